Background: an optimization exercise with open tools, aiming at small area. Do not read the settings as production practice.
In this exercise RTL edits were held to simulation tests only and were not proved equivalent to the original.
The runs stand in the order in which they began. Some may have run side by side, so a run need not build on the results above it, and the first need not be the original design.
The series may have gaps, and a smaller design here may also do less where the tests do not look.
The clock port is modelled as an ideal driver; clocking choices that lean on that would not hold on a real chip.
Power figures rest on the tool's default switching activity, not on a simulated workload.

`run.sh`:
```
#!/bin/bash
# synth_recipe.tcl (not shown) runs the flow's synth.tcl, then flattens the netlist and writes it again
# the make line also repeats each setting of config.mk as NAME=value (left out here)
make -C /OpenROAD-flow-scripts/flow DESIGN_CONFIG=/design/flow/config.mk WORK_HOME=/design/flow/orfs CLKGATE_MAP_FILE= SYNTH_SCRIPT=/design/flow/synth_recipe.tcl finish
```
`config.mk`:
```
export PLATFORM = sky130hd
export DESIGN_NAME = axi4_straddle_convertor
export DESIGN_NICKNAME = axi4_straddle_convertor
export VERILOG_FILES = /design/flow/design.v
export SDC_FILE = /design/flow/constraint.sdc
export NUM_CORES = 4
export LEC_CHECK = 0
export CAP_MARGIN = 20
export CORE_MARGIN = 2
export CORE_UTILIZATION = 40
export PLACE_DENSITY = 0.6
export SLEW_MARGIN = 20
```
`constraint.sdc`:
```
create_clock -name core_clock -period 5.5 [get_ports {ACLK}]
set_input_delay 1.1000 -clock core_clock [delete_from_list [all_inputs] [get_ports {ACLK}]]
set_output_delay 1.1000 -clock core_clock [all_outputs]
set_load 0.01 [all_outputs]
```
`design.v`:
```
`timescale 1ns / 1ps
module axi4_straddle_convertor #
(
    parameter integer AXI_TUSER_L        = 161,  
    parameter integer BUFFER_SIZE        = 4
)
(
    input wire                                  ACLK,
    input wire                                  ARESETN,
    input wire [AXI_TUSER_L-1:0]               S_AXIS_TUSER,
    input wire [511:0]                         S_AXIS_TDATA,
    input wire [15:0]                          S_AXIS_TKEEP,
    input wire                                 S_AXIS_TLAST,
    input wire                                 S_AXIS_TVALID,
    output wire                                S_AXIS_TREADY,
    output wire [AXI_TUSER_L-1:0]              M_AXIS_TUSER,
    output wire [511:0]                        M_AXIS_TDATA,
    output wire [15:0]                         M_AXIS_TKEEP,
    output wire                                M_AXIS_TLAST,
    output wire                                M_AXIS_TVALID,
    input wire                                 M_AXIS_TREADY,
    output reg [1:0]                                error_invalid_state
);
reg [511:0] data0_reg [0:BUFFER_SIZE-1];
reg [15:0]  keep0_reg [0:BUFFER_SIZE-1];
reg [511:0] data1_reg [0:BUFFER_SIZE-1];
reg [15:0]  keep1_reg [0:BUFFER_SIZE-1];
reg [$clog2(BUFFER_SIZE)-1:0] write_ptr0, read_ptr0;
reg [$clog2(BUFFER_SIZE)-1:0] write_ptr1, read_ptr1;
reg [1:0] buffer0_lanes_valid;
reg [1:0] buffer1_lanes_valid;
reg illegal_sop_encountered;
reg illegal_eop_encountered;
reg buffer1_full, buffer1_empty;
reg buffer0_full, buffer0_empty;
reg [1:0] tlp_active;
reg [1:0] tlp_active_next;
reg [1:0] tlp_active_current;
reg old_tlp;
reg old_tlp_current;
reg [BUFFER_SIZE-1:0] buffer0_eop;
reg [BUFFER_SIZE-1:0] buffer1_eop;
reg reading_from_buffer0;   
reg output_is_sop;   
reg [3:0] byte_lane_tracker;
reg [3:0] byte_lane_tracker_next;
reg [3:0] byte_lane_tracker_current;
reg [3:0] is_eop_delayed;
reg [15:0] keep0_masked;
reg [15:0] keep1_masked;
reg [15:0] mask0, mask1;
wire [3:0]  is_sop;
wire [3:0]  is_eop;
wire [1:0]  is_sop0_ptr, is_sop1_ptr;
wire [3:0]  is_eop0_ptr, is_eop1_ptr;
wire discontinue;
wire [73:0] first_be0, first_be1, last_be0, last_be1;
assign first_be0 = S_AXIS_TUSER[3:0];
assign first_be1 = S_AXIS_TUSER[7:4];
assign last_be0  = S_AXIS_TUSER[11:8];
assign last_be1  = S_AXIS_TUSER[15:12];
assign is_sop = (AXI_TUSER_L == 161) ? S_AXIS_TUSER[67:64] : S_AXIS_TUSER[81:80];
assign is_eop = (AXI_TUSER_L == 161) ? S_AXIS_TUSER[79:76] : S_AXIS_TUSER[87:86];
assign is_sop0_ptr = (AXI_TUSER_L == 161) ? S_AXIS_TUSER[69:68] : S_AXIS_TUSER[83:82];
assign is_sop1_ptr = (AXI_TUSER_L == 161) ? S_AXIS_TUSER[71:70] : S_AXIS_TUSER[85:84];
assign is_eop0_ptr = (AXI_TUSER_L == 161) ? S_AXIS_TUSER[83:80] : S_AXIS_TUSER[91:88];
assign is_eop1_ptr = (AXI_TUSER_L == 161) ? S_AXIS_TUSER[87:84] : S_AXIS_TUSER[95:92];
assign discontinue = (AXI_TUSER_L == 161) ? S_AXIS_TUSER[96]    : S_AXIS_TUSER[96];
assign S_AXIS_TREADY = !buffer0_full && !buffer1_full;
wire [$clog2(BUFFER_SIZE)-1:0] next_write_ptr0 = (write_ptr0 == BUFFER_SIZE - 1) ? 0 : write_ptr0 + 1;
wire [$clog2(BUFFER_SIZE)-1:0] next_write_ptr1 = (write_ptr1 == BUFFER_SIZE - 1) ? 0 : write_ptr1 + 1;
wire [$clog2(BUFFER_SIZE)-1:0] next_next_write_ptr0 = (next_write_ptr0 == BUFFER_SIZE - 1) ? 0 : next_write_ptr0 + 1;
wire [$clog2(BUFFER_SIZE)-1:0] next_next_write_ptr1 = (next_write_ptr1 == BUFFER_SIZE - 1) ? 0 : next_write_ptr1 + 1;
wire buffer0_would_be_full = (next_write_ptr0 == read_ptr0);
wire buffer1_would_be_full = (next_write_ptr1 == read_ptr1);
wire buffer0_next_would_be_full = (next_next_write_ptr0 == read_ptr0);
wire buffer1_next_would_be_full = (next_next_write_ptr1 == read_ptr1);
reg buffer0_lane0_filled;
reg buffer1_lane0_filled;
wire buffer0_has_data = (write_ptr0 != read_ptr0);
wire buffer1_has_data = (write_ptr1 != read_ptr1);
wire actual_read_from_buffer0 = buffer0_has_data && (!buffer1_has_data || reading_from_buffer0);
assign M_AXIS_TVALID = buffer0_has_data || buffer1_has_data;
assign M_AXIS_TDATA = actual_read_from_buffer0 ? data0_reg[read_ptr0] : data1_reg[read_ptr1];
assign M_AXIS_TKEEP = actual_read_from_buffer0 ? keep0_reg[read_ptr0] : keep1_reg[read_ptr1];
assign M_AXIS_TLAST = actual_read_from_buffer0 ? buffer0_eop[read_ptr0] : buffer1_eop[read_ptr1];
reg [3:0] output_eop_ptr;
reg [AXI_TUSER_L-1:0] output_tuser;
reg [3:0] output_first_be, output_last_be;
always @(*) begin
    output_eop_ptr = 4'b0000;
    if (M_AXIS_TKEEP[15]) output_eop_ptr = 4'd15;
    else if (M_AXIS_TKEEP[14]) output_eop_ptr = 4'd14;
    else if (M_AXIS_TKEEP[13]) output_eop_ptr = 4'd13;
    else if (M_AXIS_TKEEP[12]) output_eop_ptr = 4'd12;
    else if (M_AXIS_TKEEP[11]) output_eop_ptr = 4'd11;
    else if (M_AXIS_TKEEP[10]) output_eop_ptr = 4'd10;
    else if (M_AXIS_TKEEP[9]) output_eop_ptr = 4'd9;
    else if (M_AXIS_TKEEP[8]) output_eop_ptr = 4'd8;
    else if (M_AXIS_TKEEP[7]) output_eop_ptr = 4'd7;
    else if (M_AXIS_TKEEP[6]) output_eop_ptr = 4'd6;
    else if (M_AXIS_TKEEP[5]) output_eop_ptr = 4'd5;
    else if (M_AXIS_TKEEP[4]) output_eop_ptr = 4'd4;
    else if (M_AXIS_TKEEP[3]) output_eop_ptr = 4'd3;
    else if (M_AXIS_TKEEP[2]) output_eop_ptr = 4'd2;
    else if (M_AXIS_TKEEP[1]) output_eop_ptr = 4'd1;
    else output_eop_ptr = 4'd0;
    output_first_be = 4'h0;
    output_last_be = 4'h0;
    if (AXI_TUSER_L == 161) begin
        output_tuser = {161{1'b0}};
        output_tuser[64] = output_is_sop;   
        output_tuser[76] = M_AXIS_TLAST;    
        output_tuser[83:80] = output_eop_ptr;   
    end else begin
        output_tuser = {AXI_TUSER_L{1'b0}};
        if (output_is_sop) begin
            output_tuser[3:0] = output_first_be;    
            output_tuser[11:8] = output_last_be;    
        end
        output_tuser[80] = output_is_sop;       
        output_tuser[86] = M_AXIS_TLAST;        
        output_tuser[91:88] = output_eop_ptr;   
    end
end
assign M_AXIS_TUSER = output_tuser&{AXI_TUSER_L{M_AXIS_TVALID}};
always @(*) begin
    keep0_masked = S_AXIS_TKEEP;
    keep1_masked = S_AXIS_TKEEP;
    mask0 = S_AXIS_TKEEP & ((16'h1 << (is_eop0_ptr + 1)) - 1);
    mask1 = S_AXIS_TKEEP & ((16'h1 << (is_eop1_ptr + 1)) - 1);
    if (S_AXIS_TVALID && S_AXIS_TREADY) begin
        if (tlp_active_current[0] && !tlp_active_next[0]) begin
            keep0_masked = (is_eop[0]&&(!old_tlp_current)) ? mask0 : mask1;
        end
        if (tlp_active_current[1] && !tlp_active_next[1]) begin
            keep1_masked = (is_eop[1]&&old_tlp_current) ? mask0 : mask1;
        end
    end
end
always @(*) begin
    tlp_active_next            = tlp_active;
    tlp_active_current         = tlp_active;
    byte_lane_tracker_current  = byte_lane_tracker;
    byte_lane_tracker_next     = byte_lane_tracker;
    old_tlp_current            = old_tlp;
    illegal_sop_encountered    = 1'b0;
    illegal_eop_encountered    = 1'b0;
    if (S_AXIS_TVALID && S_AXIS_TREADY) begin
        casez ({is_sop[1:0],tlp_active})
            4'b11??:begin
                tlp_active_current        = 2'b11;
                byte_lane_tracker_current = 4'b1001;
                old_tlp_current           = 1'b0;
            end
            4'b0100:begin
                tlp_active_current        = 2'b01;  
                byte_lane_tracker_current = (is_sop0_ptr == 2'b00) ? 4'b0011 : 4'b0010;
                old_tlp_current           = 1'b0;
            end
            4'b0101:begin
                tlp_active_current        = 2'b11;  
                byte_lane_tracker_current = (is_sop0_ptr == 2'b00) ? 4'b0110 : 4'b1001;
                old_tlp_current           = 1'b0;
            end
            4'b0110:begin
                tlp_active_current        = 2'b11;  
                byte_lane_tracker_current = (is_sop0_ptr == 2'b00) ? 4'b1001 : 4'b0110;
                old_tlp_current           = 1'b1;
            end
            4'b00??:begin
                tlp_active_current        = tlp_active;
                byte_lane_tracker_current = byte_lane_tracker;
                old_tlp_current           = old_tlp;
            end
            default:begin
                tlp_active_current        = tlp_active;
                byte_lane_tracker_current = byte_lane_tracker;
                old_tlp_current           = old_tlp;
                illegal_sop_encountered   = 1'b1;
            end
        endcase
        casez ({is_eop[1:0],tlp_active_current})
            4'b1111:begin
                tlp_active_next           = 2'b00;
                byte_lane_tracker_next    = 4'b0000;
            end
            4'b0111:begin
                tlp_active_next           = (!old_tlp_current)? 2'b10 : 2'b01;  
                byte_lane_tracker_next    = (!old_tlp_current)? 4'b1100 : 4'b0011;
            end
            4'b0101:begin
                tlp_active_next           = 2'b00;  
                byte_lane_tracker_next    = 4'b0000;  
            end
            4'b0110:begin
                tlp_active_next           = 2'b00;  
                byte_lane_tracker_next    = 4'b0000;
            end
            4'b00??:begin
                tlp_active_next           = tlp_active_current;
                byte_lane_tracker_next    = byte_lane_tracker_current;
            end
            default:begin
                tlp_active_next           = tlp_active_current;
                byte_lane_tracker_next    = byte_lane_tracker_current;
                illegal_eop_encountered   = 1'b1;
            end
        endcase 
    end
end
always @(posedge ACLK) begin
    if (!ARESETN) begin
        write_ptr0 <= 0;
        read_ptr0  <= 0;
        write_ptr1 <= 0;
        read_ptr1  <= 0;
        buffer0_lanes_valid <= 2'b00;
        buffer1_lanes_valid <= 2'b00;
        tlp_active        <= 2'b00;
        byte_lane_tracker <= 4'b0000;
        is_eop_delayed    <= 4'b0000;
        buffer0_full      <= 0;
        buffer0_empty     <= 1;
        buffer1_full      <= 0;
        buffer1_empty     <= 1;
        old_tlp           <= 0;
        buffer0_eop <= {BUFFER_SIZE{1'b0}};
        buffer1_eop <= {BUFFER_SIZE{1'b0}};
        buffer0_lane0_filled <= 0;
        buffer1_lane0_filled <= 0;
        reading_from_buffer0 <= 1;   
        output_is_sop <= 1;   
        error_invalid_state  <= 2'b00;
    end else begin
        is_eop_delayed <= (S_AXIS_TVALID)? is_eop : 4'b1111;
        old_tlp        <= old_tlp_current;
        tlp_active        <= S_AXIS_TREADY? tlp_active_next : tlp_active_current;
        byte_lane_tracker <= S_AXIS_TREADY? byte_lane_tracker_next : byte_lane_tracker_current;
        if (S_AXIS_TVALID && S_AXIS_TREADY) begin
            error_invalid_state <= error_invalid_state |{illegal_sop_encountered, illegal_eop_encountered};
        end
        if (S_AXIS_TVALID && S_AXIS_TREADY) begin
            if (tlp_active_current[0]) begin
                case (byte_lane_tracker_current[1:0])
                    2'b01: begin  
                        if (!buffer0_lane0_filled) begin
                            buffer0_lane0_filled <= 1;
                            data0_reg[write_ptr0][255:0] <= S_AXIS_TDATA[255:0];
                            keep0_reg[write_ptr0][7:0] <= keep0_masked[7:0];
                            keep0_reg[write_ptr0][15:8] <= 8'h00;
                        end else begin
                            buffer0_lane0_filled <= 0;
                            data0_reg[write_ptr0][511:256] <= S_AXIS_TDATA[255:0];
                            keep0_reg[write_ptr0][15:8] <= keep0_masked[7:0];
                        end
                    end
                    2'b10: begin  
                        if (!buffer0_lane0_filled) begin
                            buffer0_lane0_filled <= 1;
                            data0_reg[write_ptr0][255:0] <= S_AXIS_TDATA[511:256];
                            keep0_reg[write_ptr0][7:0] <= keep0_masked[15:8];
                            keep0_reg[write_ptr0][15:8] <= 8'h00;
                        end else begin
                            buffer0_lane0_filled <= 0;
                            data0_reg[write_ptr0][511:256] <= S_AXIS_TDATA[511:256];
                            keep0_reg[write_ptr0][15:8] <= keep0_masked[15:8];
                        end
                    end
                    2'b11: begin  
                        if (!buffer0_lane0_filled) begin
                            buffer0_lane0_filled <= 0;
                            data0_reg[write_ptr0][255:0] <= S_AXIS_TDATA[255:0];
                            data0_reg[write_ptr0][511:256] <= S_AXIS_TDATA[511:256];
                            keep0_reg[write_ptr0][7:0] <= keep0_masked[7:0];
                            keep0_reg[write_ptr0][15:8] <= keep0_masked[15:8];
                        end else begin
                            buffer0_lane0_filled <= 1;
                            data0_reg[write_ptr0][511:256] <= S_AXIS_TDATA[255:0];
                            data0_reg[next_write_ptr0][255:0] <= S_AXIS_TDATA[511:256];
                            keep0_reg[write_ptr0][15:8] <= keep0_masked[7:0];
                            keep0_reg[next_write_ptr0][7:0] <= keep0_masked[15:8];
                            keep0_reg[next_write_ptr0][15:8] <= 8'h00;
                        end
                    end
                    default: begin  
                        buffer0_lane0_filled <= buffer0_lane0_filled;
                    end
                endcase
                if (tlp_active_current[0] && !tlp_active_next[0]) begin
                    if (byte_lane_tracker_current[1] && buffer0_lane0_filled && byte_lane_tracker_current[0]) begin
                        buffer0_eop[next_write_ptr0] <= 1'b1;
                    end else begin
                        buffer0_eop[write_ptr0] <= 1'b1;
                    end
                end else begin
                    buffer0_eop[write_ptr0] <= 1'b0;
                end
                if (tlp_active_current[0] && !tlp_active_next[0]) begin
                    write_ptr0 <= next_write_ptr0;
                    buffer0_lane0_filled <= 0;
                end else begin
                    casez({buffer0_lane0_filled, byte_lane_tracker_current[1:0]})
                        3'b11?: write_ptr0 <= next_write_ptr0;
                        3'b1?1: write_ptr0 <= next_write_ptr0;
                        3'b?11: write_ptr0 <= next_write_ptr0;
                        default: write_ptr0 <= write_ptr0;
                    endcase
                end
            end
            if (tlp_active_current[1]) begin
                case (byte_lane_tracker_current[3:2])
                    2'b01: begin  
                        if (!buffer1_lane0_filled) begin
                            buffer1_lane0_filled <= 1;
                            data1_reg[write_ptr1][255:0] <= S_AXIS_TDATA[255:0];
                            keep1_reg[write_ptr1][7:0] <= keep1_masked[7:0];
                            keep1_reg[write_ptr1][15:8] <= 8'h00;
                        end else begin
                            buffer1_lane0_filled <= 0;
                            data1_reg[write_ptr1][511:256] <= S_AXIS_TDATA[255:0];
                            keep1_reg[write_ptr1][15:8] <= keep1_masked[7:0];
                        end
                    end
                    2'b10: begin  
                        if (!buffer1_lane0_filled) begin
                            buffer1_lane0_filled <= 1;
                            data1_reg[write_ptr1][255:0] <= S_AXIS_TDATA[511:256];
                            keep1_reg[write_ptr1][7:0] <= keep1_masked[15:8];
                            keep1_reg[write_ptr1][15:8] <= 8'h00;
                        end else begin
                            buffer1_lane0_filled <= 0;
                            data1_reg[write_ptr1][511:256] <= S_AXIS_TDATA[511:256];
                            keep1_reg[write_ptr1][15:8] <= keep1_masked[15:8];
                        end
                    end
                    2'b11: begin  
                        if (!buffer1_lane0_filled) begin
                            buffer1_lane0_filled <= 0;
                            data1_reg[write_ptr1][255:0] <= S_AXIS_TDATA[255:0];
                            data1_reg[write_ptr1][511:256] <= S_AXIS_TDATA[511:256];
                            keep1_reg[write_ptr1][7:0] <= keep1_masked[7:0];
                            keep1_reg[write_ptr1][15:8] <= keep1_masked[15:8];
                        end else begin
                            buffer1_lane0_filled <= 1;
                            data1_reg[write_ptr1][511:256] <= S_AXIS_TDATA[255:0];
                            data1_reg[next_write_ptr1][255:0] <= S_AXIS_TDATA[511:256];
                            keep1_reg[write_ptr1][15:8] <= keep1_masked[7:0];
                            keep1_reg[next_write_ptr1][7:0] <= keep1_masked[15:8];
                            keep1_reg[next_write_ptr1][15:8] <= 8'h00;
                        end
                    end
                    default: begin  
                        buffer1_lane0_filled <= buffer1_lane0_filled;
                    end
                endcase
                if (tlp_active_current[1] && !tlp_active_next[1]) begin
                    if (byte_lane_tracker_current[3] && buffer1_lane0_filled && byte_lane_tracker_current[2]) begin
                        buffer1_eop[next_write_ptr1] <= 1'b1;
                    end else begin
                        buffer1_eop[write_ptr1] <= 1'b1;
                    end
                end else begin
                    buffer1_eop[write_ptr1] <= 1'b0;
                end
                if (tlp_active_current[1] && !tlp_active_next[1]) begin
                    write_ptr1 <= next_write_ptr1;
                    buffer1_lane0_filled <= 0;
                end else begin
                    casez({buffer1_lane0_filled, byte_lane_tracker_current[3:2]})
                        3'b11?: write_ptr1 <= next_write_ptr1;
                        3'b1?1: write_ptr1 <= next_write_ptr1;
                        3'b?11: write_ptr1 <= next_write_ptr1;
                        default: write_ptr1 <= write_ptr1;
                    endcase
                end
            end
        end
        if (M_AXIS_TVALID && M_AXIS_TREADY) begin
            if (actual_read_from_buffer0) begin
                read_ptr0 <= read_ptr0 + 1;
                if (buffer0_eop[read_ptr0] && buffer1_has_data) begin
                    reading_from_buffer0 <= 0;
                end
                if (buffer0_eop[read_ptr0]) begin
                    output_is_sop <= 1;
                end else begin
                    output_is_sop <= 0;
                end
            end else begin
                read_ptr1 <= read_ptr1 + 1;
                if (buffer1_eop[read_ptr1] && buffer0_has_data) begin
                    reading_from_buffer0 <= 1;
                end
                if (buffer1_eop[read_ptr1]) begin
                    output_is_sop <= 1;
                end else begin
                    output_is_sop <= 0;
                end
            end
        end
        buffer0_empty <= (write_ptr0 == read_ptr0) && (buffer0_lanes_valid == 2'b00);
        buffer0_full  <= buffer0_would_be_full || (buffer0_lane0_filled && buffer0_next_would_be_full);
        buffer1_empty <= (write_ptr1 == read_ptr1) && (buffer1_lanes_valid == 2'b00);
        buffer1_full  <= buffer1_would_be_full || (buffer1_lane0_filled && buffer1_next_would_be_full);
    end
end
endmodule
```
==> results of run 1 <==
## cell families after synthesis
family                     after synthesis
muxes                                 3480
AOI/OAI and AO/OA                      300
other                                    2
xor gates and xnor gates                13
DFF                                   4259
and+or+nand+nor                       2624
adders and majority gates               24
buffers and inverters                 1412
## critical path, stage by stage (launching register included)
cell             delay [ns]
dfxtp_1                0.49
xor2_1                 0.35
o21ai_4                0.17
nand2_4                0.11
buf_12                 0.16
buf_12                 0.25
buf_6                  0.50
nand2_1                0.16
nand2_1                0.25
clkdlybuf4s50_1        0.60
## report_power, final
part | internal (mW) | switching (mW)
clock | 17.3 | 13.3
combinational | 13.3 | 17.3
sequential | 36.2 | 0.242
## layout by cell type (no fill, tap or decap), types with 93 or more instances in the layout
master,Yosys,final
edfxtp_1,4160,4160
nand2_1,2396,2381
mux2_2,1632,1632
clkdlybuf4s50_1,0,1080
mux4_2,1058,1058
mux2_4,525,525
clkbuf_16,0,454
buf_4,410,391
buf_12,0,304
mux2_1,175,175
conb_1,2,157
clkinv_1,0,115
o21ai_0,93,93
dfxtp_1,99,93
clkbuf_1,577,93
## stage by stage
step / instance area, um^2 / TNS (ns)
global placement: 222000 / 0
global route: 236000 / 0
finish: 237000 / 0
CTS: 236000 / 0
detailed placement: 222000 / 0
floorplan: 201000 / -2677.19
## what timing repair did
| action | CTS | global route |
|---|---|---|
| setup buffers | 7 | 0 |
| resized for setup | 9 | 4 |
| cloned | 1 | 0 |
| endpoints found under the setup margin | 109 | 26 |
| pin swaps | 2 | 0 |
## metal layers
layer	up-vias	share of wire [%]
li1	48051	-
met1	60145	41
met2	4001	50
met3	909	5.6
met4	30	3.0
met5	-	0.032
## cell type report
| class | count | area, um^2 | share of cell area [%] |
|---|---|---|---|
| sequential | 4259 | 127000 | 53.7 |
| inverter | 21 | 78.8 | 0.0333 |
| timing repair buffer | 1783 | 19900 | 8.42 |
| antenna | 44 | 110 | 0.0465 |
| clock buffer | 550 | 11700 | 4.97 |
| tap | 6655 | 8330 | 3.52 |
| multi-input combinational | 6599 | 66500 | 28.1 |
| clock inverter | 290 | 3000 | 1.27 |
## how the worst max path moves through the flow
stage	cells after the start	to	from	slack, ns
finish	9	M_AXIS_TDATA[188]	write_ptr1[1]	0.16
global route	10	M_AXIS_TUSER[80]	read_ptr0[0]	0.003
CTS	9	M_AXIS_TDATA[188]	write_ptr1[0]	0.03
detailed placement	11	data1_reg[2][173]	S_AXIS_TVALID	0.18
global placement	11	data1_reg[2][167]	S_AXIS_TVALID	0.19
floorplan	9	data0_reg[1][0]	S_AXIS_TVALID	-1.29
==> reports/qor.csv, run 1 <==
stage;metric;value;unit
place;detailed-placement wirelength estimate;411;mm
clocking;Hold Buf Count CTS;0;
yosys;Post-synth ARST share;0;%
yosys;Distinct cells, synth;86;
layout;P&R area growth vs syn;18.2;%
global_routing;largest net degree at the start of global routing;96;
global_routing;GR Util met3;3.52;%
die;Initial Util;40.2;%
layout;Non-Filler Instances;20201;
flow_run;Max-Cap Viols;0;
power_and_ir_drop;Tot Pwr;97.6;mW
yosys;synth top area cells;edfxtp_1 (62%), mux4_2 (12%), mux2_2 (9.2%), nand2_1 (4.5%), mux2_4 (3.9%);
detailed_routing;via/cell ratio;5.60;
clocking;H-tree level count;5;
sta;Slew HR;25.2;%
yosys;synthesized flop and latch total;4259;
setup_path;critical path arrival;4.24;ns
layout;layout cells sized above 1;34.2;%
global_routing;total track usage;23.5;%
sta;worst setup margin;0.162;ns
global_routing;initial antenna violation count;116;
detailed_routing;wire per inst;30.1;um
die;# rows;259;
detailed_routing;Starting DRT DRC Count;10333;
worst_hold_path;hold_sp;output_is_sop;
detailed_routing;Pre-antenna DRT Iters;6;
detailed_routing;# DRC;0;
die;Core Region;498000;um^2
detailed_routing;final WL;609;mm
setup_path;Crit Path Category;reg2out;
layout;# nets final;13832;
setup_path;critical path required time;4.40;ns
sta;fin. max-slew vios;0;
place;port bufs;1084;
yosys;top-count cell post-synth;edfxtp_1;
detailed_routing;Antenna Violating Nets Remaining;0;
setup_path;Reg-to-Reg End;data1_reg[2][191];
yosys;post-synthesis adder-cell area fraction;0.150;%
sta;period utilisation layout;97.1;%
yosys;netlist area before placement;200000;um^2
clocking;CTS root buf;clkbuf_16;
power_and_ir_drop;Max rail drop VDD;350;uV
sta;RSZ-0062 raised after global routing;no;
layout;Final Util;47.5;%
die;io pins;1388;
global_routing;global route overflow;0;
power_and_ir_drop;Leakage;81.0;nW
worst_hold_path;Hold Path Class;reg2reg;
yosys;Syn Inst Count;12114;
setup_path;reg2reg path depth;12;
sta;Tightest Pin Transition;1.12;ns
run_status;status;timing/DRC/antenna clean;
sta;Hold Slack;0.480;ns
yosys;Post-Synth XOR/XNOR Area;0.0569;%
detailed_routing;Vias;113136;
layout;fill count;42305;
yosys;Synth top area share;62.4;%
worst_hold_path;Worst Hold End;output_is_sop;
yosys;combinational family with the most area after synthesis;multiplexers;
clocking;CTS tree;built;
clocking;clk slew on worst S/H paths;0.08;ns
yosys;syn avg cell area;16.5;um^2
clocking;Worst-Skew Late Latency;1.07;ns
sta;Fin. Hold Viols;0;
yosys;Seq/Total Area, Yosys;63.4;%
yosys;mux share of post-synthesis cell area;26.5;%
clocking;CTS sink cnt;4259;
clocking;Clock Path Buffers;4;
global_routing;vias in the first global route;114826;
sta;Setup Skew;0.0748;ns
setup_path;CP Capture Type;output port;
setup_path;worst reg2reg path startpoint;tlp_active[0];
yosys;Yosys Warn Count;1;
sta;min cycle time layout;5.34;ns
global_routing;grt peak-use layer;met2;
setup_path;reg2reg setup slack;1.24;ns
yosys;Synth Area in Simple Gates;5.15;%
yosys;Post-synth EDFFs;4160;
place;placed insts;19309;
global_routing;first-pass GRT wire length;869;mm
die;Die Wd;711;um
clocking;CTS buffer count;450;
sta;final setup fails;0;
worst_hold_path;Hold Crit Depth;2;
yosys;compound-gate portion of the synthesized area;0.963;%
yosys;most instantiated cells after synthesis;edfxtp_1 (4160), nand2_1 (2396), mux2_2 (1632);
yosys;Main synth FF type;edfxtp_1;
place;post-place setup slack;0.178;ns
setup_path;crit-path max FO;45;
power_and_ir_drop;PwrDens;413;nW/um^2
setup_path;crit path launch type;flop;
die;Die Y;711;um
global_routing;M2 GR Usage;40.4;%
die;die footprint;506000;um^2
yosys;cell taking the most area after synthesis;edfxtp_1;
global_routing;met1 usage in global routing;30.9;%
sta;fmax;187;MHz
place;RD Place Congestion;0.831;
==> inputs of run 2 (changes only) <==
==> design.v (replaced) <==
`timescale 1ns / 1ps
module axi4_straddle_convertor #
(
    parameter integer AXI_TUSER_L        = 161,
    parameter integer BUFFER_SIZE        = 4
)
(
    input wire                                  ACLK,
    input wire                                  ARESETN,
    input wire [AXI_TUSER_L-1:0]               S_AXIS_TUSER,
    input wire [511:0]                         S_AXIS_TDATA,
    input wire [15:0]                          S_AXIS_TKEEP,
    input wire                                 S_AXIS_TLAST,
    input wire                                 S_AXIS_TVALID,
    output wire                                S_AXIS_TREADY,
    output wire [AXI_TUSER_L-1:0]              M_AXIS_TUSER,
    output wire [511:0]                        M_AXIS_TDATA,
    output wire [15:0]                         M_AXIS_TKEEP,
    output wire                                M_AXIS_TLAST,
    output wire                                M_AXIS_TVALID,
    input wire                                 M_AXIS_TREADY,
    output reg [1:0]                           error_invalid_state
);
wire [1:0] is_sop      = S_AXIS_TUSER[65:64];
wire [1:0] is_eop      = S_AXIS_TUSER[77:76];
wire [1:0] is_sop0_ptr = S_AXIS_TUSER[69:68];
wire [3:0] is_eop0_ptr = S_AXIS_TUSER[83:80];
wire [3:0] is_eop1_ptr = S_AXIS_TUSER[87:84];
reg [1:0] wp0, rp0, wp1, rp1;
reg       f0, f1;               
reg       full0, full1;
reg [1:0] tlp_active;
reg [3:0] tracker;
reg       old_tlp;
reg [3:0] eop0, eop1;
reg       rfb0;                 
reg       out_sop;
assign S_AXIS_TREADY = !full0 && !full1;
wire fire = S_AXIS_TVALID && S_AXIS_TREADY;
reg [1:0] ac, an;
reg [3:0] tc;
reg       oc;
reg       ill_sop, ill_eop;
always @(*) begin
    ac = tlp_active;
    tc = tracker;
    oc = old_tlp;
    ill_sop = 1'b0;
    casez ({is_sop, tlp_active})
        4'b11??: begin ac = 2'b11; tc = 4'b1001; oc = 1'b0; end
        4'b0100: begin ac = 2'b01; tc = (is_sop0_ptr == 2'b00) ? 4'b0011 : 4'b0010; oc = 1'b0; end
        4'b0101: begin ac = 2'b11; tc = (is_sop0_ptr == 2'b00) ? 4'b0110 : 4'b1001; oc = 1'b0; end
        4'b0110: begin ac = 2'b11; tc = (is_sop0_ptr == 2'b00) ? 4'b1001 : 4'b0110; oc = 1'b1; end
        4'b00??: ;
        default: ill_sop = 1'b1;
    endcase
    an = ac;
    ill_eop = 1'b0;
    casez ({is_eop, ac})
        4'b1111: an = 2'b00;
        4'b0111: an = oc ? 2'b01 : 2'b10;
        4'b0101: an = 2'b00;
        4'b0110: an = 2'b00;
        4'b00??: ;
        default: ill_eop = 1'b1;
    endcase
end
reg [3:0] tn;
always @(*) begin
    tn = tc;
    if (is_eop == 2'b11 && ac == 2'b11) tn = 4'b0000;
    else if (is_eop == 2'b01) begin
        case (ac)
            2'b11: tn = oc ? 4'b0011 : 4'b1100;
            2'b01, 2'b10: tn = 4'b0000;
            default: ;
        endcase
    end
end
wire [1:0] t0 = tc[1:0];
wire [1:0] t1 = tc[3:2];
wire w0 = ARESETN && fire && ac[0];
wire w1 = ARESETN && fire && ac[1];
wire end0 = ac[0] && !an[0];
wire end1 = ac[1] && !an[1];
wire wl0_cur = w0 && !f0 && (t0 != 2'b00);
wire wl0_nxt = w0 &&  f0 && (t0 == 2'b11);
wire wu0     = w0 && ((t0 == 2'b11) || (f0 && t0 != 2'b00));
wire wl1_cur = w1 && !f1 && (t1 != 2'b00);
wire wl1_nxt = w1 &&  f1 && (t1 == 2'b11);
wire wu1     = w1 && ((t1 == 2'b11) || (f1 && t1 != 2'b00));
wire sl0 = t0[1] && (!t0[0] ||  f0);
wire su0 = t0[1] && (!t0[0] || !f0);
wire sl1 = t1[1] && (!t1[0] ||  f1);
wire su1 = t1[1] && (!t1[0] || !f1);
wire [15:0] mask0, mask1;
genvar gi;
generate
    for (gi = 0; gi < 16; gi = gi + 1) begin : g_mask
        assign mask0[gi] = S_AXIS_TKEEP[gi] && (gi <= is_eop0_ptr);
        assign mask1[gi] = S_AXIS_TKEEP[gi] && (gi <= is_eop1_ptr);
    end
endgenerate
wire [15:0] km0 = !end0 ? S_AXIS_TKEEP : (is_eop[0] && !oc) ? mask0 : mask1;
wire [15:0] km1 = !end1 ? S_AXIS_TKEEP : (is_eop[1] &&  oc) ? mask0 : mask1;
wire [255:0] wdl0 = sl0 ? S_AXIS_TDATA[511:256] : S_AXIS_TDATA[255:0];
wire [255:0] wdu0 = su0 ? S_AXIS_TDATA[511:256] : S_AXIS_TDATA[255:0];
wire [255:0] wdl1 = sl1 ? S_AXIS_TDATA[511:256] : S_AXIS_TDATA[255:0];
wire [255:0] wdu1 = su1 ? S_AXIS_TDATA[511:256] : S_AXIS_TDATA[255:0];
wire [7:0]   wkl0 = sl0 ? km0[15:8] : km0[7:0];
wire [7:0]   wku0 = su0 ? km0[15:8] : km0[7:0];
wire [7:0]   wkl1 = sl1 ? km1[15:8] : km1[7:0];
wire [7:0]   wku1 = su1 ? km1[15:8] : km1[7:0];
wire [1:0] wp0n = wp0 + 2'd1;
wire [1:0] wp1n = wp1 + 2'd1;
reg [255:0] dl0 [0:3];
reg [255:0] du0 [0:3];
reg [255:0] dl1 [0:3];
reg [255:0] du1 [0:3];
reg [7:0]   kl0 [0:3];
reg [7:0]   ku0 [0:3];
reg [7:0]   kl1 [0:3];
reg [7:0]   ku1 [0:3];
generate
    for (gi = 0; gi < 4; gi = gi + 1) begin : g_ent
        wire el0 = (wl0_cur && wp0 == gi) || (wl0_nxt && wp0n == gi);
        wire eu0 = wu0 && wp0 == gi;
        wire el1 = (wl1_cur && wp1 == gi) || (wl1_nxt && wp1n == gi);
        wire eu1 = wu1 && wp1 == gi;
        always @(posedge ACLK) begin
            if (el0) begin dl0[gi] <= wdl0; kl0[gi] <= wkl0; end
            if (eu0) begin du0[gi] <= wdu0; ku0[gi] <= wku0; end
            else if (el0) ku0[gi] <= 8'h00;
            if (el1) begin dl1[gi] <= wdl1; kl1[gi] <= wkl1; end
            if (eu1) begin du1[gi] <= wdu1; ku1[gi] <= wku1; end
            else if (el1) ku1[gi] <= 8'h00;
        end
    end
endgenerate
wire has0 = (wp0 != rp0);
wire has1 = (wp1 != rp1);
wire sel0 = has0 && (!has1 || rfb0);
assign M_AXIS_TVALID = has0 || has1;
wire [3:0] oh0, oh1;
generate
    for (gi = 0; gi < 4; gi = gi + 1) begin : g_oh
        assign oh0[gi] =  sel0 && (rp0 == gi);
        assign oh1[gi] = !sel0 && (rp1 == gi);
    end
endgenerate
reg [511:0] rdata;
reg [15:0]  rkeep;
integer k;
always @(*) begin
    rdata = 512'd0;
    rkeep = 16'd0;
    for (k = 0; k < 4; k = k + 1) begin
        rdata = rdata | ({512{oh0[k]}} & {du0[k], dl0[k]})
                      | ({512{oh1[k]}} & {du1[k], dl1[k]});
        rkeep = rkeep | ({16{oh0[k]}} & {ku0[k], kl0[k]})
                      | ({16{oh1[k]}} & {ku1[k], kl1[k]});
    end
end
assign M_AXIS_TDATA = rdata;
assign M_AXIS_TKEEP = rkeep;
wire   last0 = eop0[rp0];
wire   last1 = eop1[rp1];
assign M_AXIS_TLAST = sel0 ? last0 : last1;
reg [3:0] eop_ptr;
integer j;
always @(*) begin
    eop_ptr = 4'd0;
    for (j = 1; j < 16; j = j + 1)
        if (rkeep[j]) eop_ptr = j;
end
wire v = M_AXIS_TVALID;
assign M_AXIS_TUSER = {{(AXI_TUSER_L-84){1'b0}},
                       eop_ptr & {4{v}},
                       3'b000, M_AXIS_TLAST & v,
                       11'd0, out_sop & v,
                       64'd0};
always @(posedge ACLK) begin
    if (!ARESETN) begin
        wp0 <= 2'd0; rp0 <= 2'd0; wp1 <= 2'd0; rp1 <= 2'd0;
        f0 <= 1'b0; f1 <= 1'b0;
        full0 <= 1'b0; full1 <= 1'b0;
        tlp_active <= 2'b00;
        tracker <= 4'b0000;
        old_tlp <= 1'b0;
        eop0 <= 4'b0000; eop1 <= 4'b0000;
        rfb0 <= 1'b1;
        out_sop <= 1'b1;
        error_invalid_state <= 2'b00;
    end else begin
        if (fire) begin
            old_tlp <= oc;
            tlp_active <= an;
            tracker <= tn;
            error_invalid_state <= error_invalid_state | {ill_sop, ill_eop};
        end
        if (w0) begin
            if (end0) begin
                if (f0 && t0 == 2'b11) eop0[wp0n] <= 1'b1;
                else                   eop0[wp0]  <= 1'b1;
                wp0 <= wp0n;
                f0 <= 1'b0;
            end else begin
                eop0[wp0] <= 1'b0;
                if ((f0 && t0 != 2'b00) || t0 == 2'b11) wp0 <= wp0n;
                if (t0 == 2'b01 || t0 == 2'b10) f0 <= !f0;
            end
        end
        if (w1) begin
            if (end1) begin
                if (f1 && t1 == 2'b11) eop1[wp1n] <= 1'b1;
                else                   eop1[wp1]  <= 1'b1;
                wp1 <= wp1n;
                f1 <= 1'b0;
            end else begin
                eop1[wp1] <= 1'b0;
                if ((f1 && t1 != 2'b00) || t1 == 2'b11) wp1 <= wp1n;
                if (t1 == 2'b01 || t1 == 2'b10) f1 <= !f1;
            end
        end
        if (M_AXIS_TVALID && M_AXIS_TREADY) begin
            if (sel0) begin
                rp0 <= rp0 + 2'd1;
                if (last0 && has1) rfb0 <= 1'b0;
                out_sop <= last0;
            end else begin
                rp1 <= rp1 + 2'd1;
                if (last1 && has0) rfb0 <= 1'b1;
                out_sop <= last1;
            end
        end
        full0 <= (wp0n == rp0) || (f0 && (wp0 + 2'd2 == rp0));
        full1 <= (wp1n == rp1) || (f1 && (wp1 + 2'd2 == rp1));
    end
end
endmodule
==> reports/qor.csv, run 2 <==
stage;metric;value;unit;change
sta;Tightest Pin Transition;1.00;ns;-0.116 ns
yosys;Main synth FF type;edfxtp_1;;
global_routing;initial antenna violation count;88;;-24%
layout;final instance area;204000;um^2;-14%
yosys;Synth Area in Simple Gates;9.30;%;+4.2 points
detailed_routing;via/cell ratio;6.03;;+7.7%
setup_path;worst reg2reg path startpoint;tlp_active[1];;
setup_path;critical path required time;4.40;ns;about the same
clocking;CTS root buf;clkbuf_16;;
setup_path;critical path arrival;4.28;ns;+0.04 ns
worst_hold_path;Hold Crit Depth;2;;unchanged
yosys;syn avg cell area;14.1;um^2;-15%
sta;setup TNS;0;ns;unchanged
detailed_routing;Vias;115615;;+2.2%
power_and_ir_drop;Psw;29.1;mW;-5.6%
sta;Hold Slack;0.467;ns;-0.0131 ns
clocking;CTS tree;built;;
power_and_ir_drop;Leakage;70.1;nW;-13%
yosys;synth top area cells;edfxtp_1 (75%), nand2_1 (7.5%), a22oi_1 (2.9%), a221oi_1 (2.8%), a222oi_1 (2.2%);;
global_routing;vias in the first global route;110581;;-3.7%
die;Die Wd;652;um;-8.3%
detailed_routing;# DRC;0;;unchanged
power_and_ir_drop;Sequential Power Share;40.3;%;+3.0 points
sta;Fin. Hold Viols;0;;unchanged
power_and_ir_drop;Clk pwr share;31.7;%;+0.3 points
sta;period utilisation layout;97.8;%;+0.72 points
global_routing;total track usage;27.7;%;+4.2 points
yosys;combinational family with the most area after synthesis;compound AO/OA/AOI/OAI gates;;
detailed_routing;max layer used;met5;;
sta;final setup fails;0;;unchanged
yosys;top-count cell post-synth;edfxtp_1;;
yosys;post-synthesis adder-cell area fraction;0.179;%;+0.029 points
place;port bufs;1084;;unchanged
setup_path;Crit Path Category;reg2out;;
clocking;CTS sink cnt;4255;;-0.094%
yosys;cell taking the most area after synthesis;edfxtp_1;;
sta;Slew HR;33.2;%;+7.9 points
yosys;mux share of post-synthesis cell area;0.368;%;-26 points
yosys;Post-synth EDFFs;4224;;+1.5%
power_and_ir_drop;Tot Pwr;92.1;mW;-5.7%
setup_path;CP Capture Type;output port;;
place;RD Place Congestion;0.895;;+7.6%
detailed_routing;met3 wire length;62.7;mm;+82%
layout;# nets final;13951;;+0.86%
yosys;netlist area before placement;168000;um^2;-16%
worst_hold_path;hold_sp;out_sop;;
die;Initial Util;40.1;%;-0.076 points
yosys;compound-gate portion of the synthesized area;11.5;%;+11 points
clocking;CTS buffer count;431;;-4.2%
sta;Setup Skew;0.0797;ns;+0.00495 ns
die;Core Region;419000;um^2;-16%
clocking;clk slew on worst S/H paths;0.07;ns;about the same
detailed_routing;Starting DRT DRC Count;17410;;+68%
die;Die Y;652;um;-8.3%
die;io pins;1388;;unchanged
clocking;Clock Path Buffers;4;;unchanged
detailed_routing;met1 wire length;233;mm;-6.2%
power_and_ir_drop;Max rail drop VDD;334;uV;-4.8%
detailed_routing;Pre-antenna DRT Iters;10;;+4
layout;most common cell after layout, fill and taps aside;edfxtp_1;;
sta;worst setup margin;0.122;ns;-0.0398 ns
run_status;status;timing/DRC/antenna clean;;
layout;P&R area growth vs syn;21.6;%;
worst_hold_path;Worst Hold End;out_sop;;
clocking;H-tree level count;5;;unchanged
detailed_routing;wire per inst;32.0;um;+6.0%
power_and_ir_drop;Int Pwr;63.0;mW;-5.7%
yosys;Synth top area share;75.4;%;+13 points
place;detailed-placement wirelength estimate;397;mm;-3.4%
flow_run;Max-Cap Viols;0;;unchanged
die;# rows;238;;-8.1%
sta;min cycle time layout;5.38;ns;+0.0398 ns
yosys;synthesized flop and latch total;4255;;-0.094%
place;post-place setup slack;0.491;ns;+0.313 ns
setup_path;crit path launch type;flop;;
setup_path;crit-path max FO;53;;+18%
layout;fill count;35682;;-16%
yosys;Post-Synth XOR/XNOR Area;0.0417;%;-0.015 points
sta;fin. max-slew vios;0;;unchanged
yosys;Seq/Total Area, Yosys;75.8;%;+12 points
power_and_ir_drop;Net Sw Frac;31.6;%;about the same
worst_hold_path;Hold Path Class;reg2reg;;
setup_path;Reg-to-Reg End;du1[3][144];;
clocking;Worst-Skew Late Latency;1.05;ns;-0.02 ns
layout;most frequent cells in the layout;edfxtp_1 (4224), nand2_1 (3338), clkdlybuf4s50_1 (1067), a22oi_1 (654), a221oi_1 (539);;
yosys;Syn Inst Count;11925;;-1.6%
layout;layout cells sized above 1;9.82;%;-24 points
yosys;most instantiated cells after synthesis;edfxtp_1 (4224), nand2_1 (3352), a22oi_1 (654);;
global_routing;largest net degree at the start of global routing;88;;-8.3%
die;die footprint;426000;um^2;-16%
place;area post-placement;190000;um^2;-14%
global_routing;first-pass GRT wire length;845;mm;-2.7%
yosys;Distinct cells, synth;68;;-21%
detailed_routing;met2 routed WL;285;mm;-7.1%
global_routing;global route overflow;0;;unchanged
setup_path;reg2reg path depth;12;;unchanged
setup_path;reg2reg setup slack;1.66;ns;+0.42 ns
power_and_ir_drop;PwrDens;450;nW/um^2;+9.1%
power_and_ir_drop;logic gate share of total power;28.0;%;-3.3 points
sta;fmax;186;MHz;-0.74%
yosys;Yosys Warn Count;9;;+8
yosys;Post-synth ARST share;0;%;unchanged
detailed_routing;final WL;612;mm;+0.62%
detailed_routing;Antenna Violating Nets Remaining;0;;unchanged
run 2: per-layer routing:
layer | vias to the layer above | global-route usage, %
li1 | 48421 | -
met1 | 58555 | 37.1
met2 | 7491 | 44.2
met3 | 1126 | 4.71
met4 | 22 | 13.0
met5 | - | 0
run 2: critical path, cell delays in order (launching register included):
cell	delay, ns
dfxtp_2	0.38
inv_1	0.16
ha_4	0.40
buf_12	0.38
buf_4	0.48
a221oi_1	0.14
o21ai_0	0.18
a221o_1	0.35
clkdlybuf4s50_1	0.61
run 2: logic make-up after synthesis:
logic type | count (synthesis)
muxes | 58
other | 1
xor gates and xnor gates | 8
and+or+nand+nor | 4024
DFF | 4255
buffers and inverters | 1026
adders and majority gates | 24
AOI/OAI and AO/OA | 2529
run 2: power by group through the flow:
stage | clock network (mW) | registers (mW) | logic, mW
finish | 29.2 | 37.1 | 25.8
global route | 30.6 | 37.1 | 26.8
CTS | 29.4 | 37.1 | 25.6
detailed placement | 0 | 37.8 | 25.3
global placement | 0 | 37.8 | 25.3
floorplan | 0 | 37.8 | 10.8
run 2: layout make-up:
type	instances	area (um^2)	area share, %
flip-flops and latches	4255	127000	62.3
multi-input cells	6798	37100	18.1
repair buffers	1704	18700	9.15
clock buffers	526	11200	5.49
well taps	5520	6910	3.38
clock inverters	263	2750	1.35
inverters	43	194	0.0949
diodes	59	148	0.0722
run 2: how the worst max path moves through the flow:
stage / cells past startpoint / end / startpoint / slack (ns)
finish: 8 / M_AXIS_TDATA[446] / rp0[1] / 0.12
global route: 9 / M_AXIS_TDATA[183] / wp0[1] / -0.009
CTS: 10 / M_AXIS_TDATA[250] / wp1[1] / 0.006
detailed placement: 12 / du1[3][148] / S_AXIS_TUSER[64] / 0.49
global placement: 12 / du1[3][160] / S_AXIS_TUSER[64] / 0.50
floorplan: 11 / dl1[2][0] / S_AXIS_TUSER[65] / -1.31
run 2: timing repair:
| action | CTS | global route |
|---|---|---|
| hold buffers | 0 | 0 |
| setup buffers | 15 | 6 |
| pin swaps | 4 | 2 |
| resized for setup | 24 | 10 |
| setup endpoints to repair | 448 | 70 |
run 2: through the flow:
stage,utilization (%),instances
floorplan,-,12079
global placement,45.3,18299
detailed placement,45.3,18299
CTS,48.7,19103
global route,48.8,19163
finish,48.8,19168
==> inputs of run 3 (changes only) <==
--- a/design.v
+++ b/design.v
@@ -104,12 +104,20 @@
 wire [15:0] km0 = !end0 ? S_AXIS_TKEEP : (is_eop[0] && !oc) ? mask0 : mask1;
 wire [15:0] km1 = !end1 ? S_AXIS_TKEEP : (is_eop[1] &&  oc) ? mask0 : mask1;
-wire [255:0] wdl0 = sl0 ? S_AXIS_TDATA[511:256] : S_AXIS_TDATA[255:0];
-wire [255:0] wdu0 = su0 ? S_AXIS_TDATA[511:256] : S_AXIS_TDATA[255:0];
-wire [255:0] wdl1 = sl1 ? S_AXIS_TDATA[511:256] : S_AXIS_TDATA[255:0];
-wire [255:0] wdu1 = su1 ? S_AXIS_TDATA[511:256] : S_AXIS_TDATA[255:0];
-wire [7:0]   wkl0 = sl0 ? km0[15:8] : km0[7:0];
-wire [7:0]   wku0 = su0 ? km0[15:8] : km0[7:0];
-wire [7:0]   wkl1 = sl1 ? km1[15:8] : km1[7:0];
-wire [7:0]   wku1 = su1 ? km1[15:8] : km1[7:0];
+wire [255:0] wdl0, wdu0, wdl1, wdu1;
+wire [7:0]   wkl0, wku0, wkl1, wku1;
+generate
+    for (gi = 0; gi < 256; gi = gi + 1) begin : g_wd
+        axi4s_muxi u_l0 (.a(S_AXIS_TDATA[gi]), .b(S_AXIS_TDATA[256+gi]), .s(sl0), .y(wdl0[gi]));
+        axi4s_muxi u_u0 (.a(S_AXIS_TDATA[gi]), .b(S_AXIS_TDATA[256+gi]), .s(su0), .y(wdu0[gi]));
+        axi4s_muxi u_l1 (.a(S_AXIS_TDATA[gi]), .b(S_AXIS_TDATA[256+gi]), .s(sl1), .y(wdl1[gi]));
+        axi4s_muxi u_u1 (.a(S_AXIS_TDATA[gi]), .b(S_AXIS_TDATA[256+gi]), .s(su1), .y(wdu1[gi]));
+    end
+    for (gi = 0; gi < 8; gi = gi + 1) begin : g_wk
+        axi4s_muxi u_l0 (.a(km0[gi]), .b(km0[8+gi]), .s(sl0), .y(wkl0[gi]));
+        axi4s_muxi u_u0 (.a(km0[gi]), .b(km0[8+gi]), .s(su0), .y(wku0[gi]));
+        axi4s_muxi u_l1 (.a(km1[gi]), .b(km1[8+gi]), .s(sl1), .y(wkl1[gi]));
+        axi4s_muxi u_u1 (.a(km1[gi]), .b(km1[8+gi]), .s(su1), .y(wku1[gi]));
+    end
+endgenerate
 wire [1:0] wp0n = wp0 + 2'd1;
 wire [1:0] wp1n = wp1 + 2'd1;
@@ -131,8 +139,8 @@
             if (el0) begin dl0[gi] <= wdl0; kl0[gi] <= wkl0; end
             if (eu0) begin du0[gi] <= wdu0; ku0[gi] <= wku0; end
-            else if (el0) ku0[gi] <= 8'h00;
+            else if (el0) ku0[gi] <= 8'hff;
             if (el1) begin dl1[gi] <= wdl1; kl1[gi] <= wkl1; end
             if (eu1) begin du1[gi] <= wdu1; ku1[gi] <= wku1; end
-            else if (el1) ku1[gi] <= 8'h00;
+            else if (el1) ku1[gi] <= 8'hff;
         end
     end
@@ -140,30 +148,49 @@
 wire has0 = (wp0 != rp0);
 wire has1 = (wp1 != rp1);
-wire sel0 = has0 && (!has1 || rfb0);
 assign M_AXIS_TVALID = has0 || has1;
-wire [3:0] oh0, oh1;
-generate
-    for (gi = 0; gi < 4; gi = gi + 1) begin : g_oh
-        assign oh0[gi] =  sel0 && (rp0 == gi);
-        assign oh1[gi] = !sel0 && (rp1 == gi);
-    end
-endgenerate
-reg [511:0] rdata;
-reg [15:0]  rkeep;
-integer k;
-always @(*) begin
-    rdata = 512'd0;
-    rkeep = 16'd0;
-    for (k = 0; k < 4; k = k + 1) begin
-        rdata = rdata | ({512{oh0[k]}} & {du0[k], dl0[k]})
-                      | ({512{oh1[k]}} & {du1[k], dl1[k]});
-        rkeep = rkeep | ({16{oh0[k]}} & {ku0[k], kl0[k]})
-                      | ({16{oh1[k]}} & {ku1[k], kl1[k]});
-    end
-end
+reg       sel0;
+reg [3:0] ns0, ns1;
+wire rd    = M_AXIS_TVALID && M_AXIS_TREADY;
+wire last0 = eop0[rp0];
+wire last1 = eop1[rp1];
+wire adv0  = w0 && (end0 || (f0 && t0 != 2'b00) || t0 == 2'b11);
+wire adv1  = w1 && (end1 || (f1 && t1 != 2'b00) || t1 == 2'b11);
+wire [1:0] wp0_nx = adv0 ? wp0n : wp0;
+wire [1:0] wp1_nx = adv1 ? wp1n : wp1;
+wire [1:0] rp0_nx = (rd &&  sel0) ? rp0 + 2'd1 : rp0;
+wire [1:0] rp1_nx = (rd && !sel0) ? rp1 + 2'd1 : rp1;
+wire rfb0_nx = !rd ? rfb0 :
+               sel0 ? (rfb0 && !(last0 && has1)) : (rfb0 || (last1 && has0));
+wire sel0_nx = (wp0_nx != rp0_nx) && ((wp1_nx == rp1_nx) || rfb0_nx);
+wire [511:0] rdata;
+wire [15:0]  rkeep;
+generate
+    for (gi = 0; gi < 256; gi = gi + 1) begin : g_rd
+        axi4s_rdmux8 u_rl (
+            .ns({ns1, ns0}),
+            .dn({dl1[3][gi], dl1[2][gi], dl1[1][gi], dl1[0][gi],
+                dl0[3][gi], dl0[2][gi], dl0[1][gi], dl0[0][gi]}),
+            .y(rdata[gi]));
+        axi4s_rdmux8 u_ru (
+            .ns({ns1, ns0}),
+            .dn({du1[3][gi], du1[2][gi], du1[1][gi], du1[0][gi],
+                du0[3][gi], du0[2][gi], du0[1][gi], du0[0][gi]}),
+            .y(rdata[256+gi]));
+    end
+    for (gi = 0; gi < 8; gi = gi + 1) begin : g_rk
+        axi4s_rdmux8 u_kl (
+            .ns({ns1, ns0}),
+            .dn({kl1[3][gi], kl1[2][gi], kl1[1][gi], kl1[0][gi],
+                kl0[3][gi], kl0[2][gi], kl0[1][gi], kl0[0][gi]}),
+            .y(rkeep[gi]));
+        axi4s_rdmux8 u_ku (
+            .ns({ns1, ns0}),
+            .dn({ku1[3][gi], ku1[2][gi], ku1[1][gi], ku1[0][gi],
+                ku0[3][gi], ku0[2][gi], ku0[1][gi], ku0[0][gi]}),
+            .y(rkeep[8+gi]));
+    end
+endgenerate
 assign M_AXIS_TDATA = rdata;
 assign M_AXIS_TKEEP = rkeep;
-wire   last0 = eop0[rp0];
-wire   last1 = eop1[rp1];
 assign M_AXIS_TLAST = sel0 ? last0 : last1;
 reg [3:0] eop_ptr;
@@ -190,4 +217,6 @@
         eop0 <= 4'b0000; eop1 <= 4'b0000;
         rfb0 <= 1'b1;
+        sel0 <= 1'b0;
+        ns0 <= 4'b1111; ns1 <= 4'b1110;
         out_sop <= 1'b1;
         error_invalid_state <= 2'b00;
@@ -203,9 +232,7 @@
                 if (f0 && t0 == 2'b11) eop0[wp0n] <= 1'b1;
                 else                   eop0[wp0]  <= 1'b1;
-                wp0 <= wp0n;
                 f0 <= 1'b0;
             end else begin
                 eop0[wp0] <= 1'b0;
-                if ((f0 && t0 != 2'b00) || t0 == 2'b11) wp0 <= wp0n;
                 if (t0 == 2'b01 || t0 == 2'b10) f0 <= !f0;
             end
@@ -215,23 +242,19 @@
                 if (f1 && t1 == 2'b11) eop1[wp1n] <= 1'b1;
                 else                   eop1[wp1]  <= 1'b1;
-                wp1 <= wp1n;
                 f1 <= 1'b0;
             end else begin
                 eop1[wp1] <= 1'b0;
-                if ((f1 && t1 != 2'b00) || t1 == 2'b11) wp1 <= wp1n;
                 if (t1 == 2'b01 || t1 == 2'b10) f1 <= !f1;
             end
         end
-        if (M_AXIS_TVALID && M_AXIS_TREADY) begin
-            if (sel0) begin
-                rp0 <= rp0 + 2'd1;
-                if (last0 && has1) rfb0 <= 1'b0;
-                out_sop <= last0;
-            end else begin
-                rp1 <= rp1 + 2'd1;
-                if (last1 && has0) rfb0 <= 1'b1;
-                out_sop <= last1;
-            end
-        end
+        wp0  <= wp0_nx;
+        wp1  <= wp1_nx;
+        rp0  <= rp0_nx;
+        rp1  <= rp1_nx;
+        rfb0 <= rfb0_nx;
+        sel0 <= sel0_nx;
+        ns0  <= ~({4{ sel0_nx}} & (4'b0001 << rp0_nx));
+        ns1  <= ~({4{!sel0_nx}} & (4'b0001 << rp1_nx));
+        if (rd) out_sop <= sel0 ? last0 : last1;
         full0 <= (wp0n == rp0) || (f0 && (wp0 + 2'd2 == rp0));
         full1 <= (wp1n == rp1) || (f1 && (wp1 + 2'd2 == rp1));
@@ -239,2 +262,34 @@
 end
 endmodule
+module axi4s_rdmux8 (
+    input  wire [7:0] ns,
+    input  wire [7:0] dn,
+    output wire       y
+);
+    wire [3:0] p;
+    genvar i;
+    generate
+        for (i = 0; i < 4; i = i + 1) begin : g_p
+            axi4s_oai22 u_p (.a1(ns[2*i]), .a2(dn[2*i]), .b1(ns[2*i+1]), .b2(dn[2*i+1]), .y(p[i]));
+        end
+    endgenerate
+    axi4s_or4 u_o (.a(p), .y(y));
+endmodule
+module axi4s_oai22 (
+    input  wire a1, a2, b1, b2,
+    output wire y
+);
+    assign y = !((a1 || a2) && (b1 || b2));
+endmodule
+module axi4s_or4 (
+    input  wire [3:0] a,
+    output wire       y
+);
+    assign y = |a;
+endmodule
+module axi4s_muxi (
+    input  wire a, b, s,
+    output wire y
+);
+    assign y = !(s ? b : a);
+endmodule
==> flow/run.sh (new file) <==
#!/bin/bash
# Own layout flow: the standard flow (standard.sh) with
# minimum-size port buffers, a clock tree of larger leaf clusters without
# dummy loads, and downsizing of non-critical cells after global routing.
set -o pipefail
export BUFFER_PORTS_ARGS="-buffer_cell sky130_fd_sc_hd__buf_1"
export CTS_ARGS="-sink_clustering_enable -repair_clock_nets -dont_use_dummy_load -buf_list sky130_fd_sc_hd__clkbuf_16 -sink_clustering_size 24 -sink_clustering_max_diameter 80"
export RECOVER_POWER=100
bash standard.sh > standard.log 2>&1
==> standard.sh (new file) <==
#!/bin/bash
# synth_recipe.tcl (not shown) runs the flow's synth.tcl, then flattens the netlist and writes it again
# the make line also repeats each setting of config.mk as NAME=value (left out here)
make -C /OpenROAD-flow-scripts/flow DESIGN_CONFIG=/design/flow/config.mk WORK_HOME=/design/flow/orfs CLKGATE_MAP_FILE= SYNTH_SCRIPT=/design/flow/synth_recipe.tcl "${@:-finish}"
--- a/config.mk
+++ b/config.mk
@@ -6,7 +6,9 @@
 export NUM_CORES = 4
 export LEC_CHECK = 0
-export CAP_MARGIN = 20
+export CAP_MARGIN = 10
 export CORE_MARGIN = 2
-export CORE_UTILIZATION = 40
-export PLACE_DENSITY = 0.6
-export SLEW_MARGIN = 20
+export CORE_UTILIZATION = 65
+export PLACE_DENSITY = 0.8
+export SLEW_MARGIN = 10
+export SYNTH_HIERARCHICAL = 1
+export SYNTH_MINIMUM_KEEP_SIZE = 0
removed: run.sh
==> reports/qor.csv, run 3 <==
stage;metric;value;unit;change
die;io pins;1388;;unchanged
power_and_ir_drop;Leakage;55.0;nW;-22%
yosys;Seq/Total Area, Yosys;79.7;%;+4.0 points
global_routing;initial antenna violation count;153;;+74%
setup_path;crit-path max FO;42;;-21%
yosys;synthesized flop and latch total;4264;;+0.21%
global_routing;total track usage;37.2;%;+9.5 points
worst_hold_path;Hold Crit Depth;1;;-1
yosys;Yosys Warn Count;15;;+6
yosys;Synth top area share;79.2;%;+3.8 points
power_and_ir_drop;PwrDens;352;nW/um^2;-22%
die;die footprint;250000;um^2;-41%
sta;Fin. Hold Viols;0;;unchanged
run_status;SO Viols;max-capacitance violations, max-slew violations;;
yosys;Distinct cells, synth;71;;+4.4%
setup_path;critical path arrival;5.93;ns;+1.65 ns
sta;setup TNS;0;ns;unchanged
clocking;CTS root buf;clkbuf_16;;
layout;Final Util;71.6;%;+23 points
detailed_routing;Pre-antenna DRT Iters;6;;-4
die;Die Wd;500;um;-23%
layout;layout cells sized above 1;5.05;%;-4.8 points
die;Initial Util;65.2;%;+25 points
setup_path;crit path launch type;flop;;
sta;period utilisation layout;96.8;%;-0.96 points
detailed_routing;Antenna Violating Nets Remaining;0;;unchanged
die;# rows;182;;-24%
detailed_routing;# DRC;0;;unchanged
sta;min cycle time layout;5.32;ns;-0.0530 ns
clocking;H-tree level count;4;;-1
place;RD Place Congestion;0.874;;-2.3%
run_status;status;failed layout checks;;
detailed_routing;Starting DRT DRC Count;15348;;-12%
clocking;Worst-Skew Late Latency;0.92;ns;-0.13 ns
yosys;syn avg cell area;18.4;um^2;+31%
clocking;CTS buffer count;202;;-53%
sta;RSZ-0062 raised after global routing;no;;
global_routing;global route overflow;0;;unchanged
global_routing;largest net degree at the start of global routing;155;;+76%
sta;fmax;188;MHz;+0.99%
flow_run;Max-Cap Viols;39;;+39
layout;most common cell after layout, fill and taps aside;edfxtp_1;;
sta;Slew HR;-112;%;-150 points
clocking;CTS tree;built;;
layout;P&R area growth vs syn;9.81;%;
sta;final setup fails;0;;unchanged
setup_path;reg2reg path depth;9;;-3
worst_hold_path;Hold Path Class;reg2reg;;
yosys;Syn Inst Count;8697;;-27%
yosys;Post-synth EDFFs;4224;;unchanged
setup_path;CP Capture Type;flop;;
setup_path;critical path required time;6.11;ns;+1.71 ns
yosys;synth top area cells;edfxtp_1 (79%), o22ai_1 (8.3%), mux2i_1 (6.7%), or4_1 (2.5%), buf_4 (0.73%);;
sta;fin. max-slew vios;1511;;+1511
clocking;post-CTS setup buffers;0;;-15
place;port bufs;1084;;unchanged
power_and_ir_drop;Max rail drop VDD;362;uV;+8.5%
sta;Setup Skew;0.137;ns;+0.0571 ns
die;Die Y;500;um;-23%
clocking;clk slew on worst S/H paths;0.09;ns;+0.02 ns
clocking;CTS sink cnt;4264;;+0.21%
setup_path;Crit Path Category;reg2reg;;
clocking;Clock Path Buffers;3;;-1
detailed_routing;via/cell ratio;7.37;;+22%
layout;most frequent cells in the layout;edfxtp_1 (4224), o22ai_1 (2114), mux2i_1 (1070), buf_1 (946), or4_1 (528);;
sta;Hold Slack;0.478;ns;+0.0109 ns
yosys;netlist area before placement;160000;um^2;-4.8%
yosys;top-count cell post-synth;edfxtp_1;;
global_routing;first-pass GRT wire length;671;mm;-21%
sta;Tightest Pin Transition;3.19;ns;+2.18 ns
detailed_routing;wire per inst;35.3;um;+10%
clocking;Hold Buf Count CTS;0;;unchanged
die;Core Region;245000;um^2;-41%
yosys;Main synth FF type;edfxtp_1;;
yosys;Post-synth ARST share;0;%;unchanged
place;detailed-placement wirelength estimate;283;mm;-29%
yosys;cell taking the most area after synthesis;edfxtp_1;;
clocking;CTS resizes;0;;-100%
detailed_routing;Vias;100067;;-13%
global_routing;vias in the first global route;95969;;-13%
detailed_routing;final WL;479;mm;-22%
yosys;most instantiated cells after synthesis;edfxtp_1 (4224), o22ai_1 (2114), mux2i_1 (1070);;
layout;# nets final;10945;;-22%
## run 3: changes by cell type in the layout (fill, tap and decap cells not counted), moves of 368 or more
cell / before / now
nand2_1: 3338 / 74
o22ai_1: 5 / 2114
clkdlybuf4s50_1: 1067 / 0
mux2i_1: 45 / 1070
buf_1: 0 / 946
a22oi_1: 654 / 1
a221oi_1: 539 / 0
or4_1: 2 / 528
a222oi_1: 368 / 0
## run 3: power breakdown
part           switching (mW)  total, mW  internal (mW)
Sequential              0.209       36.8           36.6
Combinational            6.80       9.41           2.62
Clock                    9.18       15.7           6.52
Total                    16.2       61.9           45.8
## run 3: cell type report
class,count,area (um^2)
sequential,4264,128000
fill,14726,69700
multi-input combinational,4366,31600
timing repair buffer,1372,7030
clock buffer,202,5050
tap,3220,4030
antenna,116,290
inverter,29,139
## run 3: kinds of logic (layout without fill, tap and decap cells)
group	Yosys count	after routing	share of synthesized area [%]
muxes	1074	1074	6.73
AOI/OAI and AO/OA	2309	2309	9.05
and+or+nand+nor	795	795	3.33
DFF	4264	4264	79.7
buffers and inverters	221	1603	0.900
adders and majority gates	16	16	0.125
xor gates and xnor gates	17	17	0.120
other	1	271	0.00234
## run 3: layer usage
metal | wire [um] | up-vias | GRT usage [%]
met3 | 66400 | 1409 | 9.16
met1 | 159000 | 49647 | 49.2
met5 | 449 | - | 0
li1 | - | 40132 | -
met2 | 221000 | 8809 | 56.4
met4 | 31600 | 70 | 22.9
## run 3: worst max-delay path, cell delays in order (launching register included)
cell	delay, ns
dfxtp_1	0.57
nor2b_1	0.12
o21ai_0	0.12
a21oi_1	0.10
o21ai_0	0.16
o21ai_0	0.30
a21oi_4	0.23
clkbuf_2	1.60
clkbuf_4	1.17
mux2i_1	0.45
## run 3: final timing paths
path              slack [ns]                    from                      to
hold / removal          0.48  error_invalid_state[0]  error_invalid_state[0]
hold reg to reg         0.48  error_invalid_state[0]  error_invalid_state[0]
setup reg to reg        0.18           tlp_active[0]              du1[2][58]
setup / recovery        0.18           tlp_active[0]              du1[2][58]
## run 3: modules after synthesis, one instance, submodules excluded, a selection
module | cells | flops+latches | area (um^2) | copies in the design
axi4_straddle_convertor | 5001 | 4264 | 132000 | 1
axi4s_or4 | 1 | 0 | 7.51 | 528
axi4s_oai22 | 1 | 0 | 6.26 | 2112
axi4s_muxi | 1 | 0 | 10.0 | 1056
## run 3: per-stage QoR
| stage | setup slack [ns] | area [um^2] | instances | power, mW |
|---|---|---|---|---|
| 6_report | 0.175 | 176000 | 13569 | 61.9 |
| 5_1_grt | 0.156 | 176000 | 13550 | 63.2 |
| 4_1_cts | 0.442 | 177000 | 13453 | 61.6 |
| 3_5_place_dp | 0.810 | 172000 | 13251 | 46.6 |
| 3_3_place_gp | 0.888 | 172000 | 13251 | 46.4 |
| 2_1_floorplan | -3.98 | 161000 | 8851 | 43.1 |
==> inputs of run 4 (changes only) <==
==> flow/run.sh (replaced) <==
#!/bin/bash
set -o pipefail
export BUFFER_PORTS_ARGS="-buffer_cell sky130_fd_sc_hd__buf_1"
export CTS_ARGS="-sink_clustering_enable -repair_clock_nets -dont_use_dummy_load -buf_list sky130_fd_sc_hd__clkbuf_16 -sink_clustering_size 24 -sink_clustering_max_diameter 80"
bash standard.sh > standard.log 2>&1
==> reports/qor.csv, run 4 <==
stage;metric;value;unit;change
place;port bufs;1084;;unchanged
layout;Final Util;72.1;%;+0.54 points
setup_path;critical path arrival;4.00;ns;-1.93 ns
sta;setup TNS;0;ns;unchanged
yosys;Main synth FF type;edfxtp_1;;
power_and_ir_drop;PwrDens;350;nW/um^2;-0.70%
sta;Fin. Hold Viols;0;;unchanged
detailed_routing;wire per inst;35.3;um;about the same
place;detailed-placement wirelength estimate;283;mm;unchanged
detailed_routing;final WL;479;mm;about the same
global_routing;total track usage;37.2;%;unchanged
setup_path;worst path cell trace;buf_12 -> buf_4 -> o22ai_1 -> or4_1 -> buf_1;;
yosys;netlist area before placement;160000;um^2;unchanged
worst_hold_path;Hold Crit Depth;1;;unchanged
sta;min cycle time layout;5.10;ns;-0.221 ns
place;RD Place Congestion;0.874;;unchanged
setup_path;Reg-to-Reg End;du0[1][232];;
layout;fill count;14503;;-1.5%
yosys;syn avg cell area;18.4;um^2;unchanged
clocking;post-CTS setup buffers;0;;unchanged
global_routing;global route overflow;0;;unchanged
die;# rows;182;;unchanged
yosys;Yosys Warn Count;15;;unchanged
yosys;Seq/Total Area, Yosys;79.7;%;unchanged
detailed_routing;via/cell ratio;7.36;;-0.19%
setup_path;CP peak stage delay;0.71;ns;-0.89 ns
yosys;Syn Inst Count;8697;;unchanged
sta;final setup fails;0;;unchanged
layout;Non-Filler Instances;13564;;-0.037%
clocking;CTS root buf;clkbuf_16;;
sta;fin. max-slew vios;0;;-100%
global_routing;first-pass GRT wire length;671;mm;unchanged
yosys;Post-synth EDFFs;4224;;unchanged
clocking;CTS buffer count;202;;unchanged
layout;most common cell after layout, fill and taps aside;edfxtp_1;;
detailed_routing;Pre-antenna DRT Iters;6;;unchanged
yosys;cell taking the most area after synthesis;edfxtp_1;;
sta;RSZ-0062 raised after global routing;no;;
die;Core Region;245000;um^2;unchanged
clocking;H-tree level count;4;;unchanged
setup_path;worst reg2reg path startpoint;tlp_active[1];;
layout;# nets final;10945;;unchanged
setup_path;reg2reg setup slack;1.63;ns;+1.45 ns
setup_path;CP Capture Type;output port;;
setup_path;Worst setup endpoint;M_AXIS_TDATA[297];;
worst_hold_path;Hold Path Class;reg2reg;;
clocking;Clock Path Buffers;3;;unchanged
yosys;Distinct cells, synth;71;;unchanged
clocking;Worst-Skew Late Latency;0.92;ns;about the same
setup_path;Critical Path Stages;5;;-4
power_and_ir_drop;Leakage;55.5;nW;+0.92%
die;Initial Util;65.2;%;unchanged
yosys;synthesized flop and latch total;4264;;unchanged
die;die footprint;250000;um^2;unchanged
power_and_ir_drop;Max rail drop VDD;365;uV;+0.87%
sta;Slew HR;14.1;%;+130 points
setup_path;WP buf/inv;3;;+1
setup_path;CP delay by family, top;buffers and inverters;;
flow_run;Max-Cap Viols;0;;-100%
run_status;status;timing/DRC/antenna clean;;
detailed_routing;Antenna Violating Nets Remaining;0;;unchanged
setup_path;crit path launch type;flop;;
setup_path;reg2reg path depth;13;;+4
place;placed insts;13251;;unchanged
setup_path;Crit Path Category;reg2out;;
clocking;CTS sink cnt;4264;;unchanged
die;Die Y;500;um;unchanged
clocking;CTS resizes;0;;unchanged
setup_path;slowest CP cell;dfxtp_4;;
sta;Setup Skew;0.137;ns;-0.0000280 ns
clocking;clk slew on worst S/H paths;0.07;ns;-0.02 ns
detailed_routing;# DRC;0;;unchanged
yosys;synth top area cells;edfxtp_1 (79%), o22ai_1 (8.3%), mux2i_1 (6.7%), or4_1 (2.5%), buf_4 (0.73%);;
setup_path;critical path required time;4.40;ns;-1.71 ns
layout;layout cells sized above 1;5.90;%;+0.85 points
yosys;Synth top area share;79.2;%;unchanged
clocking;CTS tree;built;;
yosys;top-count cell post-synth;edfxtp_1;;
die;io pins;1388;;unchanged
die;Die Wd;500;um;unchanged
clocking;Hold Buf Count CTS;0;;unchanged
layout;most frequent cells in the layout;edfxtp_1 (4224), o22ai_1 (2114), buf_1 (1084), mux2i_1 (1070), or4_1 (528);;
sta;Tightest Pin Transition;1.29;ns;-1.90 ns
detailed_routing;Starting DRT DRC Count;15953;;+3.9%
sta;period utilisation layout;92.8;%;-4.0 points
global_routing;initial antenna violation count;149;;-2.6%
setup_path;crit path launch;ns1[2];;
yosys;most instantiated cells after synthesis;edfxtp_1 (4224), o22ai_1 (2114), mux2i_1 (1070);;
setup_path;crit-path max FO;154;;+270%
global_routing;vias in the first global route;95969;;unchanged
sta;fmax;196;MHz;+4.3%
yosys;Post-synth ARST share;0;%;unchanged
detailed_routing;Vias;99844;;-0.22%
global_routing;largest net degree at the start of global routing;155;;unchanged
layout;P&R area growth vs syn;10.6;%;
[run 4: cell type report]
type,count,area (um^2),share of cell area (%)
Antenna cell,111,278,0.157
Clock buffer,202,5050,2.85
Inverter,29,169,0.0954
Tap cell,3220,4030,2.27
Timing Repair Buffer,1372,8170,4.61
Sequential cell,4264,128000,72.1
Multi-Input combinational cell,4366,31700,17.9
[run 4: worst min path at each step]
stage,start,end
5_1_grt,error_invalid_state[0],error_invalid_state[0]
2_1_floorplan,out_sop,out_sop
3_5_place_dp,error_invalid_state[0],error_invalid_state[0]
3_3_place_gp,error_invalid_state[0],error_invalid_state[0]
4_1_cts,error_invalid_state[0],error_invalid_state[0]
6_report,error_invalid_state[0],error_invalid_state[0]
[run 4: power breakdown]
part           switching, mW  internal (mW)  leakage, nW
Clock                   9.19           6.52         2.49
Sequential             0.210           36.6         38.5
Combinational           6.82           2.62         14.6
[run 4: layer usage]
metal  global-route usage (%)  vias up  wire length [um]
li1                         -    40119                 -
met1                     49.2    49446            158000
met2                     56.4     8790            221000
met3                     9.16     1415             67300
met4                     22.9       74             31900
met5                        0        -               474
[run 4: logic make-up (layout without fill, tap and decap cells)]
family | count (synthesis) | after routing | synth area share (%)
AOI/OAI and AO/OA | 2309 | 2309 | 9.05
xor gates and xnor gates | 17 | 17 | 0.120
adders and majority gates | 16 | 16 | 0.125
buffers and inverters | 221 | 1603 | 0.900
DFF | 4264 | 4264 | 79.7
muxes | 1074 | 1074 | 6.73
other | 1 | 266 | 0.00234
and+or+nand+nor | 795 | 795 | 3.33
[run 4: stage by stage]
step                      cell area (um^2)  hold slack [ns]  worst slack [ns]  total power, mW
after floorplan                     161000            0.432             -3.98             43.1
after global placement              172000            0.455             0.888             46.4
after detailed placement            172000            0.468             0.810             46.6
after CTS                           177000            0.480             0.442             61.6
after global routing                177000            0.507             0.350             63.2
final                               177000            0.476             0.396             62.0
[run 4: modules after synthesis (local to each module, per instance), excerpt]
| module | cell area, um^2 | cells inside |
|---|---|---|
| axi4s_muxi | 10.0 | 1 |
| axi4s_oai22 | 6.26 | 1 |
| axi4s_or4 | 7.51 | 1 |
| axi4_straddle_convertor | 132000 | 5001 |
==> inputs of run 5 (changes only) <==
==> flow/run.sh (replaced) <==
#!/bin/bash
set -o pipefail
export BUFFER_PORTS_ARGS="-buffer_cell sky130_fd_sc_hd__buf_1"
export CTS_ARGS="-sink_clustering_enable -repair_clock_nets -dont_use_dummy_load -buf_list sky130_fd_sc_hd__clkbuf_16 -sink_clustering_size 30 -sink_clustering_max_diameter 60"
bash standard.sh > standard.log 2>&1
--- a/config.mk
+++ b/config.mk
@@ -8,6 +8,6 @@
 export CAP_MARGIN = 10
 export CORE_MARGIN = 2
-export CORE_UTILIZATION = 65
-export PLACE_DENSITY = 0.8
+export CORE_UTILIZATION = 70
+export PLACE_DENSITY = 0.85
 export SLEW_MARGIN = 10
 export SYNTH_HIERARCHICAL = 1
==> reports/qor.csv, run 5 <==
stage;metric;value;unit;change
run_status;status;timing/DRC/antenna clean;;
sta;min cycle time layout;5.19;ns;+0.0845 ns
sta;setup TNS;0;ns;unchanged
clocking;CTS root buf;clkbuf_16;;
clocking;CTS sink cnt;4264;;unchanged
clocking;Clock Path Buffers;3;;unchanged
layout;Non-Filler Instances;13355;;-1.5%
detailed_routing;max layer used;met5;;
die;Initial Util;70.4;%;+5.2 points
yosys;Synth top area share;79.2;%;unchanged
worst_hold_path;hold_sp;error_invalid_state[0];;
detailed_routing;via/cell ratio;7.59;;+3.2%
die;die footprint;233000;um^2;-7.1%
layout;most frequent cells in the layout;edfxtp_1 (4224), o22ai_1 (2114), buf_1 (1084), mux2i_1 (1070), or4_1 (528);;
detailed_routing;met2 routed WL;220;mm;-0.42%
layout;P&R area growth vs syn;10.1;%;
global_routing;initial antenna violation count;158;;+6.0%
setup_path;CP peak stage delay;0.96;ns;+0.25 ns
yosys;Post-synth ARST share;0;%;unchanged
detailed_routing;met3 wire length;74.0;mm;+10%
setup_path;critical path required time;4.40;ns;about the same
detailed_routing;met1 wire length;145;mm;-8.2%
detailed_routing;final WL;477;mm;-0.29%
yosys;Syn Inst Count;8697;;unchanged
sta;Fin. Hold Viols;0;;unchanged
setup_path;Reg-to-Reg End;du0[0][92];;
yosys;synthesized flop and latch total;4264;;unchanged
detailed_routing;Pre-antenna DRT Iters;8;;+2
detailed_routing;Starting DRT DRC Count;17150;;+7.5%
clocking;Hold Buf Count CTS;0;;unchanged
yosys;synth top area cells;edfxtp_1 (79%), o22ai_1 (8.3%), mux2i_1 (6.7%), or4_1 (2.5%), buf_4 (0.73%);;
clocking;clk slew on worst S/H paths;0.09;ns;+0.02 ns
setup_path;reg2reg setup slack;1.57;ns;-0.06 ns
sta;fmax;193;MHz;-1.6%
sta;final setup fails;0;;unchanged
global_routing;vias in the first global route;98448;;+2.6%
flow_run;Max-Cap Viols;0;;unchanged
worst_hold_path;Hold Path Class;reg2reg;;
global_routing;first-pass GRT wire length;669;mm;-0.39%
sta;Setup Skew;0.145;ns;+0.00864 ns
sta;period utilisation layout;94.3;%;+1.5 points
place;placed insts;13042;;-1.6%
sta;Tightest Pin Transition;1.33;ns;+0.0441 ns
place;RD Place Congestion;0.903;;+3.4%
yosys;Main synth FF type;edfxtp_1;;
sta;worst setup margin;0.312;ns;-0.0845 ns
sta;Hold Slack;0.479;ns;+0.00333 ns
setup_path;worst path cell trace;o22ai_1 -> or4_1 -> nor4_1 -> o41ai_1 -> a21oi_1 -> buf_1;;
setup_path;reg2reg path depth;13;;unchanged
die;io pins;1388;;unchanged
detailed_routing;wire per inst;35.7;um;+1.3%
sta;Slew HR;11.2;%;-2.9 points
setup_path;CP Capture Type;output port;;
clocking;H-tree level count;4;;unchanged
detailed_routing;Vias;101427;;+1.6%
die;# rows;175;;-3.8%
yosys;syn avg cell area;18.4;um^2;unchanged
die;Die Y;482;um;-3.6%
layout;final instance area;176000;um^2;-0.51%
setup_path;crit path launch type;flop;;
layout;most common cell after layout, fill and taps aside;edfxtp_1;;
yosys;Distinct cells, synth;71;;unchanged
yosys;netlist area before placement;160000;um^2;unchanged
layout;# nets final;10940;;-0.046%
global_routing;global route overflow;0;;unchanged
detailed_routing;# DRC;0;;unchanged
place;port bufs;1084;;unchanged
power_and_ir_drop;Max rail drop VDD;356;uV;-2.6%
clocking;Worst-Skew Late Latency;0.92;ns;about the same
clocking;post-CTS setup buffers;0;;unchanged
clocking;CTS tree;built;;
setup_path;crit path launch;ns0[2];;
power_and_ir_drop;PwrDens;350;nW/um^2;about the same
sta;fin. max-slew vios;0;;unchanged
global_routing;largest net degree at the start of global routing;169;;+9.0%
setup_path;slowest CP cell;dfxtp_4;;
setup_path;Worst setup endpoint;M_AXIS_TUSER[82];;
yosys;most instantiated cells after synthesis;edfxtp_1 (4224), o22ai_1 (2114), mux2i_1 (1070);;
setup_path;Crit Path Category;reg2out;;
power_and_ir_drop;Leakage;55.3;nW;-0.38%
place;detailed-placement wirelength estimate;283;mm;about the same
yosys;top-count cell post-synth;edfxtp_1;;
global_routing;total track usage;40.0;%;+2.8 points
setup_path;critical path arrival;4.09;ns;+0.09 ns
yosys;cell taking the most area after synthesis;edfxtp_1;;
die;Core Region;227000;um^2;-7.4%
sta;RSZ-0062 raised after global routing;no;;
layout;layout cells sized above 1;5.86;%;-0.046 points
yosys;Seq/Total Area, Yosys;79.7;%;unchanged
place;post-place setup slack;0.545;ns;-0.265 ns
yosys;Yosys Warn Count;15;;unchanged
place;area post-placement;171000;um^2;-0.44%
setup_path;worst reg2reg path startpoint;tlp_active[1];;
setup_path;crit-path max FO;48;;-69%
yosys;Post-synth EDFFs;4224;;unchanged
clocking;CTS resizes;0;;unchanged
die;Die Wd;482;um;-3.6%
clocking;CTS buffer count;195;;-3.5%
detailed_routing;Antenna Violating Nets Remaining;0;;unchanged
## run 5: worst max-delay path: cells and delay by family, from the launching register on
| family | cells | cell delay (ns) |
|---|---|---|
| simple gates | 2 | 1.17 |
| flops | 1 | 0.96 |
| compound gates | 3 | 0.89 |
| buf+inv | 1 | 0.21 |
## run 5: power breakdown
part	leakage, nW	switching (mW)	internal (mW)
clock	2.40	9.03	6.31
sequential	38.5	0.229	36.6
combinational	14.4	6.89	2.58
## run 5: worst min path at each step
stage | to | slack, ns | cells after the start
finish | error_invalid_state[0] | 0.48 | 1
global placement | tracker[3] | 0.46 | 2
global route | error_invalid_state[0] | 0.50 | 1
floorplan | out_sop | 0.43 | 2
detailed placement | error_invalid_state[0] | 0.46 | 1
CTS | error_invalid_state[0] | 0.48 | 1
## run 5: stage by stage
stage | util (%) | power [mW]
global route | 77.5 | 62.8
finish | 77.5 | 61.6
global placement | 75.2 | 46.2
CTS | 77.4 | 61.1
floorplan | - | 43.1
detailed placement | 75.2 | 46.5
## run 5: layout make-up
class | count | area [um^2]
antenna | 118 | 295
clock buffer | 195 | 4880
fill | 11582 | 51100
inverter | 29 | 169
multi-input combinational | 4366 | 31700
sequential | 4264 | 128000
tap | 3009 | 3760
timing repair buffer | 1374 | 7680
## run 5: cells by family after synthesis
family	synth area share, %
compound gates	9.05
xor+xnor	0.120
fa+ha+maj	0.125
buf+inv	0.900
flops	79.7
mux	6.73
other cells	0.00234
simple gates	3.33
## run 5: layer usage
metal,vias to the layer above,track usage [%]
met4,86,28.5
li1,40114,-
met5,-,0.123
met2,10092,60.7
met3,1728,11.5
met1,49407,50.3
## run 5: modules after synthesis (local to each module, per instance), excerpt
module	times used	flip-flops and latches
axi4s_muxi	1056	0
axi4_straddle_convertor	1	4264
axi4s_oai22	2112	0
axi4s_or4	528	0
==> inputs of run 6 (changes only) <==
==> flow/run.sh (replaced) <==
#!/bin/bash
set -o pipefail
export BUFFER_PORTS_ARGS="-buffer_cell sky130_fd_sc_hd__buf_1"
export CTS_ARGS="-sink_clustering_enable -repair_clock_nets -dont_use_dummy_load -buf_list sky130_fd_sc_hd__clkbuf_16 -sink_clustering_size 24 -sink_clustering_max_diameter 80"
bash standard.sh > standard.log 2>&1
--- a/config.mk
+++ b/config.mk
@@ -6,9 +6,9 @@
 export NUM_CORES = 4
 export LEC_CHECK = 0
-export CAP_MARGIN = 10
+export CAP_MARGIN = 0
 export CORE_MARGIN = 2
-export CORE_UTILIZATION = 70
-export PLACE_DENSITY = 0.85
-export SLEW_MARGIN = 10
+export CORE_UTILIZATION = 65
+export PLACE_DENSITY = 0.8
+export SLEW_MARGIN = 0
 export SYNTH_HIERARCHICAL = 1
 export SYNTH_MINIMUM_KEEP_SIZE = 0
==> reports/qor.csv, run 6 <==
stage;metric;value;unit;change
sta;final setup fails;0;;unchanged
yosys;Seq/Total Area, Yosys;79.7;%;unchanged
clocking;CTS root buf;clkbuf_16;;
place;post-place setup slack;0.810;ns;+0.265 ns
sta;period utilisation layout;92.8;%;-1.5 points
global_routing;largest net degree at the start of global routing;155;;-8.3%
yosys;Distinct cells, synth;71;;unchanged
layout;fill count;14503;;+25%
global_routing;initial antenna violation count;149;;-5.7%
yosys;synthesized flop and latch total;4264;;unchanged
global_routing;vias in the first global route;95969;;-2.5%
sta;fmax;196;MHz;+1.7%
place;area post-placement;172000;um^2;+0.44%
die;die footprint;250000;um^2;+7.6%
clocking;clk slew on worst S/H paths;0.07;ns;-0.02 ns
place;detailed-placement wirelength estimate;283;mm;about the same
clocking;CTS tree;built;;
detailed_routing;# DRC;0;;unchanged
yosys;Synth top area share;79.2;%;unchanged
setup_path;CP Capture Type;output port;;
detailed_routing;via/cell ratio;7.36;;-3.1%
clocking;H-tree level count;4;;unchanged
layout;most frequent cells in the layout;edfxtp_1 (4224), o22ai_1 (2114), buf_1 (1084), mux2i_1 (1070), or4_1 (528);;
clocking;Hold Buf Count CTS;0;;unchanged
detailed_routing;wire per inst;35.3;um;-1.3%
yosys;most instantiated cells after synthesis;edfxtp_1 (4224), o22ai_1 (2114), mux2i_1 (1070);;
sta;setup TNS;0;ns;unchanged
yosys;top-count cell post-synth;edfxtp_1;;
die;# rows;182;;+4.0%
setup_path;critical path arrival;4.00;ns;-0.09 ns
die;io pins;1388;;unchanged
sta;Fin. Hold Viols;0;;unchanged
sta;Setup Skew;0.137;ns;-0.00864 ns
yosys;synth top area cells;edfxtp_1 (79%), o22ai_1 (8.3%), mux2i_1 (6.7%), or4_1 (2.5%), buf_4 (0.73%);;
power_and_ir_drop;Leakage;55.5;nW;+0.38%
die;Die Y;500;um;+3.7%
setup_path;critical path required time;4.40;ns;about the same
detailed_routing;Vias;99844;;-1.6%
power_and_ir_drop;Tot Pwr;62.0;mW;+0.53%
worst_hold_path;Hold Path Class;reg2reg;;
sta;RSZ-0062 raised after global routing;no;;
layout;layout cells sized above 1;5.90;%;+0.046 points
global_routing;M2 GR Usage;56.4;%;-4.2 points
layout;# nets final;10945;;+0.046%
clocking;Worst-Skew Late Latency;0.92;ns;about the same
yosys;netlist area before placement;160000;um^2;unchanged
detailed_routing;final WL;479;mm;+0.29%
yosys;Yosys Warn Count;15;;unchanged
detailed_routing;Pre-antenna DRT Iters;6;;-2
die;Initial Util;65.2;%;-5.2 points
sta;worst setup margin;0.396;ns;+0.0845 ns
detailed_routing;Antenna Violating Nets Remaining;0;;unchanged
sta;min cycle time layout;5.10;ns;-0.0845 ns
setup_path;crit-path max FO;154;;+220%
run_status;status;timing/DRC/antenna clean;;
die;Die Wd;500;um;+3.7%
clocking;CTS buffer count;202;;+3.6%
clocking;CTS sink cnt;4264;;unchanged
yosys;syn avg cell area;18.4;um^2;unchanged
sta;Slew HR;14.1;%;+2.9 points
yosys;Post-synth EDFFs;4224;;unchanged
clocking;post-CTS setup buffers;0;;unchanged
place;port bufs;1084;;unchanged
global_routing;global route overflow;0;;unchanged
layout;P&R area growth vs syn;10.6;%;
global_routing;GR Util met3;9.16;%;-2.4 points
yosys;Post-synth ARST share;0;%;unchanged
global_routing;first-pass GRT wire length;671;mm;+0.39%
layout;most common cell after layout, fill and taps aside;edfxtp_1;;
place;RD Place Congestion;0.874;;-3.3%
layout;Non-Filler Instances;13564;;+1.6%
yosys;Main synth FF type;edfxtp_1;;
power_and_ir_drop;PwrDens;350;nW/um^2;about the same
setup_path;crit path launch type;flop;;
global_routing;grt peak-use layer;met2;;
layout;final instance area;177000;um^2;+0.51%
yosys;cell taking the most area after synthesis;edfxtp_1;;
clocking;CTS resizes;0;;unchanged
setup_path;Crit Path Category;reg2out;;
flow_run;Max-Cap Viols;0;;unchanged
global_routing;met1 usage in global routing;49.2;%;-1.1 points
yosys;Syn Inst Count;8697;;unchanged
power_and_ir_drop;Max rail drop VDD;365;uV;+2.7%
sta;Tightest Pin Transition;1.29;ns;-0.0441 ns
die;Core Region;245000;um^2;+8.0%
detailed_routing;Starting DRT DRC Count;15953;;-7.0%
clocking;Clock Path Buffers;3;;unchanged
place;placed insts;13251;;+1.6%
sta;fin. max-slew vios;0;;unchanged
global_routing;total track usage;37.2;%;-2.8 points
run 6: cell counts after synthesis:
Identical to the previous run, type by type.
run 6: logic make-up after synthesis:
| logic type | Yosys count | synth area share (%) |
|---|---|---|
| multiplexers | 1074 | 6.73 |
| AND/OR/NAND/NOR | 795 | 3.33 |
| buffers and inverters | 221 | 0.900 |
| other | 1 | 0.00234 |
| flip-flops | 4264 | 79.7 |
| adder cells (fa/ha/maj) | 16 | 0.125 |
| XOR/XNOR | 17 | 0.120 |
| AO/OA/AOI/OAI | 2309 | 9.05 |
run 6: per-module statistics from Yosys, one instance, submodules excluded, a selection:
module,flops+latches,cells,times used
axi4s_or4,0,1,528
axi4s_oai22,0,1,2112
axi4_straddle_convertor,4264,5001,1
axi4s_muxi,0,1,1056
run 6: layout make-up:
cell class	instances	area [um^2]	share of cell area, %
antenna	111	278	0.157
inverter	29	169	0.0954
sequential	4264	128000	72.1
clock buffer	202	5050	2.85
timing repair buffer	1372	8170	4.61
multi-input combinational	4366	31700	17.9
tap	3220	4030	2.27
run 6: metrics by stage:
step	hold slack, ns	utilization, %
2_1_floorplan	0.432	-
3_3_place_gp	0.455	70.0
3_5_place_dp	0.468	70.0
4_1_cts	0.480	72.0
5_1_grt	0.507	72.1
6_report	0.476	72.1
run 6: critical path, cell delays in order (launching register included):
cell and delay, ns:
dfxtp_4 0.71, buf_12 0.69, buf_4 0.52, o22ai_1 0.13, or4_1 0.64, buf_1 0.18
run 6: routing by layer:
metal  share of wire, %  routed length (um)  vias to the layer above
li1                   -                   -                    40119
met1                 33              158000                    49446
met2                 46              221000                     8790
met3                 14               67300                     1415
met4                6.7               31900                       74
met5              0.099                 474                        -
run 6: worst paths after layout:
kind / start / to / slack, ns / depth (start not counted)
worst max-delay path: ns1[2] / M_AXIS_TDATA[297] / 0.40 / 5
worst min-delay path: error_invalid_state[0] / error_invalid_state[0] / 0.48 / 1
worst max register to register: tlp_active[1] / du0[1][232] / 1.63 / 13
worst min register to register: error_invalid_state[0] / error_invalid_state[0] / 0.48 / 1
run 6: power breakdown:
group          switching [mW]  internal (mW)  total [mW]
logic                    6.82           2.62        9.44
clock network            9.19           6.52        15.7
registers               0.210           36.6        36.8
==> inputs of run 7 (changes only) <==
==> flow/run.sh (replaced) <==
#!/bin/bash
set -o pipefail
export BUFFER_PORTS_ARGS="-buffer_cell sky130_fd_sc_hd__buf_1"
export CTS_ARGS="-sink_clustering_enable -repair_clock_nets -dont_use_dummy_load -buf_list sky130_fd_sc_hd__clkbuf_16 -sink_clustering_size 32 -sink_clustering_max_diameter 60"
bash standard.sh > standard.log 2>&1
--- a/config.mk
+++ b/config.mk
@@ -6,9 +6,9 @@
 export NUM_CORES = 4
 export LEC_CHECK = 0
-export CAP_MARGIN = 0
+export CAP_MARGIN = 10
 export CORE_MARGIN = 2
-export CORE_UTILIZATION = 65
-export PLACE_DENSITY = 0.8
-export SLEW_MARGIN = 0
+export CORE_UTILIZATION = 75
+export PLACE_DENSITY = 0.9
+export SLEW_MARGIN = 10
 export SYNTH_HIERARCHICAL = 1
 export SYNTH_MINIMUM_KEEP_SIZE = 0
==> reports/qor.csv, run 7 <==
stage;metric;value;unit;change
clocking;CTS sink cnt;4264;;unchanged
worst_hold_path;Hold Crit Depth;2;;+1
layout;# nets final;10925;;-0.18%
global_routing;initial antenna violation count;177;;+19%
sta;fin. max-slew vios;0;;unchanged
yosys;Syn Inst Count;8697;;unchanged
detailed_routing;Pre-antenna DRT Iters;8;;+2
power_and_ir_drop;Leakage;55.2;nW;-0.58%
sta;Slew HR;15.1;%;+0.96 points
clocking;clk slew on worst S/H paths;0.08;ns;about the same
layout;fill count;8678;;-40%
setup_path;critical path arrival;4.42;ns;+0.42 ns
yosys;Seq/Total Area, Yosys;79.7;%;unchanged
sta;Tightest Pin Transition;1.27;ns;-0.0143 ns
setup_path;CP Capture Type;output port;;
sta;worst setup margin;-0.0192;ns;-0.416 ns
layout;most frequent cells in the layout;edfxtp_1 (4224), o22ai_1 (2114), buf_1 (1084), mux2i_1 (1070), or4_1 (528);;
run_status;SO Viols;negative setup slack;;
sta;RSZ-0062 raised after global routing;no;;
detailed_routing;Antenna Violating Nets Remaining;0;;unchanged
yosys;Distinct cells, synth;71;;unchanged
yosys;cell taking the most area after synthesis;edfxtp_1;;
power_and_ir_drop;Clk pwr share;24.7;%;-0.7 points
clocking;Clock Path Buffers;3;;unchanged
clocking;Worst-Skew Late Latency;0.95;ns;+0.03 ns
clocking;H-tree level count;4;;unchanged
global_routing;total track usage;46.8;%;+9.5 points
detailed_routing;Vias;107436;;+7.6%
yosys;syn avg cell area;18.4;um^2;unchanged
power_and_ir_drop;Sequential Power Share;59.2;%;-0.2 points
global_routing;global route overflow;0;;unchanged
setup_path;reg2reg path depth;11;;-2
clocking;CTS buffer count;189;;-6.4%
sta;min cycle time layout;5.52;ns;+0.416 ns
sta;final setup fails;1;;+1
place;port bufs;1084;;unchanged
place;detailed-placement wirelength estimate;298;mm;+5.4%
die;die footprint;217000;um^2;-13%
worst_hold_path;Hold Path Class;reg2reg;;
yosys;synth top area cells;edfxtp_1 (79%), o22ai_1 (8.3%), mux2i_1 (6.7%), or4_1 (2.5%), buf_4 (0.73%);;
detailed_routing;# DRC;0;;unchanged
power_and_ir_drop;logic gate share of total power;16.1;%;+0.9 points
global_routing;vias in the first global route;103007;;+7.3%
yosys;netlist area before placement;160000;um^2;unchanged
die;Initial Util;75.5;%;+10 points
power_and_ir_drop;Psw;16.9;mW;+4.0%
layout;layout cells sized above 1;5.72;%;-0.18 points
yosys;synthesized flop and latch total;4264;;unchanged
yosys;most instantiated cells after synthesis;edfxtp_1 (4224), o22ai_1 (2114), mux2i_1 (1070);;
clocking;post-CTS setup buffers;0;;unchanged
clocking;CTS tree;built;;
detailed_routing;via/cell ratio;8.14;;+11%
detailed_routing;wire per inst;39.6;um;+12%
clocking;CTS root buf;clkbuf_16;;
power_and_ir_drop;Max rail drop VDD;461;uV;+26%
clocking;Hold Buf Count CTS;0;;unchanged
power_and_ir_drop;Tot Pwr;62.2;mW;+0.42%
setup_path;reg2reg setup slack;1.39;ns;-0.24 ns
sta;Fin. Hold Viols;0;;unchanged
flow_run;Max-Cap Viols;0;;unchanged
clocking;CTS resizes;0;;unchanged
sta;fmax;181;MHz;-7.5%
place;RD Place Congestion;0.907;;+3.8%
layout;P&R area growth vs syn;9.91;%;
yosys;Synth top area share;79.2;%;unchanged
yosys;Yosys Warn Count;15;;unchanged
setup_path;crit path launch type;flop;;
global_routing;first-pass GRT wire length;722;mm;+7.6%
detailed_routing;Starting DRT DRC Count;22524;;+41%
sta;Setup Skew;0.0864;ns;-0.0503 ns
sta;setup TNS;-0.0192;ns;-0.0192 ns
run_status;status;failed layout checks;;
die;Die Wd;466;um;-6.8%
setup_path;Crit Path Category;reg2out;;
setup_path;crit-path max FO;108;;-30%
die;Die Y;466;um;-6.8%
layout;most common cell after layout, fill and taps aside;edfxtp_1;;
power_and_ir_drop;Int Pwr;45.4;mW;-0.86%
yosys;Main synth FF type;edfxtp_1;;
yosys;top-count cell post-synth;edfxtp_1;;
yosys;Post-synth ARST share;0;%;unchanged
global_routing;largest net degree at the start of global routing;155;;unchanged
setup_path;critical path required time;4.40;ns;about the same
yosys;Post-synth EDFFs;4224;;unchanged
die;Core Region;212000;um^2;-14%
detailed_routing;final WL;522;mm;+9.1%
sta;period utilisation layout;100;%;+7.6 points
power_and_ir_drop;Net Sw Frac;27.1;%;+0.94 points
die;# rows;169;;-7.1%
power_and_ir_drop;PwrDens;354;nW/um^2;+1.1%
die;io pins;1388;;unchanged
run 7: cell types whose count changed in the layout (fill, tap and decap cells not counted), sizes merged:
cell    previous run  this run
buf             1372      1365
diode            111       163
clkbuf           202       189
run 7: area by class of cell:
cell class              count  area [um^2]  area share, %
diodes                    163          408          0.232
flip-flops and latches   4264       128000           72.6
inverters                  29          169         0.0960
repair buffers           1365         7700           4.38
clock buffers             189         4730           2.69
multi-input cells        4366        31700           18.0
well taps                2821         3530           2.01
run 7: stage by stage:
| stage | hold WS, ns | instance area (um^2) | std cells | worst slack [ns] | utilization [%] |
|---|---|---|---|---|---|
| 2_1_floorplan | 0.432 | 161000 | 8851 | -3.98 | - |
| 3_3_place_gp | 0.459 | 171000 | 12845 | 0.911 | 80.5 |
| 3_5_place_dp | 0.460 | 171000 | 12845 | 0.795 | 80.5 |
| 4_1_cts | 0.472 | 176000 | 13034 | 0.425 | 82.8 |
| 5_1_grt | 0.520 | 176000 | 13156 | 0.204 | 82.9 |
| 6_report | 0.473 | 176000 | 13197 | -0.0192 | 83.0 |
run 7: final timing paths:
check / startpoint / endpoint
min: tracker[1] / tracker[1]
min reg2reg: tracker[1] / tracker[1]
max: ns1[2] / M_AXIS_TDATA[153]
max reg2reg: tlp_active[0] / du1[0][104]
run 7: modules after synthesis (local to each module, per instance), excerpt:
module	cells inside	copies in the design
axi4_straddle_convertor	5001	1
axi4s_muxi	1	1056
axi4s_oai22	1	2112
axi4s_or4	1	528
run 7: worst max-delay path, stage by stage (launching register included):
cell     delay, ns
dfxtp_4       0.85
buf_12        0.51
buf_4         0.59
o22ai_1       0.22
or4_1         0.59
buf_1         0.42
run 7: logic make-up (layout without fill, tap and decap cells):
kind of cell    count (synthesis)  in the layout  share of synthesized area, %
simple gates                  795            795                          3.33
other cells                     1            318                       0.00234
flops                        4264           4264                          79.7
fa+ha+maj                      16             16                         0.125
compound gates               2309           2309                          9.05
buf+inv                       221           1583                         0.900
xor+xnor                       17             17                         0.120
mux                          1074           1074                          6.73
run 7: per-layer routing:
metal | global-route usage (%) | up-vias | share of wire [%]
li1 | - | 40113 | -
met1 | 56.8 | 50427 | 27
met2 | 69.7 | 13734 | 45
met3 | 16.6 | 3096 | 18
met4 | 34.9 | 66 | 9.3
met5 | 0.593 | - | 0.10
run 7: power groups by stage:
| stage | Combinational [mW] | Clock (mW) | Sequential (mW) |
|---|---|---|---|
| 2_1_floorplan | 4.99 | 0 | 38.1 |
| 3_3_place_gp | 8.69 | 0 | 37.5 |
| 3_5_place_dp | 9.07 | 0 | 37.5 |
| 4_1_cts | 9.23 | 15.0 | 36.8 |
| 5_1_grt | 10.0 | 16.1 | 36.8 |
| 6_report | 10.0 | 15.4 | 36.8 |
==> inputs of run 8 (changes only) <==
==> flow/run.sh (replaced) <==
#!/bin/bash
set -o pipefail
export BUFFER_PORTS_ARGS="-buffer_cell sky130_fd_sc_hd__buf_1"
export CTS_ARGS="-sink_clustering_enable -repair_clock_nets -dont_use_dummy_load -buf_list sky130_fd_sc_hd__clkbuf_16 -sink_clustering_size 34 -sink_clustering_max_diameter 64"
bash standard.sh > standard.log 2>&1
--- a/config.mk
+++ b/config.mk
@@ -8,6 +8,6 @@
 export CAP_MARGIN = 10
 export CORE_MARGIN = 2
-export CORE_UTILIZATION = 75
-export PLACE_DENSITY = 0.9
+export CORE_UTILIZATION = 70
+export PLACE_DENSITY = 0.85
 export SLEW_MARGIN = 10
 export SYNTH_HIERARCHICAL = 1
==> reports/qor.csv, run 8 <==
stage;metric;value;unit;change
yosys;most instantiated cells after synthesis;edfxtp_1 (4224), o22ai_1 (2114), mux2i_1 (1070);;
yosys;post-synthesis adder-cell area fraction;0.125;%;unchanged
layout;# nets final;10928;;+0.027%
sta;Slew HR;16.4;%;+1.3 points
yosys;Yosys Warn Count;15;;unchanged
sta;fin. max-slew vios;0;;unchanged
detailed_routing;Starting DRT DRC Count;16305;;-28%
yosys;Synth Area in Simple Gates;3.33;%;unchanged
place;port bufs;1084;;unchanged
layout;fill count;11684;;+35%
yosys;netlist area before placement;160000;um^2;unchanged
sta;RSZ-0062 raised after global routing;no;;
clocking;CTS tree;built;;
power_and_ir_drop;PwrDens;348;nW/um^2;-1.7%
setup_path;crit path launch type;flop;;
yosys;mux share of post-synthesis cell area;6.73;%;unchanged
detailed_routing;Antenna Violating Nets Remaining;0;;unchanged
yosys;Syn Inst Count;8697;;unchanged
sta;period utilisation layout;95.5;%;-4.8 points
global_routing;first-pass GRT wire length;664;mm;-8.0%
die;Core Region;227000;um^2;+7.2%
clocking;CTS root buf;clkbuf_16;;
global_routing;total track usage;39.8;%;-6.9 points
setup_path;Crit Path Category;reg2out;;
global_routing;largest net degree at the start of global routing;169;;+9.0%
setup_path;CP Capture Type;output port;;
setup_path;CP peak stage delay;0.96;ns;+0.11 ns
power_and_ir_drop;Tot Pwr;61.2;mW;-1.7%
yosys;top-count cell post-synth;edfxtp_1;;
place;RD Place Congestion;0.903;;-0.42%
sta;Tightest Pin Transition;1.25;ns;-0.0198 ns
detailed_routing;Pre-antenna DRT Iters;8;;unchanged
die;Initial Util;70.4;%;-5.0 points
clocking;H-tree level count;4;;unchanged
die;die footprint;233000;um^2;+7.1%
detailed_routing;via/cell ratio;7.59;;-6.8%
layout;layout cells sized above 1;5.75;%;+0.028 points
yosys;Post-Synth XOR/XNOR Area;0.120;%;unchanged
clocking;Hold Buf Count CTS;0;;unchanged
yosys;compound-gate portion of the synthesized area;9.05;%;unchanged
die;io pins;1388;;unchanged
sta;fmax;190;MHz;+5.1%
detailed_routing;final WL;474;mm;-9.2%
global_routing;initial antenna violation count;159;;-10%
power_and_ir_drop;Max rail drop VDD;397;uV;-14%
die;# rows;175;;+3.6%
place;post-place setup slack;0.545;ns;-0.250 ns
setup_path;critical path required time;4.40;ns;about the same
setup_path;worst path cell trace;o22ai_1 -> or4_1 -> nor4_1 -> o41ai_1 -> a21oi_1 -> buf_1;;
yosys;syn avg cell area;18.4;um^2;unchanged
sta;Setup Skew;0.130;ns;+0.0440 ns
run_status;status;timing/DRC/antenna clean;;
clocking;Clock Path Buffers;3;;unchanged
clocking;CTS buffer count;183;;-3.2%
yosys;Main synth FF type;edfxtp_1;;
global_routing;global route overflow;0;;unchanged
yosys;Post-synth ARST share;0;%;unchanged
clocking;Worst-Skew Late Latency;0.92;ns;-0.03 ns
yosys;combinational family with the most area after synthesis;compound AO/OA/AOI/OAI gates;;
layout;final instance area;176000;um^2;about the same
yosys;Synth top area share;79.2;%;unchanged
setup_path;crit-path max FO;48;;-56%
sta;min cycle time layout;5.25;ns;-0.266 ns
setup_path;critical path arrival;4.15;ns;-0.27 ns
yosys;Distinct cells, synth;71;;unchanged
layout;most frequent cells in the layout;edfxtp_1 (4224), o22ai_1 (2114), buf_1 (1084), mux2i_1 (1070), or4_1 (528);;
setup_path;slowest CP cell;dfxtp_4;;
sta;final setup fails;0;;-1
yosys;cell taking the most area after synthesis;edfxtp_1;;
global_routing;vias in the first global route;97720;;-5.1%
yosys;synthesized flop and latch total;4264;;unchanged
clocking;post-CTS setup buffers;0;;unchanged
flow_run;Max-Cap Viols;0;;unchanged
yosys;Seq/Total Area, Yosys;79.7;%;unchanged
clocking;CTS sink cnt;4264;;unchanged
layout;most common cell after layout, fill and taps aside;edfxtp_1;;
clocking;clk slew on worst S/H paths;0.08;ns;about the same
die;Die Wd;482;um;+3.5%
worst_hold_path;Hold Path Class;reg2reg;;
yosys;Post-synth EDFFs;4224;;unchanged
power_and_ir_drop;Leakage;55.1;nW;about the same
layout;Final Util;77.4;%;-5.6 points
detailed_routing;# DRC;0;;unchanged
die;Die Y;482;um;+3.5%
layout;footprint of the multi-input gates;31700;um^2;unchanged
layout;Seq. cell area;128000;um^2;unchanged
detailed_routing;Vias;101230;;-5.8%
sta;Fin. Hold Viols;0;;unchanged
sta;setup TNS;0;ns;+0.0192 ns
detailed_routing;wire per inst;35.5;um;-10%
clocking;CTS resizes;0;;unchanged
sta;worst setup margin;0.247;ns;+0.266 ns
place;area post-placement;171000;um^2;+0.13%
layout;P&R area growth vs syn;9.89;%;about the same
place;detailed-placement wirelength estimate;283;mm;-5.1%
yosys;synth top area cells;edfxtp_1 (79%), o22ai_1 (8.3%), mux2i_1 (6.7%), or4_1 (2.5%), buf_4 (0.73%);;
## run 8: cell count changes in the layout (fill, tap and decap cells not counted)
cell	delta
buf_12	-7
o21ai_0	-2
diode_2	-42
o21ai_1	+2
clkbuf_16	-6
buf_4	+16
## run 8: modules after synthesis, one instance, submodules excluded, a selection
| module | copies in the design | area (um^2) | flops+latches |
|---|---|---|---|
| axi4_straddle_convertor | 1 | 132000 | 4264 |
| axi4s_muxi | 1056 | 10.0 | 0 |
| axi4s_or4 | 528 | 7.51 | 0 |
| axi4s_oai22 | 2112 | 6.26 | 0 |
## run 8: cell type report
class,instances,area share (%)
multi-input combinational,4366,18.0
clock buffer,183,2.60
tap,3009,2.14
inverter,29,0.0960
sequential,4264,72.6
antenna,121,0.172
timing repair buffer,1374,4.37
## run 8: through the flow
step	cells	hold slack (ns)
final	13346	0.478
after global routing	13316	0.504
after CTS	13225	0.478
after detailed placement	13042	0.459
after global placement	13042	0.455
after floorplan	8851	0.432
## run 8: routing by layer
metal,wire (um),vias up,global-route usage [%]
met1,145000,49423,50.0
met5,620,-,0
met3,72900,1747,11.8
met2,219000,9865,60.4
li1,-,40105,-
met4,36500,90,27.7
## run 8: cell families after synthesis
logic type      after synthesis
buf+inv                     221
simple gates                795
fa+ha+maj                    16
xor+xnor                     17
compound gates             2309
mux                        1074
other cells                   1
flops                      4264
## run 8: path summary, 6_finish.rpt
check / end / slack, ns / depth (start not counted) / from
min reg2reg: error_invalid_state[0] / 0.48 / 1 / error_invalid_state[0]
min: error_invalid_state[0] / 0.48 / 1 / error_invalid_state[0]
max: M_AXIS_TUSER[82] / 0.25 / 6 / ns0[2]
max reg2reg: du1[3][147] / 1.54 / 11 / tlp_active[0]
## run 8: power breakdown
group / total [mW] / internal, mW / switching (mW)
clock network: 14.9 / 5.95 / 8.91
logic: 9.47 / 2.58 / 6.89
registers: 36.8 / 36.6 / 0.231
## run 8: critical path, delay by kind of cell (launching register included)
kind                   cells  cell delay, ns
and+or+nand+nor            2            1.20
DFF                        1            0.96
AOI/OAI and AO/OA          3            0.91
buffers and inverters      1            0.21
==> inputs of run 9 (changes only) <==
==> flow/run.sh (replaced) <==
#!/bin/bash
set -o pipefail
export BUFFER_PORTS_ARGS="-buffer_cell sky130_fd_sc_hd__buf_1"
export CTS_ARGS="-sink_clustering_enable -repair_clock_nets -dont_use_dummy_load -buf_list sky130_fd_sc_hd__clkbuf_16 -sink_clustering_size 24 -sink_clustering_max_diameter 80"
export POST_CTS_TCL="$PWD/flow/downsize_buffers.tcl"
bash standard.sh > standard.log 2>&1
==> flow/downsize_buffers.tcl (new file) <==
# POST_CTS hook: give each signal cell that placement-time repair sized up
# the smallest drive strength of the same cell whose output slew, and the
# slew at every pin it drives, stay under slew_limit (well inside the
# library's limits). Clock-tree cells are left alone. The global-route
# stage that follows repairs design rules and setup timing again with its
# own parasitics.
set slew_limit 0.6
set n_down 0
set area_saved 0.0
foreach inst [get_cells *] {
  set orig [get_property $inst ref_name]
  if {![regexp {^(sky130_fd_sc_hd__[a-z0-9]+)_([0-9]+)$} $orig -> base drive]} continue
  if {$drive <= 1} continue
  if {[regexp {clkbuf|clkinv|clkdlybuf|conb|tapvpwr|fill|diode|decap} $base]} continue
  set opins [get_pins -of_objects $inst -filter "direction == output"]
  if {[llength $opins] != 1} continue
  set opin [lindex $opins 0]
  set net [get_nets -of_objects $opin]
  if {$net eq ""} continue
  set orig_area [get_property [get_lib_cells */$orig] area]
  # smaller drive strengths of the same cell, smallest area first
  set cands {}
  foreach lc [get_lib_cells */${base}_*] {
    set n [get_property $lc name]
    if {![regexp "^${base}_(\[0-9\]+)\$" $n -> d]} continue
    set a [get_property $lc area]
    if {$a < $orig_area} { lappend cands [list $a $n] }
  }
  set done 0
  foreach c [lsort -real -index 0 $cands] {
    lassign $c c_area c_name
    replace_cell $inst $c_name
    set ok [expr {[get_property $opin slew_max] <= $slew_limit}]
    if {$ok} {
      foreach ld [get_pins -of_objects $net -filter "direction == input"] {
        if {[get_property $ld slew_max] > $slew_limit} { set ok 0; break }
      }
    }
    if {$ok} {
      incr n_down
      set area_saved [expr {$area_saved + $orig_area - $c_area}]
      set done 1
      break
    }
  }
  if {!$done} { replace_cell $inst $orig }
}
puts "downsize_buffers: downsized $n_down cells, saved $area_saved um^2"
detailed_placement
check_placement -verbose
--- a/config.mk
+++ b/config.mk
@@ -8,6 +8,6 @@
 export CAP_MARGIN = 10
 export CORE_MARGIN = 2
-export CORE_UTILIZATION = 70
-export PLACE_DENSITY = 0.85
+export CORE_UTILIZATION = 65
+export PLACE_DENSITY = 0.8
 export SLEW_MARGIN = 10
 export SYNTH_HIERARCHICAL = 1
==> reports/qor.csv, run 9 <==
stage;metric;value;unit;change
yosys;synthesized flop and latch total;4264;;unchanged
run_status;status;timing/DRC/antenna clean;;
place;detailed-placement wirelength estimate;283;mm;about the same
global_routing;initial antenna violation count;150;;-5.7%
sta;setup TNS;0;ns;unchanged
worst_hold_path;Hold Path Class;reg2reg;;
yosys;most instantiated cells after synthesis;edfxtp_1 (4224), o22ai_1 (2114), mux2i_1 (1070);;
setup_path;worst reg2reg path startpoint;tlp_active[1];;
sta;final setup fails;0;;unchanged
detailed_routing;Starting DRT DRC Count;15211;;-6.7%
yosys;Post-synth ARST share;0;%;unchanged
setup_path;WP buf/inv;2;;+1
yosys;Main synth FF type;edfxtp_1;;
yosys;syn avg cell area;18.4;um^2;unchanged
sta;Fin. Hold Viols;0;;unchanged
sta;Hold Slack;0.478;ns;-0.000145 ns
setup_path;CP Capture Type;output port;;
worst_hold_path;hold_sp;error_invalid_state[0];;
layout;most common cell after layout, fill and taps aside;edfxtp_1;;
power_and_ir_drop;Leakage;55.0;nW;-0.30%
sta;fmax;195;MHz;+2.5%
setup_path;crit path launch type;flop;;
yosys;Yosys Warn Count;15;;unchanged
clocking;CTS tree;built;;
layout;most frequent cells in the layout;edfxtp_1 (4224), o22ai_1 (2114), buf_1 (1132), mux2i_1 (1070), or4_1 (528);;
detailed_routing;via/cell ratio;7.36;;-2.9%
sta;Setup Skew;0.139;ns;+0.00869 ns
yosys;Syn Inst Count;8697;;unchanged
detailed_routing;Pre-antenna DRT Iters;8;;unchanged
sta;period utilisation layout;93.2;%;-2.3 points
detailed_routing;wire per inst;35.3;um;-0.73%
global_routing;total track usage;37.2;%;-2.6 points
die;Initial Util;65.2;%;-5.2 points
yosys;Synth top area share;79.2;%;unchanged
setup_path;CP peak stage delay;0.90;ns;-0.06 ns
yosys;Post-synth EDFFs;4224;;unchanged
sta;fin. max-slew vios;0;;unchanged
die;# rows;182;;+4.0%
layout;fill count;14778;;+26%
layout;# nets final;10946;;+0.16%
clocking;CTS sink cnt;4264;;unchanged
setup_path;critical path required time;4.40;ns;about the same
worst_hold_path;Worst Hold End;error_invalid_state[0];;
flow_run;Max-Cap Viols;0;;unchanged
global_routing;global route overflow;0;;unchanged
setup_path;Crit Path Category;reg2out;;
detailed_routing;# DRC;0;;unchanged
setup_path;reg2reg setup slack;0.60;ns;-0.94 ns
setup_path;critical path arrival;4.03;ns;-0.12 ns
setup_path;slowest CP cell;dfxtp_4;;
worst_hold_path;Hold Crit Depth;1;;unchanged
place;RD Place Congestion;0.874;;-3.3%
die;die footprint;250000;um^2;+7.6%
clocking;clk slew on worst S/H paths;0.09;ns;about the same
detailed_routing;final WL;479;mm;+0.92%
setup_path;worst path cell trace;buf_2 -> o22ai_1 -> or4_1 -> nor4_1 -> a21oi_1 -> buf_1;;
setup_path;reg2reg path depth;14;;+3
die;io pins;1388;;unchanged
detailed_routing;Antenna Violating Nets Remaining;0;;unchanged
global_routing;largest net degree at the start of global routing;155;;-8.3%
die;Die Y;500;um;+3.7%
setup_path;crit-path max FO;39;;-19%
sta;Slew HR;12.2;%;-4.2 points
sta;Tightest Pin Transition;1.32;ns;+0.0635 ns
place;port bufs;1084;;unchanged
setup_path;Reg-to-Reg End;du0[2][173];;
layout;Final Util;71.5;%;-5.9 points
layout;P&R area growth vs syn;9.60;%;
sta;min cycle time layout;5.13;ns;-0.126 ns
power_and_ir_drop;Max rail drop VDD;361;uV;-9.0%
yosys;synth top area cells;edfxtp_1 (79%), o22ai_1 (8.3%), mux2i_1 (6.7%), or4_1 (2.5%), buf_4 (0.73%);;
yosys;Seq/Total Area, Yosys;79.7;%;unchanged
setup_path;CP delay by family, top;simple AND/OR/NAND/NOR gates;;
yosys;top-count cell post-synth;edfxtp_1;;
die;Die Wd;500;um;+3.7%
yosys;cell taking the most area after synthesis;edfxtp_1;;
global_routing;first-pass GRT wire length;671;mm;+0.99%
yosys;netlist area before placement;160000;um^2;unchanged
detailed_routing;Vias;99898;;-1.3%
power_and_ir_drop;PwrDens;353;nW/um^2;+1.4%
layout;layout cells sized above 1;5.17;%;-0.58 points
sta;worst setup margin;0.373;ns;+0.126 ns
die;Core Region;245000;um^2;+8.0%
global_routing;vias in the first global route;95964;;-1.8%
yosys;Distinct cells, synth;71;;unchanged
place;post-place setup slack;0.810;ns;+0.265 ns
sta;RSZ-0062 raised after global routing;no;;
clocking;Worst-Skew Late Latency;0.92;ns;about the same
## run 9: cell types whose count changed in the layout (fill, tap and decap cells not counted), sizes merged
cell / previous run / this run
buf: 1374 / 1372
diode: 121 / 113
clkbuf: 183 / 203
## run 9: worst reg2reg max path, delay by kind of cell (launching register included)
family	cells	cell delay (ns)
adder cells (fa/ha/maj)	1	0.24
AO/OA/AOI/OAI	3	0.25
buffers and inverters	5	2.17
flip-flops	1	0.62
AND/OR/NAND/NOR	5	1.22
## run 9: per-module statistics from Yosys (local to each module, per instance), a selection
module                   cells inside  cell area [um^2]  copies in the design  flip-flops and latches
axi4s_or4                           1              7.51                   528                       0
axi4s_oai22                         1              6.26                  2112                       0
axi4s_muxi                          1              10.0                  1056                       0
axi4_straddle_convertor          5001            132000                     1                    4264
## run 9: worst max-delay path by stage
stage	start	endpoint	cells past startpoint	slack [ns]
global route	ns1[0]	M_AXIS_TUSER[83]	6	0.27
detailed placement	S_AXIS_TUSER[64]	dl0[3][102]	14	0.81
global placement	S_AXIS_TUSER[64]	du1[3][193]	15	0.89
finish	ns1[0]	M_AXIS_TUSER[83]	6	0.37
floorplan	S_AXIS_TUSER[64]	ku1[0][0]	9	-3.98
## run 9: report_power, final
part           internal, mW  leakage, nW  switching [mW]  total, mW
combinational          2.54         14.0            6.80       9.33
clock                  6.52         2.49            9.17       15.7
sequential             36.6         38.5           0.209       36.8
total                  45.7         55.0            16.2       61.8
## run 9: cell type report
type	instances	area (um^2)	area share, %
Clock buffer	202	5050	2.88
Tap cell	3220	4030	2.30
Multi-Input combinational cell	4366	31600	18.0
Timing Repair Buffer	1373	6680	3.81
Antenna cell	113	283	0.161
Sequential cell	4264	128000	72.8
Inverter	29	144	0.0820
## run 9: metrics by stage
step                instance area (um^2)  instances  power [mW]
floorplan                         161000       8851        43.1
global placement                  172000      13251        46.4
detailed placement                172000      13251        46.6
global route                      175000      13552        63.1
finish                            175000      13567        61.8
## run 9: logic make-up (layout without fill, tap and decap cells)
family	Yosys count	after routing	synth area share, %
flops	4264	4264	79.7
compound gates	2309	2309	9.05
mux	1074	1074	6.73
simple gates	795	795	3.33
buf+inv	221	1604	0.900
xor+xnor	17	17	0.120
fa+ha+maj	16	16	0.125
other cells	1	268	0.00234
## run 9: metal layers
metal	track usage (%)	up-vias	wire length, um
li1	-	40113	-
met1	49.1	49580	157000
met2	56.4	8703	220000
met3	9.21	1430	67700
met4	23.2	72	32900
met5	0	-	451
==> inputs of run 10 (changes only) <==
==> flow/run.sh (replaced) <==
#!/bin/bash
set -o pipefail
export BUFFER_PORTS_ARGS="-buffer_cell sky130_fd_sc_hd__buf_1"
export CTS_ARGS="-sink_clustering_enable -repair_clock_nets -dont_use_dummy_load -buf_list sky130_fd_sc_hd__clkbuf_16 -sink_clustering_size 30 -sink_clustering_max_diameter 60"
export POST_CTS_TCL="$PWD/flow/downsize_buffers.tcl"
bash standard.sh > standard.log 2>&1
--- a/config.mk
+++ b/config.mk
@@ -8,6 +8,6 @@
 export CAP_MARGIN = 10
 export CORE_MARGIN = 2
-export CORE_UTILIZATION = 65
-export PLACE_DENSITY = 0.8
+export CORE_UTILIZATION = 70
+export PLACE_DENSITY = 0.85
 export SLEW_MARGIN = 10
 export SYNTH_HIERARCHICAL = 1
==> reports/qor.csv, run 10 <==
stage;metric;value;unit;change
global_routing;total track usage;40.0;%;+2.8 points
layout;# nets final;10940;;-0.055%
setup_path;WP buf/inv;2;;unchanged
layout;most frequent cells in the layout;edfxtp_1 (4224), o22ai_1 (2114), buf_1 (1139), mux2i_1 (1070), or4_1 (528);;
sta;final setup fails;0;;unchanged
sta;fmax;188;MHz;-3.8%
sta;Tightest Pin Transition;1.31;ns;-0.0115 ns
global_routing;vias in the first global route;98432;;+2.6%
setup_path;CP peak stage delay;0.89;ns;about the same
global_routing;M2 GR Usage;60.6;%;+4.2 points
detailed_routing;Antenna Violating Nets Remaining;0;;unchanged
setup_path;critical path arrival;4.23;ns;+0.20 ns
yosys;mux share of post-synthesis cell area;6.73;%;unchanged
sta;setup TNS;0;ns;unchanged
layout;Seq. cell area;128000;um^2;unchanged
die;Initial Util;70.4;%;+5.2 points
clocking;clk slew on worst S/H paths;0.09;ns;about the same
place;port bufs;1084;;unchanged
setup_path;CP Capture Type;output port;;
sta;Fin. Hold Viols;0;;unchanged
place;detailed-placement wirelength estimate;283;mm;about the same
layout;layout cells sized above 1;5.02;%;-0.15 points
global_routing;grt peak-use layer;met2;;
yosys;Syn Inst Count;8697;;unchanged
setup_path;Worst setup endpoint;M_AXIS_TUSER[80];;
sta;Setup Skew;0.134;ns;-0.00464 ns
yosys;Post-synth ARST share;0;%;unchanged
run_status;status;timing/DRC/antenna clean;;
global_routing;first-pass GRT wire length;668;mm;-0.49%
layout;most common cell after layout, fill and taps aside;edfxtp_1;;
setup_path;Reg-to-Reg End;dl1[2][253];;
global_routing;met1 usage in global routing;50.2;%;+1.2 points
detailed_routing;# DRC;0;;unchanged
global_routing;GR Util met3;11.2;%;+2.0 points
yosys;Post-Synth XOR/XNOR Area;0.120;%;unchanged
detailed_routing;final WL;478;mm;about the same
detailed_routing;via/cell ratio;7.62;;+3.5%
power_and_ir_drop;Leakage;54.8;nW;-0.28%
setup_path;reg2reg path depth;11;;-3
setup_path;crit-path max FO;39;;unchanged
yosys;compound-gate portion of the synthesized area;9.05;%;unchanged
detailed_routing;Starting DRT DRC Count;17181;;+13%
layout;Final Util;76.9;%;+5.5 points
power_and_ir_drop;Max rail drop VDD;360;uV;-0.23%
die;io pins;1388;;unchanged
sta;RSZ-0062 raised after global routing;no;;
clocking;Worst-Skew Late Latency;0.93;ns;about the same
layout;footprint of the multi-input gates;31500;um^2;-0.15%
yosys;Post-synth EDFFs;4224;;unchanged
sta;fin. max-slew vios;0;;unchanged
yosys;Yosys Warn Count;15;;unchanged
setup_path;crit path launch type;flop;;
setup_path;worst path cell trace;buf_2 -> o22ai_1 -> or4_1 -> o21bai_1 -> a21oi_1 -> o21bai_1 -> a21oi_1 -> o311a_1 -> buf_1;;
setup_path;reg2reg setup slack;1.41;ns;+0.81 ns
yosys;Synth Area in Simple Gates;3.33;%;unchanged
setup_path;Crit Path Category;reg2out;;
power_and_ir_drop;PwrDens;352;nW/um^2;about the same
global_routing;global route overflow;0;;unchanged
layout;Non-Filler Instances;13359;;-1.5%
setup_path;crit path launch;ns1[0];;
setup_path;CP delay by family, top;compound AO/OA/AOI/OAI gates;;
yosys;post-synthesis adder-cell area fraction;0.125;%;unchanged
yosys;synth top area cells;edfxtp_1 (79%), o22ai_1 (8.3%), mux2i_1 (6.7%), or4_1 (2.5%), buf_4 (0.73%);;
yosys;top-count cell post-synth;edfxtp_1;;
sta;min cycle time layout;5.33;ns;+0.202 ns
yosys;combinational family with the most area after synthesis;compound AO/OA/AOI/OAI gates;;
place;RD Place Congestion;0.903;;+3.4%
clocking;CTS sink cnt;4264;;unchanged
detailed_routing;Pre-antenna DRT Iters;8;;unchanged
yosys;Distinct cells, synth;71;;unchanged
detailed_routing;Vias;101815;;+1.9%
global_routing;largest net degree at the start of global routing;169;;+9.0%
worst_hold_path;Hold Crit Depth;1;;unchanged
yosys;Synth top area share;79.2;%;unchanged
yosys;synthesized flop and latch total;4264;;unchanged
yosys;Seq/Total Area, Yosys;79.7;%;unchanged
die;die footprint;233000;um^2;-7.1%
setup_path;slowest CP cell;dfxtp_4;;
yosys;most instantiated cells after synthesis;edfxtp_1 (4224), o22ai_1 (2114), mux2i_1 (1070);;
sta;Hold Slack;0.477;ns;-0.00107 ns
layout;P&R area growth vs syn;9.22;%;
detailed_routing;wire per inst;35.8;um;+1.5%
sta;Slew HR;13.0;%;+0.77 points
yosys;netlist area before placement;160000;um^2;unchanged
yosys;syn avg cell area;18.4;um^2;unchanged
die;Core Region;227000;um^2;-7.4%
global_routing;initial antenna violation count;163;;+8.7%
setup_path;Critical Path Stages;9;;+3
place;placed insts;13042;;-1.6%
yosys;Main synth FF type;edfxtp_1;;
yosys;cell taking the most area after synthesis;edfxtp_1;;
worst_hold_path;Hold Path Class;reg2reg;;
die;Die Y;482;um;-3.6%
sta;period utilisation layout;96.9;%;+3.7 points
setup_path;worst reg2reg path startpoint;tlp_active[1];;
setup_path;critical path required time;4.40;ns;about the same
die;# rows;175;;-3.8%
clocking;CTS tree;built;;
flow_run;Max-Cap Viols;0;;unchanged
die;Die Wd;482;um;-3.6%
layout;fill count;11868;;-20%
-- run 10: logic make-up after synthesis --
group,Yosys count
AOI/OAI and AO/OA,2309
xor gates and xnor gates,17
adders and majority gates,16
buffers and inverters,221
DFF,4264
muxes,1074
other,1
and+or+nand+nor,795
-- run 10: report_power, final --
part / internal [mW] / switching, mW / leakage (nW)
Clock: 6.31 / 9.04 / 2.40
Combinational: 2.53 / 6.90 / 14.0
Sequential: 36.6 / 0.227 / 38.5
Total: 45.5 / 16.2 / 54.8
-- run 10: through the flow --
step	power [mW]	worst slack, ns	area (um^2)
2_1_floorplan	43.1	-3.98	161000
5_1_grt	62.7	0.0765	175000
6_report	61.6	0.171	175000
3_5_place_dp	46.5	0.545	171000
3_3_place_gp	46.2	0.607	171000
-- run 10: per-module statistics from Yosys (local to each module, per instance), a selection --
module	cell area, um^2	cells
axi4_straddle_convertor	132000	5001
axi4s_muxi	10.0	1
axi4s_or4	7.51	1
axi4s_oai22	6.26	1
-- run 10: cell type report --
class | instances | share of cell area [%]
antenna | 122 | 0.175
inverter | 29 | 0.0952
sequential | 4264 | 73.0
tap | 3009 | 2.15
clock buffer | 195 | 2.79
timing repair buffer | 1374 | 3.73
multi-input combinational | 4366 | 18.0
-- run 10: per-layer routing --
layer / vias up / share of wire (%)
met5: - / 0.13
met4: 88 / 8.0
met3: 1716 / 15
met2: 10021 / 46
met1: 49884 / 30
li1: 40106 / -
-- run 10: worst min path at each step --
stage,from,end,slack [ns]
after floorplan,out_sop,out_sop,0.43
after detailed placement,error_invalid_state[0],error_invalid_state[0],0.46
after global routing,error_invalid_state[0],error_invalid_state[0],0.50
final,error_invalid_state[0],error_invalid_state[0],0.48
after global placement,tracker[3],tracker[3],0.46
==> inputs of run 11 (changes only) <==
--- a/flow/downsize_buffers.tcl
+++ b/flow/downsize_buffers.tcl
@@ -2,8 +2,10 @@
 # the smallest drive strength of the same cell whose output slew, and the
 # slew at every pin it drives, stay under slew_limit (well inside the
-# library's limits). Clock-tree cells are left alone. The global-route
+# library's limits) and whose worst setup slack stays above slack_floor.
+# Clock-tree cells are left alone. The global-route
 # stage that follows repairs design rules and setup timing again with its
 # own parasitics.
-set slew_limit 0.6
+set slew_limit 1.0
+set slack_floor 0.9
 set n_down 0
 set area_saved 0.0
@@ -31,5 +33,6 @@
     lassign $c c_area c_name
     replace_cell $inst $c_name
-    set ok [expr {[get_property $opin slew_max] <= $slew_limit}]
+    set ok [expr {[get_property $opin slew_max] <= $slew_limit
+                  && [get_property $opin slack_max] >= $slack_floor}]
     if {$ok} {
       foreach ld [get_pins -of_objects $net -filter "direction == input"] {
==> reports/qor.csv, run 11 <==
stage;metric;value;unit;change
global_routing;total track usage;40.0;%;about the same
setup_path;crit path launch type;flop;;
global_routing;largest net degree at the start of global routing;169;;unchanged
layout;# nets final;10942;;+0.018%
sta;period utilisation layout;100;%;+3.1 points
flow_run;Max-Cap Viols;0;;unchanged
layout;fill count;11945;;+0.65%
setup_path;Crit Path Category;reg2out;;
setup_path;CP Capture Type;output port;;
layout;final instance area;174000;um^2;-0.32%
place;post-place setup slack;0.545;ns;unchanged
yosys;top-count cell post-synth;edfxtp_1;;
layout;footprint of the multi-input gates;31500;um^2;about the same
global_routing;vias in the first global route;98441;;+0.0091%
power_and_ir_drop;Leakage;54.6;nW;-0.48%
sta;fmax;182;MHz;-3.1%
yosys;Distinct cells, synth;71;;unchanged
yosys;most instantiated cells after synthesis;edfxtp_1 (4224), o22ai_1 (2114), mux2i_1 (1070);;
sta;Fin. Hold Viols;0;;unchanged
die;Core Region;227000;um^2;unchanged
setup_path;CP delay by family, top;buffers and inverters;;
power_and_ir_drop;Max rail drop VDD;352;uV;-2.1%
global_routing;first-pass GRT wire length;668;mm;about the same
clocking;Worst-Skew Late Latency;0.93;ns;about the same
detailed_routing;Starting DRT DRC Count;17132;;-0.29%
run_status;SO Viols;negative setup slack;;
layout;P&R area growth vs syn;8.88;%;
yosys;synth top area cells;edfxtp_1 (79%), o22ai_1 (8.3%), mux2i_1 (6.7%), or4_1 (2.5%), buf_4 (0.73%);;
setup_path;critical path required time;4.40;ns;about the same
die;Die Wd;482;um;unchanged
yosys;Seq/Total Area, Yosys;79.7;%;unchanged
clocking;clk slew on worst S/H paths;0.09;ns;about the same
place;area post-placement;171000;um^2;unchanged
place;port bufs;1084;;unchanged
die;# rows;175;;unchanged
die;die footprint;233000;um^2;unchanged
place;RD Place Congestion;0.903;;unchanged
yosys;netlist area before placement;160000;um^2;unchanged
yosys;syn avg cell area;18.4;um^2;unchanged
setup_path;critical path arrival;4.40;ns;+0.17 ns
yosys;Main synth FF type;edfxtp_1;;
yosys;Synth top area share;79.2;%;unchanged
global_routing;initial antenna violation count;151;;-7.4%
setup_path;worst path cell trace;buf_6 -> buf_2 -> o22ai_1 -> or4_1 -> buf_1;;
yosys;Post-synth ARST share;0;%;unchanged
worst_hold_path;Hold Path Class;reg2reg;;
detailed_routing;Pre-antenna DRT Iters;8;;unchanged
setup_path;slowest CP cell;dfxtp_4;;
yosys;synthesized flop and latch total;4264;;unchanged
clocking;CTS sink cnt;4264;;unchanged
yosys;Yosys Warn Count;15;;unchanged
yosys;Post-synth EDFFs;4224;;unchanged
sta;Tightest Pin Transition;1.41;ns;+0.103 ns
die;io pins;1388;;unchanged
place;detailed-placement wirelength estimate;283;mm;unchanged
global_routing;global route overflow;0;;unchanged
layout;most common cell after layout, fill and taps aside;edfxtp_1;;
detailed_routing;Antenna Violating Nets Remaining;0;;unchanged
sta;min cycle time layout;5.50;ns;+0.172 ns
sta;worst setup margin;-0.00103;ns;-0.172 ns
detailed_routing;Vias;101377;;-0.43%
yosys;Syn Inst Count;8697;;unchanged
sta;setup TNS;-0.00103;ns;-0.00103 ns
detailed_routing;# DRC;0;;unchanged
die;Die Y;482;um;unchanged
layout;layout cells sized above 1;4.58;%;-0.43 points
sta;Slew HR;6.11;%;-6.9 points
power_and_ir_drop;PwrDens;353;nW/um^2;+0.23%
yosys;cell taking the most area after synthesis;edfxtp_1;;
setup_path;CP peak stage delay;0.89;ns;about the same
layout;Seq. cell area;128000;um^2;unchanged
sta;Setup Skew;0.135;ns;+0.000601 ns
sta;fin. max-slew vios;0;;unchanged
sta;final setup fails;1;;+1
detailed_routing;wire per inst;35.7;um;-0.23%
detailed_routing;via/cell ratio;7.59;;-0.42%
die;Initial Util;70.4;%;unchanged
layout;Final Util;76.7;%;-0.25 points
detailed_routing;final WL;477;mm;-0.24%
clocking;CTS tree;built;;
setup_path;WP buf/inv;3;;+1
run_status;status;failed layout checks;;
setup_path;crit-path max FO;72;;+85%
layout;most frequent cells in the layout;edfxtp_1 (4224), o22ai_1 (2114), buf_1 (1179), mux2i_1 (1070), or4_1 (528);;
run 11: worst paths after layout:
check	from	end	slack, ns	cells after the start
max	ns1[0]	M_AXIS_TDATA[152]	-0.001	5
min	error_invalid_state[0]	error_invalid_state[0]	0.47	1
max reg2reg	tlp_active[0]	du1[1][152]	0.68	9
min reg2reg	error_invalid_state[0]	error_invalid_state[0]	0.47	1
run 11: cell families after synthesis:
logic type | Yosys count | share of synthesized area [%]
xor+xnor | 17 | 0.120
compound gates | 2309 | 9.05
flops | 4264 | 79.7
simple gates | 795 | 3.33
other cells | 1 | 0.00234
mux | 1074 | 6.73
fa+ha+maj | 16 | 0.125
buf+inv | 221 | 0.900
run 11: per-stage QoR:
step / power (mW) / hold slack [ns] / instances
3_3_place_gp: 46.2 / 0.455 / 13042
6_report: 61.6 / 0.475 / 13358
3_5_place_dp: 46.5 / 0.459 / 13042
2_1_floorplan: 43.1 / 0.432 / 8851
5_1_grt: 62.7 / 0.504 / 13330
run 11: report_power, final:
| part | total (mW) | leakage (nW) | internal, mW | switching [mW] |
|---|---|---|---|---|
| clock network | 15.4 | 2.40 | 6.31 | 9.04 |
| registers | 36.8 | 38.5 | 36.6 | 0.227 |
| logic | 9.36 | 13.7 | 2.51 | 6.86 |
| total | 61.6 | 54.6 | 45.4 | 16.1 |
run 11: cell type report:
type	instances	area share (%)
timing repair buffer	1376	3.45
sequential	4264	73.3
tap	3009	2.16
inverter	29	0.0826
antenna	119	0.171
multi-input combinational	4366	18.1
clock buffer	195	2.80
run 11: layer usage:
layer	GRT usage, %	up-vias	part of all wire, %
li1	-	40088	-
met1	50.3	49576	31
met2	60.8	9969	46
met3	11.3	1664	15
met4	28.4	80	7.9
met5	0.143	-	0.11
run 11: Yosys stat by module, one instance, submodules excluded, a selection:
module | flops+latches | cell area [um^2] | times used
axi4s_oai22 | 0 | 6.26 | 2112
axi4_straddle_convertor | 4264 | 132000 | 1
axi4s_muxi | 0 | 10.0 | 1056
axi4s_or4 | 0 | 7.51 | 528
==> inputs of run 12 (changes only) <==
--- a/flow/downsize_buffers.tcl
+++ b/flow/downsize_buffers.tcl
@@ -7,5 +7,5 @@
 # own parasitics.
 set slew_limit 1.0
-set slack_floor 0.9
+set slack_floor 0.6
 set n_down 0
 set area_saved 0.0
==> reports/qor.csv, run 12 <==
stage;metric;value;unit;change
place;post-place setup slack;0.545;ns;unchanged
yosys;synth top area cells;edfxtp_1 (79%), o22ai_1 (8.3%), mux2i_1 (6.7%), or4_1 (2.5%), buf_4 (0.73%);;
worst_hold_path;hold_sp;error_invalid_state[0];;
yosys;netlist area before placement;160000;um^2;unchanged
setup_path;CP Capture Type;output port;;
setup_path;crit path launch type;flop;;
sta;Fin. Hold Viols;0;;unchanged
global_routing;M2 GR Usage;60.8;%;about the same
sta;min cycle time layout;5.51;ns;+0.0111 ns
die;io pins;1388;;unchanged
die;Core Region;227000;um^2;unchanged
power_and_ir_drop;Leakage;54.6;nW;about the same
layout;# nets final;10942;;unchanged
flow_run;Max-Cap Viols;0;;unchanged
detailed_routing;# DRC;0;;unchanged
worst_hold_path;Worst Hold End;error_invalid_state[0];;
detailed_routing;final WL;477;mm;about the same
detailed_routing;Starting DRT DRC Count;16873;;-1.5%
clocking;clk slew on worst S/H paths;0.09;ns;about the same
yosys;Distinct cells, synth;71;;unchanged
global_routing;met1 usage in global routing;50.3;%;about the same
detailed_routing;Pre-antenna DRT Iters;6;;-2
yosys;Yosys Warn Count;15;;unchanged
die;Initial Util;70.4;%;unchanged
run_status;SO Viols;negative setup slack;;
sta;Hold Slack;0.475;ns;+0.000280 ns
layout;most common cell after layout, fill and taps aside;edfxtp_1;;
yosys;Seq/Total Area, Yosys;79.7;%;unchanged
setup_path;critical path required time;4.40;ns;about the same
yosys;Synth top area share;79.2;%;unchanged
sta;Tightest Pin Transition;1.44;ns;+0.0295 ns
sta;final setup fails;1;;unchanged
layout;final instance area;174000;um^2;about the same
detailed_routing;via/cell ratio;7.60;;+0.13%
yosys;synthesized flop and latch total;4264;;unchanged
run_status;status;failed layout checks;;
setup_path;worst reg2reg path startpoint;tlp_active[0];;
setup_path;reg2reg path depth;9;;unchanged
detailed_routing;wire per inst;35.7;um;about the same
sta;Slew HR;4.15;%;-2.0 points
layout;layout cells sized above 1;4.57;%;-0.020 points
yosys;Post-synth ARST share;0;%;unchanged
sta;Setup Skew;0.133;ns;-0.00209 ns
worst_hold_path;Hold Crit Depth;1;;unchanged
yosys;Post-synth EDFFs;4224;;unchanged
yosys;cell taking the most area after synthesis;edfxtp_1;;
power_and_ir_drop;PwrDens;353;nW/um^2;about the same
die;Die Wd;482;um;unchanged
clocking;CTS sink cnt;4264;;unchanged
sta;period utilisation layout;100;%;+0.20 points
die;Die Y;482;um;unchanged
global_routing;first-pass GRT wire length;668;mm;about the same
layout;Final Util;76.7;%;about the same
global_routing;vias in the first global route;98430;;-0.011%
sta;RSZ-0062 raised after global routing;no;;
setup_path;reg2reg setup slack;0.61;ns;-0.07 ns
sta;worst setup margin;-0.0121;ns;-0.0111 ns
setup_path;worst path cell trace;buf_6 -> buf_2 -> o22ai_1 -> or4_1 -> buf_1;;
global_routing;grt peak-use layer;met2;;
worst_hold_path;Hold Path Class;reg2reg;;
power_and_ir_drop;Max rail drop VDD;359;uV;+1.9%
global_routing;GR Util met3;11.3;%;about the same
power_and_ir_drop;Tot Pwr;61.6;mW;about the same
place;area post-placement;171000;um^2;unchanged
layout;most frequent cells in the layout;edfxtp_1 (4224), o22ai_1 (2114), buf_1 (1181), mux2i_1 (1070), or4_1 (528);;
layout;fill count;11942;;-0.025%
sta;fmax;181;MHz;-0.20%
global_routing;largest net degree at the start of global routing;169;;unchanged
die;die footprint;233000;um^2;unchanged
global_routing;total track usage;40.0;%;about the same
global_routing;initial antenna violation count;151;;unchanged
detailed_routing;Vias;101467;;+0.089%
place;port bufs;1084;;unchanged
setup_path;Crit Path Category;reg2out;;
sta;fin. max-slew vios;0;;unchanged
place;RD Place Congestion;0.903;;unchanged
layout;P&R area growth vs syn;8.86;%;about the same
yosys;top-count cell post-synth;edfxtp_1;;
setup_path;CP peak stage delay;0.89;ns;about the same
clocking;CTS tree;built;;
yosys;Syn Inst Count;8697;;unchanged
detailed_routing;Antenna Violating Nets Remaining;0;;unchanged
yosys;syn avg cell area;18.4;um^2;unchanged
setup_path;Reg-to-Reg End;du1[1][152];;
setup_path;slowest CP cell;dfxtp_4;;
place;detailed-placement wirelength estimate;283;mm;unchanged
die;# rows;175;;unchanged
global_routing;global route overflow;0;;unchanged
clocking;Worst-Skew Late Latency;0.93;ns;about the same
yosys;most instantiated cells after synthesis;edfxtp_1 (4224), o22ai_1 (2114), mux2i_1 (1070);;
setup_path;crit-path max FO;72;;unchanged
yosys;Main synth FF type;edfxtp_1;;
setup_path;critical path arrival;4.41;ns;about the same
==> run 12: cell counts after synthesis <==
No cell type changed its count.
==> run 12: layer usage <==
| metal | up-vias | wire length, um |
|---|---|---|
| met3 | 1738 | 72800 |
| met4 | 80 | 37700 |
| met1 | 49566 | 146000 |
| met5 | - | 530 |
| li1 | 40072 | - |
| met2 | 10011 | 220000 |
==> run 12: how the worst max path moves through the flow <==
stage | slack, ns | depth (start not counted) | to | from
finish | -0.01 | 5 | M_AXIS_TDATA[152] | ns1[0]
global route | 0.02 | 5 | M_AXIS_TDATA[85] | ns1[2]
global placement | 0.61 | 14 | du1[2][210] | S_AXIS_TUSER[64]
detailed placement | 0.55 | 14 | du1[2][210] | S_AXIS_TUSER[64]
floorplan | -3.98 | 9 | ku1[0][0] | S_AXIS_TUSER[64]
==> run 12: cell type report <==
cell class              count  area [um^2]  share of cell area (%)
well taps                3009         3760                    2.16
inverters                  29          144                  0.0826
repair buffers           1376         6000                    3.44
multi-input cells        4366        31500                    18.1
clock buffers             195         4880                    2.80
diodes                    114          285                   0.164
flip-flops and latches   4264       128000                    73.3
==> run 12: worst max-delay path, delay by kind of cell (launching register included) <==
kind | cells | cell delay, ns
simple gates | 1 | 0.50
compound gates | 1 | 0.19
flops | 1 | 0.89
buf+inv | 3 | 1.85
==> run 12: cells by family after synthesis <==
group | share of synthesized area [%]
buf+inv | 0.900
flops | 79.7
xor+xnor | 0.120
mux | 6.73
simple gates | 3.33
fa+ha+maj | 0.125
other cells | 0.00234
compound gates | 9.05
==> run 12: per-module statistics from Yosys (local to each module, per instance), a selection <==
module	cells	flops+latches	area (um^2)
axi4_straddle_convertor	5001	4264	132000
axi4s_muxi	1	0	10.0
axi4s_oai22	1	0	6.26
axi4s_or4	1	0	7.51
==> run 12: stage by stage <==
step	cells	TNS (ns)
after detailed placement	13042	0
after floorplan	8851	-
after global routing	13329	0
final	13353	-0.0121
after global placement	13042	0
==> run 12: where the power goes <==
part	internal [mW]	total, mW	switching (mW)	leakage (nW)
registers	36.6	36.8	0.228	38.5
logic	2.50	9.36	6.86	13.7
clock network	6.31	15.3	9.04	2.40
total	45.4	61.6	16.1	54.6

==> separate check: timing with driven ports <==
Ports are ideal in the flow. The routed layouts listed here were re-timed in OpenROAD.
Step 1 sets driving cells, clkbuf_16 on the clock port and buf_2 on the other inputs (assumed; they add their load-dependent delay and slew).
Step 2 moves the port delays by t, midway between the first and last clock arrival at a register: inputs arrive t later, outputs are due t later. That takes back most of the time a late clock gives input paths.
a / b / c = ideal / step 1 / step 2; a / b = the first two.
run	t, ns	setup WS [ns]	hold WS [ns]	latest minus earliest clock arrival (ns)	worst slew at a driven data input, ns
run 1	1.123	0.162 / 0.046 / 0.094	0.480 / 0.480 / 0.480	0.125 / 0.125	0.43
run 2	1.109	0.122 / 0.005 / 0.361	0.467 / 0.467 / 0.467	0.107 / 0.106	0.36
run 3	0.951	0.175 / 0.114 / -0.689	0.478 / 0.478 / 0.478	0.148 / 0.147	0.27
run 4	0.949	0.396 / 0.296 / 0.751	0.476 / 0.476 / 0.476	0.148 / 0.148	0.27
run 5	0.939	0.312 / 0.215 / 0.330	0.479 / 0.479 / 0.479	0.163 / 0.163	0.37
run 6	0.949	0.396 / 0.296 / 0.751	0.476 / 0.476 / 0.476	0.148 / 0.148	0.27
run 7	0.978	-0.019 / -0.122 / 0.623	0.473 / 0.473 / 0.473	0.147 / 0.147	0.46
run 8	0.948	0.247 / 0.150 / 0.261	0.478 / 0.478 / 0.478	0.142 / 0.142	0.24
run 9	0.954	0.373 / 0.268 / -0.349	0.478 / 0.478 / 0.478	0.150 / 0.150	0.28
run 10	0.952	0.171 / 0.074 / 0.079	0.477 / 0.477 / 0.477	0.148 / 0.149	0.24
run 11	0.954	-0.001 / -0.100 / -0.383	0.475 / 0.475 / 0.475	0.150 / 0.150	0.30
run 12	0.952	-0.012 / -0.111 / -0.445	0.475 / 0.475 / 0.475	0.149 / 0.149	0.31
For run 3, which loses most, drivers alone change the setup slack by -0.061 ns; drivers and shift together by -0.864 ns.
